Context: an optimization exercise on an open-source flow, tuned for a short achievable clock period and few clock cycles. The choices shown serve that exercise and are no tape-out recipe. RTL that was checked went through simulation tests only; none was proved equivalent to the original. Runs are listed by start time; runs that overlapped did not see each other's results, and the first one shown may already differ from the original design. Not every run is shown, and edits may drop behaviour that the tests do not exercise. Function not checked in runs 3 to 5, 7, 10, 11, 13 and 14: the RTL went through the layout flow alone. Power figures rest on the tool's default switching activity, not on a simulated workload.

==> design/flow/design.v <==
`timescale 1ns / 1ps
module two_to_one_multiplexer
#(parameter width = 16)
(
    input logic [width - 1:0] one,
    input logic [width - 1:0] two,
    input logic sel,
    output logic [width - 1:0] q
    );
    assign q = sel ? two : one;
endmodule
`timescale 1ns / 1ps
module three_to_one_multiplexer(
        input logic [1:0] sel,
        input logic [15:0] one,
        input logic [15:0] two,
        input logic [15:0] three,
        output logic [15:0] q
    );
    always_comb 
    begin
        case(sel)
            2'b00 : q = one;
            2'b01 : q = two;
            2'b10 : q = three;
            default : q = 0;
          endcase            
    end
endmodule
`timescale 1ns / 1ps
module four_to_one(
        input logic [15:0] one,
        input logic [15:0] two,
        input logic [15:0] three,
        input logic [15:0] four,
        input logic [1:0] sel,
        output logic [15:0] q
    );
    always_comb
    begin
    q = 0;
    if(sel == 2'b00) q = one;
    else if(sel == 2'b01) q = two;
    else if(sel == 2'b10) q = three;
    else if(sel == 2'b11) q = four;
    end
endmodule
`timescale 1ns / 1ps
module tristate_mux(
      input logic gate_pc,
      input logic gate_mar,
      input logic gate_mdr,
      input logic gate_alu,
      input logic [15:0] pc,
      input logic [15:0] mar,
      input logic [15:0] mdr,
      input logic [15:0] alu,
      output logic [15:0] q
    );
    always_comb
    begin   
    if(gate_pc == 1) q = pc;
    else if(gate_mdr == 1) q = mdr;
    else if(gate_mar == 1) q = mar;
    else if(gate_alu == 1) q = alu;
    else 
        q = 16'hx;
    end
endmodule
`timescale 1ns / 1ps
module ALU(
      input logic [1:0] aluk,
      input logic [15:0] one,
      input logic [15:0] two,
      output logic [15:0] q
    );
    always_comb
    begin
    q = 0;
    if(aluk==2'b00) q = one + two;
    else if(aluk==2'b01) q = one & two;
    else if(aluk==2'b10) q = ~one;
    else if(aluk==2'b11) q = one;
    end
endmodule
`timescale 1ns / 1ps
module ben(
        input logic [15:0] bus,
        input logic [15:0] ir,
        input logic        ld_cc,
        input logic        clk,
        input logic        reset,
        output logic       branch
    );
    logic n,z,p;
    logic N,Z,P;
    always_ff @(posedge clk)
     begin
        if(reset)
        begin
            n <= 1'b0;
            z <= 1'b0;
            p <= 1'b0;        
        end
        if(ld_cc) 
        begin
            n <= N;       
            z <= Z;      
            p <= P; 
        end
    end
    always_comb
    begin
         N = 1'b0;
         Z = 1'b0;
         P = 1'b0;
         if(bus[15] == 1'b1) 
         begin
            N = 1'b1;
            Z = 1'b0;
            P = 1'b0;
         end   
         else if (bus == 16'h0000) 
         begin
            N = 1'b0;
            Z = 1'b1;
            P = 1'b0;     
         end
         else if ((bus[15] == 1'b0) & (bus != 16'b0)) 
         begin
            N = 1'b0;
            Z = 1'b0;
            P = 1'b1; 
         end
    end
   assign branch = ((ir[11] & n) | (ir[10] & z) | (ir[9] & p)); 
endmodule
module load_reg #(
    parameter DATA_WIDTH = 1  
) (
	input  logic	    		  clk, 
	input  logic	    		  reset, 
	input  logic	    		  load,
	input  logic [DATA_WIDTH-1:0] data_i,  
	output logic [DATA_WIDTH-1:0] data_q
);
	logic [DATA_WIDTH-1:0] data_d;
	always_comb
	begin
		if (load) begin
			data_d = data_i;
		end else begin
			data_d = data_q;
		end
	end
	always_ff @(posedge clk)
	begin
			if(reset) begin  
				data_q <= '0;
			end else begin
				data_q <= data_d;
			end
	end
endmodule
`timescale 1ns / 1ps
module register(
      input logic [15:0] din,
      input logic [2:0] dr,
      input logic ld_reg,
      input logic [2:0] sr1,
      input logic [2:0] sr2,
      input logic       clk,
      input logic       reset,      
      output logic [15:0] sr1_out,
      output logic [15:0] sr2_out
    );
    logic [15:0] r00, r11, r22, r33, r44, r55, r66, r77;    
    logic ld_r0, ld_r1, ld_r2, ld_r3, ld_r4, ld_r5, ld_r6, ld_r7;
    always_comb 
    begin
    ld_r0 = 0;
    ld_r1 = 0;
    ld_r2 = 0;
    ld_r3 = 0;
    ld_r4 = 0;
    ld_r5 = 0;
    ld_r6 = 0;
    ld_r7 = 0;
    if(ld_reg)
        begin
        if(dr == 3'b000) ld_r0 = 1;
        else if(dr == 3'b001) ld_r1 = 1;
        else if(dr == 3'b010) ld_r2 = 1;
        else if(dr == 3'b011) ld_r3 = 1;
        else if(dr == 3'b100) ld_r4 = 1;
        else if(dr == 3'b101) ld_r5 = 1;
        else if(dr == 3'b110) ld_r6 = 1;
        else if(dr == 3'b111) ld_r7 = 1;
        end
    end
    always_comb 
    begin
        unique case(sr1)
            3'b000: sr1_out = r00;
            3'b001: sr1_out = r11;
            3'b010: sr1_out = r22;
            3'b011: sr1_out = r33;
            3'b100: sr1_out = r44;
            3'b101: sr1_out = r55;
            3'b110: sr1_out = r66;
            3'b111: sr1_out = r77;
        endcase
    end
    always_comb 
    begin
        unique case(sr2)
            3'b000: sr2_out = r00;
            3'b001: sr2_out = r11;
            3'b010: sr2_out = r22;
            3'b011: sr2_out = r33;
            3'b100: sr2_out = r44;
            3'b101: sr2_out = r55;
            3'b110: sr2_out = r66;
            3'b111: sr2_out = r77;
        endcase
    end
    load_reg #(.DATA_WIDTH(16)) r0 (
    .clk(clk),
    .reset(reset),
    .load(ld_r0),
    .data_i(din),
    .data_q(r00)
    );  
    load_reg #(.DATA_WIDTH(16)) r1 (
    .clk(clk),
    .reset(reset),
    .load(ld_r1),
    .data_i(din),
    .data_q(r11)
    );
    load_reg #(.DATA_WIDTH(16)) r2 (
    .clk(clk),
    .reset(reset),
    .load(ld_r2),
    .data_i(din),
    .data_q(r22)
    );
    load_reg #(.DATA_WIDTH(16)) r3 (
    .clk(clk),
    .reset(reset),
    .load(ld_r3),
    .data_i(din),
    .data_q(r33)
    );
load_reg #(.DATA_WIDTH(16)) r4 (
    .clk(clk),
    .reset(reset),
    .load(ld_r4),
    .data_i(din),
    .data_q(r44)
    );
load_reg #(.DATA_WIDTH(16)) r5 (
    .clk(clk),
    .reset(reset),
    .load(ld_r5),
    .data_i(din),
    .data_q(r55)
    );
load_reg #(.DATA_WIDTH(16)) r6 (
    .clk(clk),
    .reset(reset),
    .load(ld_r6),
    .data_i(din),
    .data_q(r66)
    );
load_reg #(.DATA_WIDTH(16)) r7 (
    .clk(clk),
    .reset(reset),
    .load(ld_r7),
    .data_i(din),
    .data_q(r77)
    );
endmodule
module control (
	input logic			clk, 
	input logic			reset,
	input logic  [15:0]	ir,
	input logic			ben,
	input logic 		continue_i,
	input logic 		run_i,
	output logic		ld_mar,
	output logic		ld_mdr,
	output logic		ld_ir,
	output logic		ld_pc,
	output logic        ld_led,
	output logic		gate_pc,
	output logic		gate_mdr,
	output logic        gate_alu,
	output logic        gate_marmux,
	output logic        ld_reg,
	output logic        mio_en,
	output logic [1:0]  aluk,
	output logic        sr2_mux,
    output logic        sr1_mux,
    output logic        ld_cc,
	output logic        dr_mux,
	output logic [1:0]	pc_mux,
	output logic        addr1_mux,
	output logic [1:0]  addr2_mux,
	output logic		mem_mem_ena,  
	output logic		mem_wr_ena   
);
	enum logic [4:0] {
		halted, 
		pause_ir1,
		pause_ir2, 
		s_18, 
		s_33_1,
		s_33_2,
		s_33_3,
		s_35,
		s_32,
		s_1,
		s_5,
		s_9,
		s_6,
		s_27,
		s_7,
		s_23,
		s_16_1,
		s_16_2,
		s_16_3,
		s_0,
		s_22,
		s_12,
		s_4,
		s_21,
		s_25_1,
		s_25_2,
		s_25_3
	} state, state_nxt;    
	always_ff @ (posedge clk)
	begin
		if (reset) 
			state <= halted;
		else 
			state <= state_nxt;
	end
	always_comb
	begin 
		ld_mar = 1'b0;
		ld_mdr = 1'b0;
		ld_ir = 1'b0;
		ld_pc = 1'b0;
		ld_led = 1'b0;
		ld_reg = 0;
		aluk =  0;
		addr1_mux = 0;
		addr2_mux = 0;
		mio_en = 1'b0;
		gate_pc = 1'b0;
		gate_mdr = 1'b0;
		gate_marmux = 1'b0;
		gate_alu = 1'b0;
		sr2_mux = 1'b0;
		sr1_mux = 1'b0;
		dr_mux = 0;
		pc_mux = 2'b10;
		mem_mem_ena = 1'b0;
		mem_wr_ena = 1'b0;
		ld_cc = 1'b0;
		case (state)
			halted: ; 
			s_18 : 
				begin 
					gate_pc = 1'b1;
					ld_mar = 1'b1;
					pc_mux = 2'b10;
					ld_pc = 1'b1;
				end
			s_33_1, s_33_2, s_33_3 :  
				begin
					mem_mem_ena = 1'b1;
					ld_mdr = 1'b1;
				end
			s_35 : 
				begin 
					gate_mdr = 1'b1;
					ld_ir = 1'b1;
				end
			pause_ir1: ld_led = 1'b1; 
			pause_ir2: ld_led = 1'b1;
			s_32 :;
			s_1:
			   begin
			       ld_reg = 1'b1;
			       gate_alu=1'b1;
			       aluk = 2'b00;
			       dr_mux = 1'b0;
			       ld_cc = 1'b1;
			       sr1_mux = 1;
			       sr2_mux = ir[5];
			   end
			s_5:
			   begin
			       ld_reg = 1'b1;
			       gate_alu=1'b1;
			       aluk = 2'b01;
			       dr_mux = 1'b0;
			       ld_cc = 1'b1;
			       sr1_mux = 1;
			       sr2_mux = ir[5];
			   end
			s_9:
			   begin
			       ld_reg = 1'b1;
			       gate_alu=1'b1;
			       aluk = 2'b10;
			       dr_mux = 1'b0;
			       ld_cc = 1'b1;
			       sr1_mux = 1;
			       sr2_mux = ir[5];
			   end
			s_0: ;
			s_12:
			   begin
			       aluk = 2'b11;
			       gate_alu = 1'b1;
			       pc_mux = 2'b00;
			       ld_pc = 1'b1;
			       sr1_mux = 1;
			   end
			 s_4:
			    begin
			        ld_reg = 1'b1;
			        gate_pc = 1'b1;
			        dr_mux = 1'b1;
			    end
			 s_21:
			    begin
			        ld_pc = 1'b1;
			        pc_mux = 2'b01;
			        addr1_mux = 1'b1;
			        addr2_mux = 2'b00;
			    end
			 s_6, s_7:
			     begin
			         sr1_mux = 1'b1;
			         addr1_mux = 1'b0;
			         addr2_mux = 2'b10;
			         gate_marmux = 1'b1;
			         ld_mar = 1'b1;
			     end
			 s_25_1, s_25_2, s_25_3:
			     begin
			         mem_mem_ena = 1'b1;
			         ld_mdr = 1'b1;			     
			     end
			 s_27:
			     begin
			         gate_mdr = 1'b1;
			         dr_mux = 1'b0;
			         ld_reg = 1'b1;
			         ld_cc = 1'b1;
			     end
			 s_23:
			     begin
			         sr1_mux = 1'b0;
			         aluk = 2'b11;
			         gate_alu = 1'b1;
			         ld_mdr=1'b1;
			     end
			 s_16_1, s_16_2, s_16_3:
			     begin
			         mem_wr_ena = 1'b1;
			         mem_mem_ena = 1;
			     end
			  s_22:
			  begin
			     addr1_mux = 1;
			     addr2_mux = 2'b01;
			     pc_mux = 2'b01;
			     ld_pc = 1;
			  end
			default : ;
		endcase
	end 
	always_comb
	begin
		state_nxt = state;
		unique case (state)
			halted : 
				if (run_i) 
					state_nxt = s_18;
			s_18 : 
				state_nxt = s_33_1;  
			s_33_1 :                  
				state_nxt = s_33_2;    
			s_33_2 :
				state_nxt = s_33_3;
			s_33_3 : 
				state_nxt = s_35;
			s_35 : 
				state_nxt = s_32;
			pause_ir1 : 
				if (continue_i) 
					state_nxt = pause_ir2;
			pause_ir2 : 
				if (~continue_i)
					state_nxt = s_18;
			s_32:
			   if(ir[15:12] == 4'b0001)
			         state_nxt = s_1;
			   else if(ir[15:12] == 4'b0101)
			         state_nxt = s_5;
			   else if(ir[15:12] == 4'b1001)
			         state_nxt = s_9;
			   else if(ir[15:12] == 4'b0000)
			         state_nxt = s_0;
			   else if(ir[15:12] == 4'b1100)
			         state_nxt = s_12;
			   else if(ir[15:12] == 4'b0100)
			         state_nxt = s_4;
			   else if(ir[15:12] == 4'b0110)
			         state_nxt = s_6;
			   else if(ir[15:12] == 4'b0111)
			         state_nxt = s_7;
			   else if(ir[15:12] == 4'b1101)
			         state_nxt = pause_ir1;
		  s_1:
		      state_nxt = s_18;
		  s_5:
		      state_nxt = s_18;
		  s_9:
		      state_nxt = s_18;
		  s_6:
		      state_nxt = s_25_1;
		  s_25_1:
		      state_nxt = s_25_2;
		  s_25_2:
		      state_nxt = s_25_3;
		  s_25_3:
		      state_nxt = s_27;
		  s_27:
		      state_nxt = s_18;
		  s_7:
		      state_nxt = s_23;
		  s_23:
		      state_nxt = s_16_1;
		  s_16_1:
		      state_nxt = s_16_2;
		  s_16_2:
		      state_nxt = s_16_3;
		  s_16_3:
		      state_nxt = s_18;
		  s_0:
		      if(ben)
		          state_nxt = s_22;
		      else
		          state_nxt = s_18;
		  s_22:
		      state_nxt = s_18;
		  s_12:
		      state_nxt = s_18;
		  s_4:
		      state_nxt = s_21;
		  s_21:
		      state_nxt = s_18;
			default :;
		endcase
	end
endmodule
module cpu (
    input   logic        clk,
    input   logic        reset,
    input   logic        run_i,
    input   logic        continue_i,
    output  logic [15:0] hex_display_debug,
    output  logic [15:0] led_o,
    output  logic        paused_o,
    input   logic [15:0] mem_rdata,
    output  logic [15:0] mem_wdata,
    output  logic [15:0] mem_addr,
    output  logic        mem_mem_ena,
    output  logic        mem_wr_ena
);
logic ld_mar; 
logic ld_mdr; 
logic ld_ir; 
logic ld_pc; 
logic ld_led;
logic gate_pc;
logic gate_mdr;
logic gate_marmux;
logic gate_alu;
logic [1:0] pc_mux;
logic [15:0] mar; 
logic [15:0] mdr;
logic [15:0] ir;
logic [15:0] pc;
logic [15:0] alu;
logic ben;
logic [15:0] bus;
logic [15:0] pcin;
logic [1:0] addr2_mux;
logic addr1_mux;
logic [15:0] addr_input1;
logic [15:0] addr_input2;
logic [15:0] sr1_out;
logic [15:0] sr2_out;
logic ld_reg;
logic [15:0] mdr_in;
assign mem_addr = mar;
assign mem_wdata = mdr;
control cpu_control (
    .*
);
assign led_o = ir;
assign paused_o = ld_led;
assign hex_display_debug = ir;
load_reg #(.DATA_WIDTH(16)) ir_reg (
    .clk    (clk),
    .reset  (reset),
    .load   (ld_ir),
    .data_i (bus),
    .data_q (ir)
);
load_reg #(.DATA_WIDTH(16)) pc_reg (
    .clk(clk),
    .reset(reset),
    .load(ld_pc),
    .data_i(pcin),
    .data_q(pc)
);
load_reg #(.DATA_WIDTH(16)) mdr_reg (
    .clk(clk),
    .reset(reset),
    .load(ld_mdr),
    .data_i(mdr_in),
    .data_q(mdr)
);
load_reg #(.DATA_WIDTH(16)) mar_reg (
    .clk(clk),
    .reset(reset),
    .load(ld_mar),
    .data_i(bus),
    .data_q(mar)
);
tristate_mux mux(
    .gate_pc(gate_pc),
    .gate_mar(gate_marmux),
    .gate_mdr(gate_mdr),
    .gate_alu(gate_alu),
    .pc(pc),
    .mar(addr_input1+addr_input2),
    .mdr(mdr),
    .alu(alu),
    .q(bus)
);
three_to_one_multiplexer PC_MUX(
    .sel(pc_mux),
    .one(bus),
    .two(addr_input1+addr_input2),
    .three(pc+ 16'h0001),
    .q(pcin)
);
four_to_one addr2mux(
    .one({{5{ir[10]}}, ir[10:0]}),
    .two({{7{ir[8]}} ,ir[8:0]}),
    .three({{10{ir[5]}},ir[5:0]}),
    .four(16'h0000),
    .sel(addr2_mux),
    .q(addr_input1)
);
two_to_one_multiplexer addr1mux(
    .one(sr1_out),
    .two(pc),
    .sel(addr1_mux),
    .q(addr_input2)
);
logic [2:0] dr;
logic dr_mux;
two_to_one_multiplexer #(3) DR_mux(
    .one(ir[11:9]),
    .two(3'b111),
    .sel(dr_mux),
    .q(dr)
);
logic [2:0] sr1;
logic sr1_mux;
two_to_one_multiplexer #(3) SR1_mux(
    .one(ir[11:9]),
    .two(ir[8:6]),
    .sel(sr1_mux),
    .q(sr1)
);
logic [15:0] alu_inputB;
logic sr2_mux;
two_to_one_multiplexer SR2_mux(
    .one(sr2_out),
    .two({{11{ir[4]}},ir[4:0]}),
    .sel(sr2_mux),
    .q(alu_inputB)
);
logic [1:0] aluk;
ALU ALU(
    .one(sr1_out),
    .two(alu_inputB),
    .aluk(aluk),
    .q(alu)
);
logic ld_cc;
ben BRANCH(
    .bus(bus),
    .ir(ir),
    .ld_cc(ld_cc),
    .clk(clk),
    .reset(reset),
    .branch(ben)
);
logic mio_en;
two_to_one_multiplexer mdr_mux(
    .one(bus),
    .two(mem_rdata),
    .sel(mem_mem_ena),
    .q(mdr_in)
);
logic [2:0] sr2;
assign sr2 = ir[2:0];
register REGISTER(
    .din(bus),
    .dr(dr),
    .ld_reg(ld_reg),
    .sr1(sr1),
    .sr2(sr2),
    .clk(clk),
    .reset(reset),
    .sr1_out(sr1_out),
    .sr2_out(sr2_out)
);
endmodule
==> design/flow/run.sh <==
#!/bin/bash
# synth_recipe.tcl (not shown) runs the flow's synth.tcl, then flattens the netlist and writes it again
# the make line also repeats each setting of config.mk as NAME=value (left out here)
make -C /OpenROAD-flow-scripts/flow DESIGN_CONFIG=/design/flow/config.mk WORK_HOME=/design/flow/orfs CLKGATE_MAP_FILE= SYNTH_SCRIPT=/design/flow/synth_recipe.tcl finish
==> design/flow/config.mk <==
export PLATFORM = sky130hd
export DESIGN_NAME = cpu
export DESIGN_NICKNAME = cpu
export VERILOG_FILES = /design/flow/design.v
export SDC_FILE = /design/flow/constraint.sdc
export NUM_CORES = 4
export LEC_CHECK = 0
export CAP_MARGIN = 20
export CORE_MARGIN = 2
export CORE_UTILIZATION = 40
export SLEW_MARGIN = 20
==> design/flow/constraint.sdc <==
create_clock -name core_clock -period 7.0 [get_ports {clk}]
set_input_delay 1.4000 -clock core_clock [delete_from_list [all_inputs] [get_ports {clk}]]
set_output_delay 1.4000 -clock core_clock [all_outputs]
set_load 0.01 [all_outputs]
==> summary.md, run 1 <==
| Metric | Value |
|---|---|
| CTS max path bufs | `2` |
| Mapped Area | `approximately 0.013 sq mm` |
| Post-CTS Setup Repair Bufs | `0` |
| Pwr Density | `302 mW/mm^2` |
| Post-cts hold buffer count | `0` |
| Worst EP required | `7200 ps` |
| Clock sinks | `200` |
| Core area | `~0.033 sq mm` |
| Status | `complete, no violations` |
| DRC Markers | `0` |
| Chip width | `188 microns` |
| Syn Nets | `around 1.9k` |
| Total wire length | `62500 microns` |
| R2r setup slk | `310 ps` |
| Mean area per synthesized cell | `7.31 sq um` |
| WP data arrival | `roughly 6900 ps` |
| Area delta synth->final | `14.2%` |
| R2R cell count | `22` |
| Via density | `6.32` |
| GRT busiest layer | `met2` |
| R2r endpoint | `BRANCH.z$_SDFFCE_PP0P_` |
| R2r startpoint | `cpu_control.state[2]$_SDFFE_PP0P_` |
| VDD IR-drop max | `204 uV` |
| Layout cells sized above 1 | `8.90%` |
| Nets@finish | `1906` |
| Fraction of the cycle the final worst path needs | `95.6%` |
| CTS root buf | `clkbuf_16` |
| CTS H-tree depth | `4` |
| Detail Placement HPWL | `45400 microns` |
| Number of global-route vias before repair | `around 13k` |
| Die area | `0.0352 sq mm` |
| Met2 Use GR | `between 50% and 60%` |
| Final Hold Viols | `0` |
| Hold Crit Depth | `2` |
| Synthesized instance count | `~1.8k` |
| Fin Setup TNS | `0 ps` |
| Nature of the critical path startpoint | `flip-flop` |
| First-pass GRT wire length | `91900 microns` |
| Clock-pin slew on the worst setup and hold paths | `80 ps` |
| Lkg Pwr | `approximately 5.5 nW` |
| Max Slew Vio Count | `0` |
| Skew-Pair Late Insertion Delay | `470 ps` |
| HP Class | `flip-flop to flip-flop` |
| Async set or reset register ratio after synthesis | `0%` |
| Max-cap violation count | `0` |
| Syn. warnings | `8` |
| Top cells by area, synth | `dfxtp_1 29%, nand2_1 7.6%, a21oi_1 6.8%` |
| Initial antenna violation count | `0` |
| Grt ovf | `0` |
| Fmax | `149 MHz` |
| GRT Total Usage | `35.2%` |
| Worst slew margin | `26.6%` |
| Total number of vias | `14.6k` |
| Row cnt | `between 60 and 70` |
| Post-synth top cells | `274 x nand2_1, 238 x nor2_1, 197 x dfxtp_1` |
| Area leader, netlist | `dfxtp_1` |
| Fin crit period | `6690 ps` |
| Setup slack at placement | `349 ps` |
| Seq/Total Area, Yosys | `29.9%` |
| M3 GR Usage | `5.84%` |
| Initial Utilization | `40.4%` |
| Crit-path max FO | `21` |
| TritonCTS Buffers | `17` |
| Final setup violation count | `0` |
| Min-Delay Startpoint | `REGISTER.r4.data_q[5]$_SDFFE_PP0P_` |
| CTS tree | `done` |
| Fill cell count | `between 3k and 4k` |
| Die extent in y | `about 190 microns` |
| Post-route setup slack | `just over 300 ps` |
| Top Ports | `87` |
| Port Buffer Count | `between 80 and 90` |
| First-iteration detailed-routing DRC count | `between 2k and 2.5k` |
| WS Path Type | `flip-flop to flip-flop` |
| Synth unique cells | `a little over 90` |
| Register bit total from synthesis | `200` |
| CP endpoint kind | `flip-flop` |
| Drt pass-1 iters | `6` |
| Worst-Margin Slew | `1100 ps` |
| Dominant synthesized flop cell | `dfxtp_1` |
| Unrepaired setup endpoints after global routing | `no` |
| Most frequent cell after synthesis | `nand2_1` |
| Largest net degree at the start of global routing | `86` |
| Drt wl/cell | `roughly 27 microns` |
| Placer congestion estimate | `1.06` |
| Setup Skew | `11.4 ps` |
| EDFF count, synth | `3` |
| Post-synth top area share | `29.2%` |
| ANT nets after route | `0` |
| Met1 Use GR | `46.3%` |
| Min-Delay Endpoint | `REGISTER.r4.data_q[5]$_SDFFE_PP0P_` |
metrics by stage:
| step | area [sq um] | cells | hold slack (ps) | power, mW | util, % |
|---|---|---|---|---|---|
| 5_1_grt | 15400 | 2313 | 493 | 4.84 | 46.2 |
| 3_3_place_gp | 14800 | 2281 | 445 | 3.56 | 44.3 |
| 2_1_floorplan | 13500 | 1845 | 436 | 2.64 | - |
| 6_report | 15400 | 2314 | 460 | 4.65 | 46.2 |
| 4_1_cts | 15400 | 2313 | 461 | 4.59 | 46.1 |
| 3_5_place_dp | 14800 | 2281 | 450 | 3.56 | 44.3 |
repair_timing:
item	4_1_cts	5_1_grt
resized for setup	0	4
endpoints found under the setup margin	0	16
endpoints found under the hold margin	0	0
cell usage in the layout (no fill, tap or decap), types with 11 or more instances in the layout:
cell type,synthesis,routed
a211oi_1,86,82
a21oi_1,184,183
nand2b_1,18,18
and2_1,11,11
dfxtp_1,197,194
o22ai_1,13,13
buf_4,18,69
clkdlybuf4s50_1,0,85
mux2i_1,41,41
a21o_1,16,16
a311oi_1,15,13
o21a_1,13,13
o21ai_0,111,109
nand4_1,13,13
xnor2_1,23,23
nor3_1,48,43
a221oi_1,29,28
nor2_1,238,238
inv_1,34,34
nand2_1,274,273
ha_1,32,32
and3_1,18,18
xor2_1,17,17
clkbuf_16,0,17
nand3_1,36,36
final cells by class:
class                      count  area [sq um]  area share, %
timing repair buffer         155          1380           8.96
multi-input combinational   1442          8710           56.6
antenna                        1          2.50         0.0162
tap                          448           561           3.64
sequential                   200          4040           26.2
clock inverter                12           129          0.837
inverter                      36           135          0.877
clock buffer                  20           447           2.90
worst max-delay path, cell delays in order, from the launching register on:
cell	delay, ps
dfxtp_1	360
buf_4	220
nor2_2	280
nor2_8	120
nor3_1	600
nor2_1	280
buf_4	270
a2111oi_0	440
o22ai_1	240
and2_1	250
nand2_1	80
nand2_1	60
ha_1	210
a2111oi_0	350
o21ai_0	220
a41oi_1	450
o21ai_0	230
a21o_1	220
a21oi_1	270
xnor3_1	360
a22oi_1	350
o21ai_1	280
nor4b_2	250
power breakdown:
part	leakage, nW	switching [mW]	total (mW)	internal, mW
logic	3.57	1.49	2.22	0.727
clock network	0.270	0.515	1.03	0.513
registers	1.62	0.158	1.40	1.24
metal layers:
| metal | wire (microns) | up-vias |
|---|---|---|
| met1 | 25900 | 7014 |
| li1 | - | 6680 |
| met3 | 5210 | 149 |
| met4 | 3020 | 0 |
| met5 | 0 | - |
| met2 | 28300 | 784 |
cell families (layout without fill, tap and decap cells):
logic type	after synthesis	count (layout)	share of synthesized area (%)
simple gates	706	706	23.2
compound gates	607	607	29.8
buf+inv	203	223	6.26
flops	200	200	29.9
mux	54	54	4.79
xor+xnor	41	41	2.76
fa+ha+maj	34	34	3.26
other cells	0	1	0
worst max path at each step:
stage                     slack (ps)  depth (start not counted)                      to                              start
after CTS                        290                         21  BRANCH.z$_SDFFCE_PP0P_  cpu_control.state[3]$_SDFFE_PP0P_
after global routing              30                         22  BRANCH.z$_SDFFCE_PP0P_  cpu_control.state[2]$_SDFFE_PP0P_
final                            310                         22  BRANCH.z$_SDFFCE_PP0P_  cpu_control.state[2]$_SDFFE_PP0P_
after detailed placement         350                         21  BRANCH.z$_SDFFCE_PP0P_  cpu_control.state[3]$_SDFFE_PP0P_
after floorplan                 1520                         21  BRANCH.p$_SDFFCE_PP0P_  cpu_control.state[1]$_SDFFE_PP0P_
after global placement           320                         21  BRANCH.z$_SDFFCE_PP0P_  cpu_control.state[0]$_SDFFE_PP0P_
Testbench counts, summed over its fixed seeds: cycles 360,808.
==> run 2: changes to the inputs <==
--- a/design/flow/design.v
+++ b/design/flow/design.v
@@ -586,156 +586,290 @@
 );
-logic ld_mar; 
-logic ld_mdr; 
-logic ld_ir; 
-logic ld_pc; 
-logic ld_led;
-logic gate_pc;
-logic gate_mdr;
-logic gate_marmux;
-logic gate_alu;
-logic [1:0] pc_mux;
-logic [15:0] mar; 
-logic [15:0] mdr;
-logic [15:0] ir;
-logic [15:0] pc;
-logic [15:0] alu;
-logic ben;
-logic [15:0] bus;
-logic [15:0] pcin;
-logic [1:0] addr2_mux;
-logic addr1_mux;
-logic [15:0] addr_input1;
-logic [15:0] addr_input2;
-logic [15:0] sr1_out;
-logic [15:0] sr2_out;
-logic ld_reg;
-logic [15:0] mdr_in;
-assign mem_addr = mar;
-assign mem_wdata = mdr;
-control cpu_control (
-    .*
-);
-assign led_o = ir;
-assign paused_o = ld_led;
-assign hex_display_debug = ir;
-load_reg #(.DATA_WIDTH(16)) ir_reg (
-    .clk    (clk),
-    .reset  (reset),
-    .load   (ld_ir),
-    .data_i (bus),
-    .data_q (ir)
-);
-load_reg #(.DATA_WIDTH(16)) pc_reg (
-    .clk(clk),
-    .reset(reset),
-    .load(ld_pc),
-    .data_i(pcin),
-    .data_q(pc)
-);
-load_reg #(.DATA_WIDTH(16)) mdr_reg (
-    .clk(clk),
-    .reset(reset),
-    .load(ld_mdr),
-    .data_i(mdr_in),
-    .data_q(mdr)
-);
-load_reg #(.DATA_WIDTH(16)) mar_reg (
-    .clk(clk),
-    .reset(reset),
-    .load(ld_mar),
-    .data_i(bus),
-    .data_q(mar)
-);
-tristate_mux mux(
-    .gate_pc(gate_pc),
-    .gate_mar(gate_marmux),
-    .gate_mdr(gate_mdr),
-    .gate_alu(gate_alu),
-    .pc(pc),
-    .mar(addr_input1+addr_input2),
-    .mdr(mdr),
-    .alu(alu),
-    .q(bus)
-);
-three_to_one_multiplexer PC_MUX(
-    .sel(pc_mux),
-    .one(bus),
-    .two(addr_input1+addr_input2),
-    .three(pc+ 16'h0001),
-    .q(pcin)
-);
-four_to_one addr2mux(
-    .one({{5{ir[10]}}, ir[10:0]}),
-    .two({{7{ir[8]}} ,ir[8:0]}),
-    .three({{10{ir[5]}},ir[5:0]}),
-    .four(16'h0000),
-    .sel(addr2_mux),
-    .q(addr_input1)
-);
-two_to_one_multiplexer addr1mux(
-    .one(sr1_out),
-    .two(pc),
-    .sel(addr1_mux),
-    .q(addr_input2)
-);
-logic [2:0] dr;
-logic dr_mux;
-two_to_one_multiplexer #(3) DR_mux(
-    .one(ir[11:9]),
-    .two(3'b111),
-    .sel(dr_mux),
-    .q(dr)
-);
-logic [2:0] sr1;
-logic sr1_mux;
-two_to_one_multiplexer #(3) SR1_mux(
-    .one(ir[11:9]),
-    .two(ir[8:6]),
-    .sel(sr1_mux),
-    .q(sr1)
-);
-logic [15:0] alu_inputB;
-logic sr2_mux;
-two_to_one_multiplexer SR2_mux(
-    .one(sr2_out),
-    .two({{11{ir[4]}},ir[4:0]}),
-    .sel(sr2_mux),
-    .q(alu_inputB)
-);
-logic [1:0] aluk;
-ALU ALU(
-    .one(sr1_out),
-    .two(alu_inputB),
-    .aluk(aluk),
-    .q(alu)
-);
-logic ld_cc;
-ben BRANCH(
-    .bus(bus),
-    .ir(ir),
-    .ld_cc(ld_cc),
-    .clk(clk),
-    .reset(reset),
-    .branch(ben)
-);
-logic mio_en;
-two_to_one_multiplexer mdr_mux(
-    .one(bus),
-    .two(mem_rdata),
-    .sel(mem_mem_ena),
-    .q(mdr_in)
-);
-logic [2:0] sr2;
-assign sr2 = ir[2:0];
-register REGISTER(
-    .din(bus),
-    .dr(dr),
-    .ld_reg(ld_reg),
-    .sr1(sr1),
-    .sr2(sr2),
-    .clk(clk),
-    .reset(reset),
-    .sr1_out(sr1_out),
-    .sr2_out(sr2_out)
-);
+    localparam int E_IR    = 0;    
+    localparam int E_PC1   = 16;   
+    localparam int E_TGT   = 32;   
+    localparam int E_SR1   = 48;   
+    localparam int E_SR2   = 56;   
+    localparam int E_DR    = 64;   
+    localparam int E_SR1I  = 72;   
+    localparam int E_SR2I  = 75;   
+    localparam int E_DRI   = 78;   
+    localparam int E_ADD   = 81;
+    localparam int E_AND   = 82;
+    localparam int E_NOT   = 83;
+    localparam int E_BR    = 84;
+    localparam int E_JMP   = 85;
+    localparam int E_JSR   = 86;
+    localparam int E_LDR   = 87;
+    localparam int E_STR   = 88;
+    localparam int E_PSE   = 89;
+    localparam int E_USE1  = 90;
+    localparam int E_USE2  = 91;
+    localparam int E_WR    = 92;
+    localparam int E_SETCC = 93;
+    localparam int E_IMM   = 94;
+    localparam int EW      = 95;
+    function automatic logic [EW-1:0] mk_entry(input logic [15:0] w, input logic [15:0] pc1);
+        logic [EW-1:0] e;
+        logic [3:0]  op;
+        logic        fadd, fand, fnot, fbr, fjmp, fjsr, fldr, fstr, fpse;
+        logic [2:0]  s1, s2, d;
+        logic [15:0] off;
+        op   = w[15:12];
+        fadd = (op == 4'b0001);
+        fand = (op == 4'b0101);
+        fnot = (op == 4'b1001);
+        fbr  = (op == 4'b0000);
+        fjmp = (op == 4'b1100);
+        fjsr = (op == 4'b0100);
+        fldr = (op == 4'b0110);
+        fstr = (op == 4'b0111);
+        fpse = (op == 4'b1101);
+        s1   = w[8:6];
+        s2   = fstr ? w[11:9] : w[2:0];
+        d    = fjsr ? 3'd7 : w[11:9];
+        off  = fjsr ? {{5{w[10]}}, w[10:0]} : {{7{w[8]}}, w[8:0]};
+        e = '0;
+        e[E_IR  +: 16] = w;
+        e[E_PC1 +: 16] = pc1;
+        e[E_TGT +: 16] = pc1 + off;
+        e[E_SR1 +: 8]  = 8'b1 << s1;
+        e[E_SR2 +: 8]  = 8'b1 << s2;
+        e[E_DR  +: 8]  = 8'b1 << d;
+        e[E_SR1I +: 3] = s1;
+        e[E_SR2I +: 3] = s2;
+        e[E_DRI  +: 3] = d;
+        e[E_ADD]   = fadd;
+        e[E_AND]   = fand;
+        e[E_NOT]   = fnot;
+        e[E_BR]    = fbr;
+        e[E_JMP]   = fjmp;
+        e[E_JSR]   = fjsr;
+        e[E_LDR]   = fldr;
+        e[E_STR]   = fstr;
+        e[E_PSE]   = fpse;
+        e[E_USE1]  = fadd | fand | fnot | fjmp | fldr | fstr;
+        e[E_USE2]  = ((fadd | fand) & ~w[5]) | fstr;
+        e[E_WR]    = fadd | fand | fnot | fldr | fjsr;
+        e[E_SETCC] = fadd | fand | fnot | fldr;
+        e[E_IMM]   = w[5];
+        mk_entry = e;
+    endfunction
+    localparam logic [1:0] S_HALT = 2'd0, S_RUN = 2'd1, S_P1 = 2'd2, S_P2 = 2'd3;
+    logic [1:0]  run_st;
+    logic [127:0] rf;           
+    logic        cc_n, cc_z, cc_p;
+    logic [15:0] pse_ir;
+    logic [15:0] fetch_pc;      
+    logic [15:0] xpc;           
+    logic          xv;
+    logic [EW-1:0] xe;
+    logic [1:0]    qcnt;
+    logic [EW-1:0] q0, q1, q2;
+    logic        s1_v, s1_ld, s1_wreg, s1_wcc;
+    logic [2:0]  s1_dr;
+    logic [15:0] s1_pc1;
+    logic        s2_v, s2_ld, s2_wreg, s2_wcc;
+    logic [2:0]  s2_dr;
+    logic [15:0] s2_pc1;
+    logic        m_v, m_ld, m_st, m_wreg, m_wcc;
+    logic [2:0]  m_dr;
+    logic [15:0] mar, mdr;
+    logic        smc_r;
+    logic [15:0] x_ir, x_pc1, x_tgt;
+    logic [7:0]  x_sr1, x_sr2, x_droh;
+    logic [2:0]  x_sr1i, x_sr2i, x_dri;
+    logic        x_add, x_and, x_not, x_br, x_jmp, x_jsr, x_ldr, x_str, x_pse;
+    logic        x_use1, x_use2, x_wr, x_setcc, x_imm;
+    assign x_ir    = xe[E_IR  +: 16];
+    assign x_pc1   = xe[E_PC1 +: 16];
+    assign x_tgt   = xe[E_TGT +: 16];
+    assign x_sr1   = xe[E_SR1 +: 8];
+    assign x_sr2   = xe[E_SR2 +: 8];
+    assign x_droh  = xe[E_DR  +: 8];
+    assign x_sr1i  = xe[E_SR1I +: 3];
+    assign x_sr2i  = xe[E_SR2I +: 3];
+    assign x_dri   = xe[E_DRI  +: 3];
+    assign x_add   = xe[E_ADD];
+    assign x_and   = xe[E_AND];
+    assign x_not   = xe[E_NOT];
+    assign x_br    = xe[E_BR];
+    assign x_jmp   = xe[E_JMP];
+    assign x_jsr   = xe[E_JSR];
+    assign x_ldr   = xe[E_LDR];
+    assign x_str   = xe[E_STR];
+    assign x_pse   = xe[E_PSE];
+    assign x_use1  = xe[E_USE1];
+    assign x_use2  = xe[E_USE2];
+    assign x_wr    = xe[E_WR];
+    assign x_setcc = xe[E_SETCC];
+    assign x_imm   = xe[E_IMM];
+    logic [15:0] opa, opb_reg, opb, sum, alu_res, wres, agen;
+    always_comb begin
+        opa = '0;
+        opb_reg = '0;
+        for (int i = 0; i < 8; i++) begin
+            opa     = opa     | ({16{x_sr1[i]}} & rf[i*16 +: 16]);
+            opb_reg = opb_reg | ({16{x_sr2[i]}} & rf[i*16 +: 16]);
+        end
+    end
+    assign opb  = x_imm ? {{11{x_ir[4]}}, x_ir[4:0]} : opb_reg;
+    assign sum  = opa + opb;
+    assign alu_res = x_add ? sum : (x_and ? (opa & opb) : ~opa);
+    assign wres = x_jsr ? x_pc1 : alu_res;
+    assign agen = opa + {{10{x_ir[5]}}, x_ir[5:0]};
+    logic cond;
+    assign cond = (x_ir[11] & cc_n) | (x_ir[10] & cc_z) | (x_ir[9] & cc_p);
+    logic pm, p1, p2, raw, cch, hazard;
+    assign pm = m_v & m_ld;
+    assign p1 = s1_v & s1_ld;
+    assign p2 = s2_v & s2_ld;
+    assign raw = (pm & m_wreg  & ((x_use1 & (m_dr  == x_sr1i)) | (x_use2 & (m_dr  == x_sr2i))))
+               | (p1 & s1_wreg & ((x_use1 & (s1_dr == x_sr1i)) | (x_use2 & (s1_dr == x_sr2i))))
+               | (p2 & s2_wreg & ((x_use1 & (s2_dr == x_sr1i)) | (x_use2 & (s2_dr == x_sr2i))));
+    assign cch = x_br & ((pm & m_wcc) | (p1 & s1_wcc) | (p2 & s2_wcc));
+    assign hazard = raw | cch;
+    logic x_fire, x_redir, redir;
+    logic [15:0] raddr;
+    assign x_fire  = xv & (run_st == S_RUN) & ~(m_v & m_st) & ~smc_r & ~hazard;
+    assign x_redir = x_fire & ((x_br & cond) | x_jmp | x_jsr);
+    assign redir   = smc_r | x_redir;
+    assign raddr   = smc_r ? xpc : (x_jmp ? opa : x_tgt);
+    logic kill_cc;
+    assign kill_cc = x_fire & x_setcc;
+    function automatic logic kill_reg(input logic [2:0] d);
+        kill_reg = x_fire & x_wr & (x_dri == d);
+    endfunction
+    logic [2:0]  occ;
+    logic        room, can_issue;
+    logic [15:0] issue_addr, issue_pc1;
+    assign occ = {2'b0, xv} + {1'b0, qcnt} + {2'b0, s1_v & ~s1_ld} + {2'b0, s2_v & ~s2_ld};
+    assign room = (occ <= 3'd3);
+    assign can_issue = ~m_v & ((run_st != S_HALT) | run_i) & (redir | room);
+    assign issue_addr = redir ? raddr : fetch_pc;
+    assign issue_pc1  = issue_addr + 16'd1;
+    assign mem_addr    = m_v ? mar : issue_addr;
+    assign mem_mem_ena = 1'b1;
+    assign mem_wr_ena  = m_v & m_st;
+    assign mem_wdata   = mdr;
+    logic          arr_fetch;
+    logic [EW-1:0] arr_e;
+    assign arr_fetch = s2_v & ~s2_ld & ~redir;
+    assign arr_e = mk_entry(mem_rdata, s2_pc1);
+    logic ld_we, ld_cc;
+    assign ld_we = p2 & s2_wreg & ~kill_reg(s2_dr);
+    assign ld_cc = p2 & s2_wcc & ~kill_cc;
+    logic [15:0] mar1;
+    logic        hit;
+    assign mar1 = mar + 16'd1;
+    assign hit = m_v & m_st & (
+                   (xv & (x_pc1 == mar1))
+                 | ((qcnt > 2'd0) & (q0[E_PC1 +: 16] == mar1))
+                 | ((qcnt > 2'd1) & (q1[E_PC1 +: 16] == mar1))
+                 | ((qcnt > 2'd2) & (q2[E_PC1 +: 16] == mar1))
+                 | (s1_v & ~s1_ld & (s1_pc1 == mar1))
+                 | (s2_v & ~s2_ld & (s2_pc1 == mar1)));
+    assign paused_o = (run_st == S_P1) | (run_st == S_P2);
+    assign led_o = pse_ir;
+    assign hex_display_debug = pse_ir;
+    always_ff @(posedge clk) begin
+        if (reset) begin
+            run_st   <= S_HALT;
+            rf       <= '0;
+            cc_n     <= 1'b0;
+            cc_z     <= 1'b0;
+            cc_p     <= 1'b0;
+            pse_ir   <= '0;
+            fetch_pc <= '0;
+            xpc      <= '0;
+            xv       <= 1'b0;
+            qcnt     <= '0;
+            s1_v     <= 1'b0;
+            s2_v     <= 1'b0;
+            m_v      <= 1'b0;
+            m_ld     <= 1'b0;
+            m_st     <= 1'b0;
+            smc_r    <= 1'b0;
+        end else begin
+            case (run_st)
+                S_HALT: if (run_i) run_st <= S_RUN;
+                S_RUN:  if (x_fire & x_pse) run_st <= S_P1;
+                S_P1:   if (continue_i) run_st <= S_P2;
+                S_P2:   if (~continue_i) run_st <= S_RUN;
+            endcase
+            if (x_fire & x_pse) pse_ir <= x_ir;
+            for (int i = 0; i < 8; i++) begin
+                if (ld_we & (s2_dr == i[2:0])) rf[i*16 +: 16] <= mem_rdata;
+                if (x_fire & x_wr & ~x_ldr & x_droh[i]) rf[i*16 +: 16] <= wres;
+            end
+            if (ld_cc) begin
+                cc_n <= mem_rdata[15];
+                cc_z <= (mem_rdata == 16'h0);
+                cc_p <= ~mem_rdata[15] & (mem_rdata != 16'h0);
+            end
+            if (x_fire & x_setcc & ~x_ldr) begin
+                cc_n <= alu_res[15];
+                cc_z <= (alu_res == 16'h0);
+                cc_p <= ~alu_res[15] & (alu_res != 16'h0);
+            end
+            if (x_fire) xpc <= x_redir ? raddr : x_pc1;
+            m_v    <= x_fire & (x_ldr | x_str);
+            m_ld   <= x_fire & x_ldr;
+            m_st   <= x_fire & x_str;
+            mar    <= agen;
+            mdr    <= opb_reg;
+            m_dr   <= x_dri;
+            m_wreg <= 1'b1;
+            m_wcc  <= 1'b1;
+            smc_r <= hit;
+            if (can_issue)  fetch_pc <= issue_pc1;
+            else if (redir) fetch_pc <= raddr;
+            if (m_v) begin
+                s1_v    <= m_ld;
+                s1_ld   <= 1'b1;
+                s1_dr   <= m_dr;
+                s1_wreg <= m_wreg & ~kill_reg(m_dr);
+                s1_wcc  <= m_wcc & ~kill_cc;
+            end else begin
+                s1_v    <= can_issue;
+                s1_ld   <= 1'b0;
+                s1_pc1  <= issue_pc1;
+            end
+            s2_v    <= s1_v & ~(redir & ~s1_ld);
+            s2_ld   <= s1_ld;
+            s2_dr   <= s1_dr;
+            s2_pc1  <= s1_pc1;
+            s2_wreg <= s1_wreg & ~kill_reg(s1_dr);
+            s2_wcc  <= s1_wcc & ~kill_cc;
+            if (redir) begin
+                xv   <= 1'b0;
+                qcnt <= '0;
+            end else if (~xv | x_fire) begin
+                if (qcnt != 2'd0) begin
+                    xe <= q0;
+                    xv <= 1'b1;
+                    q0 <= q1;
+                    q1 <= q2;
+                    if (arr_fetch) begin
+                        case (qcnt)
+                            2'd1: q0 <= arr_e;
+                            2'd2: q1 <= arr_e;
+                            default: q2 <= arr_e;
+                        endcase
+                    end else begin
+                        qcnt <= qcnt - 2'd1;
+                    end
+                end else begin
+                    xv <= arr_fetch;
+                    if (arr_fetch) xe <= arr_e;
+                end
+            end else if (arr_fetch) begin
+                case (qcnt)
+                    2'd0: q0 <= arr_e;
+                    2'd1: q1 <= arr_e;
+                    default: q2 <= arr_e;
+                endcase
+                qcnt <= qcnt + 2'd1;
+            end
+        end
+    end
 endmodule
==> run 2 against run 1 <==
Critical path type is now flip-flop to output port. Largest power group is now sequential cells. Via count rose by 85%. Clock power rose to 3.8 times the previous value. Non-clock buffer count rose by 24.
==> summary.md, run 2 <==
| Metric | Value |
|---|---|
| GRT Total Usage | `approximately 25%` |
| Mapped Area | `0.0339 sq mm` |
| Buf/Inv on CP | `1` |
| Worst slew margin | `25.7%` |
| CTS H-tree depth | `3` |
| Initial antenna violation count | `3` |
| Register bit total from synthesis | `between 600 and 700` |
| Clock sinks | `641` |
| Nets@finish | `3451` |
| Post-CTS Setup Repair Bufs | `0` |
| Seq/Total Area, Yosys | `51.1%` |
| Post-synth top cells | `451 x edfxtp_1, 408 x nand2_1, 376 x nor2_1` |
| EDFF count, synth | `451` |
| Fin crit period | `slightly below 6000 ps` |
| Worst-Margin Slew | `1100 ps` |
| Initial Utilization | `40.5%` |
| Top Ports | `87` |
| Core area | `0.0838 sq mm` |
| Max FFs per register | `roughly 130` |
| WS Path Type | `flip-flop to output port` |
| Critical Path Max Stage Delay | `~1000 ps` |
| Post-synth top area share | `39.9%` |
| Port Buffer Count | `85` |
| Top cells by area, synth | `edfxtp_1 40%, dfxtp_1 11%, nand2_1 4.5%` |
| DRC Markers | `0` |
| Drt wl/cell | `24.7 microns` |
| Grt ovf | `0` |
| Chip width | `295 microns` |
| Layout cells sized above 1 | `10.9%` |
| R2R cell count | `15` |
| WP data arrival | `4370 ps` |
| Syn. warnings | `1` |
| Crit-path max FO | `16` |
| Status | `complete, no violations` |
| Die extent in y | `295 microns` |
| HP Class | `flip-flop to flip-flop` |
| First-iteration detailed-routing DRC count | `3515` |
| Post-cts hold buffer count | `0` |
| TritonCTS Buffers | `73` |
| Synth unique cells | `79` |
| Commonest non-fill, non-tap cell in the layout | `edfxtp_1` |
| Critical path's slowest cell | `edfxtp_1` |
| Final setup violation count | `0` |
| Fmax | `173 MHz` |
| Async set or reset register ratio after synthesis | `0%` |
| Unrepaired setup endpoints after global routing | `no` |
| First-pass GRT wire length | `approximately 170000 microns` |
| Placer congestion estimate | `0.976` |
| CP endpoint kind | `output port` |
| Drt pass-1 iters | `6` |
| Most frequent cell after synthesis | `edfxtp_1` |
| Layout Utilization | `45.9%` |
| Clock-pin slew on the worst setup and hold paths | `~60 ps` |
| Critical path, cell by cell | `a22oi_1 -> nand4_1 -> mux2i_1 -> o21ai_0 -> mux2i_1 -> o21ai_0 -> clkdlybuf4s50_1` |
| Skew-Pair Late Insertion Delay | `approximately 630 ps` |
| Area leader, netlist | `edfxtp_1` |
| Die area | `0.0871 sq mm` |
| Synthesized instance count | `about 3.4k` |
| Crit path max-delay family | `compound AO/OA/AOI/OAI gates` |
| Total number of vias | `27.1k` |
| Row cnt | `106` |
| Lkg Pwr | `14.0 nW` |
| CTS root buf | `clkbuf_16` |
| Max-cap violation count | `0` |
| CP Depth | `7` |
| Fraction of the cycle the final worst path needs | `82.5%` |
| Largest net degree at the start of global routing | `91` |
| Worst EP required | `5600 ps` |
| Max Slew Vio Count | `0` |
| Area delta synth->final | `13.3%` |
| R2r setup slk | `around 1900 ps` |
| CTS tree | `done` |
| CTS max path bufs | `3` |
| Mean area per synthesized cell | `10.1 sq um` |
| Fin Setup TNS | `0 ps` |
| Hold Crit Depth | `2` |
| ANT nets after route | `0` |
| Number of global-route vias before repair | `24.9k` |
| Dominant synthesized flop cell | `edfxtp_1` |
| Detail Placement HPWL | `74400 microns` |
| Final Hold Viols | `0` |
| Syn Nets | `3457` |
| Pwr Density | `just under 400 mW/mm^2` |
| Setup Skew | `approximately 21 ps` |
| Via density | `slightly below 6` |
| Most frequent cells in the layout | `451 x edfxtp_1, 399 x nand2_1, 375 x nor2_1` |
| Nature of the critical path startpoint | `flip-flop` |
| VDD IR-drop max | `between 200 and 300 uV` |
| Post-cts resize count | `0` |
| Total wire length | `112000 microns` |
## run 2: worst reg2reg max path, cell delays in order, from the launching register on
cell and delay [ps]:
edfxtp_1 630, buf_4 310, a22oi_1 200, nand4_1 180
mux2_2 320, ha_1 270, fa_1 500, a211oi_1 390
o21a_1 210, o31ai_1 110, o211a_1 260, or3_1 340
and3_1 230, mux2i_1 710, nor2b_1 230, a311oi_1 60
## run 2: cells by family (layout without fill, tap and decap cells)
kind of cell / Yosys count / count (layout) / synth area share [%]
adders and majority gates: 64 / 64 / 2.47
other: 1 / 2 / 0.0111
muxes: 255 / 255 / 7.98
buffers and inverters: 349 / 401 / 4.14
xor gates and xnor gates: 180 / 180 / 4.77
AOI/OAI and AO/OA: 783 / 783 / 15.1
DFF: 641 / 641 / 51.1
and+or+nand+nor: 1100 / 1100 / 14.4
## run 2: through the flow
step	total power [mW]	instance area [sq um]	setup WS, ps	instances	hold WS, ps
3_5_place_dp	10.8	36000	1920	4426	461
2_1_floorplan	8.97	33900	568	3373	403
4_1_cts	14.8	38400	1280	4559	469
5_1_grt	15.4	38400	1030	4559	489
6_report	14.8	38400	1230	4560	468
3_3_place_gp	10.8	36000	2010	4425	446
## run 2: final cells by class
cell class                 instances  area [sq um]
multi-input combinational       2383         15300
tap                             1134          1420
clock buffer                     103          2080
sequential                       641         17300
antenna                            1          2.50
inverter                          89           335
fill                            7895         45400
timing repair buffer             179          1600
clock inverter                    30           345
## run 2: final timing paths
kind                           start                 endpoint
max reg2reg         xe[58]$_DFFE_PP_      rf[14]$_SDFFE_PP0P_
min          pse_ir[15]$_SDFFE_PP0P_  pse_ir[15]$_SDFFE_PP0P_
max                 xe[49]$_DFFE_PP_              mem_addr[3]
min reg2reg  pse_ir[15]$_SDFFE_PP0P_  pse_ir[15]$_SDFFE_PP0P_
## run 2: report_power, final
part	switching, mW	internal [mW]
logic	3.16	1.72
registers	0.712	5.27
clock network	1.63	2.30
## run 2: layer usage
metal	vias to the layer above	track usage [%]	routed length, microns
li1	12357	-	-
met1	13083	37.5	50000
met2	1413	36.6	47300
met3	227	5.41	11300
met4	2	9.47	3960
met5	-	0	13
Testbench counts for the RTL of run 2, summed over its fixed seeds: cycles 72,004.
==> run 3: changes to the inputs <==
--- a/design/flow/design.v
+++ b/design/flow/design.v
@@ -586,2 +586,7 @@
 );
+    localparam int R_IR   = 0;    
+    localparam int R_PC1  = 16;   
+    localparam int R_TGT  = 32;   
+    localparam int R_PRED = 48;   
+    localparam int RW     = 49;
     localparam int E_IR    = 0;    
@@ -607,11 +612,18 @@
     localparam int E_WR    = 92;
-    localparam int E_SETCC = 93;
+    localparam int E_ALU   = 93;
     localparam int E_IMM   = 94;
-    localparam int EW      = 95;
-    function automatic logic [EW-1:0] mk_entry(input logic [15:0] w, input logic [15:0] pc1);
+    localparam int E_PRED  = 95;
+    localparam int EW      = 96;
+    function automatic logic [15:0] tgt_of(input logic [15:0] w, input logic [15:0] pc1);
+        logic [15:0] off;
+        off = (w[15:12] == 4'b0100) ? {{5{w[10]}}, w[10:0]} : {{7{w[8]}}, w[8:0]};
+        tgt_of = pc1 + off;
+    endfunction
+    function automatic logic [EW-1:0] decode(input logic [RW-1:0] r);
         logic [EW-1:0] e;
+        logic [15:0] w;
         logic [3:0]  op;
-        logic        fadd, fand, fnot, fbr, fjmp, fjsr, fldr, fstr, fpse;
+        logic        fadd, fand, fnot, fbr, fjmp, fjsr, fldr, fstr, fpse, imm;
         logic [2:0]  s1, s2, d;
-        logic [15:0] off;
+        w    = r[R_IR +: 16];
         op   = w[15:12];
@@ -626,2 +638,3 @@
         fpse = (op == 4'b1101);
+        imm  = (fadd | fand) & w[5];
         s1   = w[8:6];
@@ -629,9 +642,8 @@
         d    = fjsr ? 3'd7 : w[11:9];
-        off  = fjsr ? {{5{w[10]}}, w[10:0]} : {{7{w[8]}}, w[8:0]};
         e = '0;
         e[E_IR  +: 16] = w;
-        e[E_PC1 +: 16] = pc1;
-        e[E_TGT +: 16] = pc1 + off;
+        e[E_PC1 +: 16] = r[R_PC1 +: 16];
+        e[E_TGT +: 16] = r[R_TGT +: 16];
         e[E_SR1 +: 8]  = 8'b1 << s1;
-        e[E_SR2 +: 8]  = 8'b1 << s2;
+        e[E_SR2 +: 8]  = imm ? 8'b0 : (8'b1 << s2);
         e[E_DR  +: 8]  = 8'b1 << d;
@@ -652,5 +664,6 @@
         e[E_WR]    = fadd | fand | fnot | fldr | fjsr;
-        e[E_SETCC] = fadd | fand | fnot | fldr;
-        e[E_IMM]   = w[5];
-        mk_entry = e;
+        e[E_ALU]   = fadd | fand | fnot;
+        e[E_IMM]   = imm;
+        e[E_PRED]  = r[R_PRED];
+        decode = e;
     endfunction
@@ -661,17 +674,21 @@
     logic [15:0] pse_ir;
-    logic [15:0] fetch_pc;      
+    logic [15:0] fpc;           
     logic [15:0] xpc;           
-    logic          xv;
-    logic [EW-1:0] xe;
-    logic [1:0]    qcnt;
-    logic [EW-1:0] q0, q1, q2;
-    logic        s1_v, s1_ld, s1_wreg, s1_wcc;
+    logic [15:0] pa, pd;
+    logic        pw;            
+    logic        p_v;           
+    logic [15:0] p_pc1;
+    logic        p_pred;
+    logic        p_ld, p_wreg, p_wcc, p_hn;
+    logic [2:0]  p_dr;
+    logic        s1_v, s1_ld, s1_wreg, s1_wcc, s1_pred;
     logic [2:0]  s1_dr;
     logic [15:0] s1_pc1;
-    logic        s2_v, s2_ld, s2_wreg, s2_wcc;
+    logic        s2_v, s2_ld, s2_wreg, s2_wcc, s2_pred;
     logic [2:0]  s2_dr;
     logic [15:0] s2_pc1;
-    logic        m_v, m_ld, m_st, m_wreg, m_wcc;
-    logic [2:0]  m_dr;
-    logic [15:0] mar, mdr;
+    logic          xv;
+    logic [EW-1:0] xe;
+    logic [2:0]    qcnt;
+    logic [RW-1:0] q0, q1, q2, q3;
     logic        smc_r;
@@ -681,3 +698,3 @@
     logic        x_add, x_and, x_not, x_br, x_jmp, x_jsr, x_ldr, x_str, x_pse;
-    logic        x_use1, x_use2, x_wr, x_setcc, x_imm;
+    logic        x_use1, x_use2, x_wr, x_alu, x_imm, x_pred;
     assign x_ir    = xe[E_IR  +: 16];
@@ -703,37 +720,39 @@
     assign x_wr    = xe[E_WR];
-    assign x_setcc = xe[E_SETCC];
+    assign x_alu   = xe[E_ALU];
     assign x_imm   = xe[E_IMM];
-    logic [15:0] opa, opb_reg, opb, sum, alu_res, wres, agen;
+    assign x_pred  = xe[E_PRED];
+    logic [15:0] opa, opb, sum, alu_res, agen;
     always_comb begin
         opa = '0;
-        opb_reg = '0;
+        opb = {16{x_imm}} & {{11{x_ir[4]}}, x_ir[4:0]};
         for (int i = 0; i < 8; i++) begin
-            opa     = opa     | ({16{x_sr1[i]}} & rf[i*16 +: 16]);
-            opb_reg = opb_reg | ({16{x_sr2[i]}} & rf[i*16 +: 16]);
+            opa = opa | ({16{x_sr1[i]}} & rf[i*16 +: 16]);
+            opb = opb | ({16{x_sr2[i]}} & rf[i*16 +: 16]);
         end
     end
-    assign opb  = x_imm ? {{11{x_ir[4]}}, x_ir[4:0]} : opb_reg;
-    assign sum  = opa + opb;
+    assign sum     = opa + opb;
     assign alu_res = x_add ? sum : (x_and ? (opa & opb) : ~opa);
-    assign wres = x_jsr ? x_pc1 : alu_res;
-    assign agen = opa + {{10{x_ir[5]}}, x_ir[5:0]};
+    assign agen    = opa + {{10{x_ir[5]}}, x_ir[5:0]};
+    logic alu_z, alu_n;
+    assign alu_z = x_add ? (((opa ^ opb) ^ {opa[14:0] | opb[14:0], 1'b0}) == 16'h0)
+                         : ((x_and ? (opa & opb) : ~opa) == 16'h0);
+    assign alu_n = alu_res[15];
     logic cond;
     assign cond = (x_ir[11] & cc_n) | (x_ir[10] & cc_z) | (x_ir[9] & cc_p);
-    logic pm, p1, p2, raw, cch, hazard;
-    assign pm = m_v & m_ld;
-    assign p1 = s1_v & s1_ld;
-    assign p2 = s2_v & s2_ld;
-    assign raw = (pm & m_wreg  & ((x_use1 & (m_dr  == x_sr1i)) | (x_use2 & (m_dr  == x_sr2i))))
-               | (p1 & s1_wreg & ((x_use1 & (s1_dr == x_sr1i)) | (x_use2 & (s1_dr == x_sr2i))))
-               | (p2 & s2_wreg & ((x_use1 & (s2_dr == x_sr1i)) | (x_use2 & (s2_dr == x_sr2i))));
-    assign cch = x_br & ((pm & m_wcc) | (p1 & s1_wcc) | (p2 & s2_wcc));
+    logic raw, cch, hazard;
+    assign raw = (p_ld & p_wreg  & ((x_use1 & (p_dr  == x_sr1i)) | (x_use2 & (p_dr  == x_sr2i))))
+               | (s1_v & s1_ld & s1_wreg & ((x_use1 & (s1_dr == x_sr1i)) | (x_use2 & (s1_dr == x_sr2i))))
+               | (s2_v & s2_ld & s2_wreg & ((x_use1 & (s2_dr == x_sr1i)) | (x_use2 & (s2_dr == x_sr2i))));
+    assign cch = x_br & ((p_ld & p_wcc) | (s1_v & s1_ld & s1_wcc) | (s2_v & s2_ld & s2_wcc));
     assign hazard = raw | cch;
-    logic x_fire, x_redir, redir;
+    logic x_fire, x_taken, x_redir, redir, x_mem;
     logic [15:0] raddr;
-    assign x_fire  = xv & (run_st == S_RUN) & ~(m_v & m_st) & ~smc_r & ~hazard;
-    assign x_redir = x_fire & ((x_br & cond) | x_jmp | x_jsr);
+    assign x_fire  = xv & (run_st == S_RUN) & ~(pw & p_hn) & ~smc_r & ~hazard;
+    assign x_taken = (x_br & cond) | x_jsr;
+    assign x_redir = x_fire & (x_jmp | (x_taken != x_pred) | (x_pred & ~(x_br | x_jsr)));
     assign redir   = smc_r | x_redir;
-    assign raddr   = smc_r ? xpc : (x_jmp ? opa : x_tgt);
+    assign raddr   = smc_r ? xpc : (x_jmp ? opa : (x_taken ? x_tgt : x_pc1));
+    assign x_mem   = x_fire & (x_ldr | x_str);
     logic kill_cc;
-    assign kill_cc = x_fire & x_setcc;
+    assign kill_cc = x_fire & (x_alu | x_ldr);
     function automatic logic kill_reg(input logic [2:0] d);
@@ -741,32 +760,45 @@
     endfunction
+    logic [15:0] btb_v;
+    logic [11:0] btb_tag [0:15];
+    logic [15:0] btb_tgt [0:15];
+    logic        bhit;
+    logic [15:0] btgt;
+    logic [15:0] x_pc;
+    assign bhit = btb_v[fpc[3:0]] & (btb_tag[fpc[3:0]] == fpc[15:4]);
+    assign btgt = btb_tgt[fpc[3:0]];
+    assign x_pc = x_pc1 - 16'd1;
+    logic        p_fetch;       
     logic [2:0]  occ;
-    logic        room, can_issue;
-    logic [15:0] issue_addr, issue_pc1;
-    assign occ = {2'b0, xv} + {1'b0, qcnt} + {2'b0, s1_v & ~s1_ld} + {2'b0, s2_v & ~s2_ld};
-    assign room = (occ <= 3'd3);
-    assign can_issue = ~m_v & ((run_st != S_HALT) | run_i) & (redir | room);
-    assign issue_addr = redir ? raddr : fetch_pc;
-    assign issue_pc1  = issue_addr + 16'd1;
-    assign mem_addr    = m_v ? mar : issue_addr;
+    logic        room, can_fetch;
+    logic [15:0] faddr, faddr1, fpc1;
+    assign p_fetch   = (run_st == S_HALT) ? run_i : p_v;
+    assign occ       = {2'b0, xv} + qcnt + {2'b0, p_fetch} + {2'b0, s1_v & ~s1_ld} + {2'b0, s2_v & ~s2_ld};
+    assign room      = (occ <= 3'd4);
+    assign can_fetch = ~x_mem & ((run_st != S_HALT) | run_i) & (redir | room);
+    assign faddr     = redir ? raddr : fpc;
+    assign faddr1    = faddr + 16'd1;
+    assign fpc1      = fpc + 16'd1;
+    assign mem_addr    = pa;
     assign mem_mem_ena = 1'b1;
-    assign mem_wr_ena  = m_v & m_st;
-    assign mem_wdata   = mdr;
+    assign mem_wr_ena  = pw;
+    assign mem_wdata   = pd;
     logic          arr_fetch;
-    logic [EW-1:0] arr_e;
+    logic [RW-1:0] arr_r;
     assign arr_fetch = s2_v & ~s2_ld & ~redir;
-    assign arr_e = mk_entry(mem_rdata, s2_pc1);
+    assign arr_r = {s2_pred, tgt_of(mem_rdata, s2_pc1), s2_pc1, mem_rdata};
     logic ld_we, ld_cc;
-    assign ld_we = p2 & s2_wreg & ~kill_reg(s2_dr);
-    assign ld_cc = p2 & s2_wcc & ~kill_cc;
-    logic [15:0] mar1;
+    assign ld_we = s2_v & s2_ld & s2_wreg & ~kill_reg(s2_dr);
+    assign ld_cc = s2_v & s2_ld & s2_wcc & ~kill_cc;
+    logic [15:0] pa1;
     logic        hit;
-    assign mar1 = mar + 16'd1;
-    assign hit = m_v & m_st & (
-                   (xv & (x_pc1 == mar1))
-                 | ((qcnt > 2'd0) & (q0[E_PC1 +: 16] == mar1))
-                 | ((qcnt > 2'd1) & (q1[E_PC1 +: 16] == mar1))
-                 | ((qcnt > 2'd2) & (q2[E_PC1 +: 16] == mar1))
-                 | (s1_v & ~s1_ld & (s1_pc1 == mar1))
-                 | (s2_v & ~s2_ld & (s2_pc1 == mar1)));
-    assign paused_o = (run_st == S_P1) | (run_st == S_P2);
+    assign pa1 = pa + 16'd1;
+    assign hit = pw & (
+                   (xv & (x_pc1 == pa1))
+                 | ((qcnt > 3'd0) & (q0[R_PC1 +: 16] == pa1))
+                 | ((qcnt > 3'd1) & (q1[R_PC1 +: 16] == pa1))
+                 | ((qcnt > 3'd2) & (q2[R_PC1 +: 16] == pa1))
+                 | ((qcnt > 3'd3) & (q3[R_PC1 +: 16] == pa1))
+                 | (s1_v & ~s1_ld & (s1_pc1 == pa1))
+                 | (s2_v & ~s2_ld & (s2_pc1 == pa1)));
+    assign paused_o = run_st[1];
     assign led_o = pse_ir;
@@ -775,18 +807,22 @@
         if (reset) begin
-            run_st   <= S_HALT;
-            rf       <= '0;
-            cc_n     <= 1'b0;
-            cc_z     <= 1'b0;
-            cc_p     <= 1'b0;
-            pse_ir   <= '0;
-            fetch_pc <= '0;
-            xpc      <= '0;
-            xv       <= 1'b0;
-            qcnt     <= '0;
-            s1_v     <= 1'b0;
-            s2_v     <= 1'b0;
-            m_v      <= 1'b0;
-            m_ld     <= 1'b0;
-            m_st     <= 1'b0;
-            smc_r    <= 1'b0;
+            run_st <= S_HALT;
+            rf     <= '0;
+            cc_n   <= 1'b0;
+            cc_z   <= 1'b0;
+            cc_p   <= 1'b0;
+            pse_ir <= '0;
+            fpc    <= 16'd1;
+            xpc    <= '0;
+            pa     <= '0;
+            pw     <= 1'b0;
+            p_v    <= 1'b0;
+            p_pc1  <= 16'd1;
+            p_pred <= 1'b0;
+            p_ld   <= 1'b0;
+            s1_v   <= 1'b0;
+            s2_v   <= 1'b0;
+            xv     <= 1'b0;
+            qcnt   <= '0;
+            smc_r  <= 1'b0;
+            btb_v  <= '0;
         end else begin
@@ -800,6 +836,11 @@
             for (int i = 0; i < 8; i++) begin
-                if (ld_we & (s2_dr == i[2:0])) rf[i*16 +: 16] <= mem_rdata;
-                if (x_fire & x_wr & ~x_ldr & x_droh[i]) rf[i*16 +: 16] <= wres;
+                if (x_fire & x_alu & x_droh[i])      rf[i*16 +: 16] <= alu_res;
+                else if (x_fire & x_jsr & (i == 7))  rf[i*16 +: 16] <= x_pc1;
+                else if (ld_we & (s2_dr == i[2:0]))  rf[i*16 +: 16] <= mem_rdata;
             end
-            if (ld_cc) begin
+            if (x_fire & x_alu) begin
+                cc_n <= alu_n;
+                cc_z <= alu_z;
+                cc_p <= ~alu_n & ~alu_z;
+            end else if (ld_cc) begin
                 cc_n <= mem_rdata[15];
@@ -808,30 +849,40 @@
             end
-            if (x_fire & x_setcc & ~x_ldr) begin
-                cc_n <= alu_res[15];
-                cc_z <= (alu_res == 16'h0);
-                cc_p <= ~alu_res[15] & (alu_res != 16'h0);
-            end
             if (x_fire) xpc <= x_redir ? raddr : x_pc1;
-            m_v    <= x_fire & (x_ldr | x_str);
-            m_ld   <= x_fire & x_ldr;
-            m_st   <= x_fire & x_str;
-            mar    <= agen;
-            mdr    <= opb_reg;
-            m_dr   <= x_dri;
-            m_wreg <= 1'b1;
-            m_wcc  <= 1'b1;
+            if (x_fire & x_taken & ~x_pred) begin
+                btb_v[x_pc[3:0]]   <= 1'b1;
+                btb_tag[x_pc[3:0]] <= x_pc[15:4];
+                btb_tgt[x_pc[3:0]] <= x_tgt;
+            end
+            if (pw & (btb_tag[pa[3:0]] == pa[15:4])) btb_v[pa[3:0]] <= 1'b0;
             smc_r <= hit;
-            if (can_issue)  fetch_pc <= issue_pc1;
-            else if (redir) fetch_pc <= raddr;
-            if (m_v) begin
-                s1_v    <= m_ld;
-                s1_ld   <= 1'b1;
-                s1_dr   <= m_dr;
-                s1_wreg <= m_wreg & ~kill_reg(m_dr);
-                s1_wcc  <= m_wcc & ~kill_cc;
+            pd     <= opb;
+            p_dr   <= x_dri;
+            p_wreg <= 1'b1;
+            p_wcc  <= 1'b1;
+            p_hn   <= (agen == x_pc1);
+            if (x_mem) begin
+                pa   <= agen;
+                pw   <= x_str;
+                p_ld <= x_ldr;
+                p_v  <= 1'b0;
             end else begin
-                s1_v    <= can_issue;
-                s1_ld   <= 1'b0;
-                s1_pc1  <= issue_pc1;
+                pw   <= 1'b0;
+                p_ld <= 1'b0;
+                p_v  <= can_fetch;
+                if (can_fetch) begin
+                    pa     <= faddr;
+                    p_pc1  <= faddr1;
+                    p_pred <= ~redir & bhit;
+                    fpc    <= redir ? faddr1 : (bhit ? btgt : fpc1);
+                end else if (redir) begin
+                    fpc    <= raddr;
+                end
             end
+            s1_v    <= (p_fetch & ~redir) | p_ld;
+            s1_ld   <= p_ld;
+            s1_dr   <= p_dr;
+            s1_wreg <= p_wreg & ~kill_reg(p_dr);
+            s1_wcc  <= p_wcc & ~kill_cc;
+            s1_pc1  <= p_pc1;
+            s1_pred <= p_pred;
             s2_v    <= s1_v & ~(redir & ~s1_ld);
@@ -839,5 +890,6 @@
             s2_dr   <= s1_dr;
-            s2_pc1  <= s1_pc1;
             s2_wreg <= s1_wreg & ~kill_reg(s1_dr);
             s2_wcc  <= s1_wcc & ~kill_cc;
+            s2_pc1  <= s1_pc1;
+            s2_pred <= s1_pred;
             if (redir) begin
@@ -846,4 +898,4 @@
             end else if (~xv | x_fire) begin
-                if (qcnt != 2'd0) begin
-                    xe <= q0;
+                if (qcnt != 3'd0) begin
+                    xe <= decode(q0);
                     xv <= 1'b1;
@@ -851,10 +903,12 @@
                     q1 <= q2;
+                    q2 <= q3;
                     if (arr_fetch) begin
                         case (qcnt)
-                            2'd1: q0 <= arr_e;
-                            2'd2: q1 <= arr_e;
-                            default: q2 <= arr_e;
+                            3'd1: q0 <= arr_r;
+                            3'd2: q1 <= arr_r;
+                            3'd3: q2 <= arr_r;
+                            default: q3 <= arr_r;
                         endcase
                     end else begin
-                        qcnt <= qcnt - 2'd1;
+                        qcnt <= qcnt - 3'd1;
                     end
@@ -862,3 +916,3 @@
                     xv <= arr_fetch;
-                    if (arr_fetch) xe <= arr_e;
+                    if (arr_fetch) xe <= decode(arr_r);
                 end
@@ -866,7 +920,8 @@
                 case (qcnt)
-                    2'd0: q0 <= arr_e;
-                    2'd1: q1 <= arr_e;
-                    default: q2 <= arr_e;
+                    3'd0: q0 <= arr_r;
+                    3'd1: q1 <= arr_r;
+                    3'd2: q2 <= arr_r;
+                    default: q3 <= arr_r;
                 endcase
-                qcnt <= qcnt + 2'd1;
+                qcnt <= qcnt + 3'd1;
             end
--- a/design/flow/config.mk
+++ b/design/flow/config.mk
@@ -7,2 +7,3 @@
 export LEC_CHECK = 0
+export ABC_CLOCK_PERIOD_IN_PS = 2800
 export CAP_MARGIN = 20
@@ -10,2 +11,3 @@
 export CORE_UTILIZATION = 40
+export SETUP_SLACK_MARGIN = 4.0
 export SLEW_MARGIN = 20
==> run 3 against run 2 <==
Hold slack worse by 34 ps. Fmax up 48%. Clock skew grew 25 ps. Utilization grew 9.9 points. Largest power group is now combinational cells. Critical path type is now flip-flop to flip-flop. Still clean. Synthesized area increased by 55%. Total power is 110% higher. Highest routed layer unchanged. Routed wire length up 85%. Sequential cell count increased by 409. Sequential power grew 59%.
==> summary.md, run 3 <==
| Metric | Value |
|---|---|
| Via density | `6.33` |
| First-iteration detailed-routing DRC count | `~6.8k` |
| Drt pass-1 iters | `9` |
| Lkg Pwr | `26.9 nW` |
| Min-Delay Startpoint | `p_pc1[6]$_SDFFE_PP0P_` |
| Fraction of the cycle the final worst path needs | `55.6%` |
| ANT nets after route | `0` |
| TritonCTS Buffers | `between 100 and 150` |
| DRC Markers | `0` |
| R2R cell count | `12` |
| Die extent in y | `approximately 370 microns` |
| Hold Crit Depth | `0` |
| Syn Nets | `~4.4k` |
| Grt ovf | `0` |
| CP endpoint kind | `flip-flop` |
| CTS root buf | `clkbuf_16` |
| Max FFs per register | `256` |
| Syn. warnings | `1` |
| Register bit total from synthesis | `1050` |
| Max-cap violation count | `0` |
| R2r endpoint | `rf[124]$_SDFFE_PP0P_` |
| Skew-Pair Late Insertion Delay | `around 770 ps` |
| CTS H-tree depth | `3` |
| Chip width | `367 microns` |
| VDD IR-drop max | `roughly 280 uV` |
| Final setup violation count | `0` |
| Synth unique cells | `82` |
| HP Class | `flip-flop to flip-flop` |
| Total wire length | `around 210000 microns` |
| Fill cell count | `roughly 10k` |
| Post-synth top area share | `45.7%` |
| CTS max path bufs | `3` |
| GRT Total Usage | `between 20% and 30%` |
| Post-synth top cells | `802 x edfxtp_1, 388 x nor2_1, 340 x nand2_1` |
| Most frequent cell after synthesis | `edfxtp_1` |
| First-pass GRT wire length | `288000 microns` |
| Top Ports | `between 80 and 90` |
| Worst slew margin | `a little under a quarter` |
| Top cells by area, synth | `edfxtp_1 46%, dfxtp_1 9.4%, mux4_2 8.2%` |
| FF/Latch Area | `about 0.03 sq mm` |
| Largest net degree at the start of global routing | `75` |
| Total number of vias | `43.4k` |
| Die area | `0.135 sq mm` |
| Critical Path Start | `xe[62]$_DFFE_PP_` |
| Setup Skew | `45.5 ps` |
| Layout Utilization | `55.8%` |
| Dominant synthesized flop cell | `edfxtp_1` |
| Pwr Density | `415 mW/mm^2` |
| Most frequent cells in the layout | `802 x edfxtp_1, 368 x buf_4, 305 x nand2_1` |
| Unrepaired setup endpoints after global routing | `yes` |
| Fin crit period | `3890 ps` |
| Async set or reset register ratio after synthesis | `0%` |
| Worst EP required | `7630 ps` |
| Port Buffer Count | `between 80 and 90` |
| Worst-Margin Slew | `1140 ps` |
| Area leader, netlist | `edfxtp_1` |
| Layout cells sized above 1 | `38.1%` |
| Final Hold Viols | `0` |
| Nature of the critical path startpoint | `flip-flop` |
| WP data arrival | `4520 ps` |
| Initial antenna violation count | `10` |
| Clock sinks | `1050` |
| EDFF count, synth | `802` |
| Initial Utilization | `roughly 40%` |
| Mapped Area | `0.0527 sq mm` |
| Status | `complete, no violations` |
| Detail Placement HPWL | `113000 microns` |
| Placer congestion estimate | `0.943` |
| Core area | `~0.13 sq mm` |
| Fin Setup TNS | `0 ps` |
| Min-Delay Endpoint | `s1_pc1[6]$_DFFE_PN_` |
| Area delta synth->final | `38.8%` |
| Clock-pin slew on the worst setup and hold paths | `60 ps` |
| Crit-path max FO | `8` |
| Drt wl/cell | `30.3 microns` |
| Synthesized instance count | `approximately 4.3k` |
| R2r startpoint | `xe[62]$_DFFE_PP_` |
| Fmax | `257 MHz` |
| Mean area per synthesized cell | `around 12 sq um` |
| Nets@finish | `5116` |
| WS Path Type | `flip-flop to flip-flop` |
| Commonest non-fill, non-tap cell in the layout | `edfxtp_1` |
| R2r setup slk | `roughly 3100 ps` |
| Number of global-route vias before repair | `40.9k` |
| Max Slew Vio Count | `0` |
| CTS tree | `done` |
| Area occupied by multi-input gates | `0.0264 sq mm` |
| Row cnt | `133` |
| Post-cts hold buffer count | `0` |
| Seq/Total Area, Yosys | `around 55%` |
-- run 3: cell types whose count changed after synthesis, sizes merged, moves of 49 or more --
cell,delta
a222oi,+57
nand2,-67
dfxtp,+58
o21ai,-56
edfxtp,+351
inv,+54
mux4,+191
xnor2,+49
-- run 3: how the worst max path moves through the flow --
stage / slack [ps] / to / cells past startpoint
floorplan: 2280 / xe[0]$_DFFE_PP_ / 9
global placement: 1860 / q0[46]$_DFFE_PP_ / 13
detailed placement: 1780 / q0[46]$_DFFE_PP_ / 13
CTS: 3300 / rf[127]$_SDFFE_PP0P_ / 14
global route: 3020 / rf[124]$_SDFFE_PP0P_ / 17
finish: 3110 / rf[124]$_SDFFE_PP0P_ / 12
-- run 3: critical path: stages, from the launching register on --
cell,delay (ps)
edfxtp_1,470
buf_4,200
buf_4,160
a221oi_1,240
nand4_1,340
ha_2,400
nor3_1,680
a211oi_4,160
o31a_1,330
nor2_2,130
xnor2_2,170
a21oi_4,160
a221oi_1,340
-- run 3: report_power, final --
part           leakage (nW)  internal [mW]  switching, mW
clock network          1.72           3.23           2.59
logic                  15.8           7.03           8.01
registers              9.39           8.26           1.25
-- run 3: layout make-up --
| cell class | instances | area share (%) |
|---|---|---|
| Antenna cell | 3 | 0.0103 |
| Multi-Input combinational cell | 2792 | 36.1 |
| Clock inverter | 50 | 0.676 |
| Timing Repair Buffer | 909 | 15.5 |
| Sequential cell | 1050 | 39.8 |
| Inverter | 142 | 0.772 |
| Tap cell | 1755 | 3.00 |
| Clock buffer | 156 | 4.12 |
-- run 3: kinds of logic after synthesis --
family,Yosys count,synth area share (%)
other,1,0.00712
AOI/OAI and AO/OA,864,11.5
xor gates and xnor gates,280,5.21
buffers and inverters,462,3.58
muxes,423,12.8
DFF,1050,55.1
and+or+nand+nor,1106,9.56
adders and majority gates,91,2.25
-- run 3: layer usage --
metal | GRT usage (%) | part of all wire [%] | wire length, microns | vias up
met5 | 0 | 0.048 | 99 | -
met4 | 14.8 | 6.0 | 12500 | 10
met3 | 6.99 | 13 | 26100 | 694
met2 | 43.0 | 44 | 90900 | 3184
met1 | 39.7 | 38 | 78100 | 21636
li1 | - | - | - | 17883
-- run 3: through the flow --
stage | total power, mW | cells | area, sq um | setup slack, ps | hold slack, ps
floorplan | 15.2 | 4277 | 53200 | 2280 | 400
global placement | 18.2 | 5902 | 55600 | 1860 | 410
detailed placement | 18.3 | 5904 | 55700 | 1780 | 413
CTS | 28.2 | 6685 | 69400 | 3300 | 435
global route | 31.2 | 6855 | 73100 | 3020 | 441
finish | 30.4 | 6857 | 73100 | 3110 | 434
-- run 3: repair_timing --
item / CTS / global route
buffers inserted: 487 / 151
cloned: 88 / 18
setup endpoints to repair: 1293 / 1208
resized for setup: 1024 / 492
pin swaps: 348 / 220
==> run 4: changes to the inputs <==
--- a/design/flow/design.v
+++ b/design/flow/design.v
@@ -594,24 +594,36 @@
     localparam int E_TGT   = 32;   
-    localparam int E_SR1   = 48;   
-    localparam int E_SR2   = 56;   
-    localparam int E_DR    = 64;   
-    localparam int E_SR1I  = 72;   
-    localparam int E_SR2I  = 75;   
-    localparam int E_DRI   = 78;   
-    localparam int E_ADD   = 81;
-    localparam int E_AND   = 82;
-    localparam int E_NOT   = 83;
-    localparam int E_BR    = 84;
-    localparam int E_JMP   = 85;
-    localparam int E_JSR   = 86;
-    localparam int E_LDR   = 87;
-    localparam int E_STR   = 88;
-    localparam int E_PSE   = 89;
-    localparam int E_USE1  = 90;
-    localparam int E_USE2  = 91;
-    localparam int E_WR    = 92;
-    localparam int E_ALU   = 93;
-    localparam int E_IMM   = 94;
-    localparam int E_PRED  = 95;
-    localparam int EW      = 96;
+    localparam int E_DR    = 48;   
+    localparam int E_SR1I  = 56;   
+    localparam int E_SR2I  = 59;   
+    localparam int E_DRI   = 62;   
+    localparam int E_ADD   = 65;
+    localparam int E_AND   = 66;
+    localparam int E_NOT   = 67;
+    localparam int E_BR    = 68;
+    localparam int E_JMP   = 69;
+    localparam int E_JSR   = 70;
+    localparam int E_LDR   = 71;
+    localparam int E_STR   = 72;
+    localparam int E_PSE   = 73;
+    localparam int E_USE1  = 74;
+    localparam int E_USE2  = 75;
+    localparam int E_WR    = 76;
+    localparam int E_ALU   = 77;
+    localparam int E_IMM   = 78;
+    localparam int E_PRED  = 79;
+    localparam int E_ZOFF  = 80;   
+    localparam int EW      = 81;
+    function automatic logic [15:0] add16(input logic [15:0] a, input logic [15:0] b);
+        logic [15:0] g, p, t;
+        g = a & b;
+        p = a ^ b;
+        t = p;
+        for (int d = 1; d < 16; d = d * 2) begin
+            for (int i = 15; i >= d; i--) begin
+                g[i] = g[i] | (t[i] & g[i-d]);
+                t[i] = t[i] & t[i-d];
+            end
+        end
+        add16 = p ^ {g[14:0], 1'b0};
+    endfunction
     function automatic logic [15:0] tgt_of(input logic [15:0] w, input logic [15:0] pc1);
@@ -619,3 +631,3 @@
         off = (w[15:12] == 4'b0100) ? {{5{w[10]}}, w[10:0]} : {{7{w[8]}}, w[8:0]};
-        tgt_of = pc1 + off;
+        tgt_of = add16(pc1, off);
     endfunction
@@ -625,3 +637,3 @@
         logic [3:0]  op;
-        logic        fadd, fand, fnot, fbr, fjmp, fjsr, fldr, fstr, fpse, imm;
+        logic        fadd, fand, fnot, fbr, fjmp, fjsr, fldr, fstr, fpse;
         logic [2:0]  s1, s2, d;
@@ -638,3 +650,2 @@
         fpse = (op == 4'b1101);
-        imm  = (fadd | fand) & w[5];
         s1   = w[8:6];
@@ -646,4 +657,2 @@
         e[E_TGT +: 16] = r[R_TGT +: 16];
-        e[E_SR1 +: 8]  = 8'b1 << s1;
-        e[E_SR2 +: 8]  = imm ? 8'b0 : (8'b1 << s2);
         e[E_DR  +: 8]  = 8'b1 << d;
@@ -665,4 +674,5 @@
         e[E_ALU]   = fadd | fand | fnot;
-        e[E_IMM]   = imm;
+        e[E_IMM]   = (fadd | fand) & w[5];
         e[E_PRED]  = r[R_PRED];
+        e[E_ZOFF]  = fjsr ? (w[10:0] == 11'd0) : (w[8:0] == 9'd0);
         decode = e;
@@ -691,2 +701,3 @@
     logic [EW-1:0] xe;
+    logic [15:0]   opa, opb;    
     logic [2:0]    qcnt;
@@ -695,6 +706,6 @@
     logic [15:0] x_ir, x_pc1, x_tgt;
-    logic [7:0]  x_sr1, x_sr2, x_droh;
+    logic [7:0]  x_droh;
     logic [2:0]  x_sr1i, x_sr2i, x_dri;
     logic        x_add, x_and, x_not, x_br, x_jmp, x_jsr, x_ldr, x_str, x_pse;
-    logic        x_use1, x_use2, x_wr, x_alu, x_imm, x_pred;
+    logic        x_use1, x_use2, x_wr, x_alu, x_imm, x_pred, x_zoff;
     assign x_ir    = xe[E_IR  +: 16];
@@ -702,4 +713,2 @@
     assign x_tgt   = xe[E_TGT +: 16];
-    assign x_sr1   = xe[E_SR1 +: 8];
-    assign x_sr2   = xe[E_SR2 +: 8];
     assign x_droh  = xe[E_DR  +: 8];
@@ -723,14 +732,7 @@
     assign x_pred  = xe[E_PRED];
-    logic [15:0] opa, opb, sum, alu_res, agen;
-    always_comb begin
-        opa = '0;
-        opb = {16{x_imm}} & {{11{x_ir[4]}}, x_ir[4:0]};
-        for (int i = 0; i < 8; i++) begin
-            opa = opa | ({16{x_sr1[i]}} & rf[i*16 +: 16]);
-            opb = opb | ({16{x_sr2[i]}} & rf[i*16 +: 16]);
-        end
-    end
-    assign sum     = opa + opb;
+    assign x_zoff  = xe[E_ZOFF];
+    logic [15:0] sum, alu_res, agen;
+    assign sum     = add16(opa, opb);
     assign alu_res = x_add ? sum : (x_and ? (opa & opb) : ~opa);
-    assign agen    = opa + {{10{x_ir[5]}}, x_ir[5:0]};
+    assign agen    = add16(opa, {{10{x_ir[5]}}, x_ir[5:0]});
     logic alu_z, alu_n;
@@ -748,5 +750,5 @@
     logic x_fire, x_taken, x_redir, redir, x_mem;
-    logic [15:0] raddr;
+    logic [15:0] raddr, raddr1;
     assign x_fire  = xv & (run_st == S_RUN) & ~(pw & p_hn) & ~smc_r & ~hazard;
-    assign x_taken = (x_br & cond) | x_jsr;
+    assign x_taken = ((x_br & cond) | x_jsr) & ~x_zoff;
     assign x_redir = x_fire & (x_jmp | (x_taken != x_pred) | (x_pred & ~(x_br | x_jsr)));
@@ -754,2 +756,3 @@
     assign raddr   = smc_r ? xpc : (x_jmp ? opa : (x_taken ? x_tgt : x_pc1));
+    assign raddr1  = smc_r ? (xpc + 16'd1) : (x_jmp ? (opa + 16'd1) : (x_taken ? (x_tgt + 16'd1) : (x_pc1 + 16'd1)));
     assign x_mem   = x_fire & (x_ldr | x_str);
@@ -760,5 +763,5 @@
     endfunction
-    logic [15:0] btb_v;
-    logic [11:0] btb_tag [0:15];
-    logic [15:0] btb_tgt [0:15];
+    logic [7:0]  btb_v;
+    logic [12:0] btb_tag [0:7];
+    logic [15:0] btb_tgt [0:7];
     logic        bhit;
@@ -766,4 +769,4 @@
     logic [15:0] x_pc;
-    assign bhit = btb_v[fpc[3:0]] & (btb_tag[fpc[3:0]] == fpc[15:4]);
-    assign btgt = btb_tgt[fpc[3:0]];
+    assign bhit = btb_v[fpc[2:0]] & (btb_tag[fpc[2:0]] == fpc[15:3]);
+    assign btgt = btb_tgt[fpc[2:0]];
     assign x_pc = x_pc1 - 16'd1;
@@ -778,4 +781,4 @@
     assign faddr     = redir ? raddr : fpc;
-    assign faddr1    = faddr + 16'd1;
     assign fpc1      = fpc + 16'd1;
+    assign faddr1    = redir ? raddr1 : fpc1;
     assign mem_addr    = pa;
@@ -791,2 +794,23 @@
     assign ld_cc = s2_v & s2_ld & s2_wcc & ~kill_cc;
+    logic          take, hold;
+    logic [EW-1:0] nxe;
+    logic [15:0]   nir;
+    logic [2:0]    nsr1, nsr2;
+    logic          nimm;
+    assign take = ~xv | x_fire;
+    assign hold = ~take;
+    assign nxe  = (qcnt != 3'd0) ? decode(q0) : decode(arr_r);
+    assign nir  = hold ? x_ir : nxe[E_IR +: 16];
+    assign nsr1 = hold ? x_sr1i : nxe[E_SR1I +: 3];
+    assign nsr2 = hold ? x_sr2i : nxe[E_SR2I +: 3];
+    assign nimm = hold ? x_imm  : nxe[E_IMM];
+    logic [15:0] x_wdata;
+    logic        x_we;
+    assign x_we    = x_fire & (x_alu | x_jsr);
+    assign x_wdata = x_jsr ? x_pc1 : alu_res;
+    function automatic logic [15:0] rd_fwd(input logic [2:0] r);
+        if (x_we & (x_dri == r))         rd_fwd = x_wdata;
+        else if (ld_we & (s2_dr == r))   rd_fwd = mem_rdata;
+        else                             rd_fwd = rf[r*16 +: 16];
+    endfunction
     logic [15:0] pa1;
@@ -851,7 +875,7 @@
             if (x_fire & x_taken & ~x_pred) begin
-                btb_v[x_pc[3:0]]   <= 1'b1;
-                btb_tag[x_pc[3:0]] <= x_pc[15:4];
-                btb_tgt[x_pc[3:0]] <= x_tgt;
+                btb_v[x_pc[2:0]]   <= 1'b1;
+                btb_tag[x_pc[2:0]] <= x_pc[15:3];
+                btb_tgt[x_pc[2:0]] <= x_tgt;
             end
-            if (pw & (btb_tag[pa[3:0]] == pa[15:4])) btb_v[pa[3:0]] <= 1'b0;
+            if (pw & (btb_tag[pa[2:0]] == pa[15:3])) btb_v[pa[2:0]] <= 1'b0;
             smc_r <= hit;
@@ -875,3 +899,3 @@
                     p_pred <= ~redir & bhit;
-                    fpc    <= redir ? faddr1 : (bhit ? btgt : fpc1);
+                    fpc    <= redir ? raddr1 : (bhit ? btgt : fpc1);
                 end else if (redir) begin
@@ -894,2 +918,4 @@
             s2_pred <= s1_pred;
+            opa <= rd_fwd(nsr1);
+            opb <= nimm ? {{11{nir[4]}}, nir[4:0]} : rd_fwd(nsr2);
             if (redir) begin
@@ -897,5 +923,5 @@
                 qcnt <= '0;
-            end else if (~xv | x_fire) begin
+            end else if (take) begin
                 if (qcnt != 3'd0) begin
-                    xe <= decode(q0);
+                    xe <= nxe;
                     xv <= 1'b1;
@@ -916,3 +942,3 @@
                     xv <= arr_fetch;
-                    if (arr_fetch) xe <= decode(arr_r);
+                    if (arr_fetch) xe <= nxe;
                 end
--- a/design/flow/config.mk
+++ b/design/flow/config.mk
@@ -7,3 +7,3 @@
 export LEC_CHECK = 0
-export ABC_CLOCK_PERIOD_IN_PS = 2800
+export ABC_CLOCK_PERIOD_IN_PS = 2500
 export CAP_MARGIN = 20
@@ -11,3 +11,4 @@
 export CORE_UTILIZATION = 40
-export SETUP_SLACK_MARGIN = 4.0
+export SETUP_SLACK_MARGIN = 4.3
 export SLEW_MARGIN = 20
+export TNS_END_PERCENT = 20
==> run 4 against run 3 <==
Clock power shrank 16%. Largest cell class is now multi-input combinational cells. Hold slack worse by 6.9 ps. Setup slack improved by 270 ps. Critical endpoint is now opa[9]$_DFFE_PN_. Via count down 8.4%. Global-route usage down 0.29 points.
==> summary.md, run 4 <==
| Metric | Value |
|---|---|
| Top Ports | `87` |
| Clock power share | `16.8%` |
| Die extent in y | `between 300 and 400 microns` |
| Psw | `12.5 mW` |
| Pwr Density | `492 mW/mm^2` |
| Nature of the critical path startpoint | `flip-flop` |
| Max-cap violation count | `0` |
| Fmax | `roughly 280 MHz` |
| Most used cell, CP | `buf_6` |
| TritonCTS Buffers | `93` |
| Largest net degree at the start of global routing | `82` |
| CTS root buf | `clkbuf_16` |
| Critical path's slowest cell | `edfxtp_1` |
| Most frequent cell after synthesis | `edfxtp_1` |
| Critical Path Max Stage Delay | `about 540 ps` |
| Detail Placement HPWL | `109000 microns` |
| Crit-path max FO | `16` |
| Nets@finish | `4864` |
| Cell count after placement | `between 5k and 6k` |
| Port Buffer Count | `85` |
| Skew-Pair Late Insertion Delay | `690 ps` |
| Worst EP required | `7510 ps` |
| Mapped Area | `0.0460 sq mm` |
| Worst-Margin Slew | `about 1200 ps` |
| Max Slew Vio Count | `0` |
| Synthesized instance count | `roughly 4.4k` |
| Syn Nets | `4490` |
| Worst slew margin | `between 20 and 25%` |
| Comb pwr share | `53.5%` |
| Seq/Total Area, Yosys | `49.7%` |
| Area delta synth->final | `29.1%` |
| Most frequent cells in the layout | `603 x edfxtp_1, 502 x nand2_1, 429 x nor2_1` |
| Core area | `between 0.1 and 0.15 sq mm` |
| CTS tree | `done` |
| Mean area per synthesized cell | `~10 sq um` |
| Via density | `6.27` |
| Drt pass-1 iters | `6` |
| Fin Setup TNS | `0 ps` |
| Synth unique cells | `97` |
| Final setup violation count | `0` |
| Initial antenna violation count | `3` |
| Overall Power | `29.2 mW` |
| Placer congestion estimate | `0.939` |
| Status | `complete, no violations` |
| Syn. warnings | `1` |
| First-pass GRT wire length | `251000 microns` |
| Unrepaired setup endpoints after global routing | `yes` |
| Internal power | `16.7 mW` |
| Critical path, cell by cell | `xnor2_1 -> and4_1 -> o21a_2 -> o41ai_4 -> buf_6 -> buf_6 -> mux2_4 -> buf_4 -> and2_1 -> buf_12 -> a32oi_2 -> nand4_1 -> a31oi_1` |
| Fin crit period | `roughly 3600 ps` |
| Layout cells sized above 1 | `26.3%` |
| Sequential Power Share | `29.6%` |
| Number of global-route vias before repair | `36.2k` |
| First-iteration detailed-routing DRC count | `5700` |
| Row cnt | `around 120` |
| VDD IR-drop max | `about 220 uV` |
| Total number of vias | `around 40k` |
| Clock-pin slew on the worst setup and hold paths | `60 ps` |
| WP data arrival | `4140 ps` |
| Sw Ratio | `42.9%` |
| DRC Markers | `0` |
| WS Path Type | `flip-flop to flip-flop` |
| CTS H-tree depth | `3` |
| Total wire length | `180000 microns` |
| Commonest non-fill, non-tap cell in the layout | `edfxtp_1` |
| Register bit total from synthesis | `841` |
| Finished Layout Cells | `between 6k and 7k` |
| HP Class | `flip-flop to flip-flop` |
| Lkg Pwr | `21.3 nW` |
| CTS max path bufs | `3` |
| Final Hold Viols | `0` |
| Top cells by area, synth | `edfxtp_1 39%, dfxtp_1 10%, mux2i_1 4.9%` |
| Fraction of the cycle the final worst path needs | `51.8%` |
| Fill cell count | `slightly below 10k` |
| Clock sinks | `841` |
| Post-synth top cells | `603 x edfxtp_1, 525 x nand2_1, 459 x nor2_1` |
| Drt wl/cell | `about 28 microns` |
| Dominant synthesized flop cell | `edfxtp_1` |
| GRT Total Usage | `28.7%` |
| R2R cell count | `13` |
| Hold Crit Depth | `0` |
| Setup Skew | `41.5 ps` |
| Initial Utilization | `40.3%` |
| Die area | `0.118 sq mm` |
| Async set or reset register ratio after synthesis | `0%` |
| EDFF count, synth | `603` |
| CP endpoint kind | `flip-flop` |
| Post-synth top area share | `39.4%` |
| Chip width | `around 340 microns` |
| Area leader, netlist | `edfxtp_1` |
| ANT nets after route | `0` |
| Grt ovf | `0` |
[run 4: path summary, 6_finish.rpt]
check | slack (ps) | startpoint | endpoint
max reg2reg | 3370 | xe[57]$_DFFE_PP_ | opa[9]$_DFFE_PN_
min reg2reg | 430 | s1_pred$_DFFE_PN_ | s2_pred$_DFFE_PN_
min | 430 | s1_pred$_DFFE_PN_ | s2_pred$_DFFE_PN_
max | 3370 | xe[57]$_DFFE_PP_ | opa[9]$_DFFE_PN_
[run 4: logic make-up (layout without fill, tap and decap cells)]
family,after synthesis,after routing,synth area share [%]
adders and majority gates,89,89,2.52
and+or+nand+nor,1449,1454,14.1
muxes,381,385,10.8
DFF,841,841,49.7
other,1,2,0.00815
buffers and inverters,436,874,3.96
xor gates and xnor gates,291,291,6.08
AOI/OAI and AO/OA,893,896,12.8
[run 4: stage by stage]
stage          hold WS [ps]  cell area [sq um]  setup WS [ps]  util (%)
3_3_place_gp            410              48500           1410      42.4
2_1_floorplan           400              46200           2410         -
3_5_place_dp            410              48500           1200      42.5
5_1_grt                 437              59400           3310      52.0
4_1_cts                 426              56100           3520      49.1
6_report                428              59400           3370      52.0
[run 4: layout make-up]
| type | count | area (sq um) | area share [%] |
|---|---|---|---|
| multi-input cells | 3116 | 24300 | 41.0 |
| flip-flops and latches | 841 | 22900 | 38.6 |
| repair buffers | 597 | 6800 | 11.5 |
| clock buffers | 131 | 2610 | 4.40 |
| well taps | 1512 | 1890 | 3.19 |
| inverters | 105 | 445 | 0.750 |
| clock inverters | 40 | 375 | 0.632 |
| repair inverters | 1 | 8.76 | 0.0147 |
| diodes | 1 | 2.50 | 0.00421 |
[run 4: routing by layer]
layer | part of all wire [%] | track usage, %
met5 | 0 | 0
met1 | 39 | 39.3
met3 | 12 | 6.07
met2 | 43 | 43.1
met4 | 6.3 | 14.6
[run 4: repair_timing]
action / CTS / global route
gates cloned: 39 / 21
endpoints found under the setup margin: 1119 / 1112
resized for setup: 505 / 360
pin swaps: 115 / 138
buffers inserted: 199 / 153
hold buffers: 0 / 0
[run 4: power groups by stage]
stage | clock network, mW | logic (mW) | registers (mW)
detailed placement | 0 | 10.6 | 8.79
CTS | 4.94 | 13.5 | 8.61
floorplan | 0 | 7.72 | 7.78
finish | 4.92 | 15.6 | 8.66
global placement | 0 | 10.5 | 8.77
global route | 5.13 | 16.4 | 8.70
[run 4: critical path: cells and delay by family (launching register included)]
kind | cells | cell delay (ps)
AOI/OAI and AO/OA | 4 | 1030
xor gates and xnor gates | 1 | 190
buffers and inverters | 4 | 670
DFF | 1 | 540
muxes | 1 | 340
and+or+nand+nor | 3 | 680
==> run 5: changes to the inputs <==
--- a/design/flow/design.v
+++ b/design/flow/design.v
@@ -588,5 +588,4 @@
     localparam int R_PC1  = 16;   
-    localparam int R_TGT  = 32;   
-    localparam int R_PRED = 48;   
-    localparam int RW     = 49;
+    localparam int R_PRED = 32;   
+    localparam int RW     = 33;
     localparam int E_IR    = 0;    
@@ -628,10 +627,5 @@
     endfunction
-    function automatic logic [15:0] tgt_of(input logic [15:0] w, input logic [15:0] pc1);
-        logic [15:0] off;
-        off = (w[15:12] == 4'b0100) ? {{5{w[10]}}, w[10:0]} : {{7{w[8]}}, w[8:0]};
-        tgt_of = add16(pc1, off);
-    endfunction
     function automatic logic [EW-1:0] decode(input logic [RW-1:0] r);
         logic [EW-1:0] e;
-        logic [15:0] w;
+        logic [15:0] w, pc1, off;
         logic [3:0]  op;
@@ -640,2 +634,3 @@
         w    = r[R_IR +: 16];
+        pc1  = r[R_PC1 +: 16];
         op   = w[15:12];
@@ -653,6 +648,7 @@
         d    = fjsr ? 3'd7 : w[11:9];
+        off  = fjsr ? {{5{w[10]}}, w[10:0]} : {{7{w[8]}}, w[8:0]};
         e = '0;
         e[E_IR  +: 16] = w;
-        e[E_PC1 +: 16] = r[R_PC1 +: 16];
-        e[E_TGT +: 16] = r[R_TGT +: 16];
+        e[E_PC1 +: 16] = pc1;
+        e[E_TGT +: 16] = add16(pc1, off);
         e[E_DR  +: 8]  = 8'b1 << d;
@@ -707,5 +703,5 @@
     logic [7:0]  x_droh;
-    logic [2:0]  x_sr1i, x_sr2i, x_dri;
-    logic        x_add, x_and, x_not, x_br, x_jmp, x_jsr, x_ldr, x_str, x_pse;
-    logic        x_use1, x_use2, x_wr, x_alu, x_imm, x_pred, x_zoff;
+    logic [2:0]  x_dri;
+    logic        x_add, x_and, x_br, x_jmp, x_jsr, x_ldr, x_str, x_pse;
+    logic        x_wr, x_alu, x_pred, x_zoff;
     assign x_ir    = xe[E_IR  +: 16];
@@ -714,4 +710,2 @@
     assign x_droh  = xe[E_DR  +: 8];
-    assign x_sr1i  = xe[E_SR1I +: 3];
-    assign x_sr2i  = xe[E_SR2I +: 3];
     assign x_dri   = xe[E_DRI  +: 3];
@@ -719,3 +713,2 @@
     assign x_and   = xe[E_AND];
-    assign x_not   = xe[E_NOT];
     assign x_br    = xe[E_BR];
@@ -726,7 +719,4 @@
     assign x_pse   = xe[E_PSE];
-    assign x_use1  = xe[E_USE1];
-    assign x_use2  = xe[E_USE2];
     assign x_wr    = xe[E_WR];
     assign x_alu   = xe[E_ALU];
-    assign x_imm   = xe[E_IMM];
     assign x_pred  = xe[E_PRED];
@@ -743,11 +733,5 @@
     assign cond = (x_ir[11] & cc_n) | (x_ir[10] & cc_z) | (x_ir[9] & cc_p);
-    logic raw, cch, hazard;
-    assign raw = (p_ld & p_wreg  & ((x_use1 & (p_dr  == x_sr1i)) | (x_use2 & (p_dr  == x_sr2i))))
-               | (s1_v & s1_ld & s1_wreg & ((x_use1 & (s1_dr == x_sr1i)) | (x_use2 & (s1_dr == x_sr2i))))
-               | (s2_v & s2_ld & s2_wreg & ((x_use1 & (s2_dr == x_sr1i)) | (x_use2 & (s2_dr == x_sr2i))));
-    assign cch = x_br & ((p_ld & p_wcc) | (s1_v & s1_ld & s1_wcc) | (s2_v & s2_ld & s2_wcc));
-    assign hazard = raw | cch;
     logic x_fire, x_taken, x_redir, redir, x_mem;
     logic [15:0] raddr, raddr1;
-    assign x_fire  = xv & (run_st == S_RUN) & ~(pw & p_hn) & ~smc_r & ~hazard;
+    assign x_fire  = xv & ~(pw & p_hn) & ~smc_r;
     assign x_taken = ((x_br & cond) | x_jsr) & ~x_zoff;
@@ -777,4 +761,4 @@
     assign p_fetch   = (run_st == S_HALT) ? run_i : p_v;
-    assign occ       = {2'b0, xv} + qcnt + {2'b0, p_fetch} + {2'b0, s1_v & ~s1_ld} + {2'b0, s2_v & ~s2_ld};
-    assign room      = (occ <= 3'd4);
+    assign occ       = qcnt + {2'b0, p_fetch} + {2'b0, s1_v & ~s1_ld} + {2'b0, s2_v & ~s2_ld};
+    assign room      = (occ <= 3'd3);
     assign can_fetch = ~x_mem & ((run_st != S_HALT) | run_i) & (redir | room);
@@ -790,3 +774,3 @@
     assign arr_fetch = s2_v & ~s2_ld & ~redir;
-    assign arr_r = {s2_pred, tgt_of(mem_rdata, s2_pc1), s2_pc1, mem_rdata};
+    assign arr_r = {s2_pred, s2_pc1, mem_rdata};
     logic ld_we, ld_cc;
@@ -794,14 +778,32 @@
     assign ld_cc = s2_v & s2_ld & s2_wcc & ~kill_cc;
-    logic          take, hold;
+    logic          n_v, n_q;
     logic [EW-1:0] nxe;
-    logic [15:0]   nir;
-    logic [2:0]    nsr1, nsr2;
-    logic          nimm;
-    assign take = ~xv | x_fire;
-    assign hold = ~take;
-    assign nxe  = (qcnt != 3'd0) ? decode(q0) : decode(arr_r);
-    assign nir  = hold ? x_ir : nxe[E_IR +: 16];
-    assign nsr1 = hold ? x_sr1i : nxe[E_SR1I +: 3];
-    assign nsr2 = hold ? x_sr2i : nxe[E_SR2I +: 3];
-    assign nimm = hold ? x_imm  : nxe[E_IMM];
+    assign n_q  = (qcnt != 3'd0);
+    assign n_v  = n_q | arr_fetch;
+    assign nxe  = n_q ? decode(q0) : decode(arr_r);
+    logic       l0_v, l1_v, l2_v, l0_c, l1_c, l2_c;
+    logic [2:0] l0_d, l1_d, l2_d;
+    assign l0_v = x_fire & x_ldr;                  
+    assign l0_d = x_dri;
+    assign l0_c = x_fire & x_ldr;
+    assign l1_v = p_ld & p_wreg & ~kill_reg(p_dr);
+    assign l1_d = p_dr;
+    assign l1_c = p_ld & p_wcc & ~kill_cc;
+    assign l2_v = s1_v & s1_ld & s1_wreg & ~kill_reg(s1_dr);
+    assign l2_d = s1_dr;
+    assign l2_c = s1_v & s1_ld & s1_wcc & ~kill_cc;
+    logic n_use1, n_use2, n_hz;
+    logic [2:0] n_sr1, n_sr2;
+    assign n_use1 = nxe[E_USE1];
+    assign n_use2 = nxe[E_USE2];
+    assign n_sr1  = nxe[E_SR1I +: 3];
+    assign n_sr2  = nxe[E_SR2I +: 3];
+    assign n_hz = (l0_v & ((n_use1 & (l0_d == n_sr1)) | (n_use2 & (l0_d == n_sr2))))
+                | (l1_v & ((n_use1 & (l1_d == n_sr1)) | (n_use2 & (l1_d == n_sr2))))
+                | (l2_v & ((n_use1 & (l2_d == n_sr1)) | (n_use2 & (l2_d == n_sr2))))
+                | (nxe[E_BR] & (l0_c | l1_c | l2_c));
+    logic run_next, ent;
+    assign run_next = ((run_st == S_RUN) & ~(x_fire & x_pse))
+                    | ((run_st == S_P2) & ~continue_i);
+    assign ent = n_v & ~n_hz & run_next & ~redir;
     logic [15:0] x_wdata;
@@ -830,2 +832,48 @@
     always_ff @(posedge clk) begin
+        xe  <= nxe;
+        opa <= rd_fwd(n_sr1);
+        opb <= nxe[E_IMM] ? {{11{nxe[4]}}, nxe[4:0]} : rd_fwd(n_sr2);
+        pd     <= opb;
+        p_dr   <= x_dri;
+        p_wreg <= 1'b1;
+        p_wcc  <= 1'b1;
+        p_hn   <= (agen == x_pc1);
+        s1_ld   <= p_ld;
+        s1_dr   <= p_dr;
+        s1_wreg <= p_wreg & ~kill_reg(p_dr);
+        s1_wcc  <= p_wcc & ~kill_cc;
+        s1_pc1  <= p_pc1;
+        s1_pred <= p_pred;
+        s2_ld   <= s1_ld;
+        s2_dr   <= s1_dr;
+        s2_wreg <= s1_wreg & ~kill_reg(s1_dr);
+        s2_wcc  <= s1_wcc & ~kill_cc;
+        s2_pc1  <= s1_pc1;
+        s2_pred <= s1_pred;
+        if (x_fire & x_taken & ~x_pred) begin
+            btb_tag[x_pc[2:0]] <= x_pc[15:3];
+            btb_tgt[x_pc[2:0]] <= x_tgt;
+        end
+        if (ent & n_q) begin
+            q0 <= q1;
+            q1 <= q2;
+            q2 <= q3;
+            if (arr_fetch) begin
+                case (qcnt)
+                    3'd1: q0 <= arr_r;
+                    3'd2: q1 <= arr_r;
+                    3'd3: q2 <= arr_r;
+                    default: q3 <= arr_r;
+                endcase
+            end
+        end else if (arr_fetch & ~(ent & ~n_q)) begin
+            case (qcnt)
+                3'd0: q0 <= arr_r;
+                3'd1: q1 <= arr_r;
+                3'd2: q2 <= arr_r;
+                default: q3 <= arr_r;
+            endcase
+        end
+    end
+    always_ff @(posedge clk) begin
         if (reset) begin
@@ -874,14 +922,5 @@
             if (x_fire) xpc <= x_redir ? raddr : x_pc1;
-            if (x_fire & x_taken & ~x_pred) begin
-                btb_v[x_pc[2:0]]   <= 1'b1;
-                btb_tag[x_pc[2:0]] <= x_pc[15:3];
-                btb_tgt[x_pc[2:0]] <= x_tgt;
-            end
+            if (x_fire & x_taken & ~x_pred) btb_v[x_pc[2:0]] <= 1'b1;
             if (pw & (btb_tag[pa[2:0]] == pa[15:3])) btb_v[pa[2:0]] <= 1'b0;
             smc_r <= hit;
-            pd     <= opb;
-            p_dr   <= x_dri;
-            p_wreg <= 1'b1;
-            p_wcc  <= 1'b1;
-            p_hn   <= (agen == x_pc1);
             if (x_mem) begin
@@ -900,53 +939,12 @@
                     fpc    <= redir ? raddr1 : (bhit ? btgt : fpc1);
-                end else if (redir) begin
-                    fpc    <= raddr;
                 end
             end
-            s1_v    <= (p_fetch & ~redir) | p_ld;
-            s1_ld   <= p_ld;
-            s1_dr   <= p_dr;
-            s1_wreg <= p_wreg & ~kill_reg(p_dr);
-            s1_wcc  <= p_wcc & ~kill_cc;
-            s1_pc1  <= p_pc1;
-            s1_pred <= p_pred;
-            s2_v    <= s1_v & ~(redir & ~s1_ld);
-            s2_ld   <= s1_ld;
-            s2_dr   <= s1_dr;
-            s2_wreg <= s1_wreg & ~kill_reg(s1_dr);
-            s2_wcc  <= s1_wcc & ~kill_cc;
-            s2_pc1  <= s1_pc1;
-            s2_pred <= s1_pred;
-            opa <= rd_fwd(nsr1);
-            opb <= nimm ? {{11{nir[4]}}, nir[4:0]} : rd_fwd(nsr2);
+            s1_v <= (p_fetch & ~redir) | p_ld;
+            s2_v <= s1_v & ~(redir & ~s1_ld);
+            xv <= ent;
             if (redir) begin
-                xv   <= 1'b0;
                 qcnt <= '0;
-            end else if (take) begin
-                if (qcnt != 3'd0) begin
-                    xe <= nxe;
-                    xv <= 1'b1;
-                    q0 <= q1;
-                    q1 <= q2;
-                    q2 <= q3;
-                    if (arr_fetch) begin
-                        case (qcnt)
-                            3'd1: q0 <= arr_r;
-                            3'd2: q1 <= arr_r;
-                            3'd3: q2 <= arr_r;
-                            default: q3 <= arr_r;
-                        endcase
-                    end else begin
-                        qcnt <= qcnt - 3'd1;
-                    end
-                end else begin
-                    xv <= arr_fetch;
-                    if (arr_fetch) xe <= nxe;
-                end
-            end else if (arr_fetch) begin
-                case (qcnt)
-                    3'd0: q0 <= arr_r;
-                    3'd1: q1 <= arr_r;
-                    3'd2: q2 <= arr_r;
-                    default: q3 <= arr_r;
-                endcase
+            end else if (ent & n_q) begin
+                if (~arr_fetch) qcnt <= qcnt - 3'd1;
+            end else if (arr_fetch & ~ent) begin
                 qcnt <= qcnt + 3'd1;
--- a/design/flow/config.mk
+++ b/design/flow/config.mk
@@ -7,3 +7,3 @@
 export LEC_CHECK = 0
-export ABC_CLOCK_PERIOD_IN_PS = 2500
+export ABC_CLOCK_PERIOD_IN_PS = 2300
 export CAP_MARGIN = 20
@@ -11,3 +11,3 @@
 export CORE_UTILIZATION = 40
-export SETUP_SLACK_MARGIN = 4.3
+export SETUP_SLACK_MARGIN = 4.5
 export SLEW_MARGIN = 20
==> run 5 against run 4 <==
Still clean. Critical path depth up 4. Total power down 30%. Sequential power down about 20%. Hold slack worse by 94 ps. Combinational power down 42%. Largest cell class unchanged. Largest power group unchanged.
==> summary.md, run 5 <==
| Metric | Value |
|---|---|
| Status | `complete, no violations` |
| Largest net degree at the start of global routing | `160` |
| R2r startpoint | `pw$_SDFF_PP0_` |
| HP Class | `flip-flop to flip-flop` |
| Post-synthesis mux area share | `12.3%` |
| Chip width | `332 microns` |
| CTS root buf | `clkbuf_16` |
| Nature of the critical path startpoint | `input pin` |
| WS Path Type | `input pin to flip-flop` |
| Row cnt | `120` |
| CTS H-tree depth | `3` |
| Max Slew Vio Count | `0` |
| Drt wl/cell | `28.0 microns` |
| Worst slew margin | `16.4%` |
| Detail Placement HPWL | `102000 microns` |
| Layout cells sized above 1 | `22.3%` |
| Fin crit period | `3790 ps` |
| Unrepaired setup endpoints after global routing | `yes` |
| Post-synth top cells | `478 x nand2_1, 407 x dfxtp_1, 366 x nor2_1` |
| R2r endpoint | `q2[31]$_DFFE_PP_` |
| DRC Markers | `0` |
| CTS max path bufs | `3` |
| Grt ovf | `0` |
| Min-Delay Startpoint | `s1_pred$_DFF_P_` |
| Syn. warnings | `1` |
| Initial Utilization | `40.3%` |
| TritonCTS Buffers | `86` |
| Seq/Total Area, Yosys | `44.3%` |
| Buf/Inv on CP | `8` |
| Fin Setup TNS | `0 ps` |
| Final setup violation count | `0` |
| Placer congestion estimate | `just over 0.9` |
| ANT nets after route | `0` |
| Largest family of logic cells by synthesized area | `simple AND/OR/NAND/NOR gates` |
| GRT Total Usage | `between 20 and 30%` |
| Async set or reset register ratio after synthesis | `0%` |
| CTS tree | `done` |
| Min-Delay Endpoint | `s2_pred$_DFF_P_` |
| Post-synthesis xor/xnor area fraction | `6.24%` |
| First-iteration detailed-routing DRC count | `between 4k and 5k` |
| Port Buffer Count | `85` |
| Synthesized instance count | `4293` |
| Syn Nets | `between 4k and 5k` |
| Most frequent cell after synthesis | `nand2_1` |
| Number of global-route vias before repair | `33.9k` |
| Routed met2 length | `72900 microns` |
| Most used cell, CP | `buf_4` |
| Clock sinks | `771` |
| Lkg Pwr | `around 19 nW` |
| Crit path max-delay family | `buffers and inverters` |
| Mapped Area | `between 0.04 and 0.05 sq mm` |
| Top cells by area, synth | `edfxtp_1 25%, dfxtp_1 19%, mux2i_1 5.6%` |
| Nets@finish | `4580` |
| Critical path, cell by cell | `buf_4 -> buf_12 -> buf_4 -> buf_4 -> nand2b_4 -> nor4_4 -> a211oi_4 -> buf_4 -> nor2_2 -> nand4_1 -> nand4_4 -> nor2_4 -> buf_12 -> buf_16 -> o21ai_4 -> buf_12 -> mux2_4` |
| Skew-Pair Late Insertion Delay | `between 600 and 700 ps` |
| Critical path's slowest cell | `nor4_4` |
| Worst-Margin Slew | `1250 ps` |
| Met3 WL | `between 15000 and 20000 microns` |
| CP endpoint kind | `flip-flop` |
| Crit-path max FO | `7` |
| Dominant synthesized flop cell | `dfxtp_1` |
| Fmax | `264 MHz` |
| Most frequent cells in the layout | `467 x nand2_1, 379 x dfxtp_1, 364 x edfxtp_1` |
| Drt pass-1 iters | `7` |
| Worst EP required | `7420 ps` |
| Area delta synth->final | `24.1%` |
| Initial antenna violation count | `4` |
| Layout Utilization | `approximately 50%` |
| Total wire length | `166000 microns` |
| First-pass GRT wire length | `roughly 230000 microns` |
| WP data arrival | `4210 ps` |
| Register bit total from synthesis | `slightly below 800` |
| Post-synthesis simple-gate area fraction | `15.3%` |
| VDD IR-drop max | `199 uV` |
| Area leader, netlist | `edfxtp_1` |
| EDFF count, synth | `364` |
| R2r setup slk | `3280 ps` |
| Setup Skew | `40.3 ps` |
| Die extent in y | `332 microns` |
| Total number of vias | `37.2k` |
| Final Hold Viols | `0` |
| Commonest non-fill, non-tap cell in the layout | `nand2_1` |
| Fraction of the cycle the final worst path needs | `54.1%` |
| Core area | `0.107 sq mm` |
| R2R cell count | `12` |
| Critical Path Max Stage Delay | `340 ps` |
| Adder-Cell Fraction of Synth Area | `3.12%` |
| Clock-pin slew on the worst setup and hold paths | `70 ps` |
| Mean area per synthesized cell | `around 10 sq um` |
| Post-synthesis compound-gate area fraction | `14.5%` |
| Top Ports | `87` |
| Via density | `6.27` |
| Die area | `0.110 sq mm` |
| Max layer used | `met5` |
| Met1 wire length | `66900 microns` |
| Synth unique cells | `between 90 and 100` |
| Pwr Density | `384 mW/mm^2` |
| Post-synth top area share | `25.4%` |
| Max-cap violation count | `0` |
| Hold Crit Depth | `0` |
run 5: changes by cell type in the layout (fill, tap and decap cells not counted), moves of 32 or more:
cell and delta:
a211oi_1 +35, buf_4 -108, buf_6 -45, dfxtp_1 +163
edfxtp_1 -239, nand2_1 -35, nand3b_1 +32, nand4_1 -35
nor2_1 -88, nor3_1 +46, o22ai_1 -66, or3_1 +35
run 5: cells by family (layout without fill, tap and decap cells):
family,count (synthesis),count (layout)
other,1,2
adder cells (fa/ha/maj),104,104
flip-flops,771,771
buffers and inverters,454,666
XOR/XNOR,289,289
AO/OA/AOI/OAI,870,873
multiplexers,412,416
AND/OR/NAND/NOR,1392,1407
run 5: repair_timing:
action,in CTS,in global routing
buffers inserted,83,104
cloned,30,19
hold buffers,0,0
setup endpoints to repair,868,879
pin swaps,32,81
gates resized for setup,289,317
run 5: per-layer routing:
metal  vias to the layer above  track usage, %
met5                         -               0
li1                      16246               -
met1                     18202            39.0
met3                       504            5.60
met4                         4            12.5
met2                      2254            42.3
run 5: worst max-delay path by stage:
stage,from,end,depth (start not counted)
2_1_floorplan,mem_rdata[13],q3[0]$_DFFE_PP_,11
3_3_place_gp,mem_rdata[12],opb[15]$_DFF_P_,11
3_5_place_dp,mem_rdata[12],q2[25]$_DFFE_PP_,12
4_1_cts,flip-flop,fpc[9]$_SDFFE_PP0N_,10
5_1_grt,mem_rdata[15],q2[2]$_DFFE_PP_,14
6_report,mem_rdata[13],q0[16]$_DFFE_PP_,17
run 5: report_power, final:
part	switching, mW	total [mW]	internal, mW	leakage [nW]
Combinational	5.16	8.97	3.81	11.2
Clock	2.00	4.66	2.67	1.39
Sequential	1.30	6.94	5.64	6.65
run 5: area by class of cell:
| type | count | area, sq um |
|---|---|---|
| Timing Repair inverter | 1 | 11.3 |
| Multi-Input combinational cell | 3090 | 24500 |
| Inverter | 96 | 400 |
| Tap cell | 1403 | 1760 |
| Sequential cell | 771 | 19200 |
| Clock inverter | 44 | 433 |
| Antenna cell | 1 | 2.50 |
| Fill cell | 9561 | 53400 |
| Timing Repair Buffer | 410 | 4790 |
| Clock buffer | 115 | 2420 |
run 5: through the flow:
step	hold slack (ps)	area, sq um	power (mW)	setup slack, ps	std cells
2_1_floorplan	310	43200	11.3	2840	4293
3_3_place_gp	318	45400	13.9	1410	5534
3_5_place_dp	322	45400	14.0	1420	5535
4_1_cts	335	50900	19.3	3290	5807
5_1_grt	339	53500	21.3	3160	5930
6_report	334	53500	20.6	3210	5931
==> run 6: changes to the inputs <==
--- a/design/flow/design.v
+++ b/design/flow/design.v
@@ -592,3 +592,3 @@
     localparam int E_PC1   = 16;   
-    localparam int E_TGT   = 32;   
+    localparam int E_OFF   = 32;   
     localparam int E_DR    = 48;   
@@ -614,3 +614,3 @@
     localparam int EW      = 81;
-    function automatic logic [15:0] add16(input logic [15:0] a, input logic [15:0] b);
+    function automatic logic [15:0] add16c(input logic [15:0] a, input logic [15:0] b, input logic ci);
         logic [15:0] g, p, t;
@@ -618,2 +618,3 @@
         p = a ^ b;
+        g[0] = g[0] | (p[0] & ci);
         t = p;
@@ -625,3 +626,6 @@
         end
-        add16 = p ^ {g[14:0], 1'b0};
+        add16c = p ^ {g[14:0], ci};
+    endfunction
+    function automatic logic [15:0] add16(input logic [15:0] a, input logic [15:0] b);
+        add16 = add16c(a, b, 1'b0);
     endfunction
@@ -652,3 +656,3 @@
         e[E_PC1 +: 16] = pc1;
-        e[E_TGT +: 16] = add16(pc1, off);
+        e[E_OFF +: 16] = off;
         e[E_DR  +: 8]  = 8'b1 << d;
@@ -687,3 +691,5 @@
     logic        p_pred;
-    logic        p_ld, p_wreg, p_wcc, p_hn;
+    logic        p_ld, p_wreg, p_wcc;
+    logic        st_v, st_hx;   
+    logic [15:0] sa;            
     logic [2:0]  p_dr;
@@ -699,5 +705,6 @@
     logic [2:0]    qcnt;
-    logic [RW-1:0] q0, q1, q2, q3;
+    logic [1:0]    qh, qt;      
+    logic [RW-1:0] qd [0:3];
     logic        smc_r;
-    logic [15:0] x_ir, x_pc1, x_tgt;
+    logic [15:0] x_ir, x_pc1, x_tgt, x_tgt1;
     logic [7:0]  x_droh;
@@ -708,3 +715,4 @@
     assign x_pc1   = xe[E_PC1 +: 16];
-    assign x_tgt   = xe[E_TGT +: 16];
+    assign x_tgt   = add16c(x_pc1, xe[E_OFF +: 16], 1'b0);
+    assign x_tgt1  = add16c(x_pc1, xe[E_OFF +: 16], 1'b1);
     assign x_droh  = xe[E_DR  +: 8];
@@ -735,3 +743,3 @@
     logic [15:0] raddr, raddr1;
-    assign x_fire  = xv & ~(pw & p_hn) & ~smc_r;
+    assign x_fire  = xv & ~st_hx & ~smc_r;
     assign x_taken = ((x_br & cond) | x_jsr) & ~x_zoff;
@@ -740,3 +748,3 @@
     assign raddr   = smc_r ? xpc : (x_jmp ? opa : (x_taken ? x_tgt : x_pc1));
-    assign raddr1  = smc_r ? (xpc + 16'd1) : (x_jmp ? (opa + 16'd1) : (x_taken ? (x_tgt + 16'd1) : (x_pc1 + 16'd1)));
+    assign raddr1  = smc_r ? (xpc + 16'd1) : (x_jmp ? (opa + 16'd1) : (x_taken ? x_tgt1 : (x_pc1 + 16'd1)));
     assign x_mem   = x_fire & (x_ldr | x_str);
@@ -782,3 +790,3 @@
     assign n_v  = n_q | arr_fetch;
-    assign nxe  = n_q ? decode(q0) : decode(arr_r);
+    assign nxe  = n_q ? decode(qd[qh]) : decode(arr_r);
     logic       l0_v, l1_v, l2_v, l0_c, l1_c, l2_c;
@@ -819,9 +827,9 @@
     logic        hit;
-    assign pa1 = pa + 16'd1;
-    assign hit = pw & (
+    assign pa1 = sa + 16'd1;
+    assign hit = st_v & (
                    (xv & (x_pc1 == pa1))
-                 | ((qcnt > 3'd0) & (q0[R_PC1 +: 16] == pa1))
-                 | ((qcnt > 3'd1) & (q1[R_PC1 +: 16] == pa1))
-                 | ((qcnt > 3'd2) & (q2[R_PC1 +: 16] == pa1))
-                 | ((qcnt > 3'd3) & (q3[R_PC1 +: 16] == pa1))
+                 | ((qcnt > 3'd0) & (qd[qh]        [R_PC1 +: 16] == pa1))
+                 | ((qcnt > 3'd1) & (qd[qh + 2'd1] [R_PC1 +: 16] == pa1))
+                 | ((qcnt > 3'd2) & (qd[qh + 2'd2] [R_PC1 +: 16] == pa1))
+                 | ((qcnt > 3'd3) & (qd[qh + 2'd3] [R_PC1 +: 16] == pa1))
                  | (s1_v & ~s1_ld & (s1_pc1 == pa1))
@@ -839,3 +847,5 @@
         p_wcc  <= 1'b1;
-        p_hn   <= (agen == x_pc1);
+        st_v   <= x_mem & x_str;
+        st_hx  <= x_mem & x_str & (agen == x_pc1);
+        if (x_mem & x_str) sa <= agen;
         s1_ld   <= p_ld;
@@ -856,22 +866,3 @@
         end
-        if (ent & n_q) begin
-            q0 <= q1;
-            q1 <= q2;
-            q2 <= q3;
-            if (arr_fetch) begin
-                case (qcnt)
-                    3'd1: q0 <= arr_r;
-                    3'd2: q1 <= arr_r;
-                    3'd3: q2 <= arr_r;
-                    default: q3 <= arr_r;
-                endcase
-            end
-        end else if (arr_fetch & ~(ent & ~n_q)) begin
-            case (qcnt)
-                3'd0: q0 <= arr_r;
-                3'd1: q1 <= arr_r;
-                3'd2: q2 <= arr_r;
-                default: q3 <= arr_r;
-            endcase
-        end
+        if (arr_fetch) qd[qt] <= arr_r;
     end
@@ -897,2 +888,4 @@
             qcnt   <= '0;
+            qh     <= '0;
+            qt     <= '0;
             smc_r  <= 1'b0;
@@ -923,3 +916,3 @@
             if (x_fire & x_taken & ~x_pred) btb_v[x_pc[2:0]] <= 1'b1;
-            if (pw & (btb_tag[pa[2:0]] == pa[15:3])) btb_v[pa[2:0]] <= 1'b0;
+            if (st_v & (btb_tag[sa[2:0]] == sa[15:3])) btb_v[sa[2:0]] <= 1'b0;
             smc_r <= hit;
@@ -946,6 +939,9 @@
                 qcnt <= '0;
-            end else if (ent & n_q) begin
-                if (~arr_fetch) qcnt <= qcnt - 3'd1;
-            end else if (arr_fetch & ~ent) begin
-                qcnt <= qcnt + 3'd1;
+                qh   <= '0;
+                qt   <= '0;
+            end else begin
+                if (ent & n_q) qh <= qh + 2'd1;
+                if (arr_fetch & ~(ent & ~n_q)) qt <= qt + 2'd1;
+                if ((ent & n_q) & ~arr_fetch) qcnt <= qcnt - 3'd1;
+                else if (arr_fetch & ~ent) qcnt <= qcnt + 3'd1;
             end
==> design/flow/flow/run.sh (new file) <==
#!/bin/bash
# Standard layout, with a plain buffer (not a delay buffer) on every port.
set -euo pipefail
export BUFFER_PORTS_ARGS="-buffer_cell sky130_fd_sc_hd__buf_4"
bash standard.sh finish > run_standard.log 2>&1
==> design/flow/standard.sh (new file) <==
#!/bin/bash
# synth_recipe.tcl (not shown) runs the flow's synth.tcl, then flattens the netlist and writes it again
# the make line also repeats each setting of config.mk as NAME=value (left out here)
make -C /OpenROAD-flow-scripts/flow DESIGN_CONFIG=/design/flow/config.mk WORK_HOME=/design/flow/orfs CLKGATE_MAP_FILE= SYNTH_SCRIPT=/design/flow/synth_recipe.tcl "${@:-finish}"
--- a/design/flow/config.mk
+++ b/design/flow/config.mk
@@ -7,3 +7,3 @@
 export LEC_CHECK = 0
-export ABC_CLOCK_PERIOD_IN_PS = 2300
+export ABC_CLOCK_PERIOD_IN_PS = 2200
 export CAP_MARGIN = 20
@@ -11,3 +11,3 @@
 export CORE_UTILIZATION = 40
-export SETUP_SLACK_MARGIN = 4.5
+export SETUP_SLACK_MARGIN = 4.6
 export SLEW_MARGIN = 20
removed: design/flow/run.sh
==> run 6 against run 5 <==
Still clean. Critical path depth is the same. First-iteration DRC count down 6.6%. Fmax rose by 11%. Hold slack worse by 3.8 ps. Sequential cell count rose by 9. Critical path type unchanged. Largest cell class unchanged. Highest routed layer unchanged.
==> summary.md, run 6 <==
| Metric | Value |
|---|---|
| FF/Latch Area | `about 0.02 sq mm` |
| Core area | `0.109 sq mm` |
| Sequential Power Share | `30.9%` |
| Nets@finish | `4411` |
| DRC Markers | `0` |
| Fraction of the cycle the final worst path needs | `~49%` |
| Number of global-route vias before repair | `33.9k` |
| Layout Utilization | `49.5%` |
| Area delta synth->final | `23.0%` |
| Total number of vias | `around 36k` |
| Row cnt | `121` |
| Worst EP required | `7550 ps` |
| Chip width | `335 microns` |
| Drt wl/cell | `around 27 microns` |
| Skew-Pair Late Insertion Delay | `690 ps` |
| First-pass GRT wire length | `228000 microns` |
| Pwr Density | `421 mW/mm^2` |
| Internal power | `13.3 mW` |
| Syn. warnings | `1` |
| Hold_ws | `330 ps` |
| Max-cap violation count | `0` |
| Commonest non-fill, non-tap cell in the layout | `nand2_1` |
| Mapped Area | `0.0439 sq mm` |
| CTS H-tree depth | `3` |
| Crit path capture | `p_pc1[8]$_SDFFE_PP0P_` |
| Register bit total from synthesis | `780` |
| Crit-path max FO | `7` |
| Status | `complete, no violations` |
| CTS root buf | `clkbuf_16` |
| Via density | `6.15` |
| WS Path Type | `input pin to flip-flop` |
| Critical Path Max Stage Delay | `440 ps` |
| Fmax | `292 MHz` |
| Fill cell count | `9479` |
| Psw | `around 9.4 mW` |
| Post-synth top area share | `26.0%` |
| VDD IR-drop max | `216 uV` |
| Final Hold Viols | `0` |
| Lkg Pwr | `19.0 nW` |
| Worst slew margin | `22.1%` |
| Area leader, netlist | `edfxtp_1` |
| Async set or reset register ratio after synthesis | `0%` |
| Synth unique cells | `99` |
| R2R cell count | `11` |
| Hold Crit Depth | `0` |
| GRT Total Usage | `27.1%` |
| Overall Power | `22.7 mW` |
| Nature of the critical path startpoint | `input pin` |
| Comb pwr share | `approximately 47%` |
| Placer congestion estimate | `approximately 0.96` |
| Die area | `around 0.11 sq mm` |
| ANT nets after route | `0` |
| CP Depth | `17` |
| Fin crit period | `3420 ps` |
| Fin Setup TNS | `0 ps` |
| Dominant synthesized flop cell | `dfxtp_1` |
| R2r setup slk | `3580 ps` |
| Post-cts hold buffer count | `0` |
| Port Buffer Count | `85` |
| Top Ports | `87` |
| Synthesized instance count | `between 4k and 5k` |
| Most frequent cells in the layout | `448 x nand2_1, 380 x edfxtp_1, 361 x dfxtp_1` |
| Sw Ratio | `41.4%` |
| Setup Skew | `27.6 ps` |
| R2r endpoint | `opb[5]$_DFF_P_` |
| Critical path, cell by cell | `buf_6 -> mux2i_4 -> fa_1 -> inv_1 -> ha_2 -> inv_2 -> fa_2 -> xnor2_4 -> a21oi_4 -> buf_12 -> buf_6 -> buf_6 -> buf_8 -> buf_6 -> buf_4 -> nor2_4 -> a211oi_2` |
| Total wire length | `156000 microns` |
| Final setup violation count | `0` |
| Detail Placement HPWL | `100000 microns` |
| Layout cells sized above 1 | `a little over a quarter` |
| Die extent in y | `335 microns` |
| Mean area per synthesized cell | `~11 sq um` |
| TritonCTS Buffers | `87` |
| First-iteration detailed-routing DRC count | `4223` |
| CTS max path bufs | `3` |
| Area occupied by multi-input gates | `0.0250 sq mm` |
| Clock-pin slew on the worst setup and hold paths | `roughly 60 ps` |
| Worst-Margin Slew | `1150 ps` |
| Crit path max-delay family | `buffers and inverters` |
| Clock sinks | `780` |
| Most frequent cell after synthesis | `nand2_1` |
| Initial antenna violation count | `3` |
| Drt pass-1 iters | `9` |
| Post-synth top cells | `464 x nand2_1, 400 x dfxtp_1, 380 x edfxtp_1` |
| CTS tree | `done` |
| Initial Utilization | `40.3%` |
| Max Slew Vio Count | `0` |
| HP Class | `flip-flop to flip-flop` |
| Critical Path Start | `run_i` |
| Unrepaired setup endpoints after global routing | `yes` |
| Seq/Total Area, Yosys | `between 40% and 50%` |
| Clock power share | `21.8%` |
| Syn Nets | `about 4.3k` |
| CP endpoint kind | `flip-flop` |
| WP data arrival | `3970 ps` |
| Max FFs per register | `132` |
| Top cells by area, synth | `edfxtp_1 26%, dfxtp_1 18%, mux4_2 9.5%` |
| Buf/Inv on CP | `9` |
| EDFF count, synth | `between 300 and 400` |
| Critical path's slowest cell | `fa_1` |
| Grt ovf | `0` |
| Most used cell, CP | `buf_6` |
| Largest net degree at the start of global routing | `78` |
run 6: cell types whose count changed after synthesis, moves of 28 or more:
| cell | before | now |
|---|---|---|
| a21oi_1 | 177 | 205 |
| mux2i_1 | 243 | 195 |
| mux4_2 | 86 | 185 |
| nor2_1 | 366 | 331 |
| nor3_1 | 101 | 73 |
| o221a_2 | 64 | 2 |
| or3_1 | 48 | 18 |
| xnor2_1 | 166 | 214 |
| xor2_1 | 111 | 82 |
run 6: logic make-up after synthesis:
| kind of cell | share of synthesized area, % |
|---|---|
| AOI/OAI and AO/OA | 12.0 |
| xor gates and xnor gates | 7.39 |
| and+or+nand+nor | 13.6 |
| adders and majority gates | 2.87 |
| other | 0.00855 |
| buffers and inverters | 4.11 |
| DFF | 44.3 |
| muxes | 15.7 |
run 6: power by group through the flow:
stage                     clock network [mW]  registers (mW)  logic (mW)
after floorplan                            0            6.42        5.92
after global placement                     0            7.07        8.11
after detailed placement                   0            7.08        8.18
after CTS                               5.02            6.96        10.1
after global routing                    5.19            7.05        11.3
final                                   4.96            7.02        10.7
run 6: worst reg2reg max path: stages, from the launching register on:
cell and delay (ps):
dfxtp_4 430, mux4_2 570, nand4b_1 210, buf_6 150, mux2_4 310, o21ai_4 200
buf_6 140, buf_12 130, mux4_2 550, mux2i_2 210, nor2_1 60, a2111o_1 350
run 6: what timing repair did:
| item | CTS | global route |
|---|---|---|
| hold endpoints to repair | 0 | 0 |
| buffers inserted | 180 | 27 |
| setup endpoints to repair | 953 | 885 |
| pin swaps | 105 | 36 |
| resized for setup | 438 | 110 |
| cloned | 22 | 5 |
run 6: worst min path at each step:
stage / endpoint / start / slack [ps]
after floorplan: s2_pred$_DFF_P_ / s1_pred$_DFF_P_ / 310
after CTS: s2_pred$_DFF_P_ / s1_pred$_DFF_P_ / 330
after global routing: s2_pred$_DFF_P_ / s1_pred$_DFF_P_ / 340
final: s2_pred$_DFF_P_ / s1_pred$_DFF_P_ / 330
after global placement: s2_pred$_DFF_P_ / s1_pred$_DFF_P_ / 310
after detailed placement: s2_pred$_DFF_P_ / s1_pred$_DFF_P_ / 320
run 6: metal layers:
metal	part of all wire, %	global-route usage, %
met1	41	36.5
met2	45	42.8
met3	9.0	4.76
met4	5.1	12.2
met5	0.019	0
run 6: layout make-up:
cell class                      instances  area share (%)
Timing Repair Buffer                  378            7.61
Sequential cell                       780            36.2
Antenna cell                            1         0.00464
Inverter                              105           0.796
Clock buffer                          124            4.80
Tap cell                             1414            3.28
Multi-Input combinational cell       2942            46.3
Clock inverter                         39            1.01
run 6: stage by stage:
stage	std cells	area (sq um)	setup slack (ps)
final	5783	53900	3580
after global routing	5782	53900	3510
after CTS	5749	53100	3580
after detailed placement	5384	45700	2300
after global placement	5384	45700	2360
after floorplan	4149	44100	3310
Testbench counts for the RTL of run 6, summed over its fixed seeds: cycles 64,652.
==> run 7: changes to the inputs <==
--- a/design/flow/design.v
+++ b/design/flow/design.v
@@ -693,3 +693,3 @@
     logic        st_v, st_hx;   
-    logic [15:0] sa;            
+    logic [15:0] sa, sa1;       
     logic [2:0]  p_dr;
@@ -707,2 +707,3 @@
     logic [RW-1:0] qd [0:3];
+    logic [EW-1:0] hr;          
     logic        smc_r;
@@ -761,4 +762,11 @@
     logic [15:0] x_pc;
-    assign bhit = btb_v[fpc[2:0]] & (btb_tag[fpc[2:0]] == fpc[15:3]);
-    assign btgt = btb_tgt[fpc[2:0]];
+    logic [7:0]  bh;
+    always_comb begin
+        btgt = '0;
+        for (int i = 0; i < 8; i++) begin
+            bh[i] = btb_v[i] & (fpc[2:0] == i[2:0]) & (btb_tag[i] == fpc[15:3]);
+            btgt  = btgt | ({16{bh[i]}} & btb_tgt[i]);
+        end
+    end
+    assign bhit = |bh;
     assign x_pc = x_pc1 - 16'd1;
@@ -769,5 +777,5 @@
     assign p_fetch   = (run_st == S_HALT) ? run_i : p_v;
-    assign occ       = qcnt + {2'b0, p_fetch} + {2'b0, s1_v & ~s1_ld} + {2'b0, s2_v & ~s2_ld};
+    assign occ       = qcnt + {2'b0, p_v} + {2'b0, s1_v & ~s1_ld} + {2'b0, s2_v & ~s2_ld};
     assign room      = (occ <= 3'd3);
-    assign can_fetch = ~x_mem & ((run_st != S_HALT) | run_i) & (redir | room);
+    assign can_fetch = ~x_mem & (redir | room);
     assign faddr     = redir ? raddr : fpc;
@@ -790,3 +798,3 @@
     assign n_v  = n_q | arr_fetch;
-    assign nxe  = n_q ? decode(qd[qh]) : decode(arr_r);
+    assign nxe  = n_q ? hr : decode(arr_r);
     logic       l0_v, l1_v, l2_v, l0_c, l1_c, l2_c;
@@ -802,36 +810,61 @@
     assign l2_c = s1_v & s1_ld & s1_wcc & ~kill_cc;
-    logic n_use1, n_use2, n_hz;
     logic [2:0] n_sr1, n_sr2;
-    assign n_use1 = nxe[E_USE1];
-    assign n_use2 = nxe[E_USE2];
     assign n_sr1  = nxe[E_SR1I +: 3];
     assign n_sr2  = nxe[E_SR2I +: 3];
-    assign n_hz = (l0_v & ((n_use1 & (l0_d == n_sr1)) | (n_use2 & (l0_d == n_sr2))))
-                | (l1_v & ((n_use1 & (l1_d == n_sr1)) | (n_use2 & (l1_d == n_sr2))))
-                | (l2_v & ((n_use1 & (l2_d == n_sr1)) | (n_use2 & (l2_d == n_sr2))))
-                | (nxe[E_BR] & (l0_c | l1_c | l2_c));
-    logic run_next, ent;
+    function automatic logic hz(input logic [EW-1:0] e);
+        logic u1, u2;
+        logic [2:0] a, b;
+        u1 = e[E_USE1];
+        u2 = e[E_USE2];
+        a  = e[E_SR1I +: 3];
+        b  = e[E_SR2I +: 3];
+        hz = (l0_v & ((u1 & (l0_d == a)) | (u2 & (l0_d == b))))
+           | (l1_v & ((u1 & (l1_d == a)) | (u2 & (l1_d == b))))
+           | (l2_v & ((u1 & (l2_d == a)) | (u2 & (l2_d == b))))
+           | (e[E_BR] & (l0_c | l1_c | l2_c));
+    endfunction
+    logic run_next, ent_q, ent_a, ent;
     assign run_next = ((run_st == S_RUN) & ~(x_fire & x_pse))
                     | ((run_st == S_P2) & ~continue_i);
-    assign ent = n_v & ~n_hz & run_next & ~redir;
-    logic [15:0] x_wdata;
-    logic        x_we;
-    assign x_we    = x_fire & (x_alu | x_jsr);
-    assign x_wdata = x_jsr ? x_pc1 : alu_res;
+    assign ent_q = ~hz(hr) & run_next & ~redir;
+    assign ent_a = arr_fetch & ~hz(decode(arr_r)) & run_next & ~redir;
+    assign ent   = n_q ? ent_q : ent_a;
     function automatic logic [15:0] rd_fwd(input logic [2:0] r);
-        if (x_we & (x_dri == r))         rd_fwd = x_wdata;
-        else if (ld_we & (s2_dr == r))   rd_fwd = mem_rdata;
-        else                             rd_fwd = rf[r*16 +: 16];
+        logic [15:0] v;
+        if (x_fire & x_jsr & (r == 3'd7))   v = x_pc1;
+        else if (ld_we & (s2_dr == r))      v = mem_rdata;
+        else                                v = rf[r*16 +: 16];
+        rd_fwd = (x_fire & x_alu & (x_dri == r)) ? alu_res : v;
     endfunction
-    logic [15:0] pa1;
-    logic        hit;
-    assign pa1 = sa + 16'd1;
+    logic [15:0] rd_opb, opb_v;
+    logic [2:0]  n_ia, n_ib;
+    assign n_ia = nxe[E_IR + 0 +: 3];
+    assign n_ib = nxe[E_IR + 9 +: 3];
+    always_comb begin
+        if (nxe[E_IMM])                         opb_v = {{11{nxe[E_IR + 4]}}, nxe[E_IR +: 5]};
+        else if (x_fire & x_jsr & (n_sr2 == 3'd7)) opb_v = x_pc1;
+        else if (ld_we & (s2_dr == n_sr2))      opb_v = mem_rdata;
+        else if (nxe[E_STR])                    opb_v = rf[n_ib*16 +: 16];
+        else                                    opb_v = rf[n_ia*16 +: 16];
+        rd_opb = (~nxe[E_IMM] & x_fire & x_alu & (x_dri == n_sr2)) ? alu_res : opb_v;
+    end
+    function automatic logic [15:0] rd_fwd2(input logic [2:0] r, input logic imm, input logic [15:0] iv);
+        logic [15:0] v;
+        if (imm)                            v = iv;
+        else if (x_fire & x_jsr & (r == 3'd7)) v = x_pc1;
+        else if (ld_we & (s2_dr == r))      v = mem_rdata;
+        else                                v = rf[r*16 +: 16];
+        rd_fwd2 = (~imm & x_fire & x_alu & (x_dri == r)) ? alu_res : v;
+    endfunction
+    logic        hit, hit_q;
+    always_comb begin
+        hit_q = 1'b0;
+        for (int i = 0; i < 4; i++)
+            hit_q = hit_q | (({1'b0, i[1:0] - qh} < qcnt) & (qd[i][R_PC1 +: 16] == sa1));
+    end
     assign hit = st_v & (
-                   (xv & (x_pc1 == pa1))
-                 | ((qcnt > 3'd0) & (qd[qh]        [R_PC1 +: 16] == pa1))
-                 | ((qcnt > 3'd1) & (qd[qh + 2'd1] [R_PC1 +: 16] == pa1))
-                 | ((qcnt > 3'd2) & (qd[qh + 2'd2] [R_PC1 +: 16] == pa1))
-                 | ((qcnt > 3'd3) & (qd[qh + 2'd3] [R_PC1 +: 16] == pa1))
-                 | (s1_v & ~s1_ld & (s1_pc1 == pa1))
-                 | (s2_v & ~s2_ld & (s2_pc1 == pa1)));
+                   (xv & (x_pc1 == sa1))
+                 | hit_q
+                 | (s1_v & ~s1_ld & (s1_pc1 == sa1))
+                 | (s2_v & ~s2_ld & (s2_pc1 == sa1)));
     assign paused_o = run_st[1];
@@ -842,3 +875,3 @@
         opa <= rd_fwd(n_sr1);
-        opb <= nxe[E_IMM] ? {{11{nxe[4]}}, nxe[4:0]} : rd_fwd(n_sr2);
+        opb <= rd_opb;
         pd     <= opb;
@@ -849,3 +882,6 @@
         st_hx  <= x_mem & x_str & (agen == x_pc1);
-        if (x_mem & x_str) sa <= agen;
+        if (x_mem & x_str) begin
+            sa  <= agen;
+            sa1 <= add16c(opa, {{10{x_ir[5]}}, x_ir[5:0]}, 1'b1);
+        end
         s1_ld   <= p_ld;
@@ -867,2 +903,6 @@
         if (arr_fetch) qd[qt] <= arr_r;
+        if (n_q & ent_q & (qcnt >= 3'd2))
+            hr <= decode(qd[qh + 2'd1]);
+        else if (arr_fetch & (n_q ? (ent_q & (qcnt == 3'd1)) : 1'b1))
+            hr <= decode(arr_r);
     end
@@ -918,3 +958,11 @@
             smc_r <= hit;
-            if (x_mem) begin
+            if (run_st == S_HALT) begin
+                pa     <= {15'd0, run_i};
+                pw     <= 1'b0;
+                p_ld   <= 1'b0;
+                p_v    <= run_i;
+                p_pc1  <= run_i ? 16'd2 : 16'd1;
+                p_pred <= 1'b0;
+                fpc    <= run_i ? 16'd2 : 16'd1;
+            end else if (x_mem) begin
                 pa   <= agen;
@@ -942,6 +990,6 @@
             end else begin
-                if (ent & n_q) qh <= qh + 2'd1;
-                if (arr_fetch & ~(ent & ~n_q)) qt <= qt + 2'd1;
-                if ((ent & n_q) & ~arr_fetch) qcnt <= qcnt - 3'd1;
-                else if (arr_fetch & ~ent) qcnt <= qcnt + 3'd1;
+                if (n_q & ent_q) qh <= qh + 2'd1;
+                if (arr_fetch & (n_q | ~ent_a)) qt <= qt + 2'd1;
+                if (n_q & ent_q & ~arr_fetch) qcnt <= qcnt - 3'd1;
+                else if (arr_fetch & (n_q ? ~ent_q : ~ent_a)) qcnt <= qcnt + 3'd1;
             end
==> design/flow/flow/run.sh (replaced) <==
#!/bin/bash
# Standard layout, with a plain buffer (not a delay buffer) on every port, and
# without the adder-extraction step in synthesis (abc maps the adders as
# plain logic). Registers are the same as the standard synthesis's.
set -euo pipefail
export BUFFER_PORTS_ARGS="-buffer_cell sky130_fd_sc_hd__buf_4"
export ADDER_MAP_FILE=
bash standard.sh finish > run_standard.log 2>&1
==> run 7 against run 6 <==
Critical endpoint is now opb[7]$_DFF_P_. Utilization rose by 2.6 points. Sequential power is 15% lower. Critical path depth is 7 lower. Combinational power shrank 61%. First-iteration DRC count increased by 31%. Die area is 2.7% higher. Sequential cell count grew 74. Synthesized area grew 2.8%. Still clean. Final cell count grew 10%. Setup slack gained 260 ps.
==> summary.md, run 7 <==
| Metric | Value |
|---|---|
| Syn Nets | `4564` |
| Final Hold Viols | `0` |
| Pwr Density | `265 mW/mm^2` |
| Placer congestion estimate | `0.968` |
| Top cells by area, synth | `edfxtp_1 31%, dfxtp_1 18%, xnor2_1 7.2%` |
| Fraction of the cycle the final worst path needs | `45.2%` |
| Via density | `roughly 6.3` |
| R2r startpoint | `xe[77]$_DFF_P_` |
| Drt wl/cell | `29.2 microns` |
| Max Slew Vio Count | `0` |
| Die area | `0.115 sq mm` |
| WS Path Type | `input pin to flip-flop` |
| Synthesized instance count | `about 4.5k` |
| Max-cap violation count | `0` |
| CP endpoint kind | `flip-flop` |
| Fin Setup TNS | `0 ps` |
| Number of global-route vias before repair | `38.1k` |
| First-iteration detailed-routing DRC count | `5520` |
| Total number of vias | `just over 40k` |
| CTS H-tree depth | `3` |
| Hold Crit Depth | `0` |
| Layout Utilization | `52.2%` |
| Drt pass-1 iters | `9` |
| Largest net degree at the start of global routing | `between 60 and 70` |
| Fin crit period | `3160 ps` |
| Syn. warnings | `1` |
| FF/Latch Area | `roughly 0.022 sq mm` |
| CTS root buf | `clkbuf_16` |
| Die extent in y | `340 microns` |
| Final setup violation count | `0` |
| VDD IR-drop max | `slightly below 200 uV` |
| Commonest non-fill, non-tap cell in the layout | `nand2_1` |
| Chip width | `roughly 340 microns` |
| Area delta synth->final | `29.9%` |
| Post-synth top area share | `30.6%` |
| R2r endpoint | `hr[21]$_DFFE_PP_` |
| Dominant synthesized flop cell | `edfxtp_1` |
| WP data arrival | `approximately 3700 ps` |
| Max FFs per register | `132` |
| Diodes inserted | `0` |
| Unrepaired setup endpoints after global routing | `yes` |
| Worst EP required | `7580 ps` |
| Worst slew margin | `between 20% and 30%` |
| Mapped Area | `0.0451 sq mm` |
| Port Buffer Count | `85` |
| Nets@finish | `4825` |
| Most frequent cell after synthesis | `nand2_1` |
| Mean area per synthesized cell | `roughly 9.9 sq um` |
| Area leader, netlist | `edfxtp_1` |
| Area occupied by multi-input gates | `0.0246 sq mm` |
| GRT Total Usage | `a little under a third` |
| CTS max path bufs | `3` |
| Top Ports | `87` |
| First-pass GRT wire length | `264000 microns` |
| Min-Delay Endpoint | `s2_pred$_DFF_P_` |
| Seq/Total Area, Yosys | `48.1%` |
| Synth unique cells | `87` |
| Crit-path max FO | `14` |
| Nature of the critical path startpoint | `input pin` |
| Status | `complete, no violations` |
| R2r setup slk | `just under 4000 ps` |
| Post-cts hold buffer count | `0` |
| Core area | `0.112 sq mm` |
| ANT nets after route | `0` |
| Clock-pin slew on the worst setup and hold paths | `~60 ps` |
| Register bit total from synthesis | `854` |
| HP Class | `flip-flop to flip-flop` |
| Initial Utilization | `about two fifths` |
| Layout cells sized above 1 | `26.7%` |
| CTS tree | `done` |
| Lkg Pwr | `20.5 nW` |
| Async set or reset register ratio after synthesis | `0%` |
| Detail Placement HPWL | `approximately 110000 microns` |
| Fmax | `approximately 320 MHz` |
| DRC Markers | `0` |
| Min-Delay Startpoint | `s1_pred$_DFF_P_` |
| Row cnt | `123` |
| Clock sinks | `854` |
| Skew-Pair Late Insertion Delay | `just over 700 ps` |
| R2R cell count | `9` |
| Total wire length | `186000 microns` |
| Worst-Margin Slew | `approximately 1200 ps` |
| Post-synth top cells | `642 x nand2_1, 459 x edfxtp_1, 395 x dfxtp_1` |
| Grt ovf | `0` |
| TritonCTS Buffers | `94` |
| Setup Skew | `56.5 ps` |
| Most frequent cells in the layout | `588 x nand2_1, 459 x edfxtp_1, 336 x dfxtp_1` |
| EDFF count, synth | `459` |
| Fill cell count | `9683` |
| Initial antenna violation count | `7` |
run 7: cell types whose count changed after synthesis, moves of 44 or more:
cell / delta
inv_1: -69
o21ai_0: +94
clkbuf_1: +64
xnor2_1: +155
ha_1: -91
nand2_1: +178
nand4_1: +56
mux4_2: -95
mux2_2: -44
mux2i_1: -47
nand3_1: +62
edfxtp_1: +79
run 7: worst max-delay path, cell delays in order:
cell      delay, ps
buf_16          130
nand2b_1        210
nor2_1          260
nand2_1         160
o21a_1          390
nand3_1         180
nor3b_2          80
a21oi_2         500
o221ai_1        250
o21a_1          150
run 7: repair_timing:
item                                   in CTS  in global routing
setup buffers                             216                 65
setup endpoints to repair                1050                992
gates resized for setup                   726                214
cloned                                     57                 19
pin swaps                                 195                 68
endpoints found under the hold margin       0                  0
run 7: cell type report:
cell class                      instances  share of cell area (%)
Clock inverter                         48                    1.19
Timing Repair inverter                  3                  0.0641
Clock buffer                          126                    4.50
Tap cell                             1500                    3.21
Sequential cell                       854                    37.3
Multi-Input combinational cell       3261                    42.1
Timing Repair Buffer                  550                    11.3
Inverter                               41                   0.329
run 7: metrics by stage:
step	hold WS (ps)	worst slack, ps	cells	instance area, sq um	power, mW
after floorplan	310	2400	4544	45200	7.71
after global placement	314	2390	5850	47200	8.80
after detailed placement	320	2360	5850	47200	8.83
after CTS	341	3970	6297	56600	15.0
after global routing	347	3730	6383	58600	15.9
final	335	3840	6383	58600	15.5
run 7: logic make-up after synthesis:
logic type / synth area share (%)
compound gates: 14.6
xor+xnor: 9.39
fa+ha+maj: 0.244
buf+inv: 3.85
flops: 48.1
mux: 8.28
other cells: 0.00832
simple gates: 15.5
run 7: power by group:
part           internal (mW)  switching [mW]  leakage, nW
clock network           3.15            2.18         1.62
logic                   1.62            2.58         11.5
registers               5.66           0.326         7.41
total                   10.4            5.09         20.5
run 7: worst max-delay path by stage:
stage / from / to / slack, ps / depth (start not counted)
after floorplan: continue_i / hr[10]$_DFFE_PP_ / 2400 / 6
after detailed placement: mem_rdata[12] / opb[11]$_DFF_P_ / 2360 / 9
after global placement: mem_rdata[12] / opb[7]$_DFF_P_ / 2390 / 9
final: mem_rdata[13] / opb[7]$_DFF_P_ / 3840 / 10
after global routing: xe[35]$_DFF_P_ / st_hx$_DFF_P_ / 3730 / 9
after CTS: cc_p$_SDFFE_PP0P_ / hr[68]$_DFFE_PP_ / 3970 / 10
run 7: per-layer routing:
layer	share of wire, %	global-route usage (%)
met1	38	39.4
met2	44	47.4
met3	11	6.80
met4	7.3	18.1
met5	0.066	0
==> run 8: changes to the inputs <==
--- a/design/flow/design.v
+++ b/design/flow/design.v
@@ -756,5 +756,5 @@
     endfunction
-    logic [7:0]  btb_v;
-    logic [12:0] btb_tag [0:7];
-    logic [15:0] btb_tgt [0:7];
+    logic [15:0] btb_v;
+    logic [11:0] btb_tag [0:15];
+    logic [15:0] btb_tgt [0:15];
     logic        bhit;
@@ -762,7 +762,7 @@
     logic [15:0] x_pc;
-    logic [7:0]  bh;
+    logic [15:0] bh;
     always_comb begin
         btgt = '0;
-        for (int i = 0; i < 8; i++) begin
-            bh[i] = btb_v[i] & (fpc[2:0] == i[2:0]) & (btb_tag[i] == fpc[15:3]);
+        for (int i = 0; i < 16; i++) begin
+            bh[i] = btb_v[i] & (fpc[3:0] == i[3:0]) & (btb_tag[i] == fpc[15:4]);
             btgt  = btgt | ({16{bh[i]}} & btb_tgt[i]);
@@ -899,4 +899,4 @@
         if (x_fire & x_taken & ~x_pred) begin
-            btb_tag[x_pc[2:0]] <= x_pc[15:3];
-            btb_tgt[x_pc[2:0]] <= x_tgt;
+            btb_tag[x_pc[3:0]] <= x_pc[15:4];
+            btb_tgt[x_pc[3:0]] <= x_tgt;
         end
@@ -954,5 +954,5 @@
             end
-            if (x_fire) xpc <= x_redir ? raddr : x_pc1;
-            if (x_fire & x_taken & ~x_pred) btb_v[x_pc[2:0]] <= 1'b1;
-            if (st_v & (btb_tag[sa[2:0]] == sa[15:3])) btb_v[sa[2:0]] <= 1'b0;
+            if (x_fire) xpc <= raddr;
+            if (x_fire & x_taken & ~x_pred) btb_v[x_pc[3:0]] <= 1'b1;
+            if (x_mem & x_str & (btb_tag[agen[3:0]] == agen[15:4])) btb_v[agen[3:0]] <= 1'b0;
             smc_r <= hit;
--- a/design/flow/config.mk
+++ b/design/flow/config.mk
@@ -7,3 +7,3 @@
 export LEC_CHECK = 0
-export ABC_CLOCK_PERIOD_IN_PS = 2200
+export ABC_CLOCK_PERIOD_IN_PS = 1500
 export CAP_MARGIN = 20
@@ -11,3 +11,3 @@
 export CORE_UTILIZATION = 40
-export SETUP_SLACK_MARGIN = 4.6
+export SETUP_SLACK_MARGIN = 4.8
 export SLEW_MARGIN = 20
==> run 8 against run 7 <==
Still clean on timing, DRC and antenna. Utilization increased by 2.7 points. Final cell count increased by 20%. Total power rose by 36%. Cell area increased by 27%. Clock power up about 20%. Setup slack got worse by 220 ps. Hold slack gained 32 ps. Combinational power rose by 74%. Critical endpoint is now btb_v[12]$_SDFF_PP0_. Largest cell class unchanged.
==> summary.md, run 8 <==
| Metric | Value |
|---|---|
| Status | `complete, no violations` |
| Max FFs per register | `256` |
| Worst slew margin | `20.0%` |
| Total number of vias | `around 51k` |
| Unrepaired setup endpoints after global routing | `yes` |
| Number of global-route vias before repair | `about 47k` |
| Drt wl/cell | `32.2 microns` |
| Detail Placement HPWL | `around 140000 microns` |
| Largest net degree at the start of global routing | `84` |
| CTS tree | `done` |
| Post-synth top cells | `659 x edfxtp_1, 622 x nand2_1, 423 x xnor2_1` |
| Row cnt | `135` |
| Grt ovf | `0` |
| Core area | `around 0.14 sq mm` |
| Synth unique cells | `between 100 and 150` |
| Seq/Total Area, Yosys | `50.8%` |
| Fraction of the cycle the final worst path needs | `48.3%` |
| CTS root buf | `clkbuf_16` |
| Fin Setup TNS | `0 ps` |
| Die extent in y | `374 microns` |
| Mean area per synthesized cell | `approximately 10 sq um` |
| Pwr Density | `284 mW/mm^2` |
| Commonest non-fill, non-tap cell in the layout | `edfxtp_1` |
| Initial Utilization | `40.3%` |
| Chip width | `374 microns` |
| GRT Total Usage | `32.9%` |
| Hold Crit Depth | `0` |
| First-iteration detailed-routing DRC count | `between 8k and 9k` |
| Crit-path max FO | `8` |
| Async set or reset register ratio after synthesis | `0%` |
| Port Buffer Count | `85` |
| Syn Nets | `5256` |
| ANT nets after route | `0` |
| Nature of the critical path startpoint | `flip-flop` |
| Clock-pin slew on the worst setup and hold paths | `70 ps` |
| Met1 wire length | `89800 microns` |
| R2R cell count | `15` |
| Fin crit period | `3380 ps` |
| Lkg Pwr | `26.2 nW` |
| Final Hold Viols | `0` |
| Register bit total from synthesis | `between 1k and 1.5k` |
| DRC Markers | `0` |
| CTS H-tree depth | `3` |
| Drt pass-1 iters | `11` |
| Met3 WL | `between 30000 and 40000 microns` |
| First-pass GRT wire length | `338000 microns` |
| Final setup violation count | `0` |
| Layout cells sized above 1 | `31.8%` |
| Fmax | `a little under 300 MHz` |
| VDD IR-drop max | `247 uV` |
| Clock sinks | `1059` |
| Total wire length | `248000 microns` |
| Top cells by area, synth | `edfxtp_1 36%, dfxtp_1 15%, xnor2_1 6.8%` |
| CTS max path bufs | `3` |
| Top Ports | `87` |
| Area delta synth->final | `36.2%` |
| TritonCTS Buffers | `111` |
| CP endpoint kind | `flip-flop` |
| Post-synth top area share | `36.2%` |
| Initial antenna violation count | `19` |
| Max layer used | `met5` |
| Synthesized instance count | `5236` |
| Max-cap violation count | `0` |
| WS Path Type | `flip-flop to flip-flop` |
| Max Slew Vio Count | `0` |
| WP data arrival | `4050 ps` |
| Most frequent cell after synthesis | `edfxtp_1` |
| Nets@finish | `5828` |
| Via density | `about 6.7` |
| Dominant synthesized flop cell | `edfxtp_1` |
| HP Class | `flip-flop to flip-flop` |
| Die area | `0.140 sq mm` |
| Fill cell count | `between 10k and 15k` |
| Most frequent cells in the layout | `659 x edfxtp_1, 599 x nand2_1, 523 x buf_4` |
| EDFF count, synth | `659` |
| Overall Power | `~21 mW` |
| Area leader, netlist | `edfxtp_1` |
| Syn. warnings | `1` |
| Mapped Area | `0.0547 sq mm` |
| Worst EP required | `7660 ps` |
| Routed met2 length | `roughly 100000 microns` |
| Placer congestion estimate | `between 1 and 1.5` |
| Skew-Pair Late Insertion Delay | `roughly 800 ps` |
| Setup Skew | `41.9 ps` |
| Worst-Margin Slew | `around 1200 ps` |
| Post-cts hold buffer count | `0` |
-- run 8: worst paths after layout --
path | startpoint | to | slack [ps]
worst max-delay path | opa[1]$_DFF_P_ | btb_v[12]$_SDFF_PP0_ | 3620
worst min-delay path | s1_pc1[4]$_DFF_P_ | s2_pc1[4]$_DFF_P_ | 370
worst max register to register | opa[1]$_DFF_P_ | btb_v[12]$_SDFF_PP0_ | 3620
worst min register to register | s1_pc1[4]$_DFF_P_ | s2_pc1[4]$_DFF_P_ | 370
-- run 8: repair_timing --
action | CTS | global route
setup endpoints to repair | 1490 | 1439
resized for setup | 881 | 445
gates cloned | 67 | 26
setup buffers | 364 | 164
pin swaps | 205 | 166
-- run 8: logic make-up after synthesis --
family / share of synthesized area [%]
buffers and inverters: 3.68
AND/OR/NAND/NOR: 14.8
other: 0.00685
flip-flops: 50.8
multiplexers: 7.40
XOR/XNOR: 9.14
adder cells (fa/ha/maj): 0.219
AO/OA/AOI/OAI: 14.0
-- run 8: through the flow --
step,hold slack (ps),utilization (%),instances,worst slack (ps),instance area [sq um]
6_report,367,54.9,7685,3620,74500
5_1_grt,372,54.9,7680,3640,74500
4_1_cts,367,52.0,7489,3840,70600
3_5_place_dp,358,42.6,6854,2350,57800
3_3_place_gp,355,42.6,6854,2380,57800
2_1_floorplan,310,-,5236,2770,55000
-- run 8: final cells by class --
| cell class | instances | area [sq um] | share of cell area [%] |
|---|---|---|---|
| antenna | 5 | 12.5 | 0.0168 |
| clock buffer | 142 | 3060 | 4.11 |
| clock inverter | 62 | 838 | 1.13 |
| inverter | 40 | 173 | 0.232 |
| multi-input combinational | 3710 | 29500 | 39.6 |
| sequential | 1059 | 28000 | 37.6 |
| tap | 1781 | 2230 | 2.99 |
| timing repair buffer | 885 | 10700 | 14.3 |
| timing repair inverter | 1 | 7.51 | 0.0101 |
-- run 8: power by group --
group / switching [mW] / internal (mW)
Sequential: 0.349 / 7.16
Clock: 2.74 / 3.63
Combinational: 4.30 / 3.00
-- run 8: worst max-delay path, stage by stage, from the launching register on --
cell      delay [ps]
dfxtp_4          410
buf_12           140
xor2_4           310
buf_6            170
mux2i_4           70
buf_12           150
buf_6            110
a222oi_1         520
nand3_1          150
o211ai_1         160
o41ai_4          150
xnor2_1          170
nand4_1          170
nor4_4           240
buf_6            210
a31oi_1          100
-- run 8: per-layer routing --
metal,GRT usage (%),vias up
met5,0.137,-
met4,19.1,18
met3,10.6,1256
met2,46.2,4535
met1,44.2,24740
li1,-,20722
Testbench counts for the RTL of run 8, summed over its fixed seeds: cycles 64,271.
==> run 9: changes to the inputs <==
--- a/design/flow/design.v
+++ b/design/flow/design.v
@@ -756,5 +756,5 @@
     endfunction
-    logic [15:0] btb_v;
-    logic [11:0] btb_tag [0:15];
-    logic [15:0] btb_tgt [0:15];
+    logic [7:0]  btb_v;
+    logic [12:0] btb_tag [0:7];
+    logic [15:0] btb_tgt [0:7];
     logic        bhit;
@@ -762,7 +762,7 @@
     logic [15:0] x_pc;
-    logic [15:0] bh;
+    logic [7:0]  bh;
     always_comb begin
         btgt = '0;
-        for (int i = 0; i < 16; i++) begin
-            bh[i] = btb_v[i] & (fpc[3:0] == i[3:0]) & (btb_tag[i] == fpc[15:4]);
+        for (int i = 0; i < 8; i++) begin
+            bh[i] = btb_v[i] & (fpc[2:0] == i[2:0]) & (btb_tag[i] == fpc[15:3]);
             btgt  = btgt | ({16{bh[i]}} & btb_tgt[i]);
@@ -899,4 +899,4 @@
         if (x_fire & x_taken & ~x_pred) begin
-            btb_tag[x_pc[3:0]] <= x_pc[15:4];
-            btb_tgt[x_pc[3:0]] <= x_tgt;
+            btb_tag[x_pc[2:0]] <= x_pc[15:3];
+            btb_tgt[x_pc[2:0]] <= x_tgt;
         end
@@ -955,4 +955,4 @@
             if (x_fire) xpc <= raddr;
-            if (x_fire & x_taken & ~x_pred) btb_v[x_pc[3:0]] <= 1'b1;
-            if (x_mem & x_str & (btb_tag[agen[3:0]] == agen[15:4])) btb_v[agen[3:0]] <= 1'b0;
+            if (x_fire & x_taken & ~x_pred) btb_v[x_pc[2:0]] <= 1'b1;
+            if (x_mem & x_str & (btb_tag[agen[2:0]] == agen[15:3])) btb_v[agen[2:0]] <= 1'b0;
             smc_r <= hit;
==> run 9 against run 8 <==
Still clean. First-iteration DRC count shrank 41%. Hold slack lost 6.7 ps. Synthesized area shrank 18%. Final cell count shrank 18%. Sequential power shrank 22%. Clock skew grew 17 ps. Cell area shrank 23%. Fmax grew 5.3%. Count of clock-buffer cells in the layout shrank 21. Sequential cell count shrank 224. Register-to-register slack gained 220 ps. Critical path type is now input pin to flip-flop.
==> summary.md, run 9 <==
| Metric | Value |
|---|---|
| Status | `complete, no violations` |
| Initial Utilization | `between 40% and 50%` |
| Die extent in y | `339 microns` |
| Nets@finish | `4720` |
| EDFF count, synth | `443` |
| Port Buffer Count | `85` |
| Chip width | `~340 microns` |
| Detail Placement HPWL | `109000 microns` |
| Syn. warnings | `1` |
| Clock power share | `between 30% and 40%` |
| First-iteration detailed-routing DRC count | `4934` |
| Hold_ws | `360 ps` |
| CTS H-tree depth | `3` |
| Nature of the critical path startpoint | `input pin` |
| Synth unique cells | `104` |
| Most frequent cell after synthesis | `nand2_1` |
| Total wire length | `177000 microns` |
| Drt pass-1 iters | `6` |
| Final setup violation count | `0` |
| Placer congestion estimate | `0.972` |
| Most used cell, CP | `buf_6` |
| Core area | `0.111 sq mm` |
| Commonest non-fill, non-tap cell in the layout | `nand2_1` |
| Critical Path Max Stage Delay | `380 ps` |
| Comb pwr share | `29.5%` |
| CTS max path bufs | `3` |
| Fin Setup TNS | `0 ps` |
| Crit-path max FO | `17` |
| Max-cap violation count | `0` |
| Buf/Inv on CP | `4` |
| Row cnt | `122` |
| Largest net degree at the start of global routing | `77` |
| HP Class | `flip-flop to flip-flop` |
| Fin crit period | `~3200 ps` |
| Total number of vias | `39.0k` |
| Die area | `about 0.11 sq mm` |
| Mean area per synthesized cell | `9.94 sq um` |
| Area delta synth->final | `27.4%` |
| Async set or reset register ratio after synthesis | `0%` |
| Setup Skew | `slightly below 60 ps` |
| Grt ovf | `0` |
| Syn Nets | `4530` |
| Final Cell Area | `0.0571 sq mm` |
| CTS root buf | `clkbuf_16` |
| Layout cells sized above 1 | `26.0%` |
| Worst EP required | `7570 ps` |
| Critical path, cell by cell | `buf_16 -> nand4b_1 -> buf_6 -> mux2i_4 -> a21o_1 -> buf_4 -> xnor2_1 -> nor3_1 -> nand3_1 -> buf_6 -> and3_4 -> a221o_1` |
| Drt wl/cell | `28.2 microns` |
| DP Area | `0.0469 sq mm` |
| Max FFs per register | `132` |
| First-pass GRT wire length | `~250000 microns` |
| Sw Ratio | `34.3%` |
| CTS tree | `done` |
| Overall Power | `16.0 mW` |
| Worst-Margin Slew | `between 1000 and 1500 ps` |
| CP endpoint kind | `flip-flop` |
| TritonCTS Buffers | `94` |
| Pwr Density | `~280 mW/mm^2` |
| Dominant synthesized flop cell | `edfxtp_1` |
| Number of global-route vias before repair | `36.7k` |
| Seq/Total Area, Yosys | `a little under half` |
| DRC Markers | `0` |
| Fraction of the cycle the final worst path needs | `45.9%` |
| ANT nets after route | `0` |
| Internal power | `10.5 mW` |
| Top cells by area, synth | `edfxtp_1 30%, dfxtp_1 17%, xnor2_1 5.4%` |
| Psw | `5.49 mW` |
| Clock sinks | `roughly 840` |
| Worst slew margin | `20.4%` |
| Final Hold Viols | `0` |
| WP data arrival | `3780 ps` |
| Layout Utilization | `51.5%` |
| Skew-Pair Late Insertion Delay | `about 740 ps` |
| Most frequent cells in the layout | `547 x nand2_1, 443 x edfxtp_1, 338 x dfxtp_1` |
| Critical path's slowest cell | `mux2i_4` |
| Lkg Pwr | `20.2 nW` |
| GRT Total Usage | `29.3%` |
| Post-synth top area share | `between 20% and 30%` |
| Area leader, netlist | `edfxtp_1` |
| Register bit total from synthesis | `835` |
| Sequential Power Share | `36.8%` |
| Top Ports | `a little under 90` |
| Post-synth top cells | `576 x nand2_1, 443 x edfxtp_1, 392 x dfxtp_1` |
| Clock-pin slew on the worst setup and hold paths | `60 ps` |
| Crit path max-delay family | `simple AND/OR/NAND/NOR gates` |
| Fmax | `around 310 MHz` |
| WS Path Type | `input pin to flip-flop` |
| Initial antenna violation count | `6` |
| Via density | `6.22` |
| Mapped Area | `0.0449 sq mm` |
| VDD IR-drop max | `230 uV` |
| Max Slew Vio Count | `0` |
| Unrepaired setup endpoints after global routing | `yes` |
| Synthesized instance count | `4510` |
## run 9: cell count changes after synthesis, sizes merged, moves of 29 or more
cell    previous run  this run
a211oi           163       192
edfxtp           659       443
nand2            624       576
nand4            159        70
nor2             344       311
o21ai            252       196
xnor2            431       282
xor2             130       204
## run 9: routing by layer
layer  up-vias  share of wire [%]  track usage, %
li1      16950                  -               -
met1     19156                 39            38.9
met2      2313                 44            44.8
met3       562                9.6            5.31
met4         6                6.9            17.5
met5         -              0.023               0
## run 9: cell families (layout without fill, tap and decap cells)
family / count (synthesis) / after routing / synth area share, %
buffers and inverters: 447 / 706 / 4.22
AND/OR/NAND/NOR: 1453 / 1460 / 15.3
XOR/XNOR: 486 / 486 / 9.57
adder cells (fa/ha/maj): 17 / 17 / 0.388
other: 1 / 2 / 0.00836
flip-flops: 835 / 835 / 47.2
AO/OA/AOI/OAI: 987 / 990 / 14.9
multiplexers: 284 / 286 / 8.44
## run 9: cell type report
type / instances / area, sq um
Tap cell: 1488 / 1860
Inverter: 48 / 220
Clock buffer: 121 / 2590
Sequential cell: 835 / 21300
Fill cell: 9792 / 53900
Multi-Input combinational cell: 3240 / 24700
Clock inverter: 56 / 818
Timing Repair inverter: 1 / 8.76
Timing Repair Buffer: 480 / 5640
Antenna cell: 1 / 2.50
## run 9: worst reg2reg max path, stage by stage (launching register included)
cell and delay, ps:
dfxtp_2 320, a222oi_1 440, o21bai_2 240, and3_4 220
o31ai_4 360, nand4_1 260, buf_4 210, buf_6 100
a22oi_2 180, buf_6 160, buf_6 130, buf_12 110
buf_16 130
## run 9: path summary, 6_finish.rpt
| kind | start | end | slack [ps] | cells past startpoint |
|---|---|---|---|---|
| max | mem_rdata[15] | opb[0]$_DFF_P_ | 3790 | 12 |
| max reg2reg | xe[9]$_DFF_P_ | hr[32]$_DFFE_PP_ | 3840 | 12 |
| min reg2reg | p_pc1[0]$_SDFFE_PP1P_ | s1_pc1[0]$_DFF_P_ | 360 | 0 |
| min | p_pc1[0]$_SDFFE_PP1P_ | s1_pc1[0]$_DFF_P_ | 360 | 0 |
## run 9: repair_timing
item,4_1_cts,5_1_grt
endpoints found under the setup margin,1052,1019
buffers inserted,185,60
resized for setup,534,263
pin swaps,125,96
hold buffers,0,0
gates cloned,47,10
## run 9: stage by stage
stage | instances | setup slack, ps
floorplan | 4510 | 2820
global placement | 5790 | 2070
detailed placement | 5790 | 2070
CTS | 6199 | 3890
global route | 6269 | 3730
finish | 6270 | 3790
## run 9: power by group through the flow
stage,Combinational (mW),Clock (mW),Sequential [mW]
final,4.72,5.40,5.89
after global routing,4.89,5.61,5.90
after CTS,4.23,5.44,5.86
after detailed placement,3.33,0,5.94
after global placement,3.30,0,5.94
after floorplan,2.36,0,5.70
Testbench counts for the RTL of run 9, summed over its fixed seeds: cycles 64,652.
==> run 10: changes to the inputs <==
--- a/design/flow/design.v
+++ b/design/flow/design.v
@@ -683,3 +683,4 @@
     logic        cc_n, cc_z, cc_p;
-    logic [15:0] pse_ir;
+    logic [15:0] pse_ir;        
+    logic        paused_r;
     logic [15:0] fpc;           
@@ -756,5 +757,5 @@
     endfunction
-    logic [7:0]  btb_v;
-    logic [12:0] btb_tag [0:7];
-    logic [15:0] btb_tgt [0:7];
+    logic [15:0] btb_v;
+    logic [11:0] btb_tag [0:15];
+    logic [15:0] btb_tgt [0:15];
     logic        bhit;
@@ -762,7 +763,7 @@
     logic [15:0] x_pc;
-    logic [7:0]  bh;
+    logic [15:0] bh;
     always_comb begin
         btgt = '0;
-        for (int i = 0; i < 8; i++) begin
-            bh[i] = btb_v[i] & (fpc[2:0] == i[2:0]) & (btb_tag[i] == fpc[15:3]);
+        for (int i = 0; i < 16; i++) begin
+            bh[i] = btb_v[i] & (fpc[3:0] == i[3:0]) & (btb_tag[i] == fpc[15:4]);
             btgt  = btgt | ({16{bh[i]}} & btb_tgt[i]);
@@ -770,3 +771,10 @@
     end
-    assign bhit = |bh;
+    logic        lp_v;
+    logic [15:0] lp_pc;
+    logic [2:0]  lp_c;
+    logic        dec_v;         
+    logic [2:0]  dec_c;
+    logic        lp_exit;
+    assign lp_exit = lp_v & (fpc == lp_pc) & (rf[lp_c*16 +: 16] == 16'd1);
+    assign bhit = (|bh) & ~lp_exit & ~(st_v & (fpc == sa));
     assign x_pc = x_pc1 - 16'd1;
@@ -828,4 +836,8 @@
                     | ((run_st == S_P2) & ~continue_i);
-    assign ent_q = ~hz(hr) & run_next & ~redir;
-    assign ent_a = arr_fetch & ~hz(decode(arr_r)) & run_next & ~redir;
+    logic st_next;
+    assign st_next = x_fire & x_str | (run_st != S_RUN);
+    assign ent_q = ~hz(hr) & ~(hr[E_PSE] & st_next) & run_next & ~redir;
+    logic [EW-1:0] arr_d;
+    assign arr_d = decode(arr_r);
+    assign ent_a = arr_fetch & ~hz(arr_d) & ~(arr_d[E_PSE] & st_next) & run_next & ~redir;
     assign ent   = n_q ? ent_q : ent_a;
@@ -869,3 +881,6 @@
                  | (s2_v & ~s2_ld & (s2_pc1 == sa1)));
-    assign paused_o = run_st[1];
+    logic paused_nx;
+    assign paused_nx = ((run_st == S_RUN) & x_fire & x_pse) | (run_st == S_P1)
+                     | ((run_st == S_P2) & continue_i) | (ent & nxe[E_PSE] & ~hit);
+    assign paused_o = paused_r;
     assign led_o = pse_ir;
@@ -899,4 +914,4 @@
         if (x_fire & x_taken & ~x_pred) begin
-            btb_tag[x_pc[2:0]] <= x_pc[15:3];
-            btb_tgt[x_pc[2:0]] <= x_tgt;
+            btb_tag[x_pc[3:0]] <= x_pc[15:4];
+            btb_tgt[x_pc[3:0]] <= x_tgt;
         end
@@ -916,2 +931,3 @@
             pse_ir <= '0;
+            paused_r <= 1'b0;
             fpc    <= 16'd1;
@@ -932,6 +948,18 @@
             btb_v  <= '0;
+            lp_v   <= 1'b0;
+            dec_v  <= 1'b0;
         end else begin
+            if (x_fire) begin
+                dec_v <= x_add & x_ir[5] & (x_ir[4:0] == 5'h1f) & (x_ir[11:9] == x_ir[8:6]);
+                dec_c <= x_dri;
+                if (x_br & x_taken & dec_v & x_ir[8]
+                    & x_ir[9] & ~x_ir[10]) begin
+                    lp_v  <= 1'b1;
+                    lp_pc <= x_pc;
+                    lp_c  <= dec_c;
+                end
+            end
             case (run_st)
                 S_HALT: if (run_i) run_st <= S_RUN;
-                S_RUN:  if (x_fire & x_pse) run_st <= S_P1;
+                S_RUN:  if (x_fire & x_pse) run_st <= continue_i ? S_P2 : S_P1;
                 S_P1:   if (continue_i) run_st <= S_P2;
@@ -939,3 +967,4 @@
             endcase
-            if (x_fire & x_pse) pse_ir <= x_ir;
+            if (ent & nxe[E_PSE]) pse_ir <= nxe[E_IR +: 16];
+            paused_r <= paused_nx;
             for (int i = 0; i < 8; i++) begin
@@ -955,4 +984,4 @@
             if (x_fire) xpc <= raddr;
-            if (x_fire & x_taken & ~x_pred) btb_v[x_pc[2:0]] <= 1'b1;
-            if (x_mem & x_str & (btb_tag[agen[2:0]] == agen[15:3])) btb_v[agen[2:0]] <= 1'b0;
+            if (x_fire & x_taken & ~x_pred) btb_v[x_pc[3:0]] <= 1'b1;
+            if (st_v & (btb_tag[sa[3:0]] == sa[15:4])) btb_v[sa[3:0]] <= 1'b0;
             smc_r <= hit;
==> run 10 against run 9 <==
Setup slack worse by 200 ps. Non-clock buffer count up 144. Critical endpoint is now hr[69]$_DFFE_PP_. Combinational power down 18%.
==> summary.md, run 10 <==
| Metric | Value |
|---|---|
| Worst-Margin Slew | `1120 ps` |
| Initial antenna violation count | `6` |
| Hold Crit Depth | `0` |
| ANT nets after route | `0` |
| Drt pass-1 iters | `7` |
| Max Slew Vio Count | `0` |
| Syn. warnings | `1` |
| Placer congestion estimate | `0.971` |
| Port Buffer Count | `85` |
| Drt wl/cell | `roughly 30 microns` |
| Area delta synth->final | `29.6%` |
| Crit-path max FO | `6` |
| Mapped Area | `between 0.05 and 0.06 sq mm` |
| Max FFs per register | `around 260` |
| Dominant synthesized flop cell | `edfxtp_1` |
| Clock-pin slew on the worst setup and hold paths | `70 ps` |
| Fraction of the cycle the final worst path needs | `48.7%` |
| WS Path Type | `flip-flop to flip-flop` |
| First-pass GRT wire length | `310000 microns` |
| Overall Power | `18.1 mW` |
| Area leader, netlist | `edfxtp_1` |
| Layout Utilization | `52.1%` |
| WP data arrival | `3900 ps` |
| Clock sinks | `around 1.1k` |
| R2R cell count | `15` |
| Seq/Total Area, Yosys | `52.6%` |
| Most frequent cells in the layout | `697 x edfxtp_1, 522 x nand2_1, 402 x xnor2_1` |
| First-iteration detailed-routing DRC count | `6754` |
| Nets@finish | `~5.4k` |
| Pwr Density | `254 mW/mm^2` |
| Die extent in y | `375 microns` |
| Mean area per synthesized cell | `between 10 and 15 sq um` |
| Via density | `around 6.4` |
| Status | `complete, no violations` |
| Worst EP required | `7490 ps` |
| Row cnt | `approximately 140` |
| Skew-Pair Late Insertion Delay | `around 780 ps` |
| Max-cap violation count | `0` |
| Register bit total from synthesis | `1100` |
| R2r setup slk | `between 3000 and 4000 ps` |
| Top Ports | `87` |
| Async set or reset register ratio after synthesis | `0%` |
| Most frequent cell after synthesis | `edfxtp_1` |
| Post-cts hold buffer count | `0` |
| CTS max path bufs | `3` |
| Fmax | `293 MHz` |
| VDD IR-drop max | `205 uV` |
| Synthesized instance count | `5031` |
| CTS tree | `done` |
| Nature of the critical path startpoint | `flip-flop` |
| TritonCTS Buffers | `116` |
| Layout cells sized above 1 | `approximately 30%` |
| Commonest non-fill, non-tap cell in the layout | `edfxtp_1` |
| GRT Total Usage | `29.8%` |
| Grt ovf | `0` |
| Number of global-route vias before repair | `43.0k` |
| HP Class | `flip-flop to flip-flop` |
| Detail Placement HPWL | `131000 microns` |
| Synth unique cells | `just over 90` |
| Final setup violation count | `0` |
| Worst slew margin | `25.0%` |
| Post-synth top cells | `697 x edfxtp_1, 555 x nand2_1, 444 x xnor2_1` |
| Largest net degree at the start of global routing | `95` |
| Top cells by area, synth | `edfxtp_1 38%, dfxtp_1 15%, xnor2_1 7.0%` |
| CTS H-tree depth | `3` |
| Unrepaired setup endpoints after global routing | `yes` |
| Lkg Pwr | `24.4 nW` |
| Total number of vias | `46.2k` |
| CP endpoint kind | `flip-flop` |
| Chip width | `about 380 microns` |
| Syn Nets | `5051` |
| CTS root buf | `clkbuf_16` |
| DRC Markers | `0` |
| Fin Setup TNS | `0 ps` |
| Setup Skew | `48.2 ps` |
| Die area | `0.141 sq mm` |
| Core area | `about 0.14 sq mm` |
| Total wire length | `221000 microns` |
| Fin crit period | `3410 ps` |
| Final Hold Viols | `0` |
| Initial Utilization | `40.2%` |
| Post-synth top area share | `37.9%` |
| EDFF count, synth | `697` |
run 10: cell types whose count changed after synthesis, sizes merged, moves of 19 or more:
cell | before | now
nand4 | 70 | 114
nor2 | 311 | 338
a211oi | 192 | 147
a21oi | 202 | 177
edfxtp | 443 | 697
xor2 | 204 | 162
a22oi | 37 | 84
o22ai | 35 | 9
xnor2 | 282 | 444
mux2 | 63 | 44
clkbuf | 269 | 296
nand3 | 145 | 169
nand2 | 576 | 556
mux4 | 66 | 125
run 10: kinds of logic (layout without fill, tap and decap cells):
logic type	after synthesis	after routing	share of synthesized area (%)
simple gates	1509	1516	12.8
flops	1100	1100	52.6
compound gates	984	997	12.1
xor+xnor	606	606	9.62
buf+inv	481	894	3.56
mux	329	329	8.91
fa+ha+maj	21	22	0.388
other cells	1	3	0.00680
run 10: what timing repair did:
action,in CTS,in global routing
pin swaps,206,111
gates cloned,63,14
gates resized for setup,802,305
setup buffers,245,100
endpoints found under the setup margin,1561,1497
run 10: area by class of cell:
class	instances	area, sq um
Fill cell	11480	65700
Sequential cell	1100	29200
Multi-Input combinational cell	3471	28400
Timing Repair Buffer	624	7280
Clock buffer	147	3260
Tap cell	1794	2240
Clock inverter	71	840
Inverter	51	223
Timing Repair inverter	1	5.00
Antenna cell	2	5.00
run 10: final timing paths:
path               startpoint          endpoint
max          smc_r$_SDFF_PP0_  hr[69]$_DFFE_PP_
min reg2reg   s1_pred$_DFF_P_   s2_pred$_DFF_P_
min           s1_pred$_DFF_P_   s2_pred$_DFF_P_
max reg2reg  smc_r$_SDFF_PP0_  hr[69]$_DFFE_PP_
run 10: per-layer routing:
layer	share of wire (%)	GRT usage (%)
met1	38	40.0
met2	44	46.1
met3	11	6.18
met4	6.4	14.1
met5	0.0050	0
run 10: critical path: stages (launching register included):
cell and delay [ps]:
dfxtp_4 350, buf_12 130, nand4bb_4 220, o41ai_4 460, a21oi_2 80, or4_4 450
nor4_4 270, buf_4 170, buf_6 100, o21ai_4 80, buf_12 160, buf_16 150
buf_12 130, buf_16 140, nand4_1 140, o21ai_1 110
run 10: power by group:
part	switching (mW)	internal [mW]
combinational	2.38	1.48
clock	2.77	3.86
sequential	0.313	7.33
total	5.46	12.7
run 10: metrics by stage:
| stage | hold slack (ps) | setup WS (ps) | std cells | cell area (sq um) |
|---|---|---|---|---|
| floorplan | 310 | 3370 | 5031 | 55500 |
| global placement | 317 | 2330 | 6619 | 57900 |
| detailed placement | 320 | 2310 | 6619 | 57900 |
| CTS | 350 | 3750 | 7145 | 69000 |
| global route | 358 | 3500 | 7261 | 71500 |
| finish | 348 | 3590 | 7261 | 71500 |
==> run 11: changes to the inputs <==
--- a/design/flow/design.v
+++ b/design/flow/design.v
@@ -838,3 +838,5 @@
     assign st_next = x_fire & x_str | (run_st != S_RUN);
-    assign ent_q = ~hz(hr) & ~(hr[E_PSE] & st_next) & run_next & ~redir;
+    logic ent_q_nr;
+    assign ent_q_nr = ~hz(hr) & ~(hr[E_PSE] & st_next) & run_next;
+    assign ent_q = ent_q_nr & ~redir;
     logic [EW-1:0] arr_d;
@@ -896,3 +898,3 @@
         st_v   <= x_mem & x_str;
-        st_hx  <= x_mem & x_str & (agen == x_pc1);
+        st_hx  <= x_mem & x_str & (opa == add16c(x_pc1, ~{{10{x_ir[5]}}, x_ir[5:0]}, 1'b1));
         if (x_mem & x_str) begin
@@ -918,5 +920,5 @@
         if (arr_fetch) qd[qt] <= arr_r;
-        if (n_q & ent_q & (qcnt >= 3'd2))
+        if (n_q & ent_q_nr & (qcnt >= 3'd2))
             hr <= decode(qd[qh + 2'd1]);
-        else if (arr_fetch & (n_q ? (ent_q & (qcnt == 3'd1)) : 1'b1))
+        else if (s2_v & ~s2_ld & (n_q ? (ent_q_nr & (qcnt == 3'd1)) : 1'b1))
             hr <= decode(arr_r);
@@ -967,3 +969,3 @@
             endcase
-            if (ent & nxe[E_PSE]) pse_ir <= nxe[E_IR +: 16];
+            if (~paused_r) pse_ir <= nxe[E_IR +: 16];
             paused_r <= paused_nx;
==> run 11 against run 10 <==
Still clean. Synthesized cell count up 4.1%. Hold slack better by 14 ps. Routed wire length up 5.8%. Utilization about the same. Largest cell class unchanged.
==> summary.md, run 11 <==
| Metric | Value |
|---|---|
| Drt wl/cell | `between 30 and 40 microns` |
| Most frequent cell after synthesis | `edfxtp_1` |
| Status | `complete, no violations` |
| Syn Nets | `between 5k and 6k` |
| Drt pass-1 iters | `6` |
| DRC Markers | `0` |
| Nature of the critical path startpoint | `flip-flop` |
| Top cells by area, synth | `edfxtp_1 37%, dfxtp_1 14%, xnor2_1 7.1%` |
| Fmax | `between 200 and 300 MHz` |
| Total wire length | `234000 microns` |
| ANT nets after route | `0` |
| TritonCTS Buffers | `117` |
| Hold_ws | `362 ps` |
| Chip width | `between 300 and 400 microns` |
| Clock-pin slew on the worst setup and hold paths | `70 ps` |
| WS Path Type | `flip-flop to flip-flop` |
| CTS tree | `done` |
| Total number of vias | `about 48k` |
| First-pass GRT wire length | `approximately 320000 microns` |
| CTS root buf | `clkbuf_16` |
| Nets@finish | `5608` |
| Synthesized instance count | `5237` |
| VDD IR-drop max | `190 uV` |
| Fin crit period | `3480 ps` |
| Max Slew Vio Count | `0` |
| GRT Total Usage | `just over 30%` |
| Mapped Area | `0.0561 sq mm` |
| HP Class | `flip-flop to flip-flop` |
| Layout cells sized above 1 | `approximately 28%` |
| WP data arrival | `4080 ps` |
| Max-cap violation count | `0` |
| Clock sinks | `1100` |
| Mean area per synthesized cell | `10.7 sq um` |
| Setup Skew | `79.5 ps` |
| Max FFs per register | `256` |
| EDFF count, synth | `697` |
| Area leader, netlist | `edfxtp_1` |
| Post-cts hold buffer count | `0` |
| Initial Utilization | `around two fifths` |
| Worst-Margin Slew | `1280 ps` |
| Seq/Total Area, Yosys | `between 50% and 60%` |
| Row cnt | `137` |
| Number of global-route vias before repair | `around 44k` |
| Initial antenna violation count | `12` |
| First-iteration detailed-routing DRC count | `6720` |
| Lkg Pwr | `about 25 nW` |
| Via density | `6.31` |
| Fill cell count | `11.9k` |
| Post-synth top cells | `697 x edfxtp_1, 620 x nand2_1, 454 x xnor2_1` |
| Dominant synthesized flop cell | `edfxtp_1` |
| Area delta synth->final | `29.6%` |
| Syn. warnings | `1` |
| Most frequent cells in the layout | `697 x edfxtp_1, 573 x nand2_1, 413 x xnor2_1` |
| Die area | `0.143 sq mm` |
| Top Ports | `just under 90` |
| Worst slew margin | `about 13%` |
| Skew-Pair Late Insertion Delay | `800 ps` |
| Final Hold Viols | `0` |
| Unrepaired setup endpoints after global routing | `yes` |
| Register bit total from synthesis | `1100` |
| Placer congestion estimate | `around 0.99` |
| CP endpoint kind | `flip-flop` |
| CTS H-tree depth | `3` |
| Pwr Density | `269 mW/mm^2` |
| Post-synth top area share | `37.3%` |
| Largest net degree at the start of global routing | `68` |
| Crit-path max FO | `5` |
| Fin Setup TNS | `0 ps` |
| Synth unique cells | `92` |
| Fraction of the cycle the final worst path needs | `about 50%` |
| Async set or reset register ratio after synthesis | `0%` |
| Core area | `0.139 sq mm` |
| Commonest non-fill, non-tap cell in the layout | `edfxtp_1` |
| Die extent in y | `378 microns` |
| Port Buffer Count | `85` |
| CTS max path bufs | `3` |
| Grt ovf | `0` |
| Worst EP required | `7610 ps` |
| Detail Placement HPWL | `roughly 140000 microns` |
| Final setup violation count | `0` |
==> run 11: cell types whose count changed in the layout (fill, tap and decap cells not counted), moves of 13 or more <==
cell,delta
clkbuf_16,+16
o22ai_1,+21
mux2_2,-19
a211oi_1,+33
a22oi_1,-20
nand2_1,+51
a21oi_1,+42
buf_12,+33
o21ai_0,+30
nor2b_1,+23
nor4_1,+13
nor2_1,+13
==> run 11: where the power goes <==
group / leakage, nW / switching, mW / total (mW) / internal [mW]
clock: 1.96 / 2.80 / 6.47 / 3.66
combinational: 13.3 / 3.27 / 5.27 / 2.00
sequential: 9.63 / 0.325 / 7.83 / 7.51
total: 24.9 / 6.40 / 19.6 / 13.2
==> run 11: per-layer routing <==
| layer | up-vias | track usage (%) | share of wire, % |
|---|---|---|---|
| met4 | 6 | 18.4 | 8.0 |
| li1 | 20168 | - | - |
| met1 | 23581 | 39.8 | 37 |
| met5 | - | 0 | 0.018 |
| met2 | 3176 | 48.2 | 45 |
| met3 | 856 | 5.65 | 10 |
==> run 11: logic make-up after synthesis <==
kind of cell | count (synthesis) | share of synthesized area (%)
buf+inv | 495 | 3.72
other cells | 1 | 0.00669
xor+xnor | 618 | 9.65
flops | 1100 | 51.7
compound gates | 1065 | 12.7
mux | 299 | 8.14
simple gates | 1641 | 13.8
fa+ha+maj | 18 | 0.335
==> run 11: worst max-delay path: stages (launching register included) <==
cell	delay, ps
dfxtp_4	360
buf_12	140
nand2b_4	140
maj3_2	320
maj3_2	350
maj3_2	320
maj3_2	340
nand2b_2	250
o221ai_2	210
o2111a_1	200
o211ai_1	150
nor4_4	530
==> run 11: path summary, 6_finish.rpt <==
check,startpoint,to,slack [ps],depth (start not counted)
setup / recovery,xe[16]$_DFF_P_,st_hx$_DFF_P_,3520,11
hold / removal,p_pred$_SDFFE_PP0P_,s1_pred$_DFF_P_,360,0
setup reg to reg,xe[16]$_DFF_P_,st_hx$_DFF_P_,3520,11
hold reg to reg,p_pred$_SDFFE_PP0P_,s1_pred$_DFF_P_,360,0
==> run 11: area by class of cell <==
cell class / count / area (sq um) / share of cell area, %
Tap cell: 1876 / 2350 / 3.23
Multi-Input combinational cell: 3647 / 28600 / 39.4
Antenna cell: 5 / 12.5 / 0.0172
Timing Repair inverter: 1 / 8.76 / 0.0121
Inverter: 52 / 243 / 0.334
Sequential cell: 1100 / 29200 / 40.2
Clock inverter: 65 / 676 / 0.930
Clock buffer: 156 / 3290 / 4.53
Timing Repair Buffer: 669 / 8280 / 11.4
==> run 11: per-stage QoR <==
stage               cells  cell area [sq um]  util, %  power [mW]  setup slack (ps)
global route         7566              72600     52.1        20.0              3490
CTS                  7428              69600     49.9        18.9              3540
finish               7571              72700     52.1        19.6              3520
global placement     6917              59100     42.4        11.5              2070
detailed placement   6919              59100     42.4        11.5              1920
floorplan            5237              56700        -        10.0              2770
==> run 11: what timing repair did <==
action,CTS,global route
buffers inserted,235,106
resized for setup,759,314
pin swaps,156,127
cloned,53,32
endpoints found under the setup margin,1561,1498
==> run 12: changes to the inputs <==
--- a/design/flow/design.v
+++ b/design/flow/design.v
@@ -683,4 +683,3 @@
     logic        cc_n, cc_z, cc_p;
-    logic [15:0] pse_ir;        
-    logic        paused_r;
+    logic [15:0] pse_ir;
     logic [15:0] fpc;           
@@ -752,2 +751,10 @@
     assign x_mem   = x_fire & (x_ldr | x_str);
+    logic [15:0] hx_a, hx_b, hx_c, hx_s, hx_k;
+    logic        hx_eq;
+    assign hx_a  = opa;
+    assign hx_b  = {{10{x_ir[5]}}, x_ir[5:0]};
+    assign hx_c  = ~x_pc1;
+    assign hx_s  = hx_a ^ hx_b ^ hx_c;
+    assign hx_k  = {(((hx_a & hx_b) | (hx_a & hx_c) | (hx_b & hx_c)) << 1)} | 16'd1;
+    assign hx_eq = ((hx_s ^ hx_k) == {hx_s[14:0] | hx_k[14:0], 1'b0});
     logic kill_cc;
@@ -757,5 +764,5 @@
     endfunction
-    logic [15:0] btb_v;
-    logic [11:0] btb_tag [0:15];
-    logic [15:0] btb_tgt [0:15];
+    logic [7:0]  btb_v;
+    logic [12:0] btb_tag [0:7];
+    logic [15:0] btb_tgt [0:7];
     logic        bhit;
@@ -763,7 +770,7 @@
     logic [15:0] x_pc;
-    logic [15:0] bh;
+    logic [7:0]  bh;
     always_comb begin
         btgt = '0;
-        for (int i = 0; i < 16; i++) begin
-            bh[i] = btb_v[i] & (fpc[3:0] == i[3:0]) & (btb_tag[i] == fpc[15:4]);
+        for (int i = 0; i < 8; i++) begin
+            bh[i] = btb_v[i] & (fpc[2:0] == i[2:0]) & (btb_tag[i] == fpc[15:3]);
             btgt  = btgt | ({16{bh[i]}} & btb_tgt[i]);
@@ -836,10 +843,6 @@
                     | ((run_st == S_P2) & ~continue_i);
-    logic st_next;
-    assign st_next = x_fire & x_str | (run_st != S_RUN);
     logic ent_q_nr;
-    assign ent_q_nr = ~hz(hr) & ~(hr[E_PSE] & st_next) & run_next;
+    assign ent_q_nr = ~hz(hr) & run_next;
     assign ent_q = ent_q_nr & ~redir;
-    logic [EW-1:0] arr_d;
-    assign arr_d = decode(arr_r);
-    assign ent_a = arr_fetch & ~hz(arr_d) & ~(arr_d[E_PSE] & st_next) & run_next & ~redir;
+    assign ent_a = arr_fetch & ~hz(decode(arr_r)) & run_next & ~redir;
     assign ent   = n_q ? ent_q : ent_a;
@@ -883,6 +886,3 @@
                  | (s2_v & ~s2_ld & (s2_pc1 == sa1)));
-    logic paused_nx;
-    assign paused_nx = ((run_st == S_RUN) & x_fire & x_pse) | (run_st == S_P1)
-                     | ((run_st == S_P2) & continue_i) | (ent & nxe[E_PSE] & ~hit);
-    assign paused_o = paused_r;
+    assign paused_o = run_st[1];
     assign led_o = pse_ir;
@@ -898,3 +898,3 @@
         st_v   <= x_mem & x_str;
-        st_hx  <= x_mem & x_str & (opa == add16c(x_pc1, ~{{10{x_ir[5]}}, x_ir[5:0]}, 1'b1));
+        st_hx  <= x_mem & x_str & hx_eq;
         if (x_mem & x_str) begin
@@ -916,4 +916,4 @@
         if (x_fire & x_taken & ~x_pred) begin
-            btb_tag[x_pc[3:0]] <= x_pc[15:4];
-            btb_tgt[x_pc[3:0]] <= x_tgt;
+            btb_tag[x_pc[2:0]] <= x_pc[15:3];
+            btb_tgt[x_pc[2:0]] <= x_tgt;
         end
@@ -933,3 +933,2 @@
             pse_ir <= '0;
-            paused_r <= 1'b0;
             fpc    <= 16'd1;
@@ -956,4 +955,3 @@
                 dec_c <= x_dri;
-                if (x_br & x_taken & dec_v & x_ir[8]
-                    & x_ir[9] & ~x_ir[10]) begin
+                if (x_br & x_taken & dec_v & x_ir[8] & x_ir[9] & ~x_ir[10]) begin
                     lp_v  <= 1'b1;
@@ -965,3 +963,3 @@
                 S_HALT: if (run_i) run_st <= S_RUN;
-                S_RUN:  if (x_fire & x_pse) run_st <= continue_i ? S_P2 : S_P1;
+                S_RUN:  if (x_fire & x_pse) run_st <= S_P1;
                 S_P1:   if (continue_i) run_st <= S_P2;
@@ -969,4 +967,3 @@
             endcase
-            if (~paused_r) pse_ir <= nxe[E_IR +: 16];
-            paused_r <= paused_nx;
+            if (x_fire & x_pse) pse_ir <= x_ir;
             for (int i = 0; i < 8; i++) begin
@@ -986,4 +983,5 @@
             if (x_fire) xpc <= raddr;
-            if (x_fire & x_taken & ~x_pred) btb_v[x_pc[3:0]] <= 1'b1;
-            if (st_v & (btb_tag[sa[3:0]] == sa[15:4])) btb_v[sa[3:0]] <= 1'b0;
+            if (x_fire & x_taken & ~x_pred) btb_v[x_pc[2:0]] <= 1'b1;
+            for (int i = 0; i < 8; i++)
+                if (st_v & (sa[2:0] == i[2:0]) & (btb_tag[i] == sa[15:3])) btb_v[i] <= 1'b0;
             smc_r <= hit;
==> run 12 against run 11 <==
Die area shrank 15%. Still clean on timing, DRC and antenna. Fmax is 9.8% higher. Hold slack got worse by 30 ps. Clock skew is 21 ps lower. Via count fell by 8.5%. Final cell count down 9.2%. Highest routed layer unchanged. Largest cell class is now multi-input combinational cells.
==> summary.md, run 12 <==
| Metric | Value |
|---|---|
| Max FFs per register | `132` |
| Syn Nets | `between 4k and 5k` |
| Post-cts hold buffer count | `0` |
| Port Buffer Count | `85` |
| Most frequent cell after synthesis | `nand2_1` |
| Skew-Pair Late Insertion Delay | `720 ps` |
| Row cnt | `roughly 130` |
| R2r startpoint | `qcnt[2]$_SDFFE_PP0P_` |
| Area delta synth->final | `34.4%` |
| VDD IR-drop max | `222 uV` |
| Mapped Area | `0.0478 sq mm` |
| Finished Layout Cells | `6872` |
| Fmax | `316 MHz` |
| Die extent in y | `350 microns` |
| Largest net degree at the start of global routing | `149` |
| CTS max path bufs | `3` |
| Clock-pin slew on the worst setup and hold paths | `60 ps` |
| Max-cap violation count | `0` |
| Crit-path max FO | `14` |
| Total number of vias | `43.7k` |
| Critical Path Max Stage Delay | `about 870 ps` |
| Post-synth top cells | `516 x nand2_1, 481 x edfxtp_1, 394 x dfxtp_1` |
| Pwr Density | `260 mW/mm^2` |
| Post-synth top area share | `between 30% and 40%` |
| CP endpoint kind | `flip-flop` |
| Layout cells sized above 1 | `30.9%` |
| Nature of the critical path startpoint | `flip-flop` |
| Buf/Inv on CP | `5` |
| Chip width | `350 microns` |
| Mean area per synthesized cell | `9.93 sq um` |
| Total wire length | `208000 microns` |
| Dominant synthesized flop cell | `edfxtp_1` |
| Seq/Total Area, Yosys | `46.7%` |
| Fin Setup TNS | `0 ps` |
| Placer congestion estimate | `1.01` |
| Register bit total from synthesis | `875` |
| Detail Placement HPWL | `122000 microns` |
| Min-Delay Startpoint | `s1_pred$_DFF_P_` |
| Setup Skew | `58.2 ps` |
| Synth unique cells | `100` |
| Worst-Margin Slew | `approximately 1300 ps` |
| HP Class | `flip-flop to flip-flop` |
| Critical path, cell by cell | `buf_12 -> nor3_4 -> buf_6 -> buf_12 -> buf_2 -> a211oi_2 -> a21oi_4 -> buf_12 -> mux4_2 -> mux2i_2 -> a211oi_1 -> a211oi_1 -> o21ai_0` |
| First-pass GRT wire length | `286000 microns` |
| Drt pass-1 iters | `9` |
| Fraction of the cycle the final worst path needs | `45.2%` |
| WP data arrival | `around 3700 ps` |
| Syn. warnings | `1` |
| Initial Utilization | `between 40% and 50%` |
| Initial antenna violation count | `5` |
| Via density | `between 6 and 7` |
| CTS tree | `done` |
| EDFF count, synth | `a little under 500` |
| Die area | `0.122 sq mm` |
| Nets@finish | `5209` |
| First-iteration detailed-routing DRC count | `5882` |
| Commonest non-fill, non-tap cell in the layout | `nand2_1` |
| Final setup violation count | `0` |
| Core area | `between 0.1 and 0.15 sq mm` |
| Critical Path Start | `qcnt[2]$_SDFFE_PP0P_` |
| Final Hold Viols | `0` |
| Fin crit period | `3170 ps` |
| Grt ovf | `0` |
| Top Ports | `87` |
| CTS root buf | `clkbuf_16` |
| Top cells by area, synth | `edfxtp_1 30%, dfxtp_1 16%, xnor2_1 7.2%` |
| DP Area | `0.0501 sq mm` |
| Number of global-route vias before repair | `around 40k` |
| ANT nets after route | `0` |
| Worst EP required | `7560 ps` |
| Critical path's slowest cell | `a211oi_2` |
| Worst slew margin | `between 10% and 20%` |
| Synthesized instance count | `4814` |
| Most frequent cells in the layout | `491 x nand2_1, 481 x edfxtp_1, 407 x buf_4` |
| CTS H-tree depth | `3` |
| Area leader, netlist | `edfxtp_1` |
| DRC Markers | `0` |
| WS Path Type | `flip-flop to flip-flop` |
| Status | `complete, no violations` |
| Async set or reset register ratio after synthesis | `0%` |
| TritonCTS Buffers | `97` |
| Final Cell Area | `between 0.06 and 0.07 sq mm` |
| Max Slew Vio Count | `0` |
| Drt wl/cell | `30.2 microns` |
| Clock sinks | `875` |
| Crit path max-delay family | `compound AO/OA/AOI/OAI gates` |
| Cell count after placement | `6193` |
| GRT Total Usage | `31.8%` |
| Most used cell, CP | `buf_12` |
| Unrepaired setup endpoints after global routing | `yes` |
| Lkg Pwr | `between 20 and 25 nW` |
## run 12: cell count changes in the layout (fill, tap and decap cells not counted), moves of 32 or more
cell	previous run	this run
edfxtp_1	697	481
nand2_1	573	491
xnor2_1	413	340
mux4_2	122	65
xor2_1	149	194
a211oi_1	149	105
a211oi_2	21	60
o21ai_0	151	119
## run 12: cell type report
type,count,area [sq um]
fillers,9947,54100
clock buffers,132,2800
repair inverters,2,25.0
diodes,2,5.00
well taps,1600,2000
inverters,42,255
multi-input cells,3481,27900
clock inverters,48,631
repair buffers,690,8080
flip-flops and latches,875,22500
## run 12: what timing repair did
action | 4_1_cts | 5_1_grt
setup endpoints to repair | 1111 | 1064
gates cloned | 52 | 21
hold endpoints to repair | 0 | 0
pin swaps | 174 | 227
gates resized for setup | 735 | 487
buffers inserted | 253 | 170
## run 12: path summary, 6_finish.rpt
check                                  endpoint  slack [ps]  cells past startpoint
worst max-delay path             opb[9]$_DFF_P_        3830                     13
worst min-delay path            s2_pred$_DFF_P_         330                      0
worst min register to register  s2_pred$_DFF_P_         330                      0
worst max register to register   opb[9]$_DFF_P_        3830                     13
## run 12: layer usage
metal,GRT usage (%),vias up,wire length (microns)
li1,-,18467,-
met4,21.2,10,17700
met3,7.35,1024,23800
met1,39.7,21085,75100
met2,49.2,3147,91000
met5,0.196,-,70
## run 12: cell families after synthesis
family | synth area share [%]
XOR/XNOR | 11.1
multiplexers | 7.65
buffers and inverters | 4.09
AND/OR/NAND/NOR | 15.7
adder cells (fa/ha/maj) | 0.280
other | 0.00784
AO/OA/AOI/OAI | 14.5
flip-flops | 46.7
## run 12: metrics by stage
stage,utilization [%],hold slack (ps),worst slack [ps],total power [mW]
after floorplan,-,310,3530,7.94
after global placement,42.3,312,2510,9.13
after detailed placement,42.3,317,2470,9.15
after CTS,50.7,337,3970,15.6
after global routing,54.3,340,3870,17.0
final,54.3,332,3830,16.7
## run 12: report_power, final
| part | internal (mW) | total, mW | switching, mW |
|---|---|---|---|
| logic | 2.04 | 5.13 | 3.09 |
| clock network | 3.23 | 5.48 | 2.25 |
| registers | 5.80 | 6.08 | 0.280 |
| total | 11.1 | 16.7 | 5.62 |
## run 12: worst reg2reg max path, delay by kind of cell, from the launching register on
| kind | cells | cell delay [ps] |
|---|---|---|
| and+or+nand+nor | 1 | 40 |
| buffers and inverters | 5 | 740 |
| AOI/OAI and AO/OA | 5 | 1300 |
| DFF | 1 | 380 |
| muxes | 2 | 520 |
Testbench counts for the RTL of run 12, summed over its fixed seeds: cycles 62,264.
==> run 13: changes to the inputs <==
--- a/design/flow/design.v
+++ b/design/flow/design.v
@@ -838,3 +838,4 @@
            | (l2_v & ((u1 & (l2_d == a)) | (u2 & (l2_d == b))))
-           | (e[E_BR] & (l0_c | l1_c | l2_c));
+           | (e[E_BR] & (l0_c | l1_c | l2_c))
+           | (u2 & (b == 3'd7) & x_fire & x_jsr);    
     endfunction
@@ -861,3 +862,2 @@
         if (nxe[E_IMM])                         opb_v = {{11{nxe[E_IR + 4]}}, nxe[E_IR +: 5]};
-        else if (x_fire & x_jsr & (n_sr2 == 3'd7)) opb_v = x_pc1;
         else if (ld_we & (s2_dr == n_sr2))      opb_v = mem_rdata;
==> run 13 against run 12 <==
Still clean on timing, DRC and antenna. Sequential cell count unchanged. Sequential share of layout area up 1.7 points. Hold slack improved by 6.8 ps. Die area is 0.30% lower. Clock power fell by 4.4%. Via count is 2.9% lower. Synthesized cell count shrank 0.96%. Utilization shrank 2.5 points. Critical endpoint is now fpc[0]$_SDFFE_PP1P_. Largest cell class unchanged. Highest routed layer unchanged.
==> summary.md, run 13 <==
| Metric | Value |
|---|---|
| Fin crit period | `3100 ps` |
| Hold_ws | `339 ps` |
| Register bit total from synthesis | `875` |
| Nets@finish | `between 5k and 6k` |
| Initial antenna violation count | `2` |
| Post-synth top area share | `30.3%` |
| Crit path max-delay family | `compound AO/OA/AOI/OAI gates` |
| Clock-pin slew on the worst setup and hold paths | `60 ps` |
| Total number of vias | `42.5k` |
| DRC Markers | `0` |
| Area occupied by multi-input gates | `roughly 0.026 sq mm` |
| Worst EP required | `7600 ps` |
| Max-cap violation count | `0` |
| Die area | `0.122 sq mm` |
| Post-synth top cells | `533 x nand2_1, 481 x edfxtp_1, 450 x xnor2_1` |
| Largest net degree at the start of global routing | `approximately 80` |
| GRT Total Usage | `29.3%` |
| Area delta synth->final | `28.3%` |
| EDFF count, synth | `481` |
| Commonest non-fill, non-tap cell in the layout | `nand2_1` |
| Fin Setup TNS | `0 ps` |
| Via density | `6.38` |
| Fraction of the cycle the final worst path needs | `44.3%` |
| WP data arrival | `3700 ps` |
| Port Buffer Count | `85` |
| Fill cell count | `~10k` |
| Syn Nets | `4788` |
| Chip width | `approximately 350 microns` |
| CTS H-tree depth | `3` |
| Seq/Total Area, Yosys | `46.8%` |
| Unrepaired setup endpoints after global routing | `yes` |
| Pwr Density | `between 200 and 300 mW/mm^2` |
| ANT nets after route | `0` |
| Lkg Pwr | `21.2 nW` |
| Final setup violation count | `0` |
| Final Hold Viols | `0` |
| Critical path's slowest cell | `mux4_2` |
| Syn. warnings | `1` |
| CTS root buf | `clkbuf_16` |
| CTS max path bufs | `3` |
| Worst-Margin Slew | `1240 ps` |
| Dominant synthesized flop cell | `edfxtp_1` |
| Most frequent cells in the layout | `521 x nand2_1, 481 x edfxtp_1, 416 x xnor2_1` |
| Row cnt | `between 100 and 150` |
| FF/Latch Area | `around 0.022 sq mm` |
| Mapped Area | `0.0477 sq mm` |
| Area leader, netlist | `edfxtp_1` |
| CP endpoint kind | `flip-flop` |
| Nature of the critical path startpoint | `flip-flop` |
| Most frequent cell after synthesis | `nand2_1` |
| TritonCTS Buffers | `97` |
| Post-cts hold buffer count | `0` |
| First-pass GRT wire length | `265000 microns` |
| First-iteration detailed-routing DRC count | `6225` |
| Critical path, cell by cell | `buf_12 -> nor4b_1 -> nand2_1 -> a22oi_1 -> mux4_2 -> a221o_2 -> buf_6 -> nor3_4 -> a21o_1 -> o21ai_1 -> a221o_1` |
| Grt ovf | `0` |
| Detail Placement HPWL | `118000 microns` |
| Drt wl/cell | `29.5 microns` |
| HP Class | `flip-flop to flip-flop` |
| Synth unique cells | `102` |
| Top Ports | `87` |
| Layout cells sized above 1 | `about a quarter` |
| Skew-Pair Late Insertion Delay | `720 ps` |
| VDD IR-drop max | `224 uV` |
| Drt pass-1 iters | `9` |
| Core area | `0.118 sq mm` |
| Placer congestion estimate | `about 0.99` |
| Fmax | `323 MHz` |
| Async set or reset register ratio after synthesis | `0%` |
| Status | `complete, no violations` |
| Crit-path max FO | `6` |
| Die extent in y | `349 microns` |
| Worst slew margin | `17.1%` |
| Post-route setup slack | `around 3900 ps` |
| Buf/Inv on CP | `2` |
| Setup Skew | `55.8 ps` |
| Top cells by area, synth | `edfxtp_1 30%, dfxtp_1 17%, xnor2_1 8.3%` |
| Number of global-route vias before repair | `around 38k` |
| Synthesized instance count | `4768` |
| Layout Utilization | `51.8%` |
| Setup slack at placement | `2310 ps` |
| WS Path Type | `flip-flop to flip-flop` |
| Cell count after placement | `6098` |
| Total wire length | `196000 microns` |
| Initial Utilization | `40.4%` |
| Finished Layout Cells | `6656` |
| Mean area per synthesized cell | `10.0 sq um` |
| Max FFs per register | `around 130` |
| CTS tree | `done` |
| Critical Path Max Stage Delay | `630 ps` |
| Max Slew Vio Count | `0` |
| Clock sinks | `875` |
==> run 13: cell types whose count changed after synthesis, moves of 15 or more <==
cell | before | now
clkbuf_1 | 296 | 261
a21o_1 | 32 | 17
buf_2 | 63 | 84
nand2_1 | 516 | 533
o21ai_0 | 173 | 222
inv_1 | 35 | 52
a21oi_1 | 226 | 189
xor2_1 | 213 | 176
a31oi_1 | 58 | 39
a22oi_1 | 39 | 56
nor2_1 | 361 | 344
nor4_1 | 89 | 70
nand4_1 | 93 | 112
xnor2_1 | 393 | 450
==> run 13: final timing paths <==
check	startpoint	to	slack, ps	depth (start not counted)
setup reg to reg	lp_c[0]$_DFFE_PP_	fpc[0]$_SDFFE_PP1P_	3900	11
hold reg to reg	s1_pred$_DFF_P_	s2_pred$_DFF_P_	340	0
hold / removal	s1_pred$_DFF_P_	s2_pred$_DFF_P_	340	0
setup / recovery	lp_c[0]$_DFFE_PP_	fpc[0]$_SDFFE_PP1P_	3900	11
==> run 13: logic make-up after synthesis <==
| group | count (synthesis) | share of synthesized area, % |
|---|---|---|
| compound gates | 983 | 13.8 |
| mux | 283 | 7.84 |
| simple gates | 1499 | 15.2 |
| other cells | 1 | 0.00787 |
| xor+xnor | 628 | 11.6 |
| buf+inv | 484 | 4.45 |
| fa+ha+maj | 15 | 0.320 |
| flops | 875 | 46.8 |
==> run 13: layout make-up <==
| class | instances | area share (%) |
|---|---|---|
| multi-input cells | 3428 | 43.3 |
| flip-flops and latches | 875 | 36.8 |
| repair buffers | 577 | 11.0 |
| clock buffers | 137 | 4.62 |
| well taps | 1536 | 3.14 |
| clock inverters | 45 | 0.699 |
| inverters | 57 | 0.464 |
| diodes | 1 | 0.00409 |
==> run 13: worst register-to-register path, stage by stage, from the launching register on <==
cell	delay [ps]
edfxtp_1	420
buf_12	180
nor4b_1	150
nand2_1	190
a22oi_1	150
mux4_2	630
a221o_2	530
buf_6	160
nor3_4	110
a21o_1	130
o21ai_1	60
a221o_1	300
==> run 13: metal layers <==
metal  wire [microns]  vias to the layer above  GRT usage, %
li1                 -                    17993             -
met1            74600                    20756          38.9
met2            85600                     2932          45.0
met3            20500                      791          4.76
met4            15800                        2          17.2
met5               11                        -             0
==> run 13: per-stage QoR <==
step / power, mW / instance area, sq um
global route: 16.5 / 61200
global placement: 9.31 / 49600
floorplan: 8.09 / 47800
CTS: 15.1 / 56300
detailed placement: 9.35 / 49600
finish: 16.2 / 61200
==> run 13: report_power, final <==
group / leakage, nW / switching (mW) / internal, mW
clock: 1.59 / 2.26 / 2.99
combinational: 12.0 / 2.97 / 1.85
sequential: 7.61 / 0.286 / 5.83
total: 21.2 / 5.52 / 10.7
==> run 13: repair_timing <==
item | CTS | global route
buffers inserted | 122 | 185
cloned | 32 | 36
setup endpoints to repair | 1109 | 1090
gates resized for setup | 339 | 603
pin swaps | 61 | 176
==> run 14: changes to the inputs <==
--- a/design/flow/config.mk
+++ b/design/flow/config.mk
@@ -7,3 +7,3 @@
 export LEC_CHECK = 0
-export ABC_CLOCK_PERIOD_IN_PS = 1500
+export ABC_CLOCK_PERIOD_IN_PS = 1200
 export CAP_MARGIN = 20
@@ -11,3 +11,3 @@
 export CORE_UTILIZATION = 40
-export SETUP_SLACK_MARGIN = 4.8
+export SETUP_SLACK_MARGIN = 5.0
 export SLEW_MARGIN = 20
==> run 14 against run 13 <==
Combinational power grew 5.6%. Global-route usage is 0.95 points higher. Still clean. Fmax is 2.2% lower. Critical endpoint is now fpc[14]$_SDFFE_PP0P_.
==> summary.md, run 14 <==
| Metric | Value |
|---|---|
| Status | `complete, no violations` |
| Lkg Pwr | `22.0 nW` |
| Mean area per synthesized cell | `10.0 sq um` |
| CP endpoint kind | `flip-flop` |
| Max Slew Vio Count | `0` |
| Post-cts hold buffer count | `0` |
| ANT nets after route | `0` |
| Drt pass-1 iters | `7` |
| Mapped Area | `0.0477 sq mm` |
| Fill cell count | `a little under 10k` |
| CTS max path bufs | `3` |
| Final Hold Viols | `0` |
| Seq/Total Area, Yosys | `46.8%` |
| Worst EP required | `7520 ps` |
| Drt wl/cell | `30.0 microns` |
| CTS H-tree depth | `3` |
| Max-cap violation count | `0` |
| Total wire length | `203000 microns` |
| Fraction of the cycle the final worst path needs | `between 40 and 50%` |
| Skew-Pair Late Insertion Delay | `720 ps` |
| Synthesized instance count | `4768` |
| Most frequent cells in the layout | `506 x nand2_1, 481 x edfxtp_1, 410 x buf_4` |
| Finished Layout Cells | `6760` |
| Min-Delay Startpoint | `s1_pred$_DFF_P_` |
| CTS tree | `done` |
| Commonest non-fill, non-tap cell in the layout | `nand2_1` |
| Hold Crit Depth | `0` |
| Clock sinks | `875` |
| WP data arrival | `3690 ps` |
| Worst-Margin Slew | `1210 ps` |
| VDD IR-drop max | `205 uV` |
| TritonCTS Buffers | `96` |
| Overall Power | `about 17 mW` |
| Fin crit period | `3170 ps` |
| Max FFs per register | `132` |
| Unrepaired setup endpoints after global routing | `yes` |
| Cell count after placement | `6091` |
| Dominant synthesized flop cell | `edfxtp_1` |
| HP Class | `flip-flop to flip-flop` |
| Final setup violation count | `0` |
| Most frequent cell after synthesis | `nand2_1` |
| R2r endpoint | `fpc[14]$_SDFFE_PP0P_` |
| Largest net degree at the start of global routing | `81` |
| Top cells by area, synth | `edfxtp_1 30%, dfxtp_1 17%, xnor2_1 8.3%` |
| First-iteration detailed-routing DRC count | `approximately 5.9k` |
| Clock-pin slew on the worst setup and hold paths | `roughly 60 ps` |
| DP Area | `roughly 0.050 sq mm` |
| Number of global-route vias before repair | `just under 40k` |
| Final Cell Area | `0.0631 sq mm` |
| Syn Nets | `4788` |
| Total number of vias | `43.2k` |
| Setup Skew | `77.1 ps` |
| Crit-path max FO | `5` |
| Detail Placement HPWL | `118000 microns` |
| Fmax | `316 MHz` |
| Fin Setup TNS | `0 ps` |
| R2R cell count | `10` |
| R2r setup slk | `about 3800 ps` |
| Area leader, netlist | `edfxtp_1` |
| Post-route setup slack | `3830 ps` |
| WS Path Type | `flip-flop to flip-flop` |
| Synth unique cells | `~100` |
| Syn. warnings | `1` |
| Via density | `6.39` |
| Nets@finish | `just over 5k` |
| Layout Utilization | `between 50% and 60%` |
| Row cnt | `126` |
| GRT Total Usage | `between 30% and 40%` |
| Core area | `0.118 sq mm` |
| Initial antenna violation count | `3` |
| Worst slew margin | `18.6%` |
| Layout cells sized above 1 | `29.6%` |
| Die area | `0.122 sq mm` |
| Hold_ws | `346 ps` |
| Post-synth top area share | `30.3%` |
| Area delta synth->final | `32.3%` |
| Nature of the critical path startpoint | `flip-flop` |
| EDFF count, synth | `481` |
| Pwr Density | `263 mW/mm^2` |
| Post-synth top cells | `533 x nand2_1, 481 x edfxtp_1, 450 x xnor2_1` |
| R2r startpoint | `rf[126]$_SDFFE_PP0P_` |
| Die extent in y | `349 microns` |
| Min-Delay Endpoint | `s2_pred$_DFF_P_` |
| Register bit total from synthesis | `875` |
| Placer congestion estimate | `0.965` |
| CTS root buf | `clkbuf_16` |
| Chip width | `349 microns` |
| Async set or reset register ratio after synthesis | `0%` |
| Initial Utilization | `between 40% and 50%` |
| First-pass GRT wire length | `about 270000 microns` |
| Setup slack at placement | `between 2000 and 2500 ps` |
| Top Ports | `87` |
| DRC Markers | `0` |
| Grt ovf | `0` |
| Port Buffer Count | `85` |
[run 14: layout make-up]
class / instances / area (sq um) / share of cell area [%]
repair buffers: 681 / 8110 / 12.9
multi-input cells: 3426 / 26800 / 42.5
flip-flops and latches: 875 / 22500 / 35.7
inverters: 57 / 287 / 0.454
clock inverters: 40 / 447 / 0.708
repair inverters: 2 / 13.8 / 0.0218
diodes: 1 / 2.50 / 0.00397
well taps: 1536 / 1920 / 3.05
clock buffers: 142 / 2910 / 4.62
[run 14: logic make-up after synthesis]
group                      share of synthesized area (%)
muxes                                               7.84
adders and majority gates                          0.320
DFF                                                 46.8
other                                            0.00787
buffers and inverters                               4.45
AOI/OAI and AO/OA                                   13.8
xor gates and xnor gates                            11.6
and+or+nand+nor                                     15.2
[run 14: worst max-delay path by stage]
stage / cells after the start / to / slack [ps] / startpoint
after detailed placement: 8 / hr[9]$_DFFE_PP_ / 2440 / continue_i
after global placement: 8 / hr[11]$_DFFE_PP_ / 2500 / continue_i
after CTS: 10 / fpc[3]$_SDFFE_PP0P_ / 4020 / lp_c[0]$_DFFE_PP_
after global routing: 12 / fpc[14]$_SDFFE_PP0P_ / 3900 / lp_c[0]$_DFFE_PP_
final: 10 / fpc[14]$_SDFFE_PP0P_ / 3830 / rf[126]$_SDFFE_PP0P_
after floorplan: 5 / hr[10]$_DFFE_PP_ / 2500 / continue_i
[run 14: critical path: stages (launching register included)]
cell and delay (ps):
dfxtp_1 390, nor3_1 770, nand4_1 180, a21oi_1 230, mux4_2 290, buf_12 150, a221o_2 300, buf_12 150
mux2_2 340, a22oi_2 130, nor2_1 50
[run 14: layer usage]
metal | routed length [microns] | GRT usage [%] | up-vias
met5 | 24 | 0 | -
met4 | 16600 | 18.0 | 4
met3 | 22900 | 5.71 | 884
met2 | 88300 | 46.7 | 3103
met1 | 74900 | 39.3 | 21011
li1 | - | - | 18191
[run 14: what timing repair did]
item                                    in CTS  in global routing
pin swaps                                   90                202
buffers inserted                           166                239
resized for setup                          480                623
endpoints found under the setup margin    1181               1137
cloned                                      50                 31
[run 14: where the power goes]
| part | switching [mW] | total [mW] | internal [mW] |
|---|---|---|---|
| Clock | 2.26 | 5.36 | 3.10 |
| Combinational | 3.09 | 5.09 | 2.00 |
| Sequential | 0.308 | 6.14 | 5.83 |
| Total | 5.66 | 16.6 | 10.9 |
==> run 15: changes to the inputs <==
--- a/design/flow/design.v
+++ b/design/flow/design.v
@@ -683,3 +683,4 @@
     logic        cc_n, cc_z, cc_p;
-    logic [15:0] pse_ir;
+    logic [15:0] pse_ir;        
+    logic        paused_r;
     logic [15:0] fpc;           
@@ -838,4 +839,3 @@
            | (l2_v & ((u1 & (l2_d == a)) | (u2 & (l2_d == b))))
-           | (e[E_BR] & (l0_c | l1_c | l2_c))
-           | (u2 & (b == 3'd7) & x_fire & x_jsr);    
+           | (e[E_BR] & (l0_c | l1_c | l2_c));
     endfunction
@@ -844,6 +844,10 @@
                     | ((run_st == S_P2) & ~continue_i);
+    logic st_next;
+    assign st_next = (x_fire & x_str) | (run_st != S_RUN);
     logic ent_q_nr;
-    assign ent_q_nr = ~hz(hr) & run_next;
+    assign ent_q_nr = ~hz(hr) & ~(hr[E_PSE] & st_next) & run_next;
     assign ent_q = ent_q_nr & ~redir;
-    assign ent_a = arr_fetch & ~hz(decode(arr_r)) & run_next & ~redir;
+    logic [EW-1:0] arr_d;
+    assign arr_d = decode(arr_r);
+    assign ent_a = arr_fetch & ~hz(arr_d) & ~(arr_d[E_PSE] & st_next) & run_next & ~redir;
     assign ent   = n_q ? ent_q : ent_a;
@@ -862,2 +866,3 @@
         if (nxe[E_IMM])                         opb_v = {{11{nxe[E_IR + 4]}}, nxe[E_IR +: 5]};
+        else if (x_fire & x_jsr & (n_sr2 == 3'd7)) opb_v = x_pc1;
         else if (ld_we & (s2_dr == n_sr2))      opb_v = mem_rdata;
@@ -886,3 +891,6 @@
                  | (s2_v & ~s2_ld & (s2_pc1 == sa1)));
-    assign paused_o = run_st[1];
+    logic paused_nx;
+    assign paused_nx = ((run_st == S_RUN) & x_fire & x_pse) | (run_st == S_P1)
+                     | ((run_st == S_P2) & continue_i) | (ent & nxe[E_PSE] & ~hit);
+    assign paused_o = paused_r;
     assign led_o = pse_ir;
@@ -933,2 +941,3 @@
             pse_ir <= '0;
+            paused_r <= 1'b0;
             fpc    <= 16'd1;
@@ -963,3 +972,3 @@
                 S_HALT: if (run_i) run_st <= S_RUN;
-                S_RUN:  if (x_fire & x_pse) run_st <= S_P1;
+                S_RUN:  if (x_fire & x_pse) run_st <= continue_i ? S_P2 : S_P1;
                 S_P1:   if (continue_i) run_st <= S_P2;
@@ -967,3 +976,4 @@
             endcase
-            if (x_fire & x_pse) pse_ir <= x_ir;
+            if (n_v & ~paused_r) pse_ir <= nxe[E_IR +: 16];
+            paused_r <= paused_nx;
             for (int i = 0; i < 8; i++) begin
--- a/design/flow/config.mk
+++ b/design/flow/config.mk
@@ -7,3 +7,3 @@
 export LEC_CHECK = 0
-export ABC_CLOCK_PERIOD_IN_PS = 1200
+export ABC_CLOCK_PERIOD_IN_PS = 1500
 export CAP_MARGIN = 20
@@ -11,3 +11,3 @@
 export CORE_UTILIZATION = 40
-export SETUP_SLACK_MARGIN = 5.0
+export SETUP_SLACK_MARGIN = 4.8
 export SLEW_MARGIN = 20
==> run 15 against run 14 <==
Critical path depth shrank 1. Largest cell class unchanged. Sequential power grew 4.9%. Sequential share of layout area grew 0.097 points. Largest power group is now combinational cells. Die area grew 0.31%. Final cell count grew 0.67%. Non-clock buffer count shrank 69. Global-route usage grew 1.9 points. Cell area shrank 0.71%. Synthesized area grew 0.31%.
==> summary.md, run 15 <==
| Metric | Value |
|---|---|
| CTS H-tree depth | `3` |
| Port Buffer Count | `85` |
| Synth unique cells | `105` |
| Fmax | `319 MHz` |
| Crit-path max FO | `20` |
| ANT nets after route | `0` |
| Fin Setup TNS | `0 ps` |
| Via density | `6.34` |
| Lkg Pwr | `21.8 nW` |
| Area leader, netlist | `edfxtp_1` |
| Core area | `0.118 sq mm` |
| Die area | `between 0.1 and 0.15 sq mm` |
| Row cnt | `126` |
| WS Path Type | `flip-flop to flip-flop` |
| Most frequent cells in the layout | `481 x edfxtp_1, 436 x nand2_1, 375 x xnor2_1` |
| R2r endpoint | `fpc[11]$_SDFFE_PP0P_` |
| Final setup violation count | `0` |
| Synthesized instance count | `4800` |
| Initial antenna violation count | `5` |
| Syn. warnings | `1` |
| Max Slew Vio Count | `0` |
| Most frequent cell after synthesis | `edfxtp_1` |
| Die extent in y | `350 microns` |
| Final Hold Viols | `0` |
| Top Ports | `87` |
| Clock-pin slew on the worst setup and hold paths | `60 ps` |
| WP data arrival | `3720 ps` |
| CTS max path bufs | `3` |
| Max-cap violation count | `0` |
| EDFF count, synth | `481` |
| Nets@finish | `5134` |
| Fraction of the cycle the final worst path needs | `approximately 45%` |
| Finished Layout Cells | `6805` |
| Grt ovf | `0` |
| Min-Delay Startpoint | `s1_pred$_DFF_P_` |
| Drt pass-1 iters | `7` |
| DRC Markers | `0` |
| Chip width | `350 microns` |
| Syn Nets | `4820` |
| Top cells by area, synth | `edfxtp_1 30%, dfxtp_1 16%, xnor2_1 7.5%` |
| Commonest non-fill, non-tap cell in the layout | `edfxtp_1` |
| Nature of the critical path startpoint | `flip-flop` |
| Post-synth top area share | `30.2%` |
| Seq/Total Area, Yosys | `46.6%` |
| Placer congestion estimate | `0.983` |
| Drt wl/cell | `30.2 microns` |
| Hold_ws | `349 ps` |
| Dominant synthesized flop cell | `edfxtp_1` |
| Worst-Margin Slew | `1150 ps` |
| TritonCTS Buffers | `97` |
| Post-cts hold buffer count | `0` |
| Max FFs per register | `132` |
| Total wire length | `206000 microns` |
| Mean area per synthesized cell | `9.96 sq um` |
| CTS tree | `done` |
| Register bit total from synthesis | `872` |
| First-iteration detailed-routing DRC count | `6088` |
| Total number of vias | `roughly 43k` |
| R2R cell count | `9` |
| Initial Utilization | `40.4%` |
| Clock sinks | `between 800 and 900` |
| Unrepaired setup endpoints after global routing | `yes` |
| CP endpoint kind | `flip-flop` |
| Skew-Pair Late Insertion Delay | `770 ps` |
| VDD IR-drop max | `267 uV` |
| Area delta synth->final | `30.9%` |
| Mapped Area | `roughly 0.048 sq mm` |
| GRT Total Usage | `32.2%` |
| Setup Skew | `approximately 61 ps` |
| R2r setup slk | `3870 ps` |
| Largest net degree at the start of global routing | `between 90 and 100` |
| Post-synth top cells | `481 x edfxtp_1, 467 x nand2_1, 411 x xnor2_1` |
| Layout cells sized above 1 | `between 20% and 30%` |
| Detail Placement HPWL | `123000 microns` |
| Number of global-route vias before repair | `between 40k and 50k` |
| HP Class | `flip-flop to flip-flop` |
| Min-Delay Endpoint | `s2_pred$_DFF_P_` |
| R2r startpoint | `lp_c[0]$_DFFE_PP_` |
| CTS root buf | `clkbuf_16` |
| Fill cell count | `10.1k` |
| Async set or reset register ratio after synthesis | `0%` |
| Status | `complete, no violations` |
| Worst slew margin | `23.1%` |
| Hold Crit Depth | `0` |
| First-pass GRT wire length | `between 200000 and 300000 microns` |
| Worst EP required | `7590 ps` |
| Pwr Density | `296 mW/mm^2` |
| Fin crit period | `3130 ps` |
| Cell count after placement | `6182` |
run 15: cell types whose count changed after synthesis, moves of 27 or more:
cell     delta
xnor2_1    -39
nand2_1    -66
a21oi_1    +31
nor2_1     +39
xor2_1     +35
nor2b_1    +27
run 15: worst max path at each step:
stage,endpoint,slack (ps),from
floorplan,opb[12]$_DFF_P_,3290,mem_rdata[15]
global placement,opb[7]$_DFF_P_,2300,mem_rdata[13]
detailed placement,opb[7]$_DFF_P_,2210,mem_rdata[13]
CTS,fpc[11]$_SDFFE_PP0P_,4000,fpc[11]$_SDFFE_PP0P_
global route,fpc[0]$_SDFFE_PP1P_,3820,lp_c[0]$_DFFE_PP_
finish,fpc[11]$_SDFFE_PP0P_,3870,lp_c[0]$_DFFE_PP_
run 15: layout make-up:
type | instances | area, sq um | area share (%)
Clock buffer | 123 | 2650 | 4.23
Multi-Input combinational cell | 3481 | 27100 | 43.3
Clock inverter | 60 | 697 | 1.11
Sequential cell | 872 | 22400 | 35.8
Timing Repair Buffer | 612 | 7420 | 11.9
Inverter | 48 | 235 | 0.376
Tap cell | 1600 | 2000 | 3.20
Antenna cell | 7 | 17.5 | 0.0280
Timing Repair inverter | 2 | 10.0 | 0.0160
run 15: worst max-delay path, cell delays in order (launching register included):
cell and delay (ps):
edfxtp_1 590, nor3_1 150, o21bai_1 260, o2111a_1 200, a221o_2 540, a221oi_4 400, buf_12 220, mux2_2 340
o21ai_0 200, a21oi_1 90
run 15: per-layer routing:
metal  part of all wire, %  track usage (%)  up-vias  routed length [microns]
met2                    44             49.3     2934                    90100
li1                      -                -    18329                        -
met1                    37             40.5    20995                    76200
met5                     0                0        -                        0
met4                   8.4             21.9        0                    17400
met3                    11             7.07      892                    22000
run 15: metrics by stage:
step	area [sq um]	utilization (%)	total power, mW	setup slack [ps]
floorplan	48000	-	9.19	3290
global placement	49900	42.2	10.9	2300
detailed placement	49900	42.2	11.0	2210
CTS	59800	50.5	17.7	4000
global route	62600	52.9	19.0	3820
finish	62600	52.9	18.5	3870
run 15: timing repair:
| item | CTS | global route |
|---|---|---|
| gates cloned | 59 | 18 |
| buffers inserted | 249 | 107 |
| gates resized for setup | 673 | 332 |
| pin swaps | 165 | 118 |
| endpoints found under the setup margin | 1159 | 1099 |
run 15: report_power, final:
part / internal [mW] / switching [mW] / leakage (nW)
Clock: 3.02 / 2.31 / 1.60
Combinational: 2.61 / 4.17 / 12.6
Sequential: 5.99 / 0.446 / 7.60
run 15: kinds of logic (layout without fill, tap and decap cells):
family                     count (synthesis)  in the layout  share of synthesized area (%)
AOI/OAI and AO/OA                       1037           1046                           14.8
buffers and inverters                    466            845                           4.03
other                                      1              8                        0.00784
DFF                                      872            872                           46.6
adders and majority gates                 11             11                          0.235
muxes                                    283            283                           7.80
xor gates and xnor gates                 623            623                           11.4
and+or+nand+nor                         1507           1517                           15.2
Testbench counts for the RTL of run 15, summed over its fixed seeds: cycles 62,077.

-- what the ideal ports hide --
The results above use ideal ports. As a check the final layouts listed here were re-extracted and re-timed, cells and wires unchanged.
Step 1 assumes that a clkbuf_16 drives the clock port and a buf_2 every other input.
Step 2 adds t to the input delays and takes it off the output delays; t is the mean of the earliest and latest rising clock arrival at the registers after step 1. Input paths then give back, and output paths get back, about the clock's delay inside the block.
a / b / c = ideal / step 1 / step 2; a / b = the first two.
| run | shift t [ns] | setup slack, ns | worst register clock-pin slew, ns | cell pins on the clock port's net |
|---|---|---|---|---|
| run 1 | 0.521 | 0.306 / 0.306 / 0.306 | 0.08 / 0.08 | 1 |
| run 2 | 0.691 | 1.227 / 1.159 / 1.850 | 0.07 / 0.07 | 1 |
| run 3 | 0.817 | 3.106 / 3.106 / 2.685 | 0.07 / 0.07 | 1 |
| run 4 | 0.744 | 3.373 / 3.373 / 2.710 | 0.07 / 0.07 | 1 |
| run 5 | 0.746 | 3.215 / 3.253 / 2.508 | 0.07 / 0.07 | 1 |
| run 6 | 0.748 | 3.577 / 3.584 / 2.856 | 0.07 / 0.07 | 1 |
| run 7 | 0.768 | 3.838 / 3.750 / 2.982 | 0.07 / 0.07 | 1 |
| run 8 | 0.863 | 3.618 / 3.618 / 3.062 | 0.07 / 0.07 | 1 |
| run 9 | 0.776 | 3.788 / 3.729 / 2.953 | 0.07 / 0.07 | 1 |
| run 10 | 0.831 | 3.590 / 3.590 / 2.805 | 0.07 / 0.07 | 1 |
| run 11 | 0.834 | 3.523 / 3.523 / 2.800 | 0.08 / 0.08 | 1 |
| run 12 | 0.769 | 3.834 / 3.834 / 3.069 | 0.07 / 0.07 | 1 |
| run 13 | 0.765 | 3.901 / 3.901 / 3.149 | 0.07 / 0.07 | 1 |
| run 14 | 0.756 | 3.832 / 3.832 / 3.138 | 0.07 / 0.07 | 1 |
| run 15 | 0.810 | 3.866 / 3.850 / 3.040 | 0.07 / 0.07 | 1 |
After both steps every run listed still meets setup and hold. The setup slack of run 7, which loses most, moves by -0.088 ns with the drivers and by -0.856 ns with both steps.
